What follows belongs to an exercise in optimizing a design on an open flow for small area; a production flow would make more cautious choices. At most, simulation tests tie the RTL to the original design; equivalence was not proved. The runs stand in the order in which they began. Some may have run side by side, so a run need not build on the results above it, and the first need not be the original design. Some runs may be left out. An edit can pass the tests and still lose a function that they never use. Function not checked in runs 4 to 6: the RTL went through the layout flow alone. The clock input has no modelled driver; a real chip could not lean on it and would need a root buffer or a full tree.

==> design/flow/design.v <==
module sclk_gen #(
  parameter I2CCLK = 100,  
  parameter SYSCLK = 100   
)
(
  input	 clk,          
  input	 async_rst,    
  input	 sync_rst,     
  input	 sclk_en,      
  input	 sclk_sync,    
  output dbl_sclk,     
  output dbl_sclk_d,   
  output sclk,         
  output ticktock      
);
  parameter PRESCALE = (((SYSCLK*1000000)/(5*I2CCLK*1000))-1);
  parameter [1:0]
    STATE_CLK_HIGH = 2'b01,
    STATE_CLK_LOW  = 2'b10;
  wire [15:0] prescaleval = PRESCALE[15:0];  
  reg  [15:0] tick;      
  reg  [15:0] tock;      
  reg [1:0]   sclk_state;  
  reg         sclk_i;       
  reg         sclk_en_i;    
  reg         dbl_sclk_i;   
  reg         dbl_sclk_d_i;  
  reg         ticktock_i;   
  always @(posedge clk or negedge async_rst)
  begin : DSCLK_GEN
  	if (!async_rst) begin
  		tick       <= 16'h0001;
  		tock       <= 16'h0001;
  		ticktock_i <= 1'b0;
  		dbl_sclk_i   <= 1'b1;
  		dbl_sclk_d_i <= 1'b1;
  	end else if (sync_rst) begin
  		tick       <= 16'h0001;
  		tock       <= 16'h0001;
  		ticktock_i <= 1'b0;
  		dbl_sclk_i   <= 1'b1;
  		dbl_sclk_d_i <= 1'b1;
  	end else begin
  		if (tick == prescaleval) begin
  			tick <= 16'h0001;
  			dbl_sclk_i <= ~dbl_sclk_i;
  		end else if (tick == (prescaleval/2)) begin
  			tick <= tick+1;
  			dbl_sclk_i <= ~dbl_sclk_i;
  		end else begin
  			tick <= tick+1;
  			dbl_sclk_i <= dbl_sclk_i;		
  		end
  		dbl_sclk_d_i <= dbl_sclk_i;
  		ticktock_i <= 1'b0;
        if (tick == tock) begin
  	      ticktock_i <= 1'b1;
        end
        if (sclk_sync == 1'b1) begin
          tock <= tick;
        end
  	end
  end
  always @(posedge clk or negedge async_rst)
  begin : SCLK_GEN
    if (!async_rst) begin
      sclk_state <= STATE_CLK_HIGH;
      sclk_en_i  <= 1'b0;
      sclk_i     <= 1'b0;
    end else if (sync_rst) begin
      sclk_state <= STATE_CLK_HIGH;
      sclk_en_i  <= 1'b0;
      sclk_i     <= 1'b0;
    end else begin
      if (dbl_sclk_i == 1'b1 && dbl_sclk_d_i == 1'b0) begin
        sclk_en_i <= sclk_en;
        case (sclk_state)
          STATE_CLK_HIGH :
          begin
            if (sclk_en_i == 1'b1) begin
              sclk_state <= STATE_CLK_LOW;
              sclk_i     <= 1'b0;
            end else begin
              sclk_state <= STATE_CLK_HIGH;
              sclk_i     <= 1'b1;
            end
          end
          STATE_CLK_LOW :
          begin
            sclk_state <= STATE_CLK_HIGH;
            sclk_i     <= 1'b1;
          end
          default :
          begin
            sclk_state <= STATE_CLK_HIGH;
          end
        endcase
      end
    end
  end
  assign sclk       = sclk_i;
  assign dbl_sclk   = dbl_sclk_i;
  assign dbl_sclk_d = dbl_sclk_d_i;
  assign ticktock   = ticktock_i;
endmodule
module ser2par_gen #(
  parameter width = 16
)
(
  input	        clk,        
  input         dbl_sclk,   
  input         dbl_sclk_d, 
  input	        async_rst,  
  input	        sync_rst,   
  input	        ser2par_en, 
  input	        ser_in,     
  output [15:0] par_out,    
  output        valid       
);
  reg [15:0] par_data;
  reg [3:0]  bit_cntr;
  reg        validout;
  always @(posedge clk or negedge async_rst)
  begin
    if (!async_rst) begin
      par_data <= 16'h0000;
      bit_cntr <= 4'b0000;
      validout <= 1'b0;
    end else if (sync_rst) begin
      par_data <= 16'h0000;
      bit_cntr <= 4'b0000;
      validout <= 1'b0;
    end else begin
      if (dbl_sclk == 1'b0 && dbl_sclk_d == 1'b1) begin
        if(ser2par_en == 1'b1) begin
          par_data[15:1] <= par_data[14:0];
          par_data[0]    <= ser_in;
          if(bit_cntr == 4'b1111) begin
            bit_cntr <= 4'b0000;
            validout <= 1'b1;
          end else begin
            bit_cntr <= bit_cntr+1;
            validout <= 1'b0;
          end
        end
      end
    end
  end
  assign valid   = validout;
  assign par_out = par_data;
endmodule
module TWireSerIntrfc #(
  parameter I2CCLK = 100,  
  parameter SYSCLK = 100,  
  parameter [7:0] SLAVE_RD_ADDR = 8'h21,  
  parameter [7:0] SLAVE_WR_ADDR = 8'h20   
)
(
  input         clk,        
  input         async_rst,  
  input         sync_rst,   
  input         rw,         
  input         valid_in,   
  input  [15:0] reg_addr,   
  input  [15:0] data_in,    
  output        valid_out,  
  output [15:0] data_out,   
  output        busy,       
  output        error,      
  input         SDA_I,   
  output        SDA_O,   
  output        SDA_T,   
  output        SCL      
);
  parameter [23:0]
    WAIT_VALID           = 24'h000001,
    INIT_WRITE_START     = 24'h000002, 
    SEND_WRITE_START     = 24'h000004,
    SEND_WRITE_ADDR      = 24'h000008,
    RECV_WRITE_ADDR_ACK  = 24'h000010,
    SEND_HI_REG_ADDR     = 24'h000020,
    RECV_HI_REG_ADDR_ACK = 24'h000040,
    SEND_LO_REG_ADDR     = 24'h000080,
    RECV_LO_REG_ADDR_ACK = 24'h000100,
    SEND_HI_DATA         = 24'h000200,
    RECV_HI_DATA_ACK     = 24'h000400,
    SEND_LO_DATA         = 24'h000800,
    RECV_LO_DATA_ACK     = 24'h001000,
    STOP                 = 24'h002000,
    I2C_ERROR            = 24'h004000,
    INIT_READ_START      = 24'h008000,
    SEND_READ_START      = 24'h010000,
    SEND_READ_ADDR       = 24'h020000,
    RECV_READ_ADDR_ACK   = 24'h040000,
    RECV_HI_DATA         = 24'h080000,
    SEND_HI_DATA_ACK     = 24'h100000,
    RECV_LO_DATA         = 24'h200000,
    SEND_LO_DATA_NACK    = 24'h400000;
  reg  [23:0] i2c_state;       
  reg  [23:0] i2c_prev_state;  
  reg  [23:0] i2c_next_state;
  reg         bit_cntr_rst;   
  reg  [2:0]  bit_cntr;  
  wire        ticktock;           
  reg         sclk_sync;   
  wire        dbl_sclk;           
  wire        dbl_sclk_d;         
  wire        sclk;               
  reg         sclk_en;     
  reg         sdata;       
  reg         tdata;       
  reg         ser2par_en;       
  reg         ser2par_en_sync;  
  wire        i2c_valid_out;
  reg         i2c_valid_out_d;
  reg         validout;
  reg  [1:0]  valid;
  reg         i2c_valid_in;
  reg         i2c_failed;
  reg         busy0;      
  reg         busy1;      
  reg         sda_i_d;    
  sclk_gen #(
    I2CCLK,
    SYSCLK
  )
  u_sclk_gen
  (
    .clk       (clk),
    .async_rst (async_rst),
    .sync_rst  (sync_rst),
    .sclk_en   (sclk_en),
    .sclk_sync (sclk_sync),
    .dbl_sclk  (dbl_sclk),
    .dbl_sclk_d(dbl_sclk_d),
    .sclk      (sclk),
    .ticktock  (ticktock)
  );
  ser2par_gen u_ser2par_gen
  (
    .clk       (clk),
    .dbl_sclk  (dbl_sclk),
    .dbl_sclk_d(dbl_sclk_d),
    .async_rst (async_rst),
    .sync_rst  (sync_rst),
    .ser2par_en(ser2par_en_sync),
    .ser_in    (SDA_I),
    .valid     (i2c_valid_out),
    .par_out   (data_out)		
  );
  always @(posedge clk or negedge async_rst)
  begin : IN_OUT_VALID_HANDLER
    if (!async_rst) begin
      i2c_valid_out_d <= 1'b0;
      validout     <= 1'b0;
      i2c_valid_in <= 1'b0;
      sclk_sync    <= 1'b0;
      ser2par_en_sync <= 1'b0;
    end else if (sync_rst) begin
      i2c_valid_out_d <= 1'b0;
      validout     <= 1'b0;
      i2c_valid_in <= 1'b0;
      sclk_sync    <= 1'b0;
      ser2par_en_sync <= 1'b0;
    end else begin
      if (ser2par_en && sclk) begin
        ser2par_en_sync <= 1'b1;
      end else begin
        ser2par_en_sync <= 1'b0;
      end
      sclk_sync <= 1'b0;
      valid = {valid_in,i2c_valid_in};
      case(valid)
        2'b00 : 
        begin
          i2c_valid_in <= 1'b0;
        end
        2'b01 : 
        begin
          if (ticktock == 1'b1) begin
            i2c_valid_in <= 1'b0;
          end else begin
            i2c_valid_in <= 1'b1;
          end
        end
        2'b10 :
        begin
          i2c_valid_in <= 1'b1;
          sclk_sync <= 1'b1;
        end
        default : 
        begin
          i2c_valid_in <= i2c_valid_in;
        end
      endcase
      if (i2c_valid_out == 1'b1) begin
        if (i2c_valid_out_d == 1'b0) begin
          validout <= 1'b1;
        end else begin
          validout <= 1'b0;
        end
        i2c_valid_out_d <= 1'b1;
      end else begin
        validout <= 1'b0;
        i2c_valid_out_d <= 1'b0;
      end
    end
  end  
  always @(posedge clk or negedge async_rst)
  begin : SER_BIT_CNTR_HANDLER
    if (!async_rst) begin
      bit_cntr    <= 8'h07;
    end else if (sync_rst) begin
      bit_cntr    <= 8'h07;
    end else begin
      if (dbl_sclk == 1'b0 && dbl_sclk_d == 1'b1) begin
        if (bit_cntr_rst == 1'b1) begin
          bit_cntr <= 8'h07;
        end else if ((i2c_state == i2c_prev_state) && (sclk == 1'b0)) begin
          if (bit_cntr == 8'h00) begin
            bit_cntr <= 8'h07;
          end else begin
            bit_cntr <= bit_cntr-1;
          end
        end
      end
    end
  end  
  always @(posedge clk or negedge async_rst)
  begin : SYNC_FAILURE_GEN
    if (!async_rst) begin
      i2c_failed <= 1'b0;
    end else if (sync_rst) begin
      i2c_failed <= 1'b0;
    end else begin
      if (dbl_sclk == 1'b0 && dbl_sclk_d == 1'b1) begin
        case(i2c_state)
          WAIT_VALID : 
          begin
            i2c_failed <= i2c_failed;
          end
          I2C_ERROR : 
          begin
            i2c_failed <= 1'b1;
          end
          default : 
          begin
            i2c_failed <= 1'b0;
          end
        endcase
      end
    end
  end  
  always @(posedge clk or negedge async_rst)
  begin : BUSY_GEN
    if (!async_rst) begin
      busy1 <= 1'b0;
    end else if (sync_rst) begin
      busy1 <= 1'b0;
    end else begin
      if (i2c_state == WAIT_VALID) begin
        if (valid_in == 1'b1) begin
          busy1 <= 1'b1;
        end else begin
          busy1 <= busy1;
        end
      end else begin
        busy1 <= 1'b0;
      end
    end
  end  
  always @(posedge clk or negedge async_rst)
  begin : MAIN_FSM
    if (!async_rst) begin
      i2c_state  <= WAIT_VALID;
      i2c_prev_state <= WAIT_VALID;
      sda_i_d    <= 1'b1;
    end else if (sync_rst) begin
      i2c_state  <= WAIT_VALID;
      i2c_prev_state <= WAIT_VALID;
      sda_i_d    <= 1'b1;
    end else begin
      if (dbl_sclk == 1'b0 && dbl_sclk_d == 1'b1) begin
        i2c_prev_state <= i2c_state;
        i2c_state      <= i2c_next_state;
         sda_i_d <= SDA_I;
      end
    end
  end  
  always @(*)
  begin : FSM_COMBO
    case(i2c_state)
      WAIT_VALID : 
      begin
        if (i2c_valid_in == 1'b1) begin
          i2c_next_state = INIT_WRITE_START;
        end else begin
          i2c_next_state = WAIT_VALID;
        end
      end
      INIT_WRITE_START : 
      begin
        i2c_next_state = SEND_WRITE_START;
      end
      SEND_WRITE_START :
      begin
        i2c_next_state = SEND_WRITE_ADDR;
      end
      SEND_WRITE_ADDR :
      begin
        if (bit_cntr == 8'h00 && sclk == 1'b0) begin
          i2c_next_state = RECV_WRITE_ADDR_ACK;
        end else begin
          i2c_next_state = SEND_WRITE_ADDR;
        end
      end
      RECV_WRITE_ADDR_ACK :
      begin
        if (sclk == 1'b0) begin
          if (sda_i_d == 1'b0) begin
            i2c_next_state = SEND_HI_REG_ADDR;
          end else begin
            i2c_next_state = I2C_ERROR;
          end 
        end else begin
          i2c_next_state = RECV_WRITE_ADDR_ACK;
        end 
      end
      SEND_HI_REG_ADDR :
      begin
        if ( bit_cntr == 8'h00 && sclk == 1'b0 )	begin
          i2c_next_state = RECV_HI_REG_ADDR_ACK;
        end else begin
          i2c_next_state = SEND_HI_REG_ADDR;
        end 
      end
      RECV_HI_REG_ADDR_ACK :
      begin
        if ( sclk == 1'b0 ) begin
          if ( sda_i_d == 1'b0 ) begin
            i2c_next_state = SEND_LO_REG_ADDR;
          end else begin
            i2c_next_state = I2C_ERROR;
          end 
        end else begin
          i2c_next_state = RECV_HI_REG_ADDR_ACK;
        end 
      end
      SEND_LO_REG_ADDR :
      begin
        if ( bit_cntr == 8'h00 && sclk == 1'b0 ) begin
          i2c_next_state = RECV_LO_REG_ADDR_ACK;
        end else begin
          i2c_next_state = SEND_LO_REG_ADDR;
        end 
      end
      RECV_LO_REG_ADDR_ACK :
      begin
        if ( sclk == 1'b0 ) begin
          if ( sda_i_d == 1'b0 ) begin
            if ( rw == 1'b1 ) begin
              i2c_next_state = INIT_READ_START;
            end else begin
              i2c_next_state = SEND_HI_DATA;
            end 
          end else begin
            i2c_next_state = I2C_ERROR;
          end 
        end else begin
          i2c_next_state = RECV_LO_REG_ADDR_ACK;
        end 
      end
      SEND_HI_DATA :
      begin
        if ( bit_cntr == 8'h00 && sclk == 1'b0 ) begin
          i2c_next_state = RECV_HI_DATA_ACK;
        end else begin
          i2c_next_state = SEND_HI_DATA;
        end 
      end
      RECV_HI_DATA_ACK :
      begin
        if ( sclk == 1'b0 ) begin
          if ( sda_i_d == 1'b0 ) begin
            i2c_next_state = SEND_LO_DATA;
          end else begin
            i2c_next_state = I2C_ERROR;
          end 
        end else begin
          i2c_next_state = RECV_HI_DATA_ACK;
        end 
      end
      SEND_LO_DATA :
      begin
        if ( bit_cntr == 8'h00 && sclk == 1'b0 ) begin
          i2c_next_state = RECV_LO_DATA_ACK;
        end else begin
          i2c_next_state = SEND_LO_DATA;
        end 
      end
      RECV_LO_DATA_ACK :
      begin
        if ( sclk == 1'b0 ) begin
          if ( sda_i_d == 1'b0 ) begin
            i2c_next_state = STOP;
          end else begin
            i2c_next_state = I2C_ERROR;
          end 
        end else begin
          i2c_next_state = RECV_LO_DATA_ACK;
        end 
      end
      INIT_READ_START :
      begin
        i2c_next_state = SEND_READ_START;
      end
      SEND_READ_START :
      begin
        i2c_next_state = SEND_READ_ADDR;
      end
      SEND_READ_ADDR :
      begin
        if ( bit_cntr == 8'h00 && sclk == 1'b0 ) begin
          i2c_next_state = RECV_READ_ADDR_ACK;
        end else begin
          i2c_next_state = SEND_READ_ADDR;
        end 
      end
      RECV_READ_ADDR_ACK :
      begin
        if ( sclk == 1'b0 ) begin
          if ( sda_i_d == 1'b0 ) begin
            i2c_next_state = RECV_HI_DATA;
          end else begin
            i2c_next_state = I2C_ERROR;
          end 
        end else begin
          i2c_next_state = RECV_READ_ADDR_ACK;
        end 
      end
      RECV_HI_DATA :
      begin
        if ( bit_cntr == 8'h00 && sclk == 1'b0 ) begin
          i2c_next_state = SEND_HI_DATA_ACK;
        end else begin
          i2c_next_state = RECV_HI_DATA;
        end 
      end
      SEND_HI_DATA_ACK :
      begin
        if ( sclk == 1'b0 ) begin
          i2c_next_state = RECV_LO_DATA;
        end else begin
          i2c_next_state = SEND_HI_DATA_ACK;
        end 
      end
      RECV_LO_DATA :
      begin
        if ( bit_cntr == 8'h00 && sclk == 1'b0 ) begin
          i2c_next_state = SEND_LO_DATA_NACK;
        end else begin
          i2c_next_state = RECV_LO_DATA;
        end 
      end
      SEND_LO_DATA_NACK :
      begin
        if ( sclk == 1'b0 ) begin
          i2c_next_state = STOP;
        end else begin
          i2c_next_state = SEND_LO_DATA_NACK;
        end 
      end
      STOP :
      begin
        i2c_next_state = WAIT_VALID;
      end
      I2C_ERROR :
      begin
        i2c_next_state = WAIT_VALID;
      end
      default : 
      begin
        i2c_next_state = WAIT_VALID;
      end
    endcase		  
  end  
  always @(*)
  begin : FSM_OUTPUT
    case(i2c_state)
      WAIT_VALID : 
      begin
        busy0         = 1'b0;
        sdata         = 1'b1;
        tdata         = 1'b1;
        bit_cntr_rst  = 1'b1;
        sclk_en       = 1'b0;
        ser2par_en    = 1'b0;
      end
      INIT_WRITE_START : 
      begin
        busy0         = 1'b1;
        sdata         = 1'b1; 
        tdata         = 1'b1;
        bit_cntr_rst  = 1'b1; 
        sclk_en       = 1'b1; 
        ser2par_en    = 1'b0;
      end
      SEND_WRITE_START : 
      begin
        busy0         = 1'b1;
        sdata         = 1'b0; 
        tdata         = 1'b0;
        bit_cntr_rst  = 1'b1; 
        sclk_en       = 1'b1; 
        ser2par_en    = 1'b0;
      end
      SEND_WRITE_ADDR : 
      begin
        busy0         = 1'b1;
        sdata         = SLAVE_WR_ADDR[bit_cntr]; 
        tdata         = 1'b0;
        bit_cntr_rst  = 1'b0; 
        sclk_en       = 1'b1; 
        ser2par_en    = 1'b0;
      end
      RECV_WRITE_ADDR_ACK : 
      begin
        busy0         = 1'b1;
        sdata         = 1'b1; 
        tdata         = 1'b1;
        bit_cntr_rst  = 1'b1; 
        sclk_en       = 1'b1; 
        ser2par_en    = 1'b0;
      end
      SEND_HI_REG_ADDR : 
      begin
        busy0         = 1'b1;
        sdata         = reg_addr[bit_cntr+8]; 
        tdata         = 1'b0;
        bit_cntr_rst  = 1'b0; 
        sclk_en       = 1'b1; 
        ser2par_en    = 1'b0;
       end
      RECV_HI_REG_ADDR_ACK : 
      begin
        busy0         = 1'b1;
        sdata         = 1'b1; 
        tdata         = 1'b1;
        bit_cntr_rst  = 1'b1; 
        sclk_en       = 1'b1; 
        ser2par_en    = 1'b0;
      end
      SEND_LO_REG_ADDR : 
      begin
        busy0         = 1'b1;
        sdata         = reg_addr[bit_cntr]; 
        tdata         = 1'b0;
        bit_cntr_rst  = 1'b0; 
        sclk_en       = 1'b1; 
        ser2par_en    = 1'b0;
      end
      RECV_LO_REG_ADDR_ACK : 
      begin
        busy0         = 1'b1;
        sdata         = 1'b1; 
        tdata         = 1'b1;
        bit_cntr_rst  = 1'b1; 
        sclk_en       = 1'b1; 
        ser2par_en    = 1'b0;
      end
      SEND_HI_DATA : 
      begin
        busy0         =  1'b1;
        sdata         =  data_in[bit_cntr+8]; 
        tdata         = 1'b0;
        bit_cntr_rst  = 1'b0; 
        sclk_en       = 1'b1; 
        ser2par_en    = 1'b0;
      end
      RECV_HI_DATA_ACK : 
      begin
        busy0         = 1'b1;
        sdata         = 1'b1; 
        tdata         = 1'b1;
        bit_cntr_rst  = 1'b1; 
        sclk_en       = 1'b1; 
        ser2par_en    = 1'b0;
      end
      SEND_LO_DATA : 
      begin
        busy0         = 1'b1;
        sdata         = data_in[bit_cntr]; 
        tdata         = 1'b0;
        bit_cntr_rst  = 1'b0; 
        sclk_en       = 1'b1; 
        ser2par_en    = 1'b0;
      end
      RECV_LO_DATA_ACK : 
      begin
        busy0         = 1'b1;
        sdata         = 1'b1; 
        tdata         = 1'b1;
        bit_cntr_rst  = 1'b1; 
        sclk_en       = 1'b1; 
        ser2par_en    = 1'b0;
      end
      INIT_READ_START : 
      begin
        busy0         = 1'b1;
        sdata         = 1'b1; 
        tdata         = 1'b1;
        bit_cntr_rst  = 1'b1; 
        sclk_en       = 1'b1; 
        ser2par_en    = 1'b0;
      end
      SEND_READ_START : 
      begin
        busy0         = 1'b1;
        sdata         = 1'b0; 
        tdata         = 1'b0;
        bit_cntr_rst  = 1'b1; 
        sclk_en       = 1'b1; 
        ser2par_en    = 1'b0;
      end
      SEND_READ_ADDR : 
      begin
        busy0         = 1'b1;
        sdata         = SLAVE_RD_ADDR[bit_cntr]; 
        tdata         = 1'b0;
        bit_cntr_rst  = 1'b0; 
        sclk_en       = 1'b1; 
        ser2par_en    = 1'b0;
      end
      RECV_READ_ADDR_ACK : 
      begin
        busy0         = 1'b1;
        sdata         = 1'b1; 
        tdata         = 1'b1;
        bit_cntr_rst  = 1'b1; 
        sclk_en       = 1'b1; 
        ser2par_en    = 1'b0;
      end
      RECV_HI_DATA : 
      begin
        busy0         = 1'b1;
        sdata         = 1'b1; 
        tdata         = 1'b1;
        bit_cntr_rst  = 1'b0; 
        sclk_en       = 1'b1; 
        ser2par_en    = 1'b1;
      end
      SEND_HI_DATA_ACK : 
      begin
        busy0         = 1'b1;
        sdata         = 1'b0; 
        tdata         = 1'b0;
        bit_cntr_rst  = 1'b1; 
        sclk_en       = 1'b1; 
        ser2par_en    = 1'b0;
      end
      RECV_LO_DATA : 
      begin
        busy0         = 1'b1;
        sdata         = 1'b1; 
        tdata         = 1'b1;
        bit_cntr_rst  = 1'b0; 
        sclk_en       = 1'b1; 
        ser2par_en    = 1'b1;
      end
      SEND_LO_DATA_NACK : 
      begin
        busy0         = 1'b1;
        sdata         = 1'b1; 
        tdata         = 1'b0;
        bit_cntr_rst  = 1'b1; 
        sclk_en       = 1'b1; 
        ser2par_en    = 1'b0;
      end
      STOP : 
      begin
        busy0         = 1'b1;
        sdata         = 1'b0; 
        tdata         = 1'b0;
        bit_cntr_rst  = 1'b1; 
        sclk_en       = 1'b0; 
        ser2par_en    = 1'b0;
      end
      I2C_ERROR : 
      begin
        busy0         = 1'b1;
        sdata         = 1'b0; 
        tdata         = 1'b0;
        bit_cntr_rst  = 1'b1; 
        sclk_en       = 1'b0; 
        ser2par_en    = 1'b0;
      end
      default : 
      begin
        busy0         = 1'b1;
        sdata         = 1'b1; 
        tdata         = 1'b1;
        bit_cntr_rst  = 1'b1;
        sclk_en       = 1'b0;
        ser2par_en    = 1'b0;
      end
    endcase
  end  
  assign valid_out = validout;
  assign error = i2c_failed;
  assign busy  = busy0 | busy1;
  assign SCL   = sclk;
  assign SDA_O = sdata;
  assign SDA_T = tdata; 
endmodule
==> design/flow/run.sh <==
#!/bin/bash
# synth_recipe.tcl (not shown) runs the flow's synth.tcl, then flattens the netlist and writes it again
# the make line also repeats each setting of config.mk as NAME=value (left out here)
make -C /OpenROAD-flow-scripts/flow DESIGN_CONFIG=/design/flow/config.mk WORK_HOME=/design/flow/orfs CLKGATE_MAP_FILE= SYNTH_SCRIPT=/design/flow/synth_recipe.tcl finish
==> design/flow/config.mk <==
export PLATFORM = sky130hd
export DESIGN_NAME = TWireSerIntrfc
export DESIGN_NICKNAME = TWireSerIntrfc
export VERILOG_FILES = /design/flow/design.v
export SDC_FILE = /design/flow/constraint.sdc
export NUM_CORES = 4
export LEC_CHECK = 0
export CAP_MARGIN = 20
export CORE_MARGIN = 2
export CORE_UTILIZATION = 40
export SLEW_MARGIN = 20
==> design/flow/constraint.sdc <==
create_clock -name core_clock -period 10.0 [get_ports {clk}]
set_input_delay 2.0000 -clock core_clock [delete_from_list [all_inputs] [get_ports {clk}]]
set_output_delay 2.0000 -clock core_clock [all_outputs]
set_load 0.01 [all_outputs]
==> qor_table.md, run 1 <==
| Parameter | Reported | Unit |
|---|---|---|
| Clock transition at the registers of the reported paths | 0.05 | ns |
| Most frequent cell after synthesis | sky130_fd_sc_hd__dfrtp_1 | - |
| Filler-free cell count of the finished design | 897 | - |
| Biggest cell delay along the critical path | 0.68 | ns |
| Nets@finish | 718 | - |
| Buffering stage count on the worst path with inverters included | 1 | - |
| Cts-stage hold buffer count | 0 | - |
| Avg Cell Area, Syn | 9.905 | sq um |
| Primary flip-flop cell chosen by synthesis mapping | sky130_fd_sc_hd__dfrtp_1 | - |
| Met2 track demand over resource in global routing | 30.37 | % |
| Number of synthesized flops with an enable pin | 0 | - |
| Top achievable clock speed | 0.1605 | GHz |
| Result of the run | complete, no violations | - |
| Routed length per placed instance | 18.01 | um |
| Total negative slack | 0 | ns |
| Critical path, cell by cell | nor4_1 > nand3_2 > nor4_4 > mux4_2 > mux4_2 > nor2b_1 > a31o_1 > clkdlybuf4s50_1 | - |
| Total number of placement rows | 45 | - |
| Clk buf depth | 2 | - |
| Clock Skew | 0.01031 | ns |
| CP top delay family | simple AND/OR/NAND/NOR gates | - |
| Total count of hold-check failures in the final report | 0 | - |
| Routing usage on met1 | 29.85 | % |
| First-pass GRT wire length | 26560 | um |
| Resize count post-CTS | 0 | - |
| Classification of the worst-slack hold path | reg -> reg | - |
| Ant. Diodes | 0 | - |
| Worst Setup Start Kind | flop | - |
| Number of max-cap violations | 0 | - |
| Setup Viol. Count Final | 0 | - |
| Vias in the first global route | 5038 | - |
| Routed WL | 16160 | um |
| Flop and latch count out of synthesis | 117 | - |
| Time the final worst path needs with I/O delays and setup | 6.232 | ns |
| Part of the Yosys area used for sequential elements | 46.69 | % |
| Fin. max-slew vios | 0 | - |
| Area of the die | 0.01677 | sq mm |
| Placed cell count | 865 | - |
| Fraction of layout cells with a size suffix above 1 | 10.50 | % |
| Category of the worst setup path capture point | output pin | - |
| Number of antenna violations at the first check in global routing | 0 | - |
| Clock buffers created by TritonCTS | 17 | - |
| # Post-CTS Setup Buffers | 0 | - |
| Port bufs | 59 | - |
| Maximum net fanout on the critical path | 9 | - |
| Post-Synthesis Cell Area | 0.006300 | sq mm |
| Synth area leaders | sky130_fd_sc_hd__dfrtp_1 42%, sky130_fd_sc_hd__a22o_1 6.0%, sky130_fd_sc_hd__xor2_1 5.6%, sky130_fd_sc_hd__dfstp_2 4.6%, sky130_fd_sc_hd__nor2_1 3.5% | - |
| Vias after detailed routing | 5112 | - |
| Die Width | 129.5 | um |
| Measured slew at the worst slew-check pin | 0.9195 | ns |
| H-tree levels | 4 | - |
| Buffer cell driving the clock tree root | sky130_fd_sc_hd__clkbuf_16 | - |
| Area fraction of the dominant cell type after synthesis | 42.11 | % |
| Clock tree from TritonCTS | built | - |
| Final period utilization | 62.32 | % |
| Yosys Warn Count | 3 | - |
| RSZ-0062 raised after global routing | false | - |
| Post-Route Utilization | 49.35 | % |
| Count of clock tree sinks | 117 | - |
| Cell count after synthesis | 636 | - |
| Boundary Pins | 60 | - |
| Worst path slowest cell | sky130_fd_sc_hd__nor4_4 | - |
| Number of DRC violations after detailed-routing iteration 0 | 326 | - |
| Data arrival time of the critical path | 4.23 | ns |
| GR Util All Layers | 20.42 | % |
| Initial Util | 41.14 | % |
| Worst relative slew slack | 38.70 | % |
| Most repeated library cell on the critical path | sky130_fd_sc_hd__mux4_2 | - |
| Residual overflow from global routing | 0 | - |
| Layout Area Growth over Synthesis | 19.96 | % |
| Most utilized layer in the global route result | met2 | - |
| Required time of the worst setup path | 8.00 | ns |
| Post-Synthesis Net Count | 681 | - |
| Per-cell via count in the routed design | 5.699 | - |
| Post-synthesis cell type count | 63 | - |
| Largest net degree at the start of global routing | 68 | - |
| Standard cell core area | 0.01531 | sq mm |
| Number of antenna-violating nets in the routed design | 0 | - |
| First drt pass iteration count | 5 | - |
| Post-synth top cells | 106 x sky130_fd_sc_hd__dfrtp_1, 59 x sky130_fd_sc_hd__nor2_1, 52 x sky130_fd_sc_hd__nand2_1, 43 x sky130_fd_sc_hd__a22o_1, 40 x sky130_fd_sc_hd__xor2_1 | - |
| DRC violations left | 0 | - |
| Clock latency at the later pin of the worst-skew pair | 0.41 | ns |
| Post-synthesis cell type with the largest combined area | sky130_fd_sc_hd__dfrtp_1 | - |
| Async set or reset register ratio after synthesis | 100.0 | % |
| Path type of the worst setup path | reg -> out | - |
| Chip height | 129.5 | um |
| Global-route track usage on met3 | 3.675 | % |
| Routability Congestion | 0.9979 | - |
| Detailed-placement wirelength estimate | 11150 | um |
==> final timing paths <==
kind	start	to	cells after the start	slack, ns
worst min register to register	i2c_valid_out_d	validout	1	0.41
worst max register to register	i2c_state[5]	bit_cntr[2]	7	6.76
max in group asynchronous	async_rst	i2c_valid_out_d	2	7.11
worst max-delay path	i2c_state[5]	SDA_O	8	3.77
min in group asynchronous	async_rst	i2c_state[18]	1	1.62
worst min-delay path	i2c_valid_out_d	validout	1	0.41
==> stage by stage <==
stage | setup slack, ns | hold WS [ns] | area, sq um
global placement | 3.849 | 0.3842 | 7018
floorplan | 4.768 | 0.3777 | 6300
global route | 3.620 | 0.4422 | 7557
finish | 3.768 | 0.4061 | 7557
CTS | 3.763 | 0.4121 | 7557
detailed placement | 3.840 | 0.3919 | 7018
==> final cells by class <==
| cell class | count | area (sq um) |
|---|---|---|
| Clock buffer | 22 | 454.2 |
| Sequential cell | 117 | 2942 |
| Tap cell | 211 | 264.0 |
| Fill cell | 1437 | 7757 |
| Multi-Input combinational cell | 458 | 3123 |
| Clock inverter | 10 | 85.08 |
| Inverter | 13 | 48.80 |
| Timing Repair Buffer | 66 | 640.6 |
==> routing by layer <==
metal,share of wire [%],vias to the layer above
met5,0,-
met4,1.5,0
met3,5.8,18
li1,-,2390
met2,44,151
met1,48,2553
==> state kept, by name, summed over array words and instances, names as in the netlist, 2 cells and up <==
signal and flops:
i2c_state 23, i2c_prev_state 23, u_sclk_gen.tick 16, u_sclk_gen.tock 16
bit_cntr 3, u_sclk_gen.sclk_state 2, u_ser2par_gen.par_data 16, u_ser2par_gen.bit_cntr 4
==> layout by cell type (no fill, tap or decap), drive strengths merged, types with 5 or more instances in the layout <==
cell type / synthesis / routed
nor2: 59 / 59
nand4: 9 / 9
or3: 6 / 6
a22oi: 7 / 7
dfrtp: 106 / 106
and3: 5 / 5
inv: 13 / 14
o22a: 6 / 6
nor2b: 11 / 11
mux2i: 16 / 16
nand2b: 11 / 11
buf: 14 / 8
mux4: 5 / 5
clkinv: 0 / 7
xor2: 40 / 40
nor3: 16 / 16
nand3: 24 / 24
or4: 6 / 6
a22o: 44 / 44
o21ai: 31 / 31
ha: 7 / 7
nor4: 29 / 29
clkdlybuf4s50: 0 / 58
xnor2: 15 / 15
clkbuf: 34 / 22
a21oi: 10 / 10
dfstp: 11 / 11
nand2: 52 / 52
or2: 5 / 5
==> cells by family (layout without fill, tap and decap cells) <==
group,after synthesis,in the layout,share of synthesized area [%]
AND/OR/NAND/NOR,246,246,20.58
AO/OA/AOI/OAI,128,128,15.25
flip-flops,117,117,46.69
buffers and inverters,61,111,3.932
XOR/XNOR,55,55,7.647
multiplexers,22,22,4.508
adder cells (fa/ha/maj),7,7,1.390
Power of run 1 is not shown: the default activity estimate is doubtful for this run.
==> inputs of run 2 (changes only) <==
==> design/flow/design.v (replaced) <==
module TWireSerIntrfc #(
  parameter I2CCLK = 100,  
  parameter SYSCLK = 100,  
  parameter [7:0] SLAVE_RD_ADDR = 8'h21,  
  parameter [7:0] SLAVE_WR_ADDR = 8'h20   
)
(
  input         clk,
  input         async_rst,
  input         sync_rst,
  input         rw,
  input         valid_in,
  input  [15:0] reg_addr,
  input  [15:0] data_in,
  output        valid_out,
  output [15:0] data_out,
  output        busy,
  output        error,
  input         SDA_I,
  output        SDA_O,
  output        SDA_T,
  output        SCL
);
  localparam PRESCALE = (((SYSCLK*1000000)/(5*I2CCLK*1000))-1);
  localparam HALF     = PRESCALE/2;
  localparam TW       = 8;   
  localparam [TW-1:0] T_ONE  = 1;
  localparam [TW-1:0] T_LAST = PRESCALE;
  localparam [TW-1:0] T_FE   = HALF+1;
  localparam [TW-1:0] T_VO   = HALF+3;
  localparam [4:0]
    WAIT   = 5'd0,    
    WAIT_E = 5'd1,    
    INIT_W = 5'd2,
    INIT_E = 5'd3,    
    SWS    = 5'd4,    
    SWA    = 5'd5,    
    RWAA   = 5'd6,
    SHRA   = 5'd7,
    RHRAA  = 5'd8,
    SLRA   = 5'd9,
    RLRAA  = 5'd10,
    SHD    = 5'd11,
    RHDA   = 5'd12,
    SLD    = 5'd13,
    RLDA   = 5'd14,
    STOP   = 5'd15,
    ERR    = 5'd16,
    INIT_R = 5'd17,
    SRS    = 5'd18,
    SRA    = 5'd19,
    RRAA   = 5'd20,
    RHD    = 5'd21,
    SHDA   = 5'd22,
    RLD    = 5'd23,
    SLDN   = 5'd24;
  reg [TW-1:0] tick, tock;
  reg          ticktock, sclk_sync, ivi, first, sclk, busy1;
  reg [4:0]    st, nst;
  reg [2:0]    bc;
  reg [15:0]   par;
  wire fe   = (tick == T_FE);
  wire re   = (tick == T_ONE) & ~first;
  wire idle = (st == WAIT) | (st == WAIT_E);
  wire sen  = ~(idle | (st == INIT_W) | (st == INIT_E));
  wire last = (bc == 3'd0) & ~sclk;
  wire ack  = par[0];
  always @(posedge clk or negedge async_rst) begin
    if (!async_rst) begin
      tick      <= T_ONE;
      tock      <= T_ONE;
      ticktock  <= 1'b0;
      sclk_sync <= 1'b0;
      ivi       <= 1'b0;
      first     <= 1'b1;
      sclk      <= 1'b0;
      busy1     <= 1'b0;
    end else begin
      first <= sync_rst;
      if (sync_rst) begin
        tick      <= T_ONE;
        tock      <= T_ONE;
        ticktock  <= 1'b0;
        sclk_sync <= 1'b0;
        ivi       <= 1'b0;
        sclk      <= 1'b0;
        busy1     <= 1'b0;
      end else begin
        tick      <= (tick == T_LAST) ? T_ONE : tick + 1'b1;
        ticktock  <= (tick == tock);
        if (sclk_sync) tock <= tick;
        sclk_sync <= valid_in & ~ivi;
        ivi       <= valid_in | (ivi & ~ticktock);
        if (re) sclk <= ~(sclk & sen);
        busy1     <= idle & (valid_in | busy1);
      end
    end
  end
  always @(*) begin
    nst = st;
    case (st)
      WAIT   : if (ivi) nst = INIT_W;
      WAIT_E : if (ivi) nst = INIT_E;
      INIT_W : nst = SWS;
      INIT_E : nst = SWS;
      SWS    : nst = SWA;
      SWA    : if (last) nst = RWAA;
      RWAA   : if (!sclk) nst = ack ? ERR : SHRA;
      SHRA   : if (last) nst = RHRAA;
      RHRAA  : if (!sclk) nst = ack ? ERR : SLRA;
      SLRA   : if (last) nst = RLRAA;
      RLRAA  : if (!sclk) nst = ack ? ERR : (rw ? INIT_R : SHD);
      SHD    : if (last) nst = RHDA;
      RHDA   : if (!sclk) nst = ack ? ERR : SLD;
      SLD    : if (last) nst = RLDA;
      RLDA   : if (!sclk) nst = ack ? ERR : STOP;
      STOP   : nst = WAIT;
      ERR    : nst = WAIT_E;
      INIT_R : nst = SRS;
      SRS    : nst = SRA;
      SRA    : if (last) nst = RRAA;
      RRAA   : if (!sclk) nst = ack ? ERR : RHD;
      RHD    : if (last) nst = SHDA;
      SHDA   : if (!sclk) nst = RLD;
      RLD    : if (last) nst = SLDN;
      SLDN   : if (!sclk) nst = STOP;
      default: nst = WAIT;
    endcase
  end
  wire counting = (st == SWA) | (st == SHRA) | (st == SLRA) | (st == SHD) |
                  (st == SLD) | (st == SRA)  | (st == RHD)  | (st == RLD);
  always @(posedge clk or negedge async_rst) begin
    if (!async_rst) begin
      st <= WAIT;
      bc <= 3'd7;
    end else if (sync_rst) begin
      st <= WAIT;
      bc <= 3'd7;
    end else if (fe) begin
      st <= nst;
      if (!counting)
        bc <= 3'd7;
      else if (!sclk)
        bc <= bc - 1'b1;
    end
  end
  always @(posedge clk) begin
    if (fe & sclk & (st != SHDA))
      par <= {par[14:0], SDA_I};
  end
  reg sdo, sdt;
  always @(*) begin
    sdt = 1'b0;
    sdo = 1'b0;
    case (st)
      SWA    : sdo = SLAVE_WR_ADDR[bc];
      SHRA   : sdo = reg_addr[{1'b1, bc}];
      SLRA   : sdo = reg_addr[{1'b0, bc}];
      SHD    : sdo = data_in[{1'b1, bc}];
      SLD    : sdo = data_in[{1'b0, bc}];
      SRA    : sdo = SLAVE_RD_ADDR[bc];
      SLDN   : sdo = 1'b1;
      SWS, SRS, SHDA, STOP, ERR : sdo = 1'b0;
      default: begin sdt = 1'b1; sdo = 1'b1; end
    endcase
  end
  assign SDA_T     = sdt;
  assign SDA_O     = sdo;
  assign SCL       = sclk;
  assign busy      = ~idle | busy1;
  assign error     = (st == WAIT_E) | (st == INIT_E);
  assign valid_out = (tick == T_VO) & (st == RLD) & (bc == 3'd0) & sclk;
  assign data_out  = par;
endmodule
--- a/design/flow/config.mk
+++ b/design/flow/config.mk
@@ -5,6 +5,7 @@
 export SDC_FILE = /design/flow/constraint.sdc
 export NUM_CORES = 4
 export LEC_CHECK = 0
+export ABC_AREA = 1
 export CAP_MARGIN = 20
 export CORE_MARGIN = 2
 export CORE_UTILIZATION = 40
==> run 2 against run 1 <==
- fmax rose by 12%
- die area down 53%
- non-clock buffer count decreased by 5
- worst hold slack better by 0.044 ns
- count of clock-buffer cells in the layout decreased by 16
- cell area shrank 52%
- sequential cell count fell by 71
- first-iteration DRC count fell by 33%
- clock skew fell by 0.0048 ns
- final cell count fell by 42%
- synthesized cell count fell by 42%
- worst setup slack improved by 0.65 ns
==> qor_table.md, run 2 <==
| Parameter | Reported | Unit | Change |
|---|---|---|---|
| Count of clock tree sinks | 46 | - | -61% |
| Final period utilization | 55.87 | % | -6.5 points |
| Number of flip-flops in the largest register | 16 | - |  |
| Classification of the worst-slack hold path | reg -> reg | - |  |
| Worst Setup Start Kind | input port | - |  |
| Worst relative slew slack | 37.41 | % | -1.3 points |
| Post-synthesis share of cell area spent on and, or, nand and nor gates | 33.99 | % | +13 points |
| Yosys Warn Count | 1 | - | -2 |
| Vias in the first global route | 2461 | - | -51% |
| Number of synthesized flops with an enable pin | 16 | - | +16 |
| Total negative slack | 0 | ns | unchanged |
| CP top delay family | buffers and inverters | - |  |
| Per-cell via count in the routed design | 5.237 | - | -8.1% |
| Top register by number of flip-flops | par | - |  |
| Cts-stage hold buffer count | 0 | - | unchanged |
| Most repeated library cell on the critical path | sky130_fd_sc_hd__nand3_1 | - |  |
| Placed cell count | 515 | - | -40% |
| Commonest cells after routing, fill and taps aside | 82 x sky130_fd_sc_hd__nand2_1, 59 x sky130_fd_sc_hd__clkdlybuf4s50_1, 55 x sky130_fd_sc_hd__nand3_1, 38 x sky130_fd_sc_hd__inv_1, 34 x sky130_fd_sc_hd__nor2_1 | - |  |
| Clock transition at the registers of the reported paths | 0.09 | ns | +0.04 ns |
| Ant. Diodes | 0 | - | unchanged |
| H-tree levels | 2 | - | -2 |
| Port bufs | 59 | - | unchanged |
| Data arrival time of the critical path | 3.59 | ns | -0.64 ns |
| Primary flip-flop cell chosen by synthesis mapping | sky130_fd_sc_hd__dfrtp_1 | - |  |
| Vias after detailed routing | 2739 | - | -46% |
| Number of max-cap violations | 0 | - | unchanged |
| Most common cell after layout, fill and taps aside | sky130_fd_sc_hd__nand2_1 | - |  |
| Avg Cell Area, Syn | 7.732 | sq um | -22% |
| First drt pass iteration count | 6 | - | +1 |
| Clock Skew | 0.005521 | ns | -0.004793 ns |
| Clk buf depth | 2 | - | unchanged |
| DRC violations left | 0 | - | unchanged |
| RSZ-0062 raised after global routing | false | - |  |
| Worst path slowest cell | sky130_fd_sc_hd__clkdlybuf4s50_1 | - |  |
| Setup WS post-layout | 4.413 | ns | +0.6456 ns |
| Measured slew at the worst slew-check pin | 0.9353 | ns | +0.01583 ns |
| Routability Congestion | 0.9631 | - | -3.5% |
| Worst slack at placement | 4.415 | ns | +0.5750 ns |
| Setup Viol. Count Final | 0 | - | unchanged |
| Post-synthesis adder-cell area fraction | 2.639 | % | +1.2 points |
| Post-Synthesis Cell Area | 0.002845 | sq mm | -55% |
| Number of antenna violations at the first check in global routing | 0 | - | unchanged |
| XOR/XNOR Fraction of Synth Area | 1.847 | % | -5.8 points |
| Fin. max-slew vios | 0 | - | unchanged |
| Number of antenna-violating nets in the routed design | 0 | - | unchanged |
| Top achievable clock speed | 0.1790 | GHz | +12% |
| Standard cell core area | 0.006832 | sq mm | -55% |
| Flop and latch count out of synthesis | 46 | - | -61% |
| Routed WL | 7465 | um | -54% |
| Clock buffers created by TritonCTS | 5 | - | -12 |
| Post-synth top cells | 82 x sky130_fd_sc_hd__nand2_1, 55 x sky130_fd_sc_hd__nand3_1, 38 x sky130_fd_sc_hd__inv_1, 34 x sky130_fd_sc_hd__nor2_1, 24 x sky130_fd_sc_hd__dfrtp_1 | - |  |
| GR Util All Layers | 19.91 | % | -0.52 points |
| Fraction of layout cells with a size suffix above 1 | 9.133 | % | -1.4 points |
| Dominant combinational cell family by area after synthesis | simple AND/OR/NAND/NOR gates | - |  |
| Path type of the worst setup path | in -> out | - |  |
| Synth area leaders | sky130_fd_sc_hd__dfrtp_1 21%, sky130_fd_sc_hd__edfxtp_1 17%, sky130_fd_sc_hd__nand2_1 11%, sky130_fd_sc_hd__nand3_1 9.7%, sky130_fd_sc_hd__dfstp_2 5.5% | - |  |
| Category of the worst setup path capture point | output pin | - |  |
| # Post-CTS Setup Buffers | 0 | - | unchanged |
| Synthesized-area fraction occupied by ao, oa, aoi and oai cells | 10.25 | % | -5.0 points |
| Area fraction of the dominant cell type after synthesis | 21.11 | % | -21 points |
| Result of the run | complete, no violations | - |  |
| Time the final worst path needs with I/O delays and setup | 5.587 | ns | -0.6456 ns |
| Post-synthesis cell type count | 37 | - | -41% |
| Area of the die | 0.007804 | sq mm | -53% |
| Post-synthesis cell type with the largest combined area | sky130_fd_sc_hd__dfrtp_1 | - |  |
| Top flop regs | par (16), tick (8), tock (8) | - |  |
| Initial Util | 41.65 | % | +0.51 points |
| Residual overflow from global routing | 0 | - | unchanged |
| Cell count after synthesis | 368 | - | -42% |
| Total number of placement rows | 30 | - | -33% |
| Async set or reset register ratio after synthesis | 65.22 | % | -35 points |
| Buffering stage count on the worst path with inverters included | 3 | - | +2 |
| Number of DRC violations after detailed-routing iteration 0 | 218 | - | -33% |
| Buffer cell driving the clock tree root | sky130_fd_sc_hd__clkbuf_8 | - |  |
| Required time of the worst setup path | 8.00 | ns | about the same |
| Clock latency at the later pin of the worst-skew pair | 0.30 | ns | -0.11 ns |
| Largest net degree at the start of global routing | 31 | - | -54% |
| First-pass GRT wire length | 12200 | um | -54% |
| Post-Synthesis Net Count | 412 | - | -40% |
| Biggest cell delay along the critical path | 0.54 | ns | -0.14 ns |
| Most frequent cell after synthesis | sky130_fd_sc_hd__nand2_1 | - |  |
| Resize count post-CTS | 0 | - | unchanged |
| Boundary Pins | 60 | - | unchanged |
| Detailed-placement wirelength estimate | 5645 | um | -49% |
| Filler-free cell count of the finished design | 523 | - | -42% |
| Chip height | 88.34 | um | -32% |
| Die Width | 88.34 | um | -32% |
| Part of the Yosys area used for sequential elements | 43.54 | % | -3.2 points |
| Total count of hold-check failures in the final report | 0 | - | unchanged |
| Critical path, cell by cell | clkdlybuf4s50_1 > nand3_1 > nand3_1 > nand2_1 > inv_1 > nand2_1 > nand3_1 > nand3_1 > nand3_1 > clkdlybuf4s50_1 | - |  |
| Maximum net fanout on the critical path | 1 | - | -8 |
| Nets@finish | 470 | - | -35% |
| Routed length per placed instance | 14.27 | um | -21% |
| Clock tree from TritonCTS | built | - |  |
| Proportion of synthesized area in mux cells | 0 | % | -4.5 points |
| Layout Area Growth over Synthesis | 27.70 | % |  |
[run 2: cell types whose count changed in the layout (fill, tap and decap cells not counted), sizes merged, moves of 17 or more]
cell / before / now
inv: 14 / 45
xor2: 40 / 2
nor4: 29 / 3
nand2: 52 / 85
a22o: 44 / 0
nand3: 24 / 59
nor2: 59 / 42
dfrtp: 106 / 24
[run 2: stage by stage]
step	hold WS (ns)	area, sq um	util [%]
after floorplan	0.4552	2845	-
after global placement	0.4317	3525	51.59
after detailed placement	0.4367	3525	51.59
after CTS	0.4566	3633	53.19
after global routing	0.4665	3633	53.19
final	0.4502	3633	53.19
[run 2: kinds of logic after synthesis]
group / Yosys count
AND/OR/NAND/NOR: 206
buffers and inverters: 55
AO/OA/AOI/OAI: 49
flip-flops: 46
XOR/XNOR: 6
adder cells (fa/ha/maj): 6
[run 2: area by class of cell]
type / instances / area (sq um)
flip-flops and latches: 46 / 1239
clock inverters: 2 / 36.28
fillers: 657 / 3198
inverters: 45 / 168.9
well taps: 96 / 120.1
repair buffers: 61 / 605.6
multi-input cells: 267 / 1391
clock buffers: 6 / 72.57
[run 2: worst paths after layout]
check	from	end	slack [ns]	cells after the start
setup / recovery	reg_addr[4]	SDA_O	4.41	10
hold / removal	par[6]	par[7]	0.45	0
setup reg to reg	st[4]	st[4]	7.77	8
hold reg to reg	par[6]	par[7]	0.45	0
max in group asynchronous	async_rst	bc[0]	7.59	2
min in group asynchronous	async_rst	tick[7]	2.08	2
[run 2: metal layers]
metal  wire length, um  global-route usage [%]
met2              3373                   29.67
met3               430                   3.638
met5                 0                       0
met1              3579                   30.55
met4                82                   3.581
Power of run 2 is not shown: the default activity estimate is doubtful for this run.
==> inputs of run 3 (changes only) <==
--- a/design/flow/design.v
+++ b/design/flow/design.v
@@ -21,13 +21,16 @@
   output        SDA_T,
   output        SCL
 );
-  localparam PRESCALE = (((SYSCLK*1000000)/(5*I2CCLK*1000))-1);
-  localparam HALF     = PRESCALE/2;
-  localparam TW       = 8;   
-  localparam [TW-1:0] T_ONE  = 1;
-  localparam [TW-1:0] T_LAST = PRESCALE;
-  localparam [TW-1:0] T_FE   = HALF+1;
-  localparam [TW-1:0] T_VO   = HALF+3;
+  localparam [7:0] LMASK = 8'b11100001;
+  localparam [7:0] LJ    = 8'b11100101;    
+  localparam [7:0] LR    = 8'b01100101;    
+  localparam [7:0] LL    = 8'b11001011;    
+  localparam [7:0] MJT   = 8'b10011111;    
+  localparam [7:0] MJD   = 8'b00111111;    
+  localparam [7:0] LF    = 8'b10101110;    
+  localparam [7:0] MF    = 8'b11110011;
+  localparam [7:0] LV    = 8'b10111001;    
+  localparam [7:0] MV    = 8'b11001111;
   localparam [4:0]
     WAIT   = 5'd0,    
     WAIT_E = 5'd1,    
@@ -54,41 +57,41 @@
     SHDA   = 5'd22,
     RLD    = 5'd23,
     SLDN   = 5'd24;
-  reg [TW-1:0] tick, tock;
-  reg          ticktock, sclk_sync, ivi, first, sclk, busy1;
+  reg [7:0]    tick, dly;
+  reg          ticktock, sclk_sync, ivi, sclk, busy1;
   reg [4:0]    st, nst;
   reg [2:0]    bc;
   reg [15:0]   par;
-  wire fe   = (tick == T_FE);
-  wire re   = (tick == T_ONE) & ~first;
+  wire tj   = (tick & MJT) == (LJ & MJT);
+  wire dj   = (dly & MJD) == (LJ & MJD);
+  wire fe   = (tick & MF) == (LF & MF);
+  wire re   = tj;
   wire idle = (st == WAIT) | (st == WAIT_E);
   wire sen  = ~(idle | (st == INIT_W) | (st == INIT_E));
   wire last = (bc == 3'd0) & ~sclk;
   wire ack  = par[0];
   always @(posedge clk or negedge async_rst) begin
     if (!async_rst) begin
-      tick      <= T_ONE;
-      tock      <= T_ONE;
+      tick      <= LR;
+      dly       <= LJ;
       ticktock  <= 1'b0;
       sclk_sync <= 1'b0;
       ivi       <= 1'b0;
-      first     <= 1'b1;
       sclk      <= 1'b0;
       busy1     <= 1'b0;
     end else begin
-      first <= sync_rst;
       if (sync_rst) begin
-        tick      <= T_ONE;
-        tock      <= T_ONE;
+        tick      <= LR;
+        dly       <= LJ;
         ticktock  <= 1'b0;
         sclk_sync <= 1'b0;
         ivi       <= 1'b0;
         sclk      <= 1'b0;
         busy1     <= 1'b0;
       end else begin
-        tick      <= (tick == T_LAST) ? T_ONE : tick + 1'b1;
-        ticktock  <= (tick == tock);
-        if (sclk_sync) tock <= tick;
+        tick      <= {tick[6:0], ^(tick & LMASK) ^ tj};
+        dly       <= sclk_sync ? LL : {dly[6:0], ^(dly & LMASK) ^ dj};
+        ticktock  <= dj;
         sclk_sync <= valid_in & ~ivi;
         ivi       <= valid_in | (ivi & ~ticktock);
         if (re) sclk <= ~(sclk & sen);
@@ -169,6 +172,6 @@
   assign SCL       = sclk;
   assign busy      = ~idle | busy1;
   assign error     = (st == WAIT_E) | (st == INIT_E);
-  assign valid_out = (tick == T_VO) & (st == RLD) & (bc == 3'd0) & sclk;
+  assign valid_out = ((tick & MV) == (LV & MV)) & (st == RLD) & (bc == 3'd0) & sclk;
   assign data_out  = par;
 endmodule
==> design/flow/flow/run.sh (new file) <==
#!/bin/bash
set -euo pipefail
export BUFFER_PORTS_ARGS="-buffer_cell sky130_fd_sc_hd__buf_1"
bash standard.sh > standard_flow.log 2>&1
==> design/flow/standard.sh (new file) <==
#!/bin/bash
# synth_recipe.tcl (not shown) runs the flow's synth.tcl, then flattens the netlist and writes it again
# the make line also repeats each setting of config.mk as NAME=value (left out here)
make -C /OpenROAD-flow-scripts/flow DESIGN_CONFIG=/design/flow/config.mk WORK_HOME=/design/flow/orfs CLKGATE_MAP_FILE= SYNTH_SCRIPT=/design/flow/synth_recipe.tcl "${@:-finish}"
removed: design/flow/run.sh
==> run 3 against run 2 <==
- register-to-register slack better by 0.14 ns
- non-clock buffer count decreased by 1
- still clean on timing, DRC and antenna
- clock skew rose by 0.0029 ns
- wire length is 15% lower
- cell area shrank 17%
==> qor_table.md, run 3 <==
| Parameter | Reported | Unit | Change |
|---|---|---|---|
| Hold path startpoint | par[11] | - |  |
| Count of clock tree sinks | 45 | - | -2.2% |
| Maximum net fanout on the critical path | 1 | - | unchanged |
| Worst path slowest cell | sky130_fd_sc_hd__nor3_1 | - |  |
| DRC violations left | 0 | - | unchanged |
| Cts-stage hold buffer count | 0 | - | unchanged |
| GR Util All Layers | 18.29 | % | -1.6 points |
| Buffer cell driving the clock tree root | sky130_fd_sc_hd__clkbuf_8 | - |  |
| Multi-input logic area | 0.001237 | sq mm | -11% |
| Most repeated library cell on the critical path | sky130_fd_sc_hd__nand3_1 | - |  |
| Filler cells | 674 | - | +2.6% |
| Final period utilization | 48.40 | % | -7.5 points |
| Clk buf depth | 2 | - | unchanged |
| Path type of the worst setup path | in -> out | - |  |
| Vias after detailed routing | 2420 | - | -12% |
| Number of antenna violations at the first check in global routing | 0 | - | unchanged |
| Number of synthesized flops with an enable pin | 16 | - | unchanged |
| Total count of hold-check failures in the final report | 0 | - | unchanged |
| Number of antenna-violating nets in the routed design | 0 | - | unchanged |
| Clock tree from TritonCTS | built | - |  |
| Result of the run | complete, no violations | - |  |
| Boundary Pins | 60 | - | unchanged |
| Clock Skew | 0.008414 | ns | +0.002893 ns |
| Total negative slack | 0 | ns | unchanged |
| Setup Viol. Count Final | 0 | - | unchanged |
| Worst Setup Start Kind | input port | - |  |
| Port bufs | 59 | - | unchanged |
| Part of the Yosys area used for sequential elements | 45.89 | % | +2.4 points |
| Startpoint of the worst-slack reg-to-reg timing path | st[3] | - |  |
| Worst relative slew slack | 42.80 | % | +5.4 points |
| Measured slew at the worst slew-check pin | 0.8549 | ns | -0.08046 ns |
| Post-Synthesis Net Count | 376 | - | -8.7% |
| Buffering stage count on the worst path with inverters included | 3 | - | unchanged |
| Post-synthesis cell type count | 39 | - | +5.4% |
| Routed length per placed instance | 13.57 | um | -5.0% |
| Category of the worst setup path capture point | output pin | - |  |
| Avg Cell Area, Syn | 7.944 | sq um | +2.7% |
| First-pass GRT wire length | 10760 | um | -12% |
| Biggest cell delay along the critical path | 0.17 | ns | -0.37 ns |
| Area fraction of the dominant cell type after synthesis | 18.05 | % | -3.1 points |
| Top achievable clock speed | 0.2066 | GHz | +15% |
| Initial Util | 41.67 | % | about the same |
| Total area of sequential cells | 0.001221 | sq mm | -1.4% |
| Residual overflow from global routing | 0 | - | unchanged |
| Async set or reset register ratio after synthesis | 64.44 | % | -0.77 points |
| Area of the die | 0.007321 | sq mm | -6.2% |
| Most frequent cell after synthesis | sky130_fd_sc_hd__nand2_1 | - |  |
| Yosys Warn Count | 1 | - | unchanged |
| Number of flip-flops in the largest register | 16 | - | unchanged |
| Fraction of layout cells with a size suffix above 1 | 11.96 | % | +2.8 points |
| Die Width | 85.57 | um | -3.1% |
| CP top delay family | simple AND/OR/NAND/NOR gates | - |  |
| Clock latency at the later pin of the worst-skew pair | 0.30 | ns | about the same |
| Required time of the worst setup path | 8.00 | ns | about the same |
| Fin. max-slew vios | 0 | - | unchanged |
| Data arrival time of the critical path | 2.84 | ns | -0.75 ns |
| Critical path, cell by cell | buf_1 > inv_1 > nor3_1 > nor2_1 > nor2_1 > nand2_1 > nand3_1 > nand3_1 > nand3_1 > buf_1 | - |  |
| Most common cell after layout, fill and taps aside | sky130_fd_sc_hd__nand2_1 | - |  |
| Time the final worst path needs with I/O delays and setup | 4.840 | ns | -0.7468 ns |
| Per-cell via count in the routed design | 5.149 | - | -1.7% |
| RSZ-0062 raised after global routing | false | - |  |
| Detailed-placement wirelength estimate | 4746 | um | -16% |
| Top flop regs | par (16), dly (8), tick (8) | - |  |
| Routed WL | 6376 | um | -15% |
| # Post-CTS Setup Buffers | 0 | - | unchanged |
| Largest net degree at the start of global routing | 30 | - | -3.2% |
| First drt pass iteration count | 4 | - | -2 |
| Primary flip-flop cell chosen by synthesis mapping | sky130_fd_sc_hd__dfrtp_1 | - |  |
| Vias in the first global route | 2390 | - | -2.9% |
| Chip height | 85.57 | um | -3.1% |
| Classification of the worst-slack hold path | reg -> reg | - |  |
| Standard cell core area | 0.006386 | sq mm | -6.5% |
| Ant. Diodes | 0 | - | unchanged |
| Commonest cells after routing, fill and taps aside | 70 x sky130_fd_sc_hd__nand2_1, 59 x sky130_fd_sc_hd__buf_1, 58 x sky130_fd_sc_hd__nand3_1, 43 x sky130_fd_sc_hd__nor2_1, 28 x sky130_fd_sc_hd__inv_1 | - |  |
| Cell count after synthesis | 335 | - | -9.0% |
| H-tree levels | 2 | - | unchanged |
| Flop and latch count out of synthesis | 45 | - | -2.2% |
| Nets@finish | 433 | - | -7.9% |
| Routability Congestion | 0.8756 | - | -9.1% |
| Resize count post-CTS | 0 | - | unchanged |
| Post-synth top cells | 70 x sky130_fd_sc_hd__nand2_1, 58 x sky130_fd_sc_hd__nand3_1, 43 x sky130_fd_sc_hd__nor2_1, 28 x sky130_fd_sc_hd__inv_1, 17 x sky130_fd_sc_hd__dfrtp_1 | - |  |
| Total number of placement rows | 29 | - | -3.3% |
| Clock buffers created by TritonCTS | 5 | - | unchanged |
| Number of DRC violations after detailed-routing iteration 0 | 273 | - | +25% |
| Top register by number of flip-flops | par | - |  |
| Synth area leaders | sky130_fd_sc_hd__edfxtp_1 18%, sky130_fd_sc_hd__dfrtp_1 16%, sky130_fd_sc_hd__dfstp_2 12%, sky130_fd_sc_hd__nand3_1 11%, sky130_fd_sc_hd__nand2_1 9.9% | - |  |
| Number of max-cap violations | 0 | - | unchanged |
| Post-Synthesis Cell Area | 0.002661 | sq mm | -6.5% |
| Clock transition at the registers of the reported paths | 0.09 | ns | about the same |
| Critical path launch point | reg_addr[4] | - |  |
| Layout Area Growth over Synthesis | 13.26 | % |  |
| Post-synthesis cell type with the largest combined area | sky130_fd_sc_hd__edfxtp_1 | - |  |
-- run 3: cell types whose count changed after synthesis, sizes merged, moves of 3 or more --
cell	previous run	this run
nor2	42	48
dfrtp	24	17
nand2	85	75
o21ai	25	16
dfstp	6	12
o21a	4	0
ha	6	3
inv	44	35
o22ai	4	0
-- run 3: layout make-up --
type | count | share of cell area, %
inverters | 36 | 4.566
repair buffers | 60 | 7.597
clock buffers | 7 | 2.864
flip-flops and latches | 45 | 40.51
clock inverters | 1 | 0.2076
multi-input cells | 244 | 41.05
well taps | 77 | 3.196
-- run 3: metal layers --
metal / part of all wire [%] / global-route usage [%] / routed length (um) / vias up
met5: 0 / 0 / 0 / -
met4: 2.0 / 6.061 / 126 / 0
met3: 6.2 / 3.754 / 398 / 11
met2: 45 / 29.19 / 2897 / 81
met1: 46 / 25.00 / 2954 / 1105
li1: - / - / - / 1223
-- run 3: path summary, 6_finish.rpt --
| check | endpoint | slack [ns] | depth (start not counted) |
|---|---|---|---|
| setup / recovery | SDA_O | 5.16 | 10 |
| hold / removal | par[12] | 0.45 | 0 |
| setup reg to reg | st[4] | 7.91 | 9 |
| hold reg to reg | par[12] | 0.45 | 0 |
| max in group asynchronous | bc[0] | 8.00 | 2 |
| min in group asynchronous | dly[4] | 1.69 | 2 |
-- run 3: stage by stage --
step	worst slack, ns	hold WS [ns]	utilization [%]	instances	area [sq um]
global placement	5.161	0.4353	45.75	462	2922
CTS	5.155	0.4514	47.20	470	3014
global route	4.998	0.4586	47.20	470	3014
floorplan	5.405	0.4251	-	335	2661
finish	5.160	0.4524	47.20	470	3014
detailed placement	5.156	0.4350	45.75	462	2922
-- run 3: cells by family after synthesis --
logic type / Yosys count / synth area share [%]
AOI/OAI and AO/OA: 32 / 7.617
xor gates and xnor gates: 5 / 1.646
adders and majority gates: 3 / 1.411
buffers and inverters: 46 / 7.616
DFF: 45 / 45.89
and+or+nand+nor: 204 / 35.82
Power of run 3 is not shown: the default activity estimate is doubtful for this run.
==> inputs of run 4 (changes only) <==
--- a/design/flow/design.v
+++ b/design/flow/design.v
@@ -32,31 +32,31 @@
   localparam [7:0] LV    = 8'b10111001;    
   localparam [7:0] MV    = 8'b11001111;
   localparam [4:0]
-    WAIT   = 5'd0,    
+    WAIT   = 5'd3,    
     WAIT_E = 5'd1,    
-    INIT_W = 5'd2,
-    INIT_E = 5'd3,    
-    SWS    = 5'd4,    
-    SWA    = 5'd5,    
-    RWAA   = 5'd6,
-    SHRA   = 5'd7,
-    RHRAA  = 5'd8,
-    SLRA   = 5'd9,
-    RLRAA  = 5'd10,
-    SHD    = 5'd11,
-    RHDA   = 5'd12,
-    SLD    = 5'd13,
-    RLDA   = 5'd14,
-    STOP   = 5'd15,
-    ERR    = 5'd16,
-    INIT_R = 5'd17,
-    SRS    = 5'd18,
-    SRA    = 5'd19,
-    RRAA   = 5'd20,
-    RHD    = 5'd21,
-    SHDA   = 5'd22,
-    RLD    = 5'd23,
-    SLDN   = 5'd24;
+    INIT_W = 5'd4,
+    INIT_E = 5'd2,    
+    SWS    = 5'd5,    
+    SWA    = 5'd6,    
+    RWAA   = 5'd7,
+    SHRA   = 5'd8,
+    RHRAA  = 5'd9,
+    SLRA   = 5'd10,
+    RLRAA  = 5'd11,
+    SHD    = 5'd12,
+    RHDA   = 5'd13,
+    SLD    = 5'd14,
+    RLDA   = 5'd15,
+    STOP   = 5'd16,
+    ERR    = 5'd0,
+    INIT_R = 5'd18,
+    SRS    = 5'd19,
+    SRA    = 5'd20,
+    RRAA   = 5'd21,
+    RHD    = 5'd22,
+    SHDA   = 5'd23,
+    RLD    = 5'd24,
+    SLDN   = 5'd25;
   reg [7:0]    tick, dly;
   reg          ticktock, sclk_sync, ivi, sclk, busy1;
   reg [4:0]    st, nst;
==> design/flow/flow/run.sh (replaced) <==
#!/bin/bash
# The standard layout, with: the smallest buffer cell for the port buffers,
# combinational cells reset to their smallest drive strength after floorplan,
# and a clock tree built from smaller clusters without dummy loads.
set -euo pipefail
export BUFFER_PORTS_ARGS="-buffer_cell sky130_fd_sc_hd__buf_1"
if [[ -f flow/cts_args ]]; then export CTS_ARGS="$(cat flow/cts_args)"; fi
bash standard.sh floorplan > standard_floorplan.log 2>&1
ODB=orfs/results/${FLOW_PLATFORM}/TWireSerIntrfc/base/2_floorplan.odb openroad -no_init -exit flow/downsize.tcl > downsize.log 2>&1
bash standard.sh > standard_finish.log 2>&1
==> design/flow/flow/downsize.tcl (new file) <==
# Give every combinational cell of the synthesized netlist the smallest drive
# strength of its cell family; later repair steps size up where needed.
read_db $::env(ODB)
set block [ord::get_db_block]
set db [ord::get_db]
set saved 0.0
set n 0
foreach inst [$block getInsts] {
  set m [$inst getMaster]
  set name [$m getName]
  if {![regexp {^(sky130_fd_sc_hd__([a-z0-9]+))_([0-9]+)$} $name -> base fam drive]} { continue }
  if {[regexp {^(e?df|sdf|dl|lpflow|probe|tap|fill|decap|conb|diode)} $fam]} { continue }
  set best $m
  set barea [expr {[$m getWidth] * [$m getHeight]}]
  foreach d {0 1 2} {
    set c [$db findMaster "${base}_$d"]
    if {$c eq "NULL" || $c eq ""} { continue }
    set a [expr {[$c getWidth] * [$c getHeight]}]
    if {$a < $barea} { set best $c; set barea $a }
  }
  if {$best ne $m} {
    set old [expr {[$m getWidth] * [$m getHeight]}]
    if {[$inst swapMaster $best]} {
      set saved [expr {$saved + ($old - $barea) / 1e6}]
      incr n
      puts "[$inst getName]: $name -> [$best getName]"
    }
  }
}
puts "downsized $n cells, [format %.2f $saved] um2"
write_db $::env(ODB)
==> run 4 against run 3 <==
- wire length down 1.4%
- still clean on timing, DRC and antenna
- synthesized area fell by 1.4%
- sequential share of layout area up 0.56 points
- sequential cell count stayed put
- core utilization decreased by 0.28 points
- count of clock-buffer cells in the layout shrank 1
- fmax barely moved
- largest cell class is now registers
- cell area fell by 1.2%
==> qor_table.md, run 4 <==
| Parameter | Reported | Unit | Change |
|---|---|---|---|
| Clock latency at the later pin of the worst-skew pair | 0.29 | ns | about the same |
| Time the final worst path needs with I/O delays and setup | 4.838 | ns | -0.002270 ns |
| Post-synthesis cell type count | 36 | - | -7.7% |
| Flop and latch count out of synthesis | 45 | - | unchanged |
| Critical path, cell by cell | buf_1 > inv_1 > nor3_1 > nor2_1 > nand3_1 > nand2_1 > nand3_1 > nand3_1 > nand3_1 > buf_1 | - |  |
| Post-synthesis cell type with the largest combined area | sky130_fd_sc_hd__edfxtp_1 | - |  |
| Worst Setup Start Kind | input port | - |  |
| Measured slew at the worst slew-check pin | 0.5029 | ns | -0.3519 ns |
| First-pass GRT wire length | 10630 | um | -1.3% |
| Commonest cells after routing, fill and taps aside | 96 x sky130_fd_sc_hd__nand2_1, 59 x sky130_fd_sc_hd__buf_1, 54 x sky130_fd_sc_hd__nand3_1, 45 x sky130_fd_sc_hd__nor2_1, 32 x sky130_fd_sc_hd__inv_1 | - |  |
| Cell count after synthesis | 341 | - | +1.8% |
| Total number of placement rows | 29 | - | unchanged |
| Biggest cell delay along the critical path | 0.19 | ns | +0.02 ns |
| Layout Area Growth over Synthesis | 13.54 | % |  |
| Clock buffers created by TritonCTS | 5 | - | unchanged |
| Boundary Pins | 60 | - | unchanged |
| Vias after detailed routing | 2439 | - | +0.79% |
| Most repeated library cell on the critical path | sky130_fd_sc_hd__nand3_1 | - |  |
| Number of antenna violations at the first check in global routing | 0 | - | unchanged |
| Total negative slack | 0 | ns | unchanged |
| CP top delay family | simple AND/OR/NAND/NOR gates | - |  |
| RSZ-0062 raised after global routing | false | - |  |
| Number of synthesized flops with an enable pin | 16 | - | unchanged |
| Setup Viol. Count Final | 0 | - | unchanged |
| Clock transition at the registers of the reported paths | 0.08 | ns | about the same |
| Yosys Warn Count | 1 | - | unchanged |
| Initial Util | 41.32 | % | -0.35 points |
| Routed WL | 6287 | um | -1.4% |
| First drt pass iteration count | 4 | - | unchanged |
| Maximum net fanout on the critical path | 1 | - | unchanged |
| Clock tree from TritonCTS | built | - |  |
| Final period utilization | 48.38 | % | about the same |
| DRC violations left | 0 | - | unchanged |
| Required time of the worst setup path | 8.00 | ns | about the same |
| Clk buf depth | 2 | - | unchanged |
| Number of antenna-violating nets in the routed design | 0 | - | unchanged |
| Area of the die | 0.007223 | sq mm | -1.3% |
| Part of the Yosys area used for sequential elements | 46.64 | % | +0.75 points |
| Multi-input logic area | 0.001167 | sq mm | -5.7% |
| Routed length per placed instance | 13.07 | um | -3.7% |
| Area fraction of the dominant cell type after synthesis | 18.31 | % | +0.26 points |
| Number of DRC violations after detailed-routing iteration 0 | 117 | - | -57% |
| Data arrival time of the critical path | 2.84 | ns | about the same |
| Ant. Diodes | 0 | - | unchanged |
| Vias in the first global route | 2251 | - | -5.8% |
| Async set or reset register ratio after synthesis | 64.44 | % | unchanged |
| GR Util All Layers | 18.14 | % | -0.15 points |
| Port bufs | 59 | - | unchanged |
| Detailed-placement wirelength estimate | 4945 | um | +4.2% |
| Most common cell after layout, fill and taps aside | sky130_fd_sc_hd__nand2_1 | - |  |
| Post-Route Utilization | 46.92 | % | -0.28 points |
| Most frequent cell after synthesis | sky130_fd_sc_hd__nand2_1 | - |  |
| Resize count post-CTS | 0 | - | unchanged |
| Number of max-cap violations | 0 | - | unchanged |
| Post-Synthesis Net Count | 382 | - | +1.6% |
| Largest net degree at the start of global routing | 30 | - | unchanged |
| Residual overflow from global routing | 0 | - | unchanged |
| Top register by number of flip-flops | par | - |  |
| Clock Skew | 0.002058 | ns | -0.006355 ns |
| Standard cell core area | 0.006350 | sq mm | -0.57% |
| Fin. max-slew vios | 0 | - | unchanged |
| Classification of the worst-slack hold path | reg -> reg | - |  |
| Chip height | 84.99 | um | -0.67% |
| Nets@finish | 444 | - | +2.5% |
| Avg Cell Area, Syn | 7.694 | sq um | -3.1% |
| Post-synth top cells | 93 x sky130_fd_sc_hd__nand2_1, 52 x sky130_fd_sc_hd__nand3_1, 38 x sky130_fd_sc_hd__nor2_1, 32 x sky130_fd_sc_hd__inv_1, 16 x sky130_fd_sc_hd__edfxtp_1 | - |  |
| Count of clock tree sinks | 45 | - | unchanged |
| Post-Synthesis Cell Area | 0.002624 | sq mm | -1.4% |
| Buffer cell driving the clock tree root | sky130_fd_sc_hd__clkbuf_8 | - |  |
| Worst path slowest cell | sky130_fd_sc_hd__nor3_1 | - |  |
| Buffering stage count on the worst path with inverters included | 3 | - | unchanged |
| Primary flip-flop cell chosen by synthesis mapping | sky130_fd_sc_hd__edfxtp_1 | - |  |
| Final Hold Slack | 0.4522 | ns | -0.0001900 ns |
| Top achievable clock speed | 0.2067 | GHz | about the same |
| # Post-CTS Setup Buffers | 0 | - | unchanged |
| Path type of the worst setup path | in -> out | - |  |
| Cts-stage hold buffer count | 0 | - | unchanged |
| Filler cells | 669 | - | -0.74% |
| Number of flip-flops in the largest register | 16 | - | unchanged |
| Total area of sequential cells | 0.001224 | sq mm | +0.20% |
| Die Width | 84.99 | um | -0.67% |
| Fraction of layout cells with a size suffix above 1 | 7.921 | % | -4.0 points |
| Synth area leaders | sky130_fd_sc_hd__edfxtp_1 18%, sky130_fd_sc_hd__dfrtp_1 14%, sky130_fd_sc_hd__dfstp_2 14%, sky130_fd_sc_hd__nand2_1 13%, sky130_fd_sc_hd__nand3_1 9.9% | - |  |
| Top flop regs | par (16), dly (8), tick (8) | - |  |
| Per-cell via count in the routed design | 5.071 | - | -1.5% |
| Total count of hold-check failures in the final report | 0 | - | unchanged |
| Routability Congestion | 0.9190 | - | +5.0% |
| H-tree levels | 2 | - | unchanged |
| Worst relative slew slack | 66.21 | % | +23 points |
| Category of the worst setup path capture point | output pin | - |  |
| Result of the run | complete, no violations | - |  |
## run 4: layout make-up
| class | instances | area share (%) |
|---|---|---|
| multi-input cells | 251 | 39.19 |
| clock buffers | 6 | 3.150 |
| flip-flops and latches | 45 | 41.08 |
| well taps | 77 | 3.234 |
| inverters | 38 | 4.788 |
| repair buffers | 62 | 8.190 |
| clock inverters | 2 | 0.3780 |
## run 4: cell families (layout without fill, tap and decap cells)
logic type,Yosys count,in the layout,share of synthesized area [%]
DFF,45,45,46.64
adders and majority gates,3,3,1.431
and+or+nand+nor,220,220,37.86
xor gates and xnor gates,7,7,2.337
AOI/OAI and AO/OA,21,21,4.960
buffers and inverters,45,108,6.772
## run 4: worst paths after layout
check	start	end	slack (ns)	cells after the start
max	data_in[5]	SDA_O	5.16	10
min	par[8]	par[9]	0.45	0
max reg2reg	st[4]	st[3]	7.42	11
min reg2reg	par[8]	par[9]	0.45	0
max in group asynchronous	async_rst	bc[2]	7.99	2
min in group asynchronous	async_rst	tick[7]	1.70	2
## run 4: layer usage
layer,GRT usage (%),up-vias,wire length (um)
met5,0,-,0
met4,5.628,0,78
met3,2.529,6,350
met2,29.19,85,2964
met1,25.42,1108,2894
li1,-,1240,-
## run 4: worst register-to-register path, cell delays in order, from the launching register on
cell,delay (ns)
sky130_fd_sc_hd__dfrtp_1,0.59
sky130_fd_sc_hd__inv_2,0.17
sky130_fd_sc_hd__nand2_1,0.14
sky130_fd_sc_hd__nor2_1,0.10
sky130_fd_sc_hd__nand2_1,0.34
sky130_fd_sc_hd__nand3_1,0.13
sky130_fd_sc_hd__nor2_1,0.30
sky130_fd_sc_hd__nor2_1,0.07
sky130_fd_sc_hd__nor2_1,0.41
sky130_fd_sc_hd__inv_2,0.11
sky130_fd_sc_hd__nand2_1,0.08
sky130_fd_sc_hd__nand2_1,0.05
## run 4: stage by stage
step | instances | instance area [sq um] | worst slack, ns
2_1_floorplan | 341 | 2624 | 5.435
3_3_place_gp | 473 | 2874 | 5.201
3_5_place_dp | 473 | 2874 | 5.180
4_1_cts | 481 | 2979 | 5.175
5_1_grt | 481 | 2979 | 5.030
6_report | 481 | 2979 | 5.162
Power of run 4 is not shown: the default activity estimate is doubtful for this run.
==> inputs of run 5 (changes only) <==
==> design/flow/flow/cts_args (new file) <==
-sink_clustering_enable -repair_clock_nets -buf_list sky130_fd_sc_hd__clkbuf_8 -sink_clustering_size 24 -sink_clustering_max_diameter 200 -dont_use_dummy_load
==> run 5 against run 4 <==
- global-route usage grew 0.082 points
- register-to-register slack worse by 0.02 ns
- worst hold slack worse by 0.014 ns
- critical endpoint unchanged
- synthesized cell count stayed put
- sequential share of layout area is 0.51 points higher
- largest cell class unchanged
- via count shrank 0.21%
- synthesized area unchanged
- worst setup slack got worse by 0.0017 ns
- count of clock-buffer cells in the layout decreased by 1
- sequential cell count did not move
==> qor_table.md, run 5 <==
| Parameter | Reported | Unit | Change |
|---|---|---|---|
| Result of the run | complete, no violations | - |  |
| Standard cell core area | 0.006350 | sq mm | unchanged |
| Number of synthesized flops with an enable pin | 16 | - | unchanged |
| Worst Setup Start Kind | input port | - |  |
| Most common cell after layout, fill and taps aside | sky130_fd_sc_hd__nand2_1 | - |  |
| First-pass GRT wire length | 10670 | um | +0.45% |
| Largest net degree at the start of global routing | 30 | - | unchanged |
| Path type of the worst setup path | in -> out | - |  |
| Area fraction of the dominant cell type after synthesis | 18.31 | % | unchanged |
| Post-Synthesis Cell Area | 0.002624 | sq mm | unchanged |
| Part of the Yosys area used for sequential elements | 46.64 | % | unchanged |
| Post-synth top cells | 93 x sky130_fd_sc_hd__nand2_1, 52 x sky130_fd_sc_hd__nand3_1, 38 x sky130_fd_sc_hd__nor2_1, 32 x sky130_fd_sc_hd__inv_1, 16 x sky130_fd_sc_hd__edfxtp_1 | - |  |
| Clk buf depth | 2 | - | unchanged |
| Time the final worst path needs with I/O delays and setup | 4.839 | ns | +0.001650 ns |
| Ant. Diodes | 0 | - | unchanged |
| Final period utilization | 48.39 | % | about the same |
| Buffer cell driving the clock tree root | sky130_fd_sc_hd__clkbuf_8 | - |  |
| Total count of hold-check failures in the final report | 0 | - | unchanged |
| Clock tree from TritonCTS | built | - |  |
| Hold path startpoint | par[10] | - |  |
| Number of antenna violations at the first check in global routing | 0 | - | unchanged |
| Number of flip-flops in the largest register | 16 | - | unchanged |
| Vias in the first global route | 2265 | - | +0.62% |
| Clock transition at the registers of the reported paths | 0.08 | ns | about the same |
| Boundary Pins | 60 | - | unchanged |
| Routed length per placed instance | 13.25 | um | +1.4% |
| Post-Synthesis Net Count | 382 | - | unchanged |
| First drt pass iteration count | 4 | - | unchanged |
| Port bufs | 59 | - | unchanged |
| Routed WL | 6333 | um | +0.73% |
| Measured slew at the worst slew-check pin | 0.5029 | ns | -0.00008351 ns |
| Total negative slack | 0 | ns | unchanged |
| Data arrival time of the critical path | 2.84 | ns | about the same |
| Count of cells along the worst hold path | 0 | - | unchanged |
| Endpoint with the worst hold slack | par[11] | - |  |
| Flop and latch count out of synthesis | 45 | - | unchanged |
| Post-synthesis cell type count | 36 | - | unchanged |
| Commonest cells after routing, fill and taps aside | 96 x sky130_fd_sc_hd__nand2_1, 59 x sky130_fd_sc_hd__buf_1, 54 x sky130_fd_sc_hd__nand3_1, 45 x sky130_fd_sc_hd__nor2_1, 32 x sky130_fd_sc_hd__inv_1 | - |  |
| RSZ-0062 raised after global routing | false | - |  |
| Async set or reset register ratio after synthesis | 64.44 | % | unchanged |
| Cell count after synthesis | 341 | - | unchanged |
| Resize count post-CTS | 0 | - | unchanged |
| Setup Viol. Count Final | 0 | - | unchanged |
| Detailed-placement wirelength estimate | 4945 | um | unchanged |
| GR Util All Layers | 18.22 | % | +0.082 points |
| Chip height | 84.99 | um | unchanged |
| Top flop regs | par (16), dly (8), tick (8) | - |  |
| Initial Util | 41.32 | % | unchanged |
| Top achievable clock speed | 0.2066 | GHz | about the same |
| Classification of the worst-slack hold path | reg -> reg | - |  |
| Total number of placement rows | 29 | - | unchanged |
| Fin. max-slew vios | 0 | - | unchanged |
| Post-synthesis cell type with the largest combined area | sky130_fd_sc_hd__edfxtp_1 | - |  |
| Clock buffers created by TritonCTS | 5 | - | unchanged |
| Top register by number of flip-flops | par | - |  |
| Category of the worst setup path capture point | output pin | - |  |
| Startpoint of the worst-slack reg-to-reg timing path | st[4] | - |  |
| Count of clock tree sinks | 45 | - | unchanged |
| Primary flip-flop cell chosen by synthesis mapping | sky130_fd_sc_hd__edfxtp_1 | - |  |
| Number of DRC violations after detailed-routing iteration 0 | 115 | - | -1.7% |
| Number of max-cap violations | 0 | - | unchanged |
| Number of cells on the worst reg-to-reg path | 11 | - | unchanged |
| # Post-CTS Setup Buffers | 0 | - | unchanged |
| Synth area leaders | sky130_fd_sc_hd__edfxtp_1 18%, sky130_fd_sc_hd__dfrtp_1 14%, sky130_fd_sc_hd__dfstp_2 14%, sky130_fd_sc_hd__nand2_1 13%, sky130_fd_sc_hd__nand3_1 9.9% | - |  |
| Fraction of layout cells with a size suffix above 1 | 7.481 | % | -0.44 points |
| Reg-to-reg critical path endpoint | st[2] | - |  |
| Clock Skew | 0.01436 | ns | +0.01230 ns |
| Die Width | 84.99 | um | unchanged |
| Area of the die | 0.007223 | sq mm | unchanged |
| Number of antenna-violating nets in the routed design | 0 | - | unchanged |
| Layout Area Growth over Synthesis | 12.16 | % |  |
| H-tree levels | 2 | - | unchanged |
| Nets@finish | 444 | - | unchanged |
| Most frequent cell after synthesis | sky130_fd_sc_hd__nand2_1 | - |  |
| Maximum net fanout on the critical path | 1 | - | unchanged |
| Cts-stage hold buffer count | 0 | - | unchanged |
| Routability Congestion | 0.9190 | - | unchanged |
| Worst relative slew slack | 66.22 | % | about the same |
| DRC violations left | 0 | - | unchanged |
| Per-cell via count in the routed design | 5.092 | - | +0.42% |
| Clock latency at the later pin of the worst-skew pair | 0.29 | ns | about the same |
| Yosys Warn Count | 1 | - | unchanged |
| Register-to-register setup slack | 7.40 | ns | -0.02 ns |
| Residual overflow from global routing | 0 | - | unchanged |
| Avg Cell Area, Syn | 7.694 | sq um | unchanged |
| Required time of the worst setup path | 8.00 | ns | about the same |
| Vias after detailed routing | 2434 | - | -0.21% |
## run 5: cell counts after synthesis
No cell type changed its count.
## run 5: logic make-up (layout without fill, tap and decap cells)
kind of cell    Yosys count  in the layout  share of synthesized area [%]
xor+xnor                  7              7                          2.337
compound gates           21             21                          4.960
flops                    45             45                          46.64
simple gates            220            220                          37.86
buf+inv                  45            105                          6.772
fa+ha+maj                 3              3                          1.431
## run 5: critical path, cell delays in order
cell                      delay [ns]
sky130_fd_sc_hd__buf_1          0.06
sky130_fd_sc_hd__inv_1          0.04
sky130_fd_sc_hd__nor3_1         0.19
sky130_fd_sc_hd__nor2_1         0.06
sky130_fd_sc_hd__nand3_1        0.06
sky130_fd_sc_hd__nand2_1        0.06
sky130_fd_sc_hd__nand3_1        0.06
sky130_fd_sc_hd__nand3_1        0.07
sky130_fd_sc_hd__nand3_1        0.08
sky130_fd_sc_hd__buf_1          0.15
## run 5: area by class of cell
cell class	count	area, sq um
fill	671	3407
inverter	38	142.6
multi-input combinational	251	1167
clock buffer	5	68.82
sequential	45	1224
timing repair buffer	62	244.0
tap	77	96.34
## run 5: how the worst max path moves through the flow
| stage | startpoint | end | cells after the start |
|---|---|---|---|
| after floorplan | data_in[5] | SDA_O | 8 |
| after global placement | data_in[5] | SDA_O | 10 |
| after detailed placement | data_in[5] | SDA_O | 10 |
| after CTS | data_in[5] | SDA_O | 10 |
| after global routing | data_in[5] | SDA_O | 10 |
| final | data_in[5] | SDA_O | 10 |
## run 5: metal layers
metal	track usage, %	part of all wire [%]
met1	25.36	47
met2	29.55	47
met3	2.529	5.1
met4	5.628	1.2
met5	0	0
## run 5: metrics by stage
step           utilization, %  instances  area (sq um)  hold slack [ns]  setup WS (ns)
2_1_floorplan               -        341          2624           0.4248          5.435
3_3_place_gp            45.26        473          2874           0.4281          5.201
3_5_place_dp            45.26        473          2874           0.4332          5.180
4_1_cts                 46.34        478          2943           0.4415          5.175
5_1_grt                 46.34        478          2943           0.4606          5.030
6_report                46.34        478          2943           0.4380          5.161
Power of run 5 is not shown: the default activity estimate is doubtful for this run.
==> inputs of run 6 (changes only) <==
==> design/flow/flow/cts_args (replaced) <==
-sink_clustering_enable -repair_clock_nets -buf_list sky130_fd_sc_hd__clkbuf_16 -root_buf sky130_fd_sc_hd__clkbuf_16 -sink_clustering_size 50 -sink_clustering_max_diameter 500 -dont_use_dummy_load
==> run 6 against run 5 <==
- fmax about the same
- still clean on timing, DRC and antenna
- worst hold slack improved by 0.0038 ns
- final cell count unchanged
- highest routed layer unchanged
- synthesized area unchanged
- synthesized cell count unchanged
- sequential cell count unchanged
- global-route usage about the same
==> qor_table.md, run 6 <==
| Parameter | Reported | Unit | Change |
|---|---|---|---|
| Result of the run | complete, no violations | - |  |
| Clock buffers created by TritonCTS | 5 | - | unchanged |
| Data arrival time of the critical path | 2.84 | ns | about the same |
| Post-synth top cells | 93 x sky130_fd_sc_hd__nand2_1, 52 x sky130_fd_sc_hd__nand3_1, 38 x sky130_fd_sc_hd__nor2_1, 32 x sky130_fd_sc_hd__inv_1, 16 x sky130_fd_sc_hd__edfxtp_1 | - |  |
| Routed WL | 6341 | um | +0.13% |
| Flop and latch count out of synthesis | 45 | - | unchanged |
| Area fraction of the dominant cell type after synthesis | 18.31 | % | unchanged |
| Filler cells | 669 | - | -0.30% |
| RSZ-0062 raised after global routing | false | - |  |
| Measured slew at the worst slew-check pin | 0.5218 | ns | +0.01896 ns |
| Fin. max-slew vios | 0 | - | unchanged |
| Die Width | 84.99 | um | unchanged |
| Routability Congestion | 0.9190 | - | unchanged |
| Worst Setup Start Kind | input port | - |  |
| Total number of placement rows | 29 | - | unchanged |
| Time the final worst path needs with I/O delays and setup | 4.840 | ns | +0.0006800 ns |
| Part of the Yosys area used for sequential elements | 46.64 | % | unchanged |
| Post-Synthesis Cell Area | 0.002624 | sq mm | unchanged |
| Cell area after placement | 0.002874 | sq mm | unchanged |
| Post-synthesis cell type with the largest combined area | sky130_fd_sc_hd__edfxtp_1 | - |  |
| Final period utilization | 48.40 | % | about the same |
| Number of flip-flops in the largest register | 16 | - | unchanged |
| Number of antenna violations at the first check in global routing | 0 | - | unchanged |
| Most frequent cell after synthesis | sky130_fd_sc_hd__nand2_1 | - |  |
| Top achievable clock speed | 0.2066 | GHz | about the same |
| Port bufs | 59 | - | unchanged |
| Yosys Warn Count | 1 | - | unchanged |
| Category of the worst setup path capture point | output pin | - |  |
| Async set or reset register ratio after synthesis | 64.44 | % | unchanged |
| Resize count post-CTS | 0 | - | unchanged |
| # Post-CTS Setup Buffers | 0 | - | unchanged |
| First drt pass iteration count | 4 | - | unchanged |
| Clock transition at the registers of the reported paths | 0.06 | ns | -0.02 ns |
| Path type of the worst setup path | in -> out | - |  |
| Required time of the worst setup path | 8.00 | ns | about the same |
| Worst relative slew slack | 64.94 | % | -1.3 points |
| Per-cell via count in the routed design | 5.105 | - | +0.25% |
| Boundary Pins | 60 | - | unchanged |
| Maximum net fanout on the critical path | 1 | - | unchanged |
| Chip height | 84.99 | um | unchanged |
| Layout Area Growth over Synthesis | 14.31 | % |  |
| Synth area leaders | sky130_fd_sc_hd__edfxtp_1 18%, sky130_fd_sc_hd__dfrtp_1 14%, sky130_fd_sc_hd__dfstp_2 14%, sky130_fd_sc_hd__nand2_1 13%, sky130_fd_sc_hd__nand3_1 9.9% | - |  |
| Ant. Diodes | 0 | - | unchanged |
| Commonest cells after routing, fill and taps aside | 96 x sky130_fd_sc_hd__nand2_1, 59 x sky130_fd_sc_hd__buf_1, 54 x sky130_fd_sc_hd__nand3_1, 45 x sky130_fd_sc_hd__nor2_1, 32 x sky130_fd_sc_hd__inv_1 | - |  |
| H-tree levels | 2 | - | unchanged |
| Initial Util | 41.32 | % | unchanged |
| Classification of the worst-slack hold path | reg -> reg | - |  |
| Total count of hold-check failures in the final report | 0 | - | unchanged |
| Number of max-cap violations | 0 | - | unchanged |
| Area of the die | 0.007223 | sq mm | unchanged |
| Clock Skew | 0.008723 | ns | -0.005637 ns |
| Cell count after synthesis | 341 | - | unchanged |
| Post-synthesis cell type count | 36 | - | unchanged |
| Nets@finish | 444 | - | unchanged |
| Final Instance Area | 0.002999 | sq mm | +1.9% |
| Largest net degree at the start of global routing | 30 | - | unchanged |
| Fraction of layout cells with a size suffix above 1 | 7.481 | % | unchanged |
| Routed length per placed instance | 13.27 | um | +0.13% |
| Vias in the first global route | 2258 | - | -0.31% |
| Count of clock tree sinks | 45 | - | unchanged |
| Setup Viol. Count Final | 0 | - | unchanged |
| Primary flip-flop cell chosen by synthesis mapping | sky130_fd_sc_hd__edfxtp_1 | - |  |
| Top flop regs | par (16), dly (8), tick (8) | - |  |
| Clk buf depth | 2 | - | unchanged |
| Vias after detailed routing | 2440 | - | +0.25% |
| Filler-free cell count of the finished design | 478 | - | unchanged |
| Placed cell count | 473 | - | unchanged |
| Multi-input logic area | 0.001167 | sq mm | unchanged |
| Total area of sequential cells | 0.001224 | sq mm | unchanged |
| Top register by number of flip-flops | par | - |  |
| DRC violations left | 0 | - | unchanged |
| Number of antenna-violating nets in the routed design | 0 | - | unchanged |
| Residual overflow from global routing | 0 | - | unchanged |
| Standard cell core area | 0.006350 | sq mm | unchanged |
| First-pass GRT wire length | 10630 | um | -0.39% |
| Number of synthesized flops with an enable pin | 16 | - | unchanged |
| Avg Cell Area, Syn | 7.694 | sq um | unchanged |
| Total negative slack | 0 | ns | unchanged |
| Clock tree from TritonCTS | built | - |  |
| Buffer cell driving the clock tree root | sky130_fd_sc_hd__clkbuf_16 | - |  |
| Post-Synthesis Net Count | 382 | - | unchanged |
| Number of DRC violations after detailed-routing iteration 0 | 113 | - | -1.7% |
| Most common cell after layout, fill and taps aside | sky130_fd_sc_hd__nand2_1 | - |  |
| Clock latency at the later pin of the worst-skew pair | 0.28 | ns | about the same |
| Detailed-placement wirelength estimate | 4945 | um | unchanged |
| Cts-stage hold buffer count | 0 | - | unchanged |
| GR Util All Layers | 18.18 | % | -0.045 points |
==> run 6: cells by family after synthesis <==
kind of cell,count (synthesis),synth area share (%)
and+or+nand+nor,220,37.86
xor gates and xnor gates,7,2.337
adders and majority gates,3,1.431
AOI/OAI and AO/OA,21,4.960
buffers and inverters,45,6.772
DFF,45,46.64
==> run 6: worst max-delay path, cell delays in order <==
cell and delay (ns):
sky130_fd_sc_hd__buf_1 0.06, sky130_fd_sc_hd__inv_1 0.04, sky130_fd_sc_hd__nor3_1 0.19, sky130_fd_sc_hd__nor2_1 0.06, sky130_fd_sc_hd__nand3_1 0.06, sky130_fd_sc_hd__nand2_1 0.06
sky130_fd_sc_hd__nand3_1 0.06, sky130_fd_sc_hd__nand3_1 0.07, sky130_fd_sc_hd__nand3_1 0.08, sky130_fd_sc_hd__buf_1 0.15
==> run 6: routing by layer <==
metal | global-route usage [%] | vias up | wire length (um)
met4 | 5.628 | 0 | 92
met1 | 25.59 | 1113 | 2969
met2 | 29.12 | 80 | 2934
li1 | - | 1239 | -
met5 | 0 | - | 0
met3 | 2.529 | 8 | 345
==> run 6: layout make-up <==
cell class	count	area share [%]
inverter	38	4.756
tap	77	3.212
sequential	45	40.80
multi-input combinational	251	38.92
clock buffer	5	4.172
timing repair buffer	62	8.135
==> run 6: stage by stage <==
stage          utilization [%]  worst slack [ns]  hold WS [ns]
3_5_place_dp             45.26             5.180        0.4332
2_1_floorplan                -             5.435        0.4248
6_report                 47.23             5.160        0.4418
5_1_grt                  47.23             5.030        0.4598
3_3_place_gp             45.26             5.201        0.4281
4_1_cts                  47.23             5.175        0.4415
==> run 6: worst paths after layout <==
kind / startpoint / endpoint / slack (ns) / cells past startpoint
min: par[10] / par[11] / 0.44 / 0
max: data_in[5] / SDA_O / 5.16 / 10
min in group asynchronous: async_rst / st[4] / 1.71 / 2
min reg2reg: par[10] / par[11] / 0.44 / 0
max reg2reg: st[4] / st[2] / 7.42 / 11
max in group asynchronous: async_rst / bc[2] / 7.97 / 2
Power of run 6 is not shown: the default activity estimate is doubtful for this run.
==> inputs of run 7 (changes only) <==
--- a/design/flow/design.v
+++ b/design/flow/design.v
@@ -24,9 +24,9 @@
   localparam [7:0] LMASK = 8'b11100001;
   localparam [7:0] LJ    = 8'b11100101;    
   localparam [7:0] LR    = 8'b01100101;    
-  localparam [7:0] LL    = 8'b11001011;    
   localparam [7:0] MJT   = 8'b10011111;    
-  localparam [7:0] MJD   = 8'b00111111;    
+  localparam [7:0] LP    = 8'b11110010;    
+  localparam [7:0] MP    = 8'b10101111;    
   localparam [7:0] LF    = 8'b10101110;    
   localparam [7:0] MF    = 8'b11110011;
   localparam [7:0] LV    = 8'b10111001;    
@@ -57,13 +57,17 @@
     SHDA   = 5'd23,
     RLD    = 5'd24,
     SLDN   = 5'd25;
-  reg [7:0]    tick, dly;
-  reg          ticktock, sclk_sync, ivi, sclk, busy1;
+  reg [7:0]    tq, dq;    
+  wire [7:0]   tick = tq ^ LR;
+  wire [7:0]   dly  = dq ^ LP;
+  reg          sclk_sync, ivi, sclk, busy1;
   reg [4:0]    st, nst;
-  reg [2:0]    bc;
+  reg [2:0]    bq;        
+  wire [2:0]   bc = ~bq;
   reg [15:0]   par;
   wire tj   = (tick & MJT) == (LJ & MJT);
-  wire dj   = (dly & MJD) == (LJ & MJD);
+  wire dj   = (dly & MJT) == (LJ & MJT);    
+  wire dp   = (dly & MP) == (LP & MP);
   wire fe   = (tick & MF) == (LF & MF);
   wire re   = tj;
   wire idle = (st == WAIT) | (st == WAIT_E);
@@ -72,28 +76,25 @@
   wire ack  = par[0];
   always @(posedge clk or negedge async_rst) begin
     if (!async_rst) begin
-      tick      <= LR;
-      dly       <= LJ;
-      ticktock  <= 1'b0;
+      tq        <= 8'd0;
+      dq        <= 8'd0;
       sclk_sync <= 1'b0;
       ivi       <= 1'b0;
       sclk      <= 1'b0;
       busy1     <= 1'b0;
     end else begin
       if (sync_rst) begin
-        tick      <= LR;
-        dly       <= LJ;
-        ticktock  <= 1'b0;
+        tq        <= 8'd0;
+        dq        <= 8'd0;
         sclk_sync <= 1'b0;
         ivi       <= 1'b0;
         sclk      <= 1'b0;
         busy1     <= 1'b0;
       end else begin
-        tick      <= {tick[6:0], ^(tick & LMASK) ^ tj};
-        dly       <= sclk_sync ? LL : {dly[6:0], ^(dly & LMASK) ^ dj};
-        ticktock  <= dj;
+        tq        <= {tick[6:0], ^(tick & LMASK) ^ tj} ^ LR;
+        dq        <= (sclk_sync ? {dp, LJ[6:0]} : {dly[6:0], ^(dly & LMASK) ^ dj}) ^ LP;
         sclk_sync <= valid_in & ~ivi;
-        ivi       <= valid_in | (ivi & ~ticktock);
+        ivi       <= valid_in | (ivi & ~dj);
         if (re) sclk <= ~(sclk & sen);
         busy1     <= idle & (valid_in | busy1);
       end
@@ -135,16 +136,16 @@
   always @(posedge clk or negedge async_rst) begin
     if (!async_rst) begin
       st <= WAIT;
-      bc <= 3'd7;
+      bq <= 3'd0;
     end else if (sync_rst) begin
       st <= WAIT;
-      bc <= 3'd7;
+      bq <= 3'd0;
     end else if (fe) begin
       st <= nst;
       if (!counting)
-        bc <= 3'd7;
+        bq <= 3'd0;
       else if (!sclk)
-        bc <= bc - 1'b1;
+        bq <= bq + 1'b1;
     end
   end
   always @(posedge clk) begin
==> design/flow/flow/run.sh (replaced) <==
#!/bin/bash
# The standard layout (standard.sh) with these changes:
#  - synthesis maps the logic with an area-oriented ABC script (flow/abc_area.script,
#    used through a copy of ORFS's scripts folder; registers are left as they are);
#  - combinational cells get their smallest drive strength after floorplan
#    (flow/downsize.tcl); later repair steps size up where needed;
#  - the port buffers use the smallest buffer cell;
#  - the clock tree uses the CTS arguments in flow/cts_args.
set -euo pipefail
rm -rf scripts_abc
cp -r "$FLOW_HOME/scripts" scripts_abc
cp flow/abc_area.script scripts_abc/abc_area.script
SCRIPTS_DIR="$PWD/scripts_abc" bash standard.sh synth > standard_synth.log 2>&1
export BUFFER_PORTS_ARGS="-buffer_cell sky130_fd_sc_hd__buf_1"
export CTS_ARGS="$(cat flow/cts_args)"
bash standard.sh floorplan > standard_floorplan.log 2>&1
ODB="orfs/results/${FLOW_PLATFORM}/TWireSerIntrfc/base/2_floorplan.odb" openroad -no_init -exit flow/downsize.tcl > downsize.log 2>&1
bash standard.sh > standard_finish.log 2>&1
==> design/flow/flow/abc_area.script (new file) <==
strash
balance
rewrite
refactor
balance
rewrite
rewrite -z
balance
refactor -z
rewrite -z
balance
dc2
dch -f
map -a
mfs2
map -a
topo
==> design/flow/flow/cts_args (replaced) <==
-sink_clustering_enable -repair_clock_nets -buf_list sky130_fd_sc_hd__clkbuf_8 -sink_clustering_size 24 -sink_clustering_max_diameter 200 -dont_use_dummy_load
==> run 7 against run 6 <==
- worst hold slack got worse by 0.022 ns
- clock skew up 0.010 ns
- non-clock buffer count fell by 1
- sequential cell count decreased by 1
==> qor_table.md, run 7 <==
| Parameter | Reported | Unit | Change |
|---|---|---|---|
| Count of cells along the worst hold path | 1 | - | +1 |
| Vias after detailed routing | 2098 | - | -14% |
| Number of DRC violations after detailed-routing iteration 0 | 199 | - | +76% |
| Number of max-cap violations | 0 | - | unchanged |
| Number of antenna violations at the first check in global routing | 0 | - | unchanged |
| Total area of sequential cells | 0.001184 | sq mm | -3.3% |
| Primary flip-flop cell chosen by synthesis mapping | sky130_fd_sc_hd__dfrtp_1 | - |  |
| Cts-stage hold buffer count | 0 | - | unchanged |
| Path type of the worst setup path | reg -> out | - |  |
| Filler cells | 565 | - | -16% |
| Worst Setup Start Kind | flop | - |  |
| Cell count after synthesis | 259 | - | -24% |
| Residual overflow from global routing | 0 | - | unchanged |
| Commonest cells after routing, fill and taps aside | 59 x sky130_fd_sc_hd__buf_1, 46 x sky130_fd_sc_hd__nor2_1, 36 x sky130_fd_sc_hd__clkinv_1, 26 x sky130_fd_sc_hd__nand2_1, 26 x sky130_fd_sc_hd__dfrtp_1 | - |  |
| Number of flip-flops in the largest register | 16 | - | unchanged |
| Die Width | 79.87 | um | -6.0% |
| Total number of placement rows | 27 | - | -6.9% |
| Initial Util | 41.55 | % | +0.23 points |
| Measured slew at the worst slew-check pin | 1.022 | ns | +0.5007 ns |
| Most frequent cell after synthesis | sky130_fd_sc_hd__nor2_1 | - |  |
| Layout Area Growth over Synthesis | 16.79 | % |  |
| Cell area after placement | 0.002620 | sq mm | -8.8% |
| Flop and latch count out of synthesis | 44 | - | -2.2% |
| GR Util All Layers | 18.71 | % | +0.53 points |
| Maximum net fanout on the critical path | 12 | - | +11 |
| Worst path slowest cell | sky130_fd_sc_hd__nor2_1 | - |  |
| Number of antenna-violating nets in the routed design | 0 | - | unchanged |
| Area of the die | 0.006378 | sq mm | -12% |
| Final Instance Area | 0.002689 | sq mm | -10% |
| Buffer cell driving the clock tree root | sky130_fd_sc_hd__clkbuf_8 | - |  |
| Data arrival time of the critical path | 3.28 | ns | +0.44 ns |
| Post-synthesis cell type with the largest combined area | sky130_fd_sc_hd__dfrtp_1 | - |  |
| Synth area leaders | sky130_fd_sc_hd__dfrtp_1 28%, sky130_fd_sc_hd__edfxtp_1 21%, sky130_fd_sc_hd__nor2_1 7.5%, sky130_fd_sc_hd__clkinv_1 5.9%, sky130_fd_sc_hd__nand2_1 4.2% | - |  |
| Category of the worst setup path capture point | output pin | - |  |
| Ant. Diodes | 0 | - | unchanged |
| Part of the Yosys area used for sequential elements | 51.41 | % | +4.8 points |
| Fraction of layout cells with a size suffix above 1 | 3.395 | % | -4.1 points |
| Worst relative slew slack | 31.83 | % | -33 points |
| Clock buffers created by TritonCTS | 5 | - | unchanged |
| Most common cell after layout, fill and taps aside | sky130_fd_sc_hd__buf_1 | - |  |
| Avg Cell Area, Syn | 8.889 | sq um | +16% |
| Clock Skew | 0.01908 | ns | +0.01036 ns |
| Clock latency at the later pin of the worst-skew pair | 0.29 | ns | about the same |
| Routed length per placed instance | 13.97 | um | +5.3% |
| First drt pass iteration count | 4 | - | unchanged |
| Required time of the worst setup path | 8.00 | ns | about the same |
| Area fraction of the dominant cell type after synthesis | 28.26 | % | +9.9 points |
| Clk buf depth | 2 | - | unchanged |
| Final period utilization | 52.82 | % | +4.4 points |
| Routability Congestion | 0.9626 | - | +4.7% |
| Yosys Warn Count | 1 | - | unchanged |
| Total count of hold-check failures in the final report | 0 | - | unchanged |
| Critical path, cell by cell | nor3_1 > clkinv_1 > nor2_1 > clkinv_1 > o21ai_0 > nor2_1 > o311ai_0 > nand2_1 > nand2_1 > nand3_1 > buf_1 | - |  |
| Setup Viol. Count Final | 0 | - | unchanged |
| First-pass GRT wire length | 9404 | um | -12% |
| Post-synth top cells | 46 x sky130_fd_sc_hd__nor2_1, 36 x sky130_fd_sc_hd__clkinv_1, 26 x sky130_fd_sc_hd__dfrtp_1, 26 x sky130_fd_sc_hd__nand2_1 | - |  |
| Time the final worst path needs with I/O delays and setup | 5.282 | ns | +0.4415 ns |
| Post-Synthesis Net Count | 300 | - | -21% |
| Total negative slack | 0 | ns | unchanged |
| Top register by number of flip-flops | par | - |  |
| Resize count post-CTS | 0 | - | unchanged |
| Biggest cell delay along the critical path | 0.58 | ns | +0.39 ns |
| Detailed-placement wirelength estimate | 4234 | um | -14% |
| Clock tree from TritonCTS | built | - |  |
| Classification of the worst-slack hold path | reg -> reg | - |  |
| Post-Synthesis Cell Area | 0.002302 | sq mm | -12% |
| Standard cell core area | 0.005540 | sq mm | -13% |
| # Post-CTS Setup Buffers | 0 | - | unchanged |
| Async set or reset register ratio after synthesis | 63.64 | % | -0.81 points |
| Port bufs | 59 | - | unchanged |
| DRC violations left | 0 | - | unchanged |
| Largest net degree at the start of global routing | 29 | - | -3.3% |
| Multi-input logic area | 974.7 | sq um | -17% |
| Result of the run | complete, no violations | - |  |
| Top achievable clock speed | 0.1893 | GHz | -8.4% |
| RSZ-0062 raised after global routing | false | - |  |
| H-tree levels | 2 | - | unchanged |
| Top flop regs | par (16), dq (8), tq (8) | - |  |
| Nets@finish | 367 | - | -17% |
| Number of synthesized flops with an enable pin | 16 | - | unchanged |
| Clock transition at the registers of the reported paths | 0.07 | ns | about the same |
| Routed WL | 5533 | um | -13% |
| Boundary Pins | 60 | - | unchanged |
| Post-synthesis cell type count | 33 | - | -8.3% |
| Chip height | 79.87 | um | -6.0% |
| Per-cell via count in the routed design | 5.298 | - | +3.8% |
| Vias in the first global route | 2019 | - | -11% |
| Count of clock tree sinks | 44 | - | -2.2% |
| Fin. max-slew vios | 0 | - | unchanged |
| Number of cells on the worst reg-to-reg path | 15 | - | +4 |
## run 7: worst paths after layout
check / startpoint / endpoint / slack, ns
min in group asynchronous: async_rst / dq[3] / 1.70
max in group asynchronous: async_rst / st[1] / 7.98
worst max-delay path: st[4] / SDA_O / 4.72
worst min register to register: tq[6] / tq[7] / 0.42
worst max register to register: st[1] / st[3] / 7.18
worst min-delay path: tq[6] / tq[7] / 0.42
## run 7: kinds of logic after synthesis
| kind of cell | synth area share (%) |
|---|---|
| adder cells (fa/ha/maj) | 1.631 |
| multiplexers | 0.4348 |
| buffers and inverters | 6.196 |
| XOR/XNOR | 2.283 |
| AO/OA/AOI/OAI | 18.97 |
| flip-flops | 51.41 |
| AND/OR/NAND/NOR | 19.08 |
## run 7: area by class of cell
cell class / count / area share, %
multi-input cells: 178 / 36.25
repair buffers: 61 / 8.795
well taps: 72 / 3.350
inverters: 36 / 5.026
flip-flops and latches: 44 / 44.02
clock buffers: 5 / 2.559
## run 7: worst max-delay path: cells and delay by family, from the launching register on
family	cells	cell delay, ns
buffers and inverters	3	0.73
AOI/OAI and AO/OA	2	0.56
and+or+nand+nor	6	1.21
DFF	1	0.52
## run 7: routing by layer
metal,global-route usage [%],up-vias,routed length (um)
met4,6.780,0,82
met1,26.21,953,2661
li1,-,1069,-
met3,3.846,10,293
met2,28.66,66,2496
met5,0,-,0
## run 7: metrics by stage
stage | instances | util (%) | worst slack [ns] | hold slack, ns
after detailed placement | 391 | 47.29 | 4.952 | 0.4179
after global routing | 396 | 48.53 | 4.287 | 0.4460
final | 396 | 48.53 | 4.718 | 0.4201
after global placement | 391 | 47.29 | 4.950 | 0.4168
after CTS | 396 | 48.53 | 4.756 | 0.4234
after floorplan | 259 | - | 5.193 | 0.4016
Power of run 7 is not shown: the default activity estimate is doubtful for this run.
==> inputs of run 8 (changes only) <==
==> design/flow/flow/cts_args (replaced) <==
-sink_clustering_enable -repair_clock_nets -buf_list sky130_fd_sc_hd__clkbuf_4 -dont_use_dummy_load
--- a/design/flow/config.mk
+++ b/design/flow/config.mk
@@ -8,5 +8,5 @@
 export ABC_AREA = 1
 export CAP_MARGIN = 20
 export CORE_MARGIN = 2
-export CORE_UTILIZATION = 40
+export CORE_UTILIZATION = 65
 export SLEW_MARGIN = 20
==> run 8 against run 7 <==
- largest cell class unchanged
- via count is 5.1% higher
- non-clock buffer count is the same
- sequential share of layout area is 1.0 points higher
- sequential cell count did not move
==> qor_table.md, run 8 <==
| Parameter | Reported | Unit | Change |
|---|---|---|---|
| Result of the run | complete, no violations | - |  |
| Total negative slack | 0 | ns | unchanged |
| Classification of the worst-slack hold path | reg -> reg | - |  |
| Routability Congestion | 0.9518 | - | -1.1% |
| Standard cell core area | 0.003363 | sq mm | -39% |
| Area fraction of the dominant cell type after synthesis | 28.26 | % | unchanged |
| Part of the Yosys area used for sequential elements | 51.41 | % | unchanged |
| Initial Util | 68.45 | % | +27 points |
| Setup WS post-layout | 4.750 | ns | +0.03185 ns |
| Clock Skew | 0.03097 | ns | +0.01189 ns |
| Largest net degree at the start of global routing | 29 | - | unchanged |
| Top flop regs | par (16), dq (8), tq (8) | - |  |
| Post-Route Utilization | 78.13 | % | +30 points |
| Total number of placement rows | 21 | - | -22% |
| Area of the die | 0.004034 | sq mm | -37% |
| Post-synthesis cell type count | 33 | - | unchanged |
| First-pass GRT wire length | 9273 | um | -1.4% |
| Yosys Warn Count | 1 | - | unchanged |
| Cell count after synthesis | 259 | - | unchanged |
| Maximum net fanout on the critical path | 12 | - | unchanged |
| Routed WL | 5457 | um | -1.4% |
| Top register by number of flip-flops | par | - |  |
| Nets@finish | 367 | - | unchanged |
| Number of DRC violations after detailed-routing iteration 0 | 221 | - | +11% |
| Top achievable clock speed | 0.1905 | GHz | +0.61% |
| Worst Setup Start Kind | flop | - |  |
| Clk buf depth | 2 | - | unchanged |
| H-tree levels | 2 | - | unchanged |
| Clock buffers created by TritonCTS | 5 | - | unchanged |
| Number of max-cap violations | 0 | - | unchanged |
| Critical path launch point | st[4] | - |  |
| Cts-stage hold buffer count | 0 | - | unchanged |
| Die Width | 63.52 | um | -20% |
| Fraction of layout cells with a size suffix above 1 | 3.704 | % | +0.31 points |
| Data arrival time of the critical path | 3.25 | ns | -0.03 ns |
| Post-synth top cells | 46 x sky130_fd_sc_hd__nor2_1, 36 x sky130_fd_sc_hd__clkinv_1, 26 x sky130_fd_sc_hd__dfrtp_1, 26 x sky130_fd_sc_hd__nand2_1 | - |  |
| Worst path slowest cell | sky130_fd_sc_hd__nor2_1 | - |  |
| Chip height | 63.52 | um | -20% |
| Count of clock tree sinks | 44 | - | unchanged |
| Avg Cell Area, Syn | 8.889 | sq um | unchanged |
| Clock transition at the registers of the reported paths | 0.12 | ns | +0.05 ns |
| Per-cell via count in the routed design | 5.959 | - | +12% |
| Number of flip-flops in the largest register | 16 | - | unchanged |
| Resize count post-CTS | 0 | - | unchanged |
| DRC violations left | 0 | - | unchanged |
| Routed length per placed instance | 14.75 | um | +5.6% |
| Vias after detailed routing | 2205 | - | +5.1% |
| Fin. max-slew vios | 0 | - | unchanged |
| Biggest cell delay along the critical path | 0.54 | ns | -0.04 ns |
| Worst relative slew slack | 52.83 | % | +21 points |
| RSZ-0062 raised after global routing | false | - |  |
| # Post-CTS Setup Buffers | 0 | - | unchanged |
| Layout Area Growth over Synthesis | 14.13 | % |  |
| Synth area leaders | sky130_fd_sc_hd__dfrtp_1 28%, sky130_fd_sc_hd__edfxtp_1 21%, sky130_fd_sc_hd__nor2_1 7.5%, sky130_fd_sc_hd__clkinv_1 5.9%, sky130_fd_sc_hd__nand2_1 4.2% | - |  |
| Vias in the first global route | 2001 | - | -0.89% |
| GR Util All Layers | 29.53 | % | +11 points |
| Most frequent cell after synthesis | sky130_fd_sc_hd__nor2_1 | - |  |
| Primary flip-flop cell chosen by synthesis mapping | sky130_fd_sc_hd__dfrtp_1 | - |  |
| Most common cell after layout, fill and taps aside | sky130_fd_sc_hd__buf_1 | - |  |
| Commonest cells after routing, fill and taps aside | 59 x sky130_fd_sc_hd__buf_1, 45 x sky130_fd_sc_hd__nor2_1, 36 x sky130_fd_sc_hd__clkinv_1, 26 x sky130_fd_sc_hd__nand2_1, 26 x sky130_fd_sc_hd__dfrtp_1 | - |  |
| Time the final worst path needs with I/O delays and setup | 5.250 | ns | -0.03185 ns |
| Total count of hold-check failures in the final report | 0 | - | unchanged |
| Post-synthesis cell type with the largest combined area | sky130_fd_sc_hd__dfrtp_1 | - |  |
| Clock tree from TritonCTS | built | - |  |
| Path type of the worst setup path | reg -> out | - |  |
| Required time of the worst setup path | 8.00 | ns | about the same |
| Number of antenna-violating nets in the routed design | 0 | - | unchanged |
| Hold path startpoint | par[13] | - |  |
| Detailed-placement wirelength estimate | 4190 | um | -1.0% |
| First drt pass iteration count | 6 | - | +2 |
| Category of the worst setup path capture point | output pin | - |  |
| Final period utilization | 52.50 | % | -0.32 points |
| Residual overflow from global routing | 0 | - | unchanged |
| Async set or reset register ratio after synthesis | 63.64 | % | unchanged |
| Post-Synthesis Net Count | 300 | - | unchanged |
| Critical path, cell by cell | nor3_1 > clkinv_1 > nor2_1 > clkinv_1 > o21ai_0 > nor2_1 > o311ai_0 > nand2_1 > nand2_1 > nand3_1 > buf_1 | - |  |
| Setup Viol. Count Final | 0 | - | unchanged |
| Number of antenna violations at the first check in global routing | 0 | - | unchanged |
| Number of synthesized flops with an enable pin | 16 | - | unchanged |
| Post-Synthesis Cell Area | 0.002302 | sq mm | unchanged |
| Boundary Pins | 60 | - | unchanged |
| Port bufs | 59 | - | unchanged |
| Clock latency at the later pin of the worst-skew pair | 0.36 | ns | +0.07 ns |
| Flop and latch count out of synthesis | 44 | - | unchanged |
| Buffer cell driving the clock tree root | sky130_fd_sc_hd__clkbuf_4 | - |  |
| Startpoint of the worst-slack reg-to-reg timing path | st[1] | - |  |
| Ant. Diodes | 0 | - | unchanged |
| Measured slew at the worst slew-check pin | 0.7069 | ns | -0.3156 ns |
| Worst slack at placement | 4.930 | ns | -0.02224 ns |
## run 8: cell counts after synthesis
Identical to the previous run, type by type.
## run 8: path summary, 6_finish.rpt
| check | to | slack [ns] | cells past startpoint |
|---|---|---|---|
| min in group asynchronous | tq[6] | 1.63 | 2 |
| worst max register to register | st[2] | 7.23 | 15 |
| worst min register to register | par[14] | 0.44 | 0 |
| worst max-delay path | SDA_O | 4.75 | 11 |
| max in group asynchronous | st[0] | 8.03 | 2 |
| worst min-delay path | par[14] | 0.44 | 0 |
## run 8: layout make-up
cell class	count	area, sq um
clock buffers	5	37.54
fillers	250	735.7
inverters	36	135.1
multi-input cells	178	977.2
flip-flops and latches	44	1184
well taps	46	57.56
repair buffers	61	236.5
## run 8: cell families (layout without fill, tap and decap cells)
kind of cell | Yosys count | count (layout) | synth area share [%]
AOI/OAI and AO/OA | 65 | 65 | 18.97
xor gates and xnor gates | 6 | 6 | 2.283
adders and majority gates | 3 | 3 | 1.631
buffers and inverters | 37 | 102 | 6.196
DFF | 44 | 44 | 51.41
muxes | 1 | 1 | 0.4348
and+or+nand+nor | 103 | 103 | 19.08
## run 8: critical path, delay by kind of cell (launching register included)
kind / cells / cell delay (ns)
compound gates: 2 / 0.52
buf+inv: 3 / 0.72
flops: 1 / 0.52
simple gates: 6 / 1.15
## run 8: per-stage QoR
step / cell area (sq um) / hold WS, ns / cells
after floorplan: 2302 / 0.4016 / 259
after global placement: 2587 / 0.4255 / 365
after detailed placement: 2590 / 0.4341 / 365
after CTS: 2628 / 0.4418 / 370
after global routing: 2628 / 0.4580 / 370
final: 2628 / 0.4429 / 370
## run 8: per-layer routing
metal	GRT usage, %	vias to the layer above	part of all wire [%]
met4	8.696	0	1.0
met5	0	-	0
met3	5.536	6	8.1
met1	42.93	1018	44
met2	45.53	108	47
li1	-	1073	-
Power of run 8 is not shown: the default activity estimate is doubtful for this run.
==> inputs of run 9 (changes only) <==
==> design/flow/flow/cts_args (replaced) <==
-sink_clustering_enable -repair_clock_nets -buf_list sky130_fd_sc_hd__clkbuf_8 -sink_clustering_size 24 -sink_clustering_max_diameter 200 -dont_use_dummy_load
==> run 9 against run 8 <==
- global-route usage unchanged
- die area unchanged
- count of clock-buffer cells in the layout unchanged
- critical path depth unchanged
- fmax decreased by 0.49%
- highest routed layer unchanged
- via count increased by 3.1%
- critical path type unchanged
- worst hold slack got worse by 0.0083 ns
==> qor_table.md, run 9 <==
| Parameter | Reported | Unit | Change |
|---|---|---|---|
| Maximum net fanout on the critical path | 12 | - | unchanged |
| Nets@finish | 367 | - | unchanged |
| # Post-CTS Setup Buffers | 0 | - | unchanged |
| Fin. max-slew vios | 0 | - | unchanged |
| Clock transition at the registers of the reported paths | 0.08 | ns | -0.04 ns |
| Total count of hold-check failures in the final report | 0 | - | unchanged |
| Fraction of layout cells with a size suffix above 1 | 3.704 | % | unchanged |
| Vias after detailed routing | 2273 | - | +3.1% |
| Chip height | 63.52 | um | unchanged |
| Resize count post-CTS | 0 | - | unchanged |
| Most common cell after layout, fill and taps aside | sky130_fd_sc_hd__buf_1 | - |  |
| Per-cell via count in the routed design | 6.143 | - | +3.1% |
| Number of antenna-violating nets in the routed design | 0 | - | unchanged |
| Count of clock tree sinks | 44 | - | unchanged |
| Standard cell core area | 0.003363 | sq mm | unchanged |
| Synth area leaders | sky130_fd_sc_hd__dfrtp_1 28%, sky130_fd_sc_hd__edfxtp_1 21%, sky130_fd_sc_hd__nor2_1 7.5%, sky130_fd_sc_hd__clkinv_1 5.9%, sky130_fd_sc_hd__nand2_1 4.2% | - |  |
| First-pass GRT wire length | 9363 | um | +0.97% |
| Routed WL | 5601 | um | +2.6% |
| Primary flip-flop cell chosen by synthesis mapping | sky130_fd_sc_hd__dfrtp_1 | - |  |
| Path type of the worst setup path | reg -> out | - |  |
| Port bufs | 59 | - | unchanged |
| RSZ-0062 raised after global routing | false | - |  |
| Time the final worst path needs with I/O delays and setup | 5.276 | ns | +0.02605 ns |
| Number of max-cap violations | 0 | - | unchanged |
| Async set or reset register ratio after synthesis | 63.64 | % | unchanged |
| Critical path, cell by cell | nor3_1 > clkinv_1 > nor2_1 > clkinv_1 > o21ai_0 > nor2_1 > o311ai_0 > nand2_1 > nand2_1 > nand3_1 > buf_1 | - |  |
| Most frequent cell after synthesis | sky130_fd_sc_hd__nor2_1 | - |  |
| Worst relative slew slack | 50.35 | % | -2.5 points |
| DRC violations left | 0 | - | unchanged |
| Total negative slack | 0 | ns | unchanged |
| Worst Setup Start Kind | flop | - |  |
| Biggest cell delay along the critical path | 0.58 | ns | +0.04 ns |
| Vias in the first global route | 2029 | - | +1.4% |
| Total number of placement rows | 21 | - | unchanged |
| Setup Viol. Count Final | 0 | - | unchanged |
| Residual overflow from global routing | 0 | - | unchanged |
| Top register by number of flip-flops | par | - |  |
| Result of the run | complete, no violations | - |  |
| Yosys Warn Count | 1 | - | unchanged |
| Initial Util | 68.45 | % | unchanged |
| Category of the worst setup path capture point | output pin | - |  |
| Number of DRC violations after detailed-routing iteration 0 | 214 | - | -3.2% |
| GR Util All Layers | 29.53 | % | unchanged |
| Clock buffers created by TritonCTS | 5 | - | unchanged |
| Buffer cell driving the clock tree root | sky130_fd_sc_hd__clkbuf_8 | - |  |
| Cts-stage hold buffer count | 0 | - | unchanged |
| Avg Cell Area, Syn | 8.889 | sq um | unchanged |
| Cell count after synthesis | 259 | - | unchanged |
| Top achievable clock speed | 0.1895 | GHz | -0.49% |
| Clock Skew | 0.01861 | ns | -0.01236 ns |
| Clk buf depth | 2 | - | unchanged |
| Buffering stage count on the worst path with inverters included | 3 | - | unchanged |
| Classification of the worst-slack hold path | reg -> reg | - |  |
| Data arrival time of the critical path | 3.28 | ns | +0.03 ns |
| Area fraction of the dominant cell type after synthesis | 28.26 | % | unchanged |
| Final Instance Area | 0.002659 | sq mm | +1.2% |
| Top flop regs | par (16), dq (8), tq (8) | - |  |
| Post-synth top cells | 46 x sky130_fd_sc_hd__nor2_1, 36 x sky130_fd_sc_hd__clkinv_1, 26 x sky130_fd_sc_hd__dfrtp_1, 26 x sky130_fd_sc_hd__nand2_1 | - |  |
| Routability Congestion | 0.9518 | - | unchanged |
| Die Width | 63.52 | um | unchanged |
| Post-synthesis cell type count | 33 | - | unchanged |
| CP top delay family | simple AND/OR/NAND/NOR gates | - |  |
| Final period utilization | 52.76 | % | +0.26 points |
| H-tree levels | 2 | - | unchanged |
| First drt pass iteration count | 7 | - | +1 |
| Post-Synthesis Cell Area | 0.002302 | sq mm | unchanged |
| Area of the die | 0.004034 | sq mm | unchanged |
| Commonest cells after routing, fill and taps aside | 59 x sky130_fd_sc_hd__buf_1, 45 x sky130_fd_sc_hd__nor2_1, 36 x sky130_fd_sc_hd__clkinv_1, 26 x sky130_fd_sc_hd__nand2_1, 26 x sky130_fd_sc_hd__dfrtp_1 | - |  |
| Routed length per placed instance | 15.14 | um | +2.6% |
| Part of the Yosys area used for sequential elements | 51.41 | % | unchanged |
| Cell area after placement | 0.002590 | sq mm | unchanged |
| Post-synthesis cell type with the largest combined area | sky130_fd_sc_hd__dfrtp_1 | - |  |
| Number of synthesized flops with an enable pin | 16 | - | unchanged |
| Number of flip-flops in the largest register | 16 | - | unchanged |
| Layout Area Growth over Synthesis | 15.49 | % |  |
| Flop and latch count out of synthesis | 44 | - | unchanged |
| Clock latency at the later pin of the worst-skew pair | 0.29 | ns | -0.07 ns |
| Boundary Pins | 60 | - | unchanged |
| Required time of the worst setup path | 8.00 | ns | about the same |
| Ant. Diodes | 0 | - | unchanged |
| Measured slew at the worst slew-check pin | 0.7440 | ns | +0.03711 ns |
| Number of antenna violations at the first check in global routing | 0 | - | unchanged |
| Post-Synthesis Net Count | 300 | - | unchanged |
| Worst path slowest cell | sky130_fd_sc_hd__nor2_1 | - |  |
| Clock tree from TritonCTS | built | - |  |
| Detailed-placement wirelength estimate | 4190 | um | unchanged |
| Largest net degree at the start of global routing | 29 | - | unchanged |
| Post-Route Utilization | 79.06 | % | +0.93 points |
[run 9: cells by family after synthesis]
group	Yosys count	share of synthesized area, %
compound gates	65	18.97
mux	1	0.4348
fa+ha+maj	3	1.631
buf+inv	37	6.196
simple gates	103	19.08
flops	44	51.41
xor+xnor	6	2.283
[run 9: metal layers]
layer / track usage [%] / part of all wire, % / vias to the layer above / routed length [um]
met3: 5.357 / 9.4 / 12 / 527
li1: - / - / 1071 / -
met4: 6.793 / 1.2 / 0 / 70
met1: 42.93 / 42 / 1043 / 2357
met5: 0 / 0 / - / 0
met2: 46.58 / 47 / 147 / 2645
[run 9: final timing paths]
kind / endpoint / cells past startpoint / slack, ns / start
worst min register to register: par[14] / 0 / 0.43 / par[13]
worst max-delay path: SDA_O / 11 / 4.72 / st[4]
worst min-delay path: par[14] / 0 / 0.43 / par[13]
worst max register to register: st[2] / 15 / 7.20 / st[1]
min in group asynchronous: tq[6] / 2 / 1.71 / async_rst
max in group asynchronous: st[0] / 2 / 7.96 / async_rst
[run 9: area by class of cell]
cell class | count | area [sq um]
Sequential cell | 44 | 1184
Multi-Input combinational cell | 178 | 977.2
Fill cell | 252 | 704.4
Timing Repair Buffer | 61 | 236.5
Inverter | 36 | 135.1
Clock buffer | 5 | 68.82
Tap cell | 46 | 57.56
[run 9: metrics by stage]
step / worst slack [ns] / hold WS, ns / instances
after floorplan: 5.193 / 0.4016 / 259
after global placement: 4.951 / 0.4255 / 365
after detailed placement: 4.930 / 0.4341 / 365
after CTS: 4.807 / 0.4408 / 370
after global routing: 4.268 / 0.4582 / 370
final: 4.724 / 0.4345 / 370
Power of run 9 is not shown: the default activity estimate is doubtful for this run.
==> inputs of run 10 (changes only) <==
--- a/design/flow/design.v
+++ b/design/flow/design.v
@@ -21,16 +21,16 @@
   output        SDA_T,
   output        SCL
 );
-  localparam [7:0] LMASK = 8'b11100001;
-  localparam [7:0] LJ    = 8'b11100101;    
-  localparam [7:0] LR    = 8'b01100101;    
-  localparam [7:0] MJT   = 8'b10011111;    
-  localparam [7:0] LP    = 8'b11110010;    
-  localparam [7:0] MP    = 8'b10101111;    
-  localparam [7:0] LF    = 8'b10101110;    
-  localparam [7:0] MF    = 8'b11110011;
-  localparam [7:0] LV    = 8'b10111001;    
-  localparam [7:0] MV    = 8'b11001111;
+  localparam [7:0] LMASK = 8'b10010000;
+  localparam [7:0] LJ    = 8'b00011111;    
+  localparam [7:0] LR    = 8'b10011111;    
+  localparam [7:0] MJT   = 8'b11011111;    
+  localparam [7:0] LP    = 8'b10001111;    
+  localparam [7:0] MP    = 8'b10111111;    
+  localparam [7:0] LF    = 8'b11110111;    
+  localparam [7:0] MF    = 8'b01110111;
+  localparam [7:0] LV    = 8'b11011101;    
+  localparam [7:0] MV    = 8'b11111101;
   localparam [4:0]
     WAIT   = 5'd3,    
     WAIT_E = 5'd1,    
@@ -92,7 +92,7 @@
         busy1     <= 1'b0;
       end else begin
         tq        <= {tick[6:0], ^(tick & LMASK) ^ tj} ^ LR;
-        dq        <= (sclk_sync ? {dp, LJ[6:0]} : {dly[6:0], ^(dly & LMASK) ^ dj}) ^ LP;
+        dq        <= (sclk_sync ? {LJ[7] ^ ~dp, LJ[6:0]} : {dly[6:0], ^(dly & LMASK) ^ dj}) ^ LP;
         sclk_sync <= valid_in & ~ivi;
         ivi       <= valid_in | (ivi & ~dj);
         if (re) sclk <= ~(sclk & sen);
--- a/design/flow/config.mk
+++ b/design/flow/config.mk
@@ -8,5 +8,5 @@
 export ABC_AREA = 1
 export CAP_MARGIN = 20
 export CORE_MARGIN = 2
-export CORE_UTILIZATION = 65
+export CORE_UTILIZATION = 40
 export SLEW_MARGIN = 20
==> run 10 against run 9 <==
- critical path depth fell by 5
- still clean on timing, DRC and antenna
- final cell count rose by 6.8%
- critical path type is now in -> out
- first-iteration DRC count fell by 45%
- core utilization fell by 31 points
- clock skew rose by 0.011 ns
- sequential share of layout area rose by 0.49 points
- via count fell by 6.4%
==> qor_table.md, run 10 <==
| Parameter | Reported | Unit | Change |
|---|---|---|---|
| Required time of the worst setup path | 8.00 | ns | about the same |
| RSZ-0062 raised after global routing | false | - |  |
| Ant. Diodes | 0 | - | unchanged |
| Fin. max-slew vios | 0 | - | unchanged |
| Category of the worst setup path capture point | output pin | - |  |
| Post-synth top cells | 50 x sky130_fd_sc_hd__nor2_1, 40 x sky130_fd_sc_hd__clkinv_1, 26 x sky130_fd_sc_hd__dfrtp_1, 23 x sky130_fd_sc_hd__o21ai_0, 20 x sky130_fd_sc_hd__nand2_1 | - |  |
| Nets@finish | 365 | - | -0.54% |
| Avg Cell Area, Syn | 8.652 | sq um | -2.7% |
| Number of max-cap violations | 0 | - | unchanged |
| Standard cell core area | 0.005473 | sq mm | +63% |
| Chip height | 78.85 | um | +24% |
| Largest net degree at the start of global routing | 29 | - | unchanged |
| Filler-free cell count of the finished design | 395 | - | +6.8% |
| Number of antenna-violating nets in the routed design | 0 | - | unchanged |
| Yosys Warn Count | 1 | - | unchanged |
| Post-Synthesis Cell Area | 0.002241 | sq mm | -2.7% |
| H-tree levels | 2 | - | unchanged |
| Top register by number of flip-flops | par | - |  |
| Area of the die | 0.006217 | sq mm | +54% |
| Clock tree from TritonCTS | built | - |  |
| Synth area leaders | sky130_fd_sc_hd__dfrtp_1 29%, sky130_fd_sc_hd__edfxtp_1 21%, sky130_fd_sc_hd__nor2_1 8.4%, sky130_fd_sc_hd__clkinv_1 6.7%, sky130_fd_sc_hd__o21ai_0 5.1% | - |  |
| Result of the run | complete, no violations | - |  |
| Worst Setup Start Kind | input port | - |  |
| Buffer cell driving the clock tree root | sky130_fd_sc_hd__clkbuf_8 | - |  |
| Part of the Yosys area used for sequential elements | 52.82 | % | +1.4 points |
| Per-cell via count in the routed design | 5.385 | - | -12% |
| Routed WL | 5346 | um | -4.6% |
| Initial Util | 40.95 | % | -28 points |
| Most common cell after layout, fill and taps aside | sky130_fd_sc_hd__buf_1 | - |  |
| Maximum net fanout on the critical path | 1 | - | -11 |
| Clock Skew | 0.02987 | ns | +0.01126 ns |
| DRC violations left | 0 | - | unchanged |
| Number of synthesized flops with an enable pin | 16 | - | unchanged |
| Time the final worst path needs with I/O delays and setup | 5.171 | ns | -0.1048 ns |
| Post-synthesis cell type count | 28 | - | -15% |
| Classification of the worst-slack hold path | reg -> reg | - |  |
| Top flop regs | par (16), dq (8), tq (8) | - |  |
| Routed length per placed instance | 13.53 | um | -11% |
| Clock buffers created by TritonCTS | 5 | - | unchanged |
| Detailed-placement wirelength estimate | 4088 | um | -2.4% |
| Path type of the worst setup path | in -> out | - |  |
| First-pass GRT wire length | 8838 | um | -5.6% |
| Async set or reset register ratio after synthesis | 63.64 | % | unchanged |
| Worst relative slew slack | 49.65 | % | -0.70 points |
| Primary flip-flop cell chosen by synthesis mapping | sky130_fd_sc_hd__dfrtp_1 | - |  |
| Post-synthesis cell type with the largest combined area | sky130_fd_sc_hd__dfrtp_1 | - |  |
| First drt pass iteration count | 4 | - | -3 |
| Number of antenna violations at the first check in global routing | 0 | - | unchanged |
| Measured slew at the worst slew-check pin | 0.7529 | ns | +0.008905 ns |
| Setup Viol. Count Final | 0 | - | unchanged |
| Layout Area Growth over Synthesis | 17.36 | % |  |
| Total negative slack | 0 | ns | unchanged |
| Top achievable clock speed | 0.1934 | GHz | +2.0% |
| Clock transition at the registers of the reported paths | 0.09 | ns | about the same |
| Flop and latch count out of synthesis | 44 | - | unchanged |
| Die Width | 78.85 | um | +24% |
| Resize count post-CTS | 0 | - | unchanged |
| Number of DRC violations after detailed-routing iteration 0 | 117 | - | -45% |
| Fraction of layout cells with a size suffix above 1 | 2.786 | % | -0.92 points |
| Boundary Pins | 60 | - | unchanged |
| Cell count after synthesis | 259 | - | unchanged |
| Commonest cells after routing, fill and taps aside | 59 x sky130_fd_sc_hd__buf_1, 50 x sky130_fd_sc_hd__nor2_1, 40 x sky130_fd_sc_hd__clkinv_1, 26 x sky130_fd_sc_hd__dfrtp_1, 23 x sky130_fd_sc_hd__o21ai_0 | - |  |
| Count of clock tree sinks | 44 | - | unchanged |
| Routability Congestion | 0.8973 | - | -5.7% |
| Clk buf depth | 2 | - | unchanged |
| Total number of placement rows | 27 | - | +29% |
| Residual overflow from global routing | 0 | - | unchanged |
| Placed cell count | 390 | - | +6.8% |
| Cts-stage hold buffer count | 0 | - | unchanged |
| Clock latency at the later pin of the worst-skew pair | 0.30 | ns | about the same |
| Area fraction of the dominant cell type after synthesis | 29.03 | % | +0.77 points |
| Post-Synthesis Net Count | 299 | - | -0.33% |
| Vias in the first global route | 1933 | - | -4.7% |
| Port bufs | 59 | - | unchanged |
| Total count of hold-check failures in the final report | 0 | - | unchanged |
| # Post-CTS Setup Buffers | 0 | - | unchanged |
| GR Util All Layers | 17.65 | % | -12 points |
| Final period utilization | 51.71 | % | -1.0 points |
| Data arrival time of the critical path | 3.17 | ns | -0.11 ns |
| Most frequent cell after synthesis | sky130_fd_sc_hd__nor2_1 | - |  |
| Number of flip-flops in the largest register | 16 | - | unchanged |
| Vias after detailed routing | 2127 | - | -6.4% |
[run 10: cell types whose count changed after synthesis, sizes merged, moves of 4 or more]
cell | previous run | this run
clkinv | 36 | 40
nand2 | 26 | 20
nand3 | 7 | 12
nand4 | 3 | 7
nor2 | 46 | 50
o21ai | 11 | 23
xnor2 | 5 | 1
[run 10: cell families (layout without fill, tap and decap cells)]
family | Yosys count | in the layout | synth area share, %
adder cells (fa/ha/maj) | 2 | 2 | 1.117
AND/OR/NAND/NOR | 106 | 106 | 20.38
AO/OA/AOI/OAI | 65 | 65 | 18.26
XOR/XNOR | 1 | 1 | 0.3909
flip-flops | 44 | 44 | 52.82
buffers and inverters | 41 | 105 | 7.035
[run 10: final cells by class]
| cell class | count | area [sq um] |
|---|---|---|
| timing repair buffer | 60 | 229.0 |
| fill | 565 | 2843 |
| multi-input combinational | 174 | 908.4 |
| sequential | 44 | 1184 |
| inverter | 40 | 150.1 |
| clock buffer | 5 | 68.82 |
| tap | 72 | 90.09 |
[run 10: worst paths after layout]
check | startpoint | end | slack, ns | depth (start not counted)
worst max-delay path | data_in[6] | SDA_O | 4.83 | 6
max in group asynchronous | async_rst | st[1] | 7.98 | 2
worst max register to register | st[4] | st[2] | 6.21 | 18
worst min register to register | tq[6] | tq[7] | 0.42 | 1
worst min-delay path | tq[6] | tq[7] | 0.42 | 1
min in group asynchronous | async_rst | dq[3] | 1.68 | 2
[run 10: through the flow]
step | util [%] | area [sq um] | setup WS, ns | hold WS [ns]
6_report | 48.06 | 2630 | 4.829 | 0.4244
5_1_grt | 48.06 | 2630 | 4.556 | 0.4524
4_1_cts | 48.06 | 2630 | 4.862 | 0.4264
3_5_place_dp | 46.80 | 2561 | 4.862 | 0.4132
3_3_place_gp | 46.69 | 2555 | 4.908 | 0.4080
2_1_floorplan | - | 2241 | 4.986 | 0.4028
[run 10: worst max-delay path, stage by stage]
cell and delay, ns:
sky130_fd_sc_hd__buf_1 0.07, sky130_fd_sc_hd__a221oi_1 0.28, sky130_fd_sc_hd__nor3_1 0.08, sky130_fd_sc_hd__o311ai_0 0.37, sky130_fd_sc_hd__o311ai_0 0.20, sky130_fd_sc_hd__buf_1 0.17
[run 10: routing by layer]
metal | part of all wire [%] | up-vias | track usage [%]
met5 | 0 | - | 0
met4 | 1.6 | 0 | 5.000
met3 | 5.2 | 10 | 3.864
met2 | 46 | 66 | 27.09
met1 | 48 | 1001 | 25.26
li1 | - | 1050 | -
Power of run 10 is not shown: the default activity estimate is doubtful for this run.
==> inputs of run 11 (changes only) <==
--- a/design/flow/design.v
+++ b/design/flow/design.v
@@ -21,16 +21,16 @@
   output        SDA_T,
   output        SCL
 );
-  localparam [7:0] LMASK = 8'b10010000;
-  localparam [7:0] LJ    = 8'b00011111;    
-  localparam [7:0] LR    = 8'b10011111;    
-  localparam [7:0] MJT   = 8'b11011111;    
-  localparam [7:0] LP    = 8'b10001111;    
-  localparam [7:0] MP    = 8'b10111111;    
-  localparam [7:0] LF    = 8'b11110111;    
-  localparam [7:0] MF    = 8'b01110111;
-  localparam [7:0] LV    = 8'b11011101;    
-  localparam [7:0] MV    = 8'b11111101;
+  localparam [7:0] LMASK = 8'b11100001;
+  localparam [7:0] LJ    = 8'b11100101;    
+  localparam [7:0] LR    = 8'b01100101;    
+  localparam [7:0] MJT   = 8'b10011111;    
+  localparam [7:0] LP    = 8'b11110010;    
+  localparam [7:0] MP    = 8'b10101111;    
+  localparam [7:0] LF    = 8'b10101110;    
+  localparam [7:0] MF    = 8'b11110011;
+  localparam [7:0] LV    = 8'b10111001;    
+  localparam [7:0] MV    = 8'b11001111;
   localparam [4:0]
     WAIT   = 5'd3,    
     WAIT_E = 5'd1,    
@@ -92,7 +92,7 @@
         busy1     <= 1'b0;
       end else begin
         tq        <= {tick[6:0], ^(tick & LMASK) ^ tj} ^ LR;
-        dq        <= (sclk_sync ? {LJ[7] ^ ~dp, LJ[6:0]} : {dly[6:0], ^(dly & LMASK) ^ dj}) ^ LP;
+        dq        <= (sclk_sync ? {dp, LJ[6:0]} : {dly[6:0], ^(dly & LMASK) ^ dj}) ^ LP;
         sclk_sync <= valid_in & ~ivi;
         ivi       <= valid_in | (ivi & ~dj);
         if (re) sclk <= ~(sclk & sen);
==> design/flow/flow/cts_args (replaced) <==
-repair_clock_nets -buf_list sky130_fd_sc_hd__clkbuf_8 -dont_use_dummy_load
==> run 11 against run 10 <==
- still clean on timing, DRC and antenna
- sequential cell count is the same
- fmax shrank 2.1%
- global-route usage grew 1.1 points
- synthesized cell count is the same
- via count shrank 1.4%
- non-clock buffer count grew 1
- final cell count grew 0.25%
- clock skew shrank 0.011 ns
- critical path type is now reg -> out
- largest cell class unchanged
==> qor_table.md, run 11 <==
| Parameter | Reported | Unit | Change |
|---|---|---|---|
| RSZ-0062 raised after global routing | false | - |  |
| Most frequent cell after synthesis | sky130_fd_sc_hd__nor2_1 | - |  |
| Post-synthesis cell type with the largest combined area | sky130_fd_sc_hd__dfrtp_1 | - |  |
| Total negative slack | 0 | ns | unchanged |
| Top register by number of flip-flops | par | - |  |
| Flop and latch count out of synthesis | 44 | - | unchanged |
| Area of the die | 0.006378 | sq mm | +2.6% |
| Routed length per placed instance | 13.97 | um | +3.2% |
| Commonest cells after routing, fill and taps aside | 59 x sky130_fd_sc_hd__buf_1, 46 x sky130_fd_sc_hd__nor2_1, 36 x sky130_fd_sc_hd__clkinv_1, 26 x sky130_fd_sc_hd__nand2_1, 26 x sky130_fd_sc_hd__dfrtp_1 | - |  |
| Chip height | 79.87 | um | +1.3% |
| Cts-stage hold buffer count | 0 | - | unchanged |
| Clock transition at the registers of the reported paths | 0.07 | ns | -0.02 ns |
| Number of DRC violations after detailed-routing iteration 0 | 199 | - | +70% |
| Yosys Warn Count | 1 | - | unchanged |
| Post-synthesis cell type count | 33 | - | +18% |
| Avg Cell Area, Syn | 8.889 | sq um | +2.7% |
| Vias after detailed routing | 2098 | - | -1.4% |
| Vias in the first global route | 2019 | - | +4.4% |
| Number of synthesized flops with an enable pin | 16 | - | unchanged |
| Worst relative slew slack | 31.83 | % | -18 points |
| CP top delay family | simple AND/OR/NAND/NOR gates | - |  |
| Number of max-cap violations | 0 | - | unchanged |
| Synth area leaders | sky130_fd_sc_hd__dfrtp_1 28%, sky130_fd_sc_hd__edfxtp_1 21%, sky130_fd_sc_hd__nor2_1 7.5%, sky130_fd_sc_hd__clkinv_1 5.9%, sky130_fd_sc_hd__nand2_1 4.2% | - |  |
| Total count of hold-check failures in the final report | 0 | - | unchanged |
| Filler cells | 565 | - | unchanged |
| Data arrival time of the critical path | 3.28 | ns | +0.11 ns |
| Largest net degree at the start of global routing | 29 | - | unchanged |
| DRC violations left | 0 | - | unchanged |
| Clock buffers created by TritonCTS | 5 | - | unchanged |
| Worst Setup Start Kind | flop | - |  |
| H-tree levels | 2 | - | unchanged |
| Number of flip-flops in the largest register | 16 | - | unchanged |
| Port bufs | 59 | - | unchanged |
| Post-synth top cells | 46 x sky130_fd_sc_hd__nor2_1, 36 x sky130_fd_sc_hd__clkinv_1, 26 x sky130_fd_sc_hd__dfrtp_1, 26 x sky130_fd_sc_hd__nand2_1 | - |  |
| Clk buf depth | 2 | - | unchanged |
| Boundary Pins | 60 | - | unchanged |
| Cell count after synthesis | 259 | - | unchanged |
| Fin. max-slew vios | 0 | - | unchanged |
| Clock latency at the later pin of the worst-skew pair | 0.29 | ns | about the same |
| Count of clock tree sinks | 44 | - | unchanged |
| Clock tree from TritonCTS | built | - |  |
| First drt pass iteration count | 4 | - | unchanged |
| Standard cell core area | 0.005540 | sq mm | +1.2% |
| Buffer cell driving the clock tree root | sky130_fd_sc_hd__clkbuf_8 | - |  |
| Most common cell after layout, fill and taps aside | sky130_fd_sc_hd__buf_1 | - |  |
| Post-Synthesis Net Count | 300 | - | +0.33% |
| Area fraction of the dominant cell type after synthesis | 28.26 | % | -0.77 points |
| Resize count post-CTS | 0 | - | unchanged |
| Primary flip-flop cell chosen by synthesis mapping | sky130_fd_sc_hd__dfrtp_1 | - |  |
| Detailed-placement wirelength estimate | 4234 | um | +3.6% |
| Time the final worst path needs with I/O delays and setup | 5.282 | ns | +0.1106 ns |
| Post-Synthesis Cell Area | 0.002302 | sq mm | +2.7% |
| Fraction of layout cells with a size suffix above 1 | 3.395 | % | +0.61 points |
| Per-cell via count in the routed design | 5.298 | - | -1.6% |
| Buffering stage count on the worst path with inverters included | 3 | - | +1 |
| Part of the Yosys area used for sequential elements | 51.41 | % | -1.4 points |
| Residual overflow from global routing | 0 | - | unchanged |
| Top flop regs | par (16), dq (8), tq (8) | - |  |
| Critical path, cell by cell | nor3_1 > clkinv_1 > nor2_1 > clkinv_1 > o21ai_0 > nor2_1 > o311ai_0 > nand2_1 > nand2_1 > nand3_1 > buf_1 | - |  |
| Final period utilization | 52.82 | % | +1.1 points |
| Required time of the worst setup path | 8.00 | ns | about the same |
| First-pass GRT wire length | 9404 | um | +6.4% |
| Clock Skew | 0.01908 | ns | -0.01079 ns |
| Total number of placement rows | 27 | - | unchanged |
| Final Hold Slack | 0.4201 | ns | -0.004286 ns |
| Classification of the worst-slack hold path | reg -> reg | - |  |
| Initial Util | 41.55 | % | +0.61 points |
| Ant. Diodes | 0 | - | unchanged |
| # Post-CTS Setup Buffers | 0 | - | unchanged |
| Measured slew at the worst slew-check pin | 1.022 | ns | +0.2696 ns |
| Top achievable clock speed | 0.1893 | GHz | -2.1% |
| Routed WL | 5533 | um | +3.5% |
| Number of antenna violations at the first check in global routing | 0 | - | unchanged |
| Result of the run | complete, no violations | - |  |
| Routability Congestion | 0.9626 | - | +7.3% |
| Worst path slowest cell | sky130_fd_sc_hd__nor2_1 | - |  |
| Path type of the worst setup path | reg -> out | - |  |
| GR Util All Layers | 18.71 | % | +1.1 points |
| Category of the worst setup path capture point | output pin | - |  |
| Biggest cell delay along the critical path | 0.58 | ns | +0.21 ns |
| Async set or reset register ratio after synthesis | 63.64 | % | unchanged |
| Maximum net fanout on the critical path | 12 | - | +11 |
| Nets@finish | 367 | - | +0.55% |
| Number of antenna-violating nets in the routed design | 0 | - | unchanged |
| Layout Area Growth over Synthesis | 16.79 | % |  |
| Setup Viol. Count Final | 0 | - | unchanged |
| Die Width | 79.87 | um | +1.3% |
==> run 11: cell type report <==
class | count | area [sq um] | share of cell area (%)
multi-input combinational | 178 | 974.7 | 36.25
sequential | 44 | 1184 | 44.02
timing repair buffer | 61 | 236.5 | 8.795
clock buffer | 5 | 68.82 | 2.559
tap | 72 | 90.09 | 3.350
inverter | 36 | 135.1 | 5.026
==> run 11: per-stage QoR <==
| stage | instance area [sq um] | util [%] | cells | setup WS [ns] |
|---|---|---|---|---|
| after floorplan | 2302 | - | 259 | 5.193 |
| after global placement | 2620 | 47.29 | 391 | 4.950 |
| after detailed placement | 2620 | 47.29 | 391 | 4.952 |
| after CTS | 2689 | 48.53 | 396 | 4.756 |
| after global routing | 2689 | 48.53 | 396 | 4.287 |
| final | 2689 | 48.53 | 396 | 4.718 |
==> run 11: worst register-to-register path: cells and delay by family (launching register included) <==
family | cells | cell delay (ns)
buffers and inverters | 5 | 0.77
and+or+nand+nor | 6 | 0.78
DFF | 1 | 0.60
AOI/OAI and AO/OA | 4 | 0.55
==> run 11: final timing paths <==
check | start | endpoint | slack (ns) | cells past startpoint
hold reg to reg | tq[6] | tq[7] | 0.42 | 1
min in group asynchronous | async_rst | dq[3] | 1.70 | 2
setup / recovery | st[4] | SDA_O | 4.72 | 11
max in group asynchronous | async_rst | st[1] | 7.98 | 2
setup reg to reg | st[1] | st[3] | 7.18 | 15
hold / removal | tq[6] | tq[7] | 0.42 | 1
==> run 11: layer usage <==
layer	GRT usage [%]	share of wire [%]	up-vias
met4	6.780	1.5	0
met5	0	0	-
met2	28.66	45	66
met3	3.846	5.3	10
li1	-	-	1069
met1	26.21	48	953
==> run 11: kinds of logic after synthesis <==
kind of cell	count (synthesis)	share of synthesized area (%)
AO/OA/AOI/OAI	65	18.97
XOR/XNOR	6	2.283
buffers and inverters	37	6.196
adder cells (fa/ha/maj)	3	1.631
multiplexers	1	0.4348
flip-flops	44	51.41
AND/OR/NAND/NOR	103	19.08
Power of run 11 is not shown: the default activity estimate is doubtful for this run.
==> inputs of run 12 (changes only) <==
--- a/design/flow/design.v
+++ b/design/flow/design.v
@@ -21,16 +21,16 @@
   output        SDA_T,
   output        SCL
 );
-  localparam [7:0] LMASK = 8'b11100001;
-  localparam [7:0] LJ    = 8'b11100101;    
-  localparam [7:0] LR    = 8'b01100101;    
-  localparam [7:0] MJT   = 8'b10011111;    
-  localparam [7:0] LP    = 8'b11110010;    
-  localparam [7:0] MP    = 8'b10101111;    
-  localparam [7:0] LF    = 8'b10101110;    
-  localparam [7:0] MF    = 8'b11110011;
-  localparam [7:0] LV    = 8'b10111001;    
-  localparam [7:0] MV    = 8'b11001111;
+  localparam [7:0] LMASK = 8'b10010000;
+  localparam [7:0] LJ    = 8'b00011111;    
+  localparam [7:0] LR    = 8'b10011111;    
+  localparam [7:0] MJT   = 8'b11011111;    
+  localparam [7:0] LP    = 8'b10001111;    
+  localparam [7:0] MP    = 8'b10111111;    
+  localparam [7:0] LF    = 8'b11110111;    
+  localparam [7:0] MF    = 8'b01110111;
+  localparam [7:0] LV    = 8'b11011101;    
+  localparam [7:0] MV    = 8'b11111101;
   localparam [4:0]
     WAIT   = 5'd3,    
     WAIT_E = 5'd1,    
@@ -92,7 +92,7 @@
         busy1     <= 1'b0;
       end else begin
         tq        <= {tick[6:0], ^(tick & LMASK) ^ tj} ^ LR;
-        dq        <= (sclk_sync ? {dp, LJ[6:0]} : {dly[6:0], ^(dly & LMASK) ^ dj}) ^ LP;
+        dq        <= (sclk_sync ? {LJ[7] ^ ~dp, LJ[6:0]} : {dly[6:0], ^(dly & LMASK) ^ dj}) ^ LP;
         sclk_sync <= valid_in & ~ivi;
         ivi       <= valid_in | (ivi & ~dj);
         if (re) sclk <= ~(sclk & sen);
==> design/flow/flow/cts_args (replaced) <==
-sink_clustering_enable -repair_clock_nets -buf_list sky130_fd_sc_hd__clkbuf_8 -sink_clustering_size 24 -sink_clustering_max_diameter 200 -dont_use_dummy_load
--- a/design/flow/config.mk
+++ b/design/flow/config.mk
@@ -6,7 +6,7 @@
 export NUM_CORES = 4
 export LEC_CHECK = 0
 export ABC_AREA = 1
-export CAP_MARGIN = 20
+export CAP_MARGIN = 0
 export CORE_MARGIN = 2
 export CORE_UTILIZATION = 40
-export SLEW_MARGIN = 20
+export SLEW_MARGIN = 0
==> run 12 against run 11 <==
- worst hold slack got worse by 0.00097 ns
- largest cell class unchanged
- critical path type is now in -> out
- still clean
- clock skew is 0.0014 ns higher
- critical path depth down 5
==> qor_table.md, run 12 <==
| Parameter | Reported | Unit | Change |
|---|---|---|---|
| Number of flip-flops in the largest register | 16 | - | unchanged |
| Result of the run | complete, no violations | - |  |
| Count of clock tree sinks | 44 | - | unchanged |
| GR Util All Layers | 17.77 | % | -0.93 points |
| Yosys Warn Count | 1 | - | unchanged |
| Async set or reset register ratio after synthesis | 63.64 | % | unchanged |
| Path type of the worst setup path | in -> out | - |  |
| Clock latency at the later pin of the worst-skew pair | 0.29 | ns | about the same |
| Post-Synthesis Cell Area | 0.002241 | sq mm | -2.7% |
| Chip height | 78.85 | um | -1.3% |
| Detailed-placement wirelength estimate | 4111 | um | -2.9% |
| Required time of the worst setup path | 8.00 | ns | about the same |
| Category of the worst setup path capture point | output pin | - |  |
| Clock transition at the registers of the reported paths | 0.08 | ns | about the same |
| Per-cell via count in the routed design | 5.357 | - | +1.1% |
| Routed WL | 5369 | um | -3.0% |
| Total negative slack | 0 | ns | unchanged |
| Classification of the worst-slack hold path | reg -> reg | - |  |
| DRC violations left | 0 | - | unchanged |
| Top flop regs | par (16), dq (8), tq (8) | - |  |
| Total number of placement rows | 27 | - | unchanged |
| Data arrival time of the critical path | 3.20 | ns | -0.08 ns |
| Final period utilization | 51.96 | % | -0.86 points |
| Clock Skew | 0.02047 | ns | +0.001385 ns |
| Die Width | 78.85 | um | -1.3% |
| Post-synth top cells | 50 x sky130_fd_sc_hd__nor2_1, 40 x sky130_fd_sc_hd__clkinv_1, 26 x sky130_fd_sc_hd__dfrtp_1, 23 x sky130_fd_sc_hd__o21ai_0, 20 x sky130_fd_sc_hd__nand2_1 | - |  |
| Most frequent cell after synthesis | sky130_fd_sc_hd__nor2_1 | - |  |
| Post-synthesis cell type count | 28 | - | -15% |
| Clk buf depth | 2 | - | unchanged |
| Routability Congestion | 0.8973 | - | -6.8% |
| Maximum net fanout on the critical path | 1 | - | -11 |
| Most common cell after layout, fill and taps aside | sky130_fd_sc_hd__buf_1 | - |  |
| Measured slew at the worst slew-check pin | 1.201 | ns | +0.1783 ns |
| Number of DRC violations after detailed-routing iteration 0 | 148 | - | -26% |
| Number of max-cap violations | 0 | - | unchanged |
| Buffer cell driving the clock tree root | sky130_fd_sc_hd__clkbuf_8 | - |  |
| Time the final worst path needs with I/O delays and setup | 5.196 | ns | -0.08580 ns |
| Post-Synthesis Net Count | 299 | - | -0.33% |
| Synth area leaders | sky130_fd_sc_hd__dfrtp_1 29%, sky130_fd_sc_hd__edfxtp_1 21%, sky130_fd_sc_hd__nor2_1 8.4%, sky130_fd_sc_hd__clkinv_1 6.7%, sky130_fd_sc_hd__o21ai_0 5.1% | - |  |
| Flop and latch count out of synthesis | 44 | - | unchanged |
| Clock tree from TritonCTS | built | - |  |
| Number of synthesized flops with an enable pin | 16 | - | unchanged |
| Setup Viol. Count Final | 0 | - | unchanged |
| Worst Setup Start Kind | input port | - |  |
| # Post-CTS Setup Buffers | 0 | - | unchanged |
| Vias after detailed routing | 2116 | - | +0.86% |
| Final Instance Area | 0.002624 | sq mm | -2.4% |
| Top achievable clock speed | 0.1925 | GHz | +1.7% |
| Cts-stage hold buffer count | 0 | - | unchanged |
| Ant. Diodes | 0 | - | unchanged |
| Avg Cell Area, Syn | 8.652 | sq um | -2.7% |
| Fin. max-slew vios | 0 | - | unchanged |
| Standard cell core area | 0.005473 | sq mm | -1.2% |
| Nets@finish | 365 | - | -0.54% |
| Boundary Pins | 60 | - | unchanged |
| Residual overflow from global routing | 0 | - | unchanged |
| Primary flip-flop cell chosen by synthesis mapping | sky130_fd_sc_hd__dfrtp_1 | - |  |
| Number of antenna violations at the first check in global routing | 0 | - | unchanged |
| Largest net degree at the start of global routing | 29 | - | unchanged |
| Top register by number of flip-flops | par | - |  |
| Worst relative slew slack | 19.51 | % | -12 points |
| Commonest cells after routing, fill and taps aside | 59 x sky130_fd_sc_hd__buf_1, 50 x sky130_fd_sc_hd__nor2_1, 40 x sky130_fd_sc_hd__clkinv_1, 26 x sky130_fd_sc_hd__dfrtp_1, 23 x sky130_fd_sc_hd__o21ai_0 | - |  |
| Cell area after placement | 0.002555 | sq mm | -2.5% |
| Resize count post-CTS | 0 | - | unchanged |
| Area fraction of the dominant cell type after synthesis | 29.03 | % | +0.77 points |
| Port bufs | 59 | - | unchanged |
| First drt pass iteration count | 4 | - | unchanged |
| Clock buffers created by TritonCTS | 5 | - | unchanged |
| Fraction of layout cells with a size suffix above 1 | 2.786 | % | -0.61 points |
| RSZ-0062 raised after global routing | false | - |  |
| Part of the Yosys area used for sequential elements | 52.82 | % | +1.4 points |
| Area of the die | 0.006217 | sq mm | -2.5% |
| Layout Area Growth over Synthesis | 17.09 | % |  |
| Routed length per placed instance | 13.59 | um | -2.7% |
| Total count of hold-check failures in the final report | 0 | - | unchanged |
| Number of antenna-violating nets in the routed design | 0 | - | unchanged |
| First-pass GRT wire length | 8942 | um | -4.9% |
| Initial Util | 40.95 | % | -0.61 points |
| Vias in the first global route | 1953 | - | -3.3% |
| Post-synthesis cell type with the largest combined area | sky130_fd_sc_hd__dfrtp_1 | - |  |
| H-tree levels | 2 | - | unchanged |
| Cell count after synthesis | 259 | - | unchanged |
## run 12: cell types whose count changed in the layout (fill, tap and decap cells not counted), sizes merged, moves of 4 or more
cell	before	now
clkinv	36	40
nand2	26	20
nand3	7	12
nand4	3	7
nor2	46	50
o21ai	11	23
xnor2	5	1
## run 12: worst max-delay path, cell delays in order
cell	delay (ns)
sky130_fd_sc_hd__buf_1	0.07
sky130_fd_sc_hd__a221oi_1	0.30
sky130_fd_sc_hd__nor3_1	0.08
sky130_fd_sc_hd__o311ai_0	0.35
sky130_fd_sc_hd__o311ai_0	0.22
sky130_fd_sc_hd__buf_1	0.17
## run 12: logic make-up after synthesis
family                   count (synthesis)  synth area share [%]
AND/OR/NAND/NOR                        106                 20.38
AO/OA/AOI/OAI                           65                 18.26
flip-flops                              44                 52.82
buffers and inverters                   41                 7.035
adder cells (fa/ha/maj)                  2                 1.117
XOR/XNOR                                 1                0.3909
## run 12: per-layer routing
| metal | part of all wire (%) | GRT usage (%) |
|---|---|---|
| met1 | 49 | 26.21 |
| met2 | 46 | 26.67 |
| met3 | 4.4 | 3.750 |
| met4 | 0.24 | 4.655 |
| met5 | 0 | 0 |
## run 12: layout make-up
cell class	count	area [sq um]
clock buffer	5	68.82
fill	561	2849
inverter	40	150.1
multi-input combinational	174	902.1
sequential	44	1184
tap	72	90.09
timing repair buffer	60	229.0
## run 12: per-stage QoR
| step | worst slack [ns] | hold WS [ns] | utilization [%] | std cells |
|---|---|---|---|---|
| finish | 4.804 | 0.4192 | 47.94 | 395 |
| global route | 4.547 | 0.4545 | 47.94 | 395 |
| CTS | 4.842 | 0.4228 | 47.94 | 395 |
| detailed placement | 4.869 | 0.4103 | 46.69 | 390 |
| global placement | 4.908 | 0.4080 | 46.69 | 390 |
| floorplan | 4.986 | 0.4028 | - | 259 |
## run 12: final timing paths
| check | start | to | slack [ns] | cells after the start |
|---|---|---|---|---|
| min | tq[6] | tq[7] | 0.42 | 1 |
| max in group asynchronous | async_rst | st[1] | 7.97 | 2 |
| max | reg_addr[6] | SDA_O | 4.80 | 6 |
| max reg2reg | st[4] | st[2] | 6.29 | 18 |
| min reg2reg | tq[6] | tq[7] | 0.42 | 1 |
| min in group asynchronous | async_rst | dq[2] | 1.70 | 2 |
Power of run 12 is not shown: the default activity estimate is doubtful for this run.
==> inputs of run 13 (changes only) <==
==> design/flow/flow/abc_area.script (replaced) <==
strash
dch -f
map -a
mfs2
strash
dch -f
map -a
mfs2
map -a
topo
--- a/design/flow/config.mk
+++ b/design/flow/config.mk
@@ -6,7 +6,7 @@
 export NUM_CORES = 4
 export LEC_CHECK = 0
 export ABC_AREA = 1
-export CAP_MARGIN = 0
+export CAP_MARGIN = 20
 export CORE_MARGIN = 2
 export CORE_UTILIZATION = 40
-export SLEW_MARGIN = 0
+export SLEW_MARGIN = 20
==> run 13 against run 12 <==
- via count rose by 2.4%
- final cell count decreased by 1.8%
- synthesized cell count down 3.5%
- fmax decreased by 3.4%
- register-to-register slack improved by 0.73 ns
- sequential share of layout area fell by 0.086 points
- worst setup slack worse by 0.18 ns
- clock skew decreased by 0.010 ns
- non-clock buffer count increased by 2
- critical path depth grew 5
- critical endpoint unchanged
==> qor_table.md, run 13 <==
| Parameter | Reported | Unit | Change |
|---|---|---|---|
| Clock transition at the registers of the reported paths | 0.08 | ns | about the same |
| # Post-CTS Setup Buffers | 0 | - | unchanged |
| Synthesized-area fraction occupied by ao, oa, aoi and oai cells | 18.68 | % | +0.42 points |
| Top achievable clock speed | 0.1859 | GHz | -3.4% |
| Startpoint of the worst-slack reg-to-reg timing path | st[3] | - |  |
| Filler-free cell count of the finished design | 388 | - | -1.8% |
| DRC violations left | 0 | - | unchanged |
| Most frequent cell after synthesis | sky130_fd_sc_hd__nor2_1 | - |  |
| Post-synthesis share of cell area spent on and, or, nand and nor gates | 20.19 | % | -0.19 points |
| Post-synthesis cell type with the largest combined area | sky130_fd_sc_hd__dfrtp_1 | - |  |
| Ant. Diodes | 0 | - | unchanged |
| Number of antenna-violating nets in the routed design | 0 | - | unchanged |
| Filler cells | 552 | - | -1.6% |
| Top register by number of flip-flops | par | - |  |
| Clock buffers created by TritonCTS | 5 | - | unchanged |
| Area fraction of the dominant cell type after synthesis | 29.16 | % | +0.13 points |
| Clock tree from TritonCTS | built | - |  |
| Largest net degree at the start of global routing | 29 | - | unchanged |
| Time the final worst path needs with I/O delays and setup | 5.378 | ns | +0.1825 ns |
| Vias in the first global route | 2017 | - | +3.3% |
| Maximum net fanout on the critical path | 9 | - | +8 |
| Synth area leaders | sky130_fd_sc_hd__dfrtp_1 29%, sky130_fd_sc_hd__edfxtp_1 22%, sky130_fd_sc_hd__nor2_1 6.4%, sky130_fd_sc_hd__clkinv_1 6.2%, sky130_fd_sc_hd__nand2_1 4.0% | - |  |
| Final Hold Slack | 0.4519 | ns | +0.03276 ns |
| Endpoint with the worst hold slack | par[7] | - |  |
| Vias after detailed routing | 2167 | - | +2.4% |
| Layout Area Growth over Synthesis | 17.84 | % |  |
| Fin. max-slew vios | 0 | - | unchanged |
| Result of the run | complete, no violations | - |  |
| Post-Synthesis Cell Area | 0.002231 | sq mm | -0.45% |
| Detailed-placement wirelength estimate | 4097 | um | -0.34% |
| Number of cells on the worst reg-to-reg path | 14 | - | -4 |
| Measured slew at the worst slew-check pin | 0.7205 | ns | -0.4803 ns |
| Routed WL | 5428 | um | +1.1% |
| Total area of sequential cells | 0.001184 | sq mm | unchanged |
| First drt pass iteration count | 7 | - | +3 |
| Buffer cell driving the clock tree root | sky130_fd_sc_hd__clkbuf_8 | - |  |
| Avg Cell Area, Syn | 8.924 | sq um | +3.1% |
| Fraction of layout cells with a size suffix above 1 | 3.797 | % | +1.0 points |
| Part of the Yosys area used for sequential elements | 53.06 | % | +0.24 points |
| Setup WS post-layout | 4.622 | ns | -0.1825 ns |
| Post-Synthesis Net Count | 290 | - | -3.0% |
| Multi-input logic area | 903.4 | sq um | +0.14% |
| Resize count post-CTS | 0 | - | unchanged |
| Path type of the worst setup path | reg -> out | - |  |
| GR Util All Layers | 18.57 | % | +0.80 points |
| Cts-stage hold buffer count | 0 | - | unchanged |
| Yosys Warn Count | 1 | - | unchanged |
| Count of clock tree sinks | 44 | - | unchanged |
| Required time of the worst setup path | 8.00 | ns | about the same |
| Flop and latch count out of synthesis | 44 | - | unchanged |
| Routability Congestion | 0.9651 | - | +7.6% |
| Async set or reset register ratio after synthesis | 63.64 | % | unchanged |
| Clock latency at the later pin of the worst-skew pair | 0.30 | ns | about the same |
| Post-synthesis adder-cell area fraction | 1.122 | % | +0.0050 points |
| Total negative slack | 0 | ns | unchanged |
| Die Width | 78.68 | um | -0.22% |
| Setup Viol. Count Final | 0 | - | unchanged |
| Standard cell core area | 0.005439 | sq mm | -0.62% |
| Number of flip-flops in the largest register | 16 | - | unchanged |
| Hold path startpoint | par[6] | - |  |
| Per-cell via count in the routed design | 5.585 | - | +4.3% |
| Number of max-cap violations | 0 | - | unchanged |
| RSZ-0062 raised after global routing | false | - |  |
| H-tree levels | 2 | - | unchanged |
| Cell count after synthesis | 250 | - | -3.5% |
| Chip height | 78.68 | um | -0.22% |
| Total number of placement rows | 27 | - | unchanged |
| Nets@finish | 358 | - | -1.9% |
| Proportion of synthesized area in mux cells | 0 | % | unchanged |
| Primary flip-flop cell chosen by synthesis mapping | sky130_fd_sc_hd__dfrtp_1 | - |  |
| Placed cell count | 383 | - | -1.8% |
| Initial Util | 41.02 | % | +0.070 points |
| Clock Skew | 0.009968 | ns | -0.01050 ns |
| Classification of the worst-slack hold path | reg -> reg | - |  |
| Worst slack at placement | 4.860 | ns | -0.009610 ns |
| Boundary Pins | 60 | - | unchanged |
| Worst Setup Start Kind | flop | - |  |
| First-pass GRT wire length | 9225 | um | +3.2% |
| Worst relative slew slack | 51.97 | % | +32 points |
| Total count of hold-check failures in the final report | 0 | - | unchanged |
| XOR/XNOR Fraction of Synth Area | 0.3926 | % | +0.0018 points |
| Port bufs | 59 | - | unchanged |
| Register-to-register setup slack | 7.02 | ns | +0.73 ns |
| Post-synth top cells | 38 x sky130_fd_sc_hd__nor2_1, 37 x sky130_fd_sc_hd__clkinv_1, 26 x sky130_fd_sc_hd__dfrtp_1, 24 x sky130_fd_sc_hd__nand2_1, 17 x sky130_fd_sc_hd__a21oi_1 | - |  |
| Reg-to-reg critical path endpoint | st[0] | - |  |
| Data arrival time of the critical path | 3.38 | ns | +0.18 ns |
| Residual overflow from global routing | 0 | - | unchanged |
| Clk buf depth | 2 | - | unchanged |
| Number of antenna violations at the first check in global routing | 0 | - | unchanged |
| Routed length per placed instance | 13.99 | um | +2.9% |
| Most common cell after layout, fill and taps aside | sky130_fd_sc_hd__buf_1 | - |  |
| Dominant combinational cell family by area after synthesis | simple AND/OR/NAND/NOR gates | - |  |
| Post-synthesis cell type count | 28 | - | unchanged |
| Count of cells along the worst hold path | 0 | - | -1 |
| Number of DRC violations after detailed-routing iteration 0 | 156 | - | +5.4% |
| Category of the worst setup path capture point | output pin | - |  |
| Area of the die | 0.006191 | sq mm | -0.43% |
| Commonest cells after routing, fill and taps aside | 59 x sky130_fd_sc_hd__buf_1, 38 x sky130_fd_sc_hd__nor2_1, 37 x sky130_fd_sc_hd__clkinv_1, 26 x sky130_fd_sc_hd__dfrtp_1, 24 x sky130_fd_sc_hd__nand2_1 | - |  |
| Final period utilization | 53.78 | % | +1.8 points |
| Number of synthesized flops with an enable pin | 16 | - | unchanged |
| Top flop regs | par (16), dq (8), tq (8) | - |  |
[run 13: cell types whose count changed after synthesis, moves of 4 or more]
cell	previous run	this run
sky130_fd_sc_hd__o21ai_0	23	12
sky130_fd_sc_hd__nor2_1	50	38
sky130_fd_sc_hd__nand2_1	20	24
sky130_fd_sc_hd__nand3_1	12	16
[run 13: worst max-delay path by stage]
stage	startpoint	end	slack, ns
2_1_floorplan	data_in[14]	SDA_O	5.02
3_3_place_gp	data_in[14]	SDA_O	4.86
3_5_place_dp	data_in[14]	SDA_O	4.86
4_1_cts	st[3]	SDA_O	4.65
5_1_grt	st[3]	SDA_O	4.38
6_report	st[3]	SDA_O	4.62
[run 13: final cells by class]
cell class                 instances  area share, %
sequential                        44          45.03
multi-input combinational        168          34.36
timing repair buffer              62          9.281
tap                               72          3.427
inverter                          37          5.283
clock buffer                       5          2.618
[run 13: per-layer routing]
metal	GRT usage, %	wire length [um]
met1	26.77	2578
met2	27.69	2345
met3	3.793	388
met4	6.491	116
met5	0	0
[run 13: cells by family after synthesis]
logic type	count (synthesis)
xor+xnor	1
simple gates	102
compound gates	63
buf+inv	38
flops	44
fa+ha+maj	2
[run 13: stage by stage]
stage	util, %	cell area [sq um]
floorplan	-	2231
detailed placement	47.07	2560
global placement	47.07	2560
CTS	48.33	2629
finish	48.33	2629
global route	48.33	2629
[run 13: critical path, cell delays in order (launching register included)]
cell,delay (ns)
sky130_fd_sc_hd__dfrtp_1,0.44
sky130_fd_sc_hd__clkinv_1,0.14
sky130_fd_sc_hd__nor2_1,0.23
sky130_fd_sc_hd__clkinv_1,0.18
sky130_fd_sc_hd__nor2_1,0.46
sky130_fd_sc_hd__clkinv_1,0.26
sky130_fd_sc_hd__nor2_1,0.42
sky130_fd_sc_hd__a221oi_1,0.17
sky130_fd_sc_hd__o311ai_0,0.37
sky130_fd_sc_hd__nand3b_1,0.12
sky130_fd_sc_hd__o311ai_0,0.11
sky130_fd_sc_hd__buf_1,0.19
Power of run 13 is not shown: the default activity estimate is doubtful for this run.
==> inputs of run 14 (changes only) <==
==> design/flow/flow/cts_args (replaced) <==
-sink_clustering_enable -repair_clock_nets -buf_list sky130_fd_sc_hd__clkbuf_4 -dont_use_dummy_load
--- a/design/flow/config.mk
+++ b/design/flow/config.mk
@@ -8,5 +8,5 @@
 export ABC_AREA = 1
 export CAP_MARGIN = 20
 export CORE_MARGIN = 2
-export CORE_UTILIZATION = 40
+export CORE_UTILIZATION = 80
 export SLEW_MARGIN = 20
==> run 14 against run 13 <==
- the flow now stops in global placement
- synthesized cell count stayed put
- synthesized area unchanged
==> qor_table.md, run 14 <==
| Parameter | Reported | Unit | Change |
|---|---|---|---|
| Post-synth top cells | 38 x sky130_fd_sc_hd__nor2_1, 37 x sky130_fd_sc_hd__clkinv_1, 26 x sky130_fd_sc_hd__dfrtp_1, 24 x sky130_fd_sc_hd__nand2_1, 17 x sky130_fd_sc_hd__a21oi_1 | - |  |
| Avg Cell Area, Syn | 8.924 | sq um | unchanged |
| Total number of placement rows | 19 | - | -30% |
| Number of synthesized flops with an enable pin | 16 | - | unchanged |
| Part of the Yosys area used for sequential elements | 53.06 | % | unchanged |
| Halt point of the flow | global placement | - |  |
| Cell count after synthesis | 250 | - | unchanged |
| Post-Synthesis Net Count | 290 | - | unchanged |
| Primary flip-flop cell chosen by synthesis mapping | sky130_fd_sc_hd__dfrtp_1 | - |  |
| Flop and latch count out of synthesis | 44 | - | unchanged |
| Boundary Pins | 60 | - | unchanged |
| Area fraction of the dominant cell type after synthesis | 29.16 | % | unchanged |
| Post-Synthesis Cell Area | 0.002231 | sq mm | unchanged |
| Most frequent cell after synthesis | sky130_fd_sc_hd__nor2_1 | - |  |
| Die Width | 56.81 | um | -28% |
| Async set or reset register ratio after synthesis | 63.64 | % | unchanged |
| Initial Util | 82.32 | % | +41 points |
| Port bufs | 59 | - | unchanged |
| Post-synthesis cell type with the largest combined area | sky130_fd_sc_hd__dfrtp_1 | - |  |
| Result of the run | aborted with a tool error | - |  |
| First error in the log | [ERROR GPL-0301] Utilization 101.076 % exceeds 100%. | - |  |
| Synth area leaders | sky130_fd_sc_hd__dfrtp_1 29%, sky130_fd_sc_hd__edfxtp_1 22%, sky130_fd_sc_hd__nor2_1 6.4%, sky130_fd_sc_hd__clkinv_1 6.2%, sky130_fd_sc_hd__nand2_1 4.0% | - |  |
| Yosys Warn Count | 1 | - | unchanged |
| Post-synthesis cell type count | 28 | - | unchanged |
| Chip height | 56.81 | um | -28% |
==> run 14: cell counts after synthesis <==
No cell type changed its count.
==> run 14: cells by family after synthesis <==
family,synth area share [%]
compound gates,18.68
xor+xnor,0.3927
fa+ha+maj,1.122
buf+inv,6.562
flops,53.06
simple gates,20.19
==> inputs of run 15 (changes only) <==
--- a/design/flow/flow/run.sh
+++ b/design/flow/flow/run.sh
@@ -5,7 +5,8 @@
 #  - combinational cells get their smallest drive strength after floorplan
 #    (flow/downsize.tcl); later repair steps size up where needed;
 #  - the port buffers use the smallest buffer cell;
-#  - the clock tree uses the CTS arguments in flow/cts_args.
+#  - one clock buffer drives all register clock pins (flow/clock_buffer.tcl, run
+#    before CTS); CTS then runs with the arguments in flow/cts_args.
 set -euo pipefail
 rm -rf scripts_abc
 cp -r "$FLOW_HOME/scripts" scripts_abc
@@ -13,6 +14,7 @@
 SCRIPTS_DIR="$PWD/scripts_abc" bash standard.sh synth > standard_synth.log 2>&1
 export BUFFER_PORTS_ARGS="-buffer_cell sky130_fd_sc_hd__buf_1"
 export CTS_ARGS="$(cat flow/cts_args)"
+export PRE_CTS_TCL="$PWD/flow/clock_buffer.tcl"
 bash standard.sh floorplan > standard_floorplan.log 2>&1
 ODB="orfs/results/${FLOW_PLATFORM}/TWireSerIntrfc/base/2_floorplan.odb" openroad -no_init -exit flow/downsize.tcl > downsize.log 2>&1
 bash standard.sh > standard_finish.log 2>&1
==> design/flow/flow/clock_buffer.tcl (new file) <==
# PRE_CTS hook: drive every register clock pin from one clock buffer placed at
# the centre of the registers; the clock port then feeds only that buffer.
set block [ord::get_db_block]
set db [ord::get_db]
set clknet [$block findNet clk]
set master [$db findMaster sky130_fd_sc_hd__clkbuf_16]
set buf [odb::dbInst_create $block $master clkbuf_root]
set leaf [odb::dbNet_create $block clk_leaf]
$leaf setSigType CLOCK
set sx 0; set sy 0; set n 0
foreach it [$clknet getITerms] {
  set inst [$it getInst]
  if {$inst eq $buf} { continue }
  set bb [$inst getBBox]
  set sx [expr {$sx + ([$bb xMin] + [$bb xMax]) / 2}]
  set sy [expr {$sy + ([$bb yMin] + [$bb yMax]) / 2}]
  incr n
  $it disconnect
  $it connect $leaf
}
[$buf findITerm A] connect $clknet
[$buf findITerm X] connect $leaf
$buf setLocation [expr {$sx / $n}] [expr {$sy / $n}]
$buf setPlacementStatus PLACED
$block globalConnect
puts "clock buffer clkbuf_root drives $n register clock pins"
==> design/flow/flow/cts_args (replaced) <==
-sink_clustering_enable -repair_clock_nets -buf_list sky130_fd_sc_hd__clkbuf_16 -dont_use_dummy_load
--- a/design/flow/config.mk
+++ b/design/flow/config.mk
@@ -8,5 +8,5 @@
 export ABC_AREA = 1
 export CAP_MARGIN = 20
 export CORE_MARGIN = 2
-export CORE_UTILIZATION = 80
+export CORE_UTILIZATION = 40
 export SLEW_MARGIN = 20
==> run 15 against run 14 <==
- the run fails in clock tree synthesis
- synthesized cell count did not move
- synthesized area did not move
==> qor_table.md, run 15 <==
| Parameter | Reported | Unit | Change |
|---|---|---|---|
| Result of the run | aborted with a tool error | - |  |
| Halt point of the flow | clock tree synthesis | - |  |
| First error in the log | Error: cts.tcl, 6 Wrong number or type of arguments for overloaded function 'dbBlock_globalConnect'. | - |  |
| Async set or reset register ratio after synthesis | 63.64 | % | unchanged |
| Cell area after placement | 0.002560 | sq mm |  |
| Number of synthesized flops with an enable pin | 16 | - | unchanged |
| Cell count after synthesis | 250 | - | unchanged |
| Port bufs | 59 | - | unchanged |
| Die Width | 78.68 | um | +39% |
| Post-synth top cells | 38 x sky130_fd_sc_hd__nor2_1, 37 x sky130_fd_sc_hd__clkinv_1, 26 x sky130_fd_sc_hd__dfrtp_1, 24 x sky130_fd_sc_hd__nand2_1, 17 x sky130_fd_sc_hd__a21oi_1 | - |  |
| Total number of placement rows | 27 | - | +8 |
| Chip height | 78.68 | um | +39% |
| Part of the Yosys area used for sequential elements | 53.06 | % | unchanged |
| Post-Synthesis Net Count | 290 | - | unchanged |
| Most frequent cell after synthesis | sky130_fd_sc_hd__nor2_1 | - |  |
| Post-synthesis cell type count | 28 | - | unchanged |
| Primary flip-flop cell chosen by synthesis mapping | sky130_fd_sc_hd__dfrtp_1 | - |  |
| Detailed-placement wirelength estimate | 4097 | um |  |
| Area fraction of the dominant cell type after synthesis | 29.16 | % | unchanged |
| Avg Cell Area, Syn | 8.924 | sq um | unchanged |
| Worst slack at placement | 4.860 | ns |  |
| Initial Util | 41.02 | % | -41 points |
| Synth area leaders | sky130_fd_sc_hd__dfrtp_1 29%, sky130_fd_sc_hd__edfxtp_1 22%, sky130_fd_sc_hd__nor2_1 6.4%, sky130_fd_sc_hd__clkinv_1 6.2%, sky130_fd_sc_hd__nand2_1 4.0% | - |  |
| Flop and latch count out of synthesis | 44 | - | unchanged |
| Post-Synthesis Cell Area | 0.002231 | sq mm | unchanged |
| Routability Congestion | 0.9651 | - |  |
| Boundary Pins | 60 | - | unchanged |
| Yosys Warn Count | 1 | - | unchanged |
| Post-synthesis cell type with the largest combined area | sky130_fd_sc_hd__dfrtp_1 | - |  |
-- run 15: cell families after synthesis --
kind of cell | synth area share (%)
AOI/OAI and AO/OA | 18.68
and+or+nand+nor | 20.19
buffers and inverters | 6.562
DFF | 53.06
xor gates and xnor gates | 0.3927
adders and majority gates | 1.122
-- run 15: worst max-delay path by stage --
stage | startpoint | to | cells past startpoint
after global placement | data_in[14] | SDA_O | 6
after floorplan | data_in[14] | SDA_O | 4
after detailed placement | data_in[14] | SDA_O | 6
-- run 15: metrics by stage --
| stage | utilization, % | std cells |
|---|---|---|
| after floorplan | - | 250 |
| after global placement | 47.07 | 383 |
| after detailed placement | 47.07 | 383 |
==> inputs of run 16 (changes only) <==
--- a/design/flow/flow/clock_buffer.tcl
+++ b/design/flow/flow/clock_buffer.tcl
@@ -22,5 +22,5 @@
 [$buf findITerm X] connect $leaf
 $buf setLocation [expr {$sx / $n}] [expr {$sy / $n}]
 $buf setPlacementStatus PLACED
-$block globalConnect
+global_connect
 puts "clock buffer clkbuf_root drives $n register clock pins"
==> run 16 against run 15 <==
- the run now finishes clean
- synthesized cell count unchanged
- synthesized area unchanged
==> qor_table.md, run 16 <==
| Parameter | Reported | Unit | Change |
|---|---|---|---|
| Residual overflow from global routing | 0 | - |  |
| Register-to-register setup slack | 7.01 | ns |  |
| Number of cells on the worst reg-to-reg path | 14 | - |  |
| Clock latency at the later pin of the worst-skew pair | 0.40 | ns |  |
| Cell count after synthesis | 250 | - | unchanged |
| Nets@finish | 359 | - |  |
| Number of DRC violations after detailed-routing iteration 0 | 171 | - |  |
| Result of the run | complete, no violations | - |  |
| Synth area leaders | sky130_fd_sc_hd__dfrtp_1 29%, sky130_fd_sc_hd__edfxtp_1 22%, sky130_fd_sc_hd__nor2_1 6.4%, sky130_fd_sc_hd__clkinv_1 6.2%, sky130_fd_sc_hd__nand2_1 4.0% | - |  |
| Cts-stage hold buffer count | 0 | - |  |
| XOR/XNOR Fraction of Synth Area | 0.3926 | % | unchanged |
| Total count of hold-check failures in the final report | 0 | - |  |
| Top flop regs | par (16), dq (8), tq (8) | - |  |
| Post-synthesis cell type with the largest combined area | sky130_fd_sc_hd__dfrtp_1 | - |  |
| Primary flip-flop cell chosen by synthesis mapping | sky130_fd_sc_hd__dfrtp_1 | - |  |
| First-pass GRT wire length | 9349 | um |  |
| Maximum net fanout on the critical path | 9 | - |  |
| Area fraction of the dominant cell type after synthesis | 29.16 | % | unchanged |
| Synthesized-area fraction occupied by ao, oa, aoi and oai cells | 18.68 | % | unchanged |
| Final period utilization | 54.70 | % |  |
| Port bufs | 59 | - | unchanged |
| Count of clock tree sinks | 44 | - |  |
| Number of max-cap violations | 0 | - |  |
| Measured slew at the worst slew-check pin | 0.7332 | ns |  |
| Per-cell via count in the routed design | 5.578 | - |  |
| Worst relative slew slack | 51.12 | % |  |
| Most frequent cell after synthesis | sky130_fd_sc_hd__nor2_1 | - |  |
| Vias in the first global route | 2023 | - |  |
| Detailed-placement wirelength estimate | 4097 | um | unchanged |
| Clock transition at the registers of the reported paths | 0.05 | ns |  |
| Most common cell after layout, fill and taps aside | sky130_fd_sc_hd__buf_1 | - |  |
| Hold path startpoint | par[6] | - |  |
| Post-synthesis cell type count | 28 | - | unchanged |
| Chip height | 78.68 | um | unchanged |
| Data arrival time of the critical path | 3.47 | ns |  |
| First drt pass iteration count | 4 | - |  |
| # Post-CTS Setup Buffers | 0 | - |  |
| Commonest cells after routing, fill and taps aside | 59 x sky130_fd_sc_hd__buf_1, 38 x sky130_fd_sc_hd__nor2_1, 37 x sky130_fd_sc_hd__clkinv_1, 26 x sky130_fd_sc_hd__dfrtp_1, 24 x sky130_fd_sc_hd__nand2_1 | - |  |
| Total number of placement rows | 27 | - | unchanged |
| Vias after detailed routing | 2170 | - |  |
| Dominant combinational cell family by area after synthesis | simple AND/OR/NAND/NOR gates | - |  |
| GR Util All Layers | 18.92 | % |  |
| Clock Skew | 0.004421 | ns |  |
| Yosys Warn Count | 1 | - | unchanged |
| Die Width | 78.68 | um | unchanged |
| Ant. Diodes | 0 | - |  |
| Fin. max-slew vios | 0 | - |  |
| Time the final worst path needs with I/O delays and setup | 5.470 | ns |  |
| Clock tree from TritonCTS | built | - |  |
| Count of cells along the worst hold path | 0 | - |  |
| Category of the worst setup path capture point | output pin | - |  |
| Top achievable clock speed | 0.1828 | GHz |  |
| Required time of the worst setup path | 8.00 | ns |  |
| Endpoint with the worst hold slack | par[7] | - |  |
| Initial Util | 41.02 | % | unchanged |
| Total negative slack | 0 | ns |  |
| Reg-to-reg critical path endpoint | st[0] | - |  |
| Largest net degree at the start of global routing | 29 | - |  |
| Number of flip-flops in the largest register | 16 | - |  |
| Worst Setup Start Kind | flop | - |  |
| Classification of the worst-slack hold path | reg -> reg | - |  |
| Avg Cell Area, Syn | 8.924 | sq um | unchanged |
| Number of antenna-violating nets in the routed design | 0 | - |  |
| DRC violations left | 0 | - |  |
| Post-Synthesis Net Count | 290 | - | unchanged |
| Total area of sequential cells | 0.001184 | sq mm |  |
| Layout Area Growth over Synthesis | 21.48 | % |  |
| Biggest cell delay along the critical path | 0.46 | ns |  |
| Routability Congestion | 0.9651 | - | unchanged |
| Post-synth top cells | 38 x sky130_fd_sc_hd__nor2_1, 37 x sky130_fd_sc_hd__clkinv_1, 26 x sky130_fd_sc_hd__dfrtp_1, 24 x sky130_fd_sc_hd__nand2_1, 17 x sky130_fd_sc_hd__a21oi_1 | - |  |
| RSZ-0062 raised after global routing | false | - |  |
| Async set or reset register ratio after synthesis | 63.64 | % | unchanged |
| Standard cell core area | 0.005439 | sq mm |  |
| Post-Synthesis Cell Area | 0.002231 | sq mm | unchanged |
| Fraction of layout cells with a size suffix above 1 | 4.101 | % |  |
| Flop and latch count out of synthesis | 44 | - | unchanged |
| Proportion of synthesized area in mux cells | 0 | % | unchanged |
| Post-synthesis share of cell area spent on and, or, nand and nor gates | 20.19 | % | unchanged |
| Routed length per placed instance | 14.23 | um |  |
| Routed WL | 5534 | um |  |
| Resize count post-CTS | 0 | - |  |
| Post-synthesis adder-cell area fraction | 1.122 | % | unchanged |
| Area of the die | 0.006191 | sq mm |  |
| Startpoint of the worst-slack reg-to-reg timing path | st[3] | - |  |
| Worst path slowest cell | sky130_fd_sc_hd__nor2_1 | - |  |
| Setup Viol. Count Final | 0 | - |  |
| Multi-input logic area | 903.4 | sq um |  |
| Part of the Yosys area used for sequential elements | 53.06 | % | unchanged |
| Critical path, cell by cell | clkinv_1 > nor2_1 > clkinv_1 > nor2_1 > clkinv_1 > nor2_1 > a221oi_1 > o311ai_0 > nand3b_1 > o311ai_0 > buf_1 | - |  |
| Clock buffers created by TritonCTS | 5 | - |  |
| Filler cells | 538 | - |  |
| Boundary Pins | 60 | - | unchanged |
| Path type of the worst setup path | reg -> out | - |  |
| Number of antenna violations at the first check in global routing | 0 | - |  |
| Top register by number of flip-flops | par | - |  |
| Number of synthesized flops with an enable pin | 16 | - | unchanged |
run 16: logic make-up after synthesis:
group,Yosys count
AO/OA/AOI/OAI,63
AND/OR/NAND/NOR,102
XOR/XNOR,1
buffers and inverters,38
adder cells (fa/ha/maj),2
flip-flops,44
run 16: area by class of cell, without the clock buffers:
type,instances,share of cell area [%]
flip-flops and latches,44,43.68
multi-input cells,168,33.33
repair buffers,62,9.003
inverters,37,5.125
well taps,72,3.324
plain buffers,1,0.9234
run 16: critical path: cells and delay by family, from the launching register on:
| family | cells | cell delay (ns) |
|---|---|---|
| simple gates | 4 | 1.21 |
| buf+inv | 4 | 0.78 |
| compound gates | 3 | 0.65 |
| flops | 1 | 0.43 |
run 16: worst max path at each step:
stage                  to   startpoint  cells past startpoint  slack [ns]
global placement    SDA_O  data_in[14]                      6        4.86
global route        SDA_O        st[3]                     11        4.28
finish              SDA_O        st[3]                     11        4.53
CTS                 SDA_O        st[3]                     11        4.55
floorplan           SDA_O  data_in[14]                      4        5.02
detailed placement  SDA_O  data_in[14]                      6        4.86
run 16: metrics by stage:
step                      instances  area (sq um)  worst slack (ns)  hold slack (ns)  util, %
final                           389          2710             4.530           0.4460    49.83
after global routing            389          2710             4.281           0.4560    49.83
after CTS                       389          2710             4.552           0.4477    49.83
after detailed placement        383          2560             4.860           0.4344    47.07
after global placement          383          2560             4.862           0.4262    47.07
after floorplan                 250          2231             5.020           0.4182        -
run 16: layer usage:
| layer | vias to the layer above | wire length (um) | track usage [%] |
|---|---|---|---|
| met5 | - | 0 | 0 |
| met4 | 0 | 80 | 6.491 |
| met3 | 11 | 414 | 4.483 |
| met2 | 93 | 2454 | 28.38 |
| met1 | 1010 | 2584 | 26.77 |
| li1 | 1056 | - | - |
Power of run 16 is not shown: the default activity estimate is doubtful for this run.
==> inputs of run 17 (changes only) <==
==> design/flow/flow/run.sh (replaced) <==
#!/bin/bash
# The standard layout (standard.sh) with these changes:
#  - synthesis maps the logic with an area-oriented ABC script (flow/abc_area.script,
#    used through a copy of ORFS's scripts folder; registers are left as they are);
#  - combinational cells get their smallest drive strength after floorplan
#    (flow/downsize.tcl); later repair steps size up where needed;
#  - the port buffers use the smallest buffer cell;
#  - CTS runs with the arguments in flow/cts_args; its tree is then collapsed
#    into the root buffer, which drives all register clock pins (flow/clock_merge.tcl).
set -euo pipefail
rm -rf scripts_abc
cp -r "$FLOW_HOME/scripts" scripts_abc
cp flow/abc_area.script scripts_abc/abc_area.script
SCRIPTS_DIR="$PWD/scripts_abc" bash standard.sh synth > standard_synth.log 2>&1
export BUFFER_PORTS_ARGS="-buffer_cell sky130_fd_sc_hd__buf_1"
export CTS_ARGS="$(cat flow/cts_args)"
export POST_CTS_TCL="$PWD/flow/clock_merge.tcl"
bash standard.sh floorplan > standard_floorplan.log 2>&1
ODB="orfs/results/${FLOW_PLATFORM}/TWireSerIntrfc/base/2_floorplan.odb" openroad -no_init -exit flow/downsize.tcl > downsize.log 2>&1
bash standard.sh > standard_finish.log 2>&1
==> design/flow/flow/clock_merge.tcl (new file) <==
# POST_CTS hook: replace the two-level clock tree that CTS built (a root buffer
# driving four leaf buffers) by two buffers fed straight from the clock port:
# the leaves are paired by position, each pair's registers move to one buffer
# of the pair, and the other buffer and the root are removed.
set block [ord::get_db_block]
set root [$block findInst clkbuf_0_clk]
if {$root eq "NULL" || $root eq ""} { error "clock_merge: no root clock buffer" }
set clknet [[$root findITerm A] getNet]
set rootnet [[$root findITerm X] getNet]
set leaves {}
foreach inst [$block getInsts] {
  if {$inst eq $root} { continue }
  if {[string match "clkbuf_*" [$inst getName]]} {
    if {[[$inst findITerm A] getNet] ne $rootnet} { error "clock_merge: unexpected tree" }
    lappend leaves [list [lindex [$inst getLocation] 0] $inst]
  }
}
if {[llength $leaves] != 4} { error "clock_merge: expected 4 leaf buffers" }
set leaves [lsort -integer -index 0 $leaves]
foreach {a b} $leaves {
  set keep [lindex $a 1]
  set drop [lindex $b 1]
  set keepnet [[$keep findITerm X] getNet]
  set dropnet [[$drop findITerm X] getNet]
  set sinks {}
  foreach it [$dropnet getITerms] {
    if {[$it getInst] ne $drop} { lappend sinks $it }
  }
  foreach it $sinks { $it disconnect; $it connect $keepnet }
  odb::dbInst_destroy $drop
  odb::dbNet_destroy $dropnet
  [$keep findITerm A] disconnect
  [$keep findITerm A] connect $clknet
  puts "clock_merge: [$keep getName] drives [expr {[llength [$keepnet getITerms]] - 1}] pins"
}
odb::dbInst_destroy $root
odb::dbNet_destroy $rootnet
estimate_parasitics -placement
report_check_types -max_slew -violators
report_checks -path_delay min -format end -group_path_count 3
report_checks -path_delay max -format end -group_path_count 3
removed: design/flow/flow/clock_buffer.tcl
==> run 17 against run 16 <==
- critical path type unchanged
- cell area is 3.7% lower
- highest routed layer unchanged
- die area unchanged
- critical endpoint unchanged
- fmax up 3.8%
- still clean
==> qor_table.md, run 17 <==
| Parameter | Reported | Unit | Change |
|---|---|---|---|
| Startpoint of the worst-slack reg-to-reg timing path | st[3] | - |  |
| Result of the run | complete, no violations | - |  |
| Number of antenna-violating nets in the routed design | 0 | - | unchanged |
| Hold path startpoint | par[11] | - |  |
| Number of DRC violations after detailed-routing iteration 0 | 138 | - | -19% |
| Setup Viol. Count Final | 0 | - | unchanged |
| Critical path launch point | st[3] | - |  |
| CP top delay family | simple AND/OR/NAND/NOR gates | - |  |
| First-pass GRT wire length | 9149 | um | -2.1% |
| Boundary Pins | 60 | - | unchanged |
| Layout Area Growth over Synthesis | 16.99 | % |  |
| Post-synth top cells | 38 x sky130_fd_sc_hd__nor2_1, 37 x sky130_fd_sc_hd__clkinv_1, 26 x sky130_fd_sc_hd__dfrtp_1, 24 x sky130_fd_sc_hd__nand2_1, 17 x sky130_fd_sc_hd__a21oi_1 | - |  |
| Number of max-cap violations | 0 | - | unchanged |
| Number of flip-flops in the largest register | 16 | - | unchanged |
| Buffering stage count on the worst path with inverters included | 4 | - | unchanged |
| Port bufs | 59 | - | unchanged |
| Primary flip-flop cell chosen by synthesis mapping | sky130_fd_sc_hd__dfrtp_1 | - |  |
| Top flop regs | par (16), dq (8), tq (8) | - |  |
| Total number of placement rows | 27 | - | unchanged |
| DRC violations left | 0 | - | unchanged |
| Reg-to-reg critical path endpoint | st[0] | - |  |
| Vias after detailed routing | 2163 | - | -0.32% |
| Cell count after synthesis | 250 | - | unchanged |
| Filler cells | 548 | - | +1.9% |
| Worst path slowest cell | sky130_fd_sc_hd__nor2_1 | - |  |
| Clock latency at the later pin of the worst-skew pair | 0.15 | ns | -0.25 ns |
| Most common cell after layout, fill and taps aside | sky130_fd_sc_hd__buf_1 | - |  |
| RSZ-0062 raised after global routing | false | - |  |
| Initial Util | 41.02 | % | unchanged |
| Category of the worst setup path capture point | output pin | - |  |
| Clock Skew | 0.007191 | ns | +0.002771 ns |
| Post-synthesis cell type with the largest combined area | sky130_fd_sc_hd__dfrtp_1 | - |  |
| Post-Synthesis Net Count | 290 | - | unchanged |
| Worst relative slew slack | 51.89 | % | +0.77 points |
| Most frequent cell after synthesis | sky130_fd_sc_hd__nor2_1 | - |  |
| Final Instance Area | 0.002610 | sq mm | -3.7% |
| Top register by number of flip-flops | par | - |  |
| Async set or reset register ratio after synthesis | 63.64 | % | unchanged |
| Post-Synthesis Cell Area | 0.002231 | sq mm | unchanged |
| Die Width | 78.68 | um | unchanged |
| Number of synthesized flops with an enable pin | 16 | - | unchanged |
| Data arrival time of the critical path | 3.27 | ns | -0.20 ns |
| Vias in the first global route | 1985 | - | -1.9% |
| Count of clock tree sinks | 44 | - | unchanged |
| Final period utilization | 52.69 | % | -2.0 points |
| Worst Setup Start Kind | flop | - |  |
| Critical path, cell by cell | clkinv_1 > nor2_1 > clkinv_1 > nor2_1 > clkinv_1 > nor2_1 > a221oi_1 > o311ai_0 > nand3b_1 > o311ai_0 > buf_1 | - |  |
| Fraction of layout cells with a size suffix above 1 | 2.875 | % | -1.2 points |
| Chip height | 78.68 | um | unchanged |
| Ant. Diodes | 0 | - | unchanged |
| Yosys Warn Count | 1 | - | unchanged |
| Detailed-placement wirelength estimate | 4097 | um | unchanged |
| Routed WL | 5391 | um | -2.6% |
| Standard cell core area | 0.005439 | sq mm | unchanged |
| Number of cells on the worst reg-to-reg path | 14 | - | unchanged |
| Per-cell via count in the routed design | 5.618 | - | +0.71% |
| Register-to-register setup slack | 7.01 | ns | about the same |
| Number of antenna violations at the first check in global routing | 0 | - | unchanged |
| Residual overflow from global routing | 0 | - | unchanged |
| Cell area after placement | 0.002560 | sq mm | unchanged |
| Routability Congestion | 0.9651 | - | unchanged |
| Required time of the worst setup path | 8.00 | ns | about the same |
| Measured slew at the worst slew-check pin | 0.7216 | ns | -0.01155 ns |
| Path type of the worst setup path | reg -> out | - |  |
| Area of the die | 0.006191 | sq mm | unchanged |
| Time the final worst path needs with I/O delays and setup | 5.269 | ns | -0.2005 ns |
| Count of cells along the worst hold path | 0 | - | unchanged |
| GR Util All Layers | 18.06 | % | -0.86 points |
| Area fraction of the dominant cell type after synthesis | 29.16 | % | unchanged |
| Classification of the worst-slack hold path | reg -> reg | - |  |
| Avg Cell Area, Syn | 8.924 | sq um | unchanged |
| Part of the Yosys area used for sequential elements | 53.06 | % | unchanged |
| Routed length per placed instance | 14.00 | um | -1.6% |
| Nets@finish | 355 | - | -1.1% |
| Synth area leaders | sky130_fd_sc_hd__dfrtp_1 29%, sky130_fd_sc_hd__edfxtp_1 22%, sky130_fd_sc_hd__nor2_1 6.4%, sky130_fd_sc_hd__clkinv_1 6.2%, sky130_fd_sc_hd__nand2_1 4.0% | - |  |
| Clock transition at the registers of the reported paths | 0.09 | ns | +0.04 ns |
| Endpoint with the worst hold slack | par[12] | - |  |
| Fin. max-slew vios | 0 | - | unchanged |
| Total negative slack | 0 | ns | unchanged |
| Maximum net fanout on the critical path | 9 | - | unchanged |
| First drt pass iteration count | 5 | - | +1 |
| Total count of hold-check failures in the final report | 0 | - | unchanged |
| Top achievable clock speed | 0.1898 | GHz | +3.8% |
| Biggest cell delay along the critical path | 0.46 | ns | about the same |
| Commonest cells after routing, fill and taps aside | 59 x sky130_fd_sc_hd__buf_1, 38 x sky130_fd_sc_hd__nor2_1, 37 x sky130_fd_sc_hd__clkinv_1, 26 x sky130_fd_sc_hd__dfrtp_1, 24 x sky130_fd_sc_hd__nand2_1 | - |  |
| Largest net degree at the start of global routing | 29 | - | unchanged |
| Post-synthesis cell type count | 28 | - | unchanged |
| Flop and latch count out of synthesis | 44 | - | unchanged |
==> run 17: cell counts after synthesis <==
Identical to the previous run, type by type.
==> run 17: cell type report <==
| class | count | area [sq um] | share of cell area [%] |
|---|---|---|---|
| multi-input combinational | 168 | 903.4 | 34.61 |
| timing repair buffer | 62 | 244.0 | 9.348 |
| sequential | 44 | 1184 | 45.35 |
| inverter | 37 | 138.9 | 5.321 |
| tap | 72 | 90.09 | 3.452 |
| clock buffer | 2 | 50.05 | 1.918 |
==> run 17: how the worst max path moves through the flow <==
stage                  to  slack [ns]  cells past startpoint
floorplan           SDA_O        5.02                      4
detailed placement  SDA_O        4.86                      6
finish              SDA_O        4.73                     11
global placement    SDA_O        4.86                      6
global route        SDA_O        4.52                     11
==> run 17: per-layer routing <==
metal	vias up	track usage, %	wire [um]	part of all wire, %
met2	84	28.80	2373	44
met5	-	0	0	0
met1	1019	26.33	2545	47
met3	13	2.874	399	7.4
li1	1047	-	-	-
met4	0	2.982	72	1.3
==> run 17: worst reg2reg max path, stage by stage, from the launching register on <==
cell and delay [ns]:
sky130_fd_sc_hd__dfrtp_1 0.45, sky130_fd_sc_hd__clkinv_1 0.14, sky130_fd_sc_hd__nor2_1 0.23, sky130_fd_sc_hd__clkinv_1 0.18, sky130_fd_sc_hd__nor2_1 0.46, sky130_fd_sc_hd__nand2_1 0.38
sky130_fd_sc_hd__nand2_1 0.15, sky130_fd_sc_hd__o21ai_0 0.12, sky130_fd_sc_hd__clkinv_1 0.12, sky130_fd_sc_hd__nand2_1 0.06, sky130_fd_sc_hd__nand3_1 0.14, sky130_fd_sc_hd__clkinv_1 0.16
sky130_fd_sc_hd__nand2_1 0.16, sky130_fd_sc_hd__o21ai_0 0.10, sky130_fd_sc_hd__o21ai_0 0.08
==> run 17: cell families after synthesis <==
family	after synthesis	share of synthesized area, %
simple gates	102	20.19
compound gates	63	18.68
flops	44	53.06
buf+inv	38	6.562
fa+ha+maj	2	1.122
xor+xnor	1	0.3927
==> run 17: per-stage QoR <==
step | setup slack [ns] | utilization [%] | hold slack [ns] | cells
global route | 4.518 | 47.99 | 0.4591 | 385
detailed placement | 4.860 | 47.07 | 0.4344 | 383
floorplan | 5.020 | - | 0.4182 | 250
finish | 4.731 | 47.99 | 0.4488 | 385
global placement | 4.862 | 47.07 | 0.4262 | 383
Power of run 17 is not shown: the default activity estimate is doubtful for this run.
==> inputs of run 18 (changes only) <==
--- a/design/flow/flow/clock_merge.tcl
+++ b/design/flow/flow/clock_merge.tcl
@@ -1,7 +1,8 @@
 # POST_CTS hook: replace the two-level clock tree that CTS built (a root buffer
 # driving four leaf buffers) by two buffers fed straight from the clock port:
 # the leaves are paired by position, each pair's registers move to one buffer
-# of the pair, and the other buffer and the root are removed.
+# of the pair, which becomes a buf_12, and the other buffer and the root are
+# removed.
 set block [ord::get_db_block]
 set root [$block findInst clkbuf_0_clk]
 if {$root eq "NULL" || $root eq ""} { error "clock_merge: no root clock buffer" }
@@ -31,6 +32,7 @@
   odb::dbNet_destroy $dropnet
   [$keep findITerm A] disconnect
   [$keep findITerm A] connect $clknet
+  if {![$keep swapMaster [[ord::get_db] findMaster sky130_fd_sc_hd__buf_12]]} { error "clock_merge: swap failed" }
   puts "clock_merge: [$keep getName] drives [expr {[llength [$keepnet getITerms]] - 1}] pins"
 }
 odb::dbInst_destroy $root
==> run 18 against run 17 <==
- core utilization is 0.18 points lower
- wire length grew 0.30%
- count of clock-buffer cells in the layout unchanged
- die area stayed put
- synthesized cell count unchanged
- sequential share of layout area rose by 0.17 points
- synthesized area unchanged
- final cell count is the same
- critical path depth did not move
- first-iteration DRC count fell by 2.9%
- worst hold slack improved by 0.0019 ns
- critical path type unchanged
==> qor_table.md, run 18 <==
| Parameter | Reported | Unit | Change |
|---|---|---|---|
| Result of the run | complete, no violations | - |  |
| Number of cells on the worst reg-to-reg path | 14 | - | unchanged |
| Clock latency at the later pin of the worst-skew pair | 0.12 | ns | -0.03 ns |
| Final Instance Area | 0.002600 | sq mm | -0.38% |
| Count of clock tree sinks | 44 | - | unchanged |
| Startpoint of the worst-slack reg-to-reg timing path | st[3] | - |  |
| Met2 track demand over resource in global routing | 28.80 | % | unchanged |
| Vias after detailed routing | 2160 | - | -0.14% |
| Flop and latch count out of synthesis | 44 | - | unchanged |
| Avg Cell Area, Syn | 8.924 | sq um | unchanged |
| Area fraction of the dominant cell type after synthesis | 29.16 | % | unchanged |
| Most common cell after layout, fill and taps aside | sky130_fd_sc_hd__buf_1 | - |  |
| Global-route track usage on met3 | 2.874 | % | unchanged |
| Fin. max-slew vios | 0 | - | unchanged |
| Path type of the worst setup path | reg -> out | - |  |
| Count of cells along the worst hold path | 0 | - | unchanged |
| Clock transition at the registers of the reported paths | 0.09 | ns | about the same |
| Most frequent cell after synthesis | sky130_fd_sc_hd__nor2_1 | - |  |
| Biggest cell delay along the critical path | 0.45 | ns | about the same |
| Cell count after synthesis | 250 | - | unchanged |
| Per-cell via count in the routed design | 5.610 | - | -0.14% |
| Residual overflow from global routing | 0 | - | unchanged |
| Die Width | 78.68 | um | unchanged |
| Worst path slowest cell | sky130_fd_sc_hd__nor2_1 | - |  |
| Port bufs | 59 | - | unchanged |
| Number of antenna violations at the first check in global routing | 0 | - | unchanged |
| Boundary Pins | 60 | - | unchanged |
| GR Util All Layers | 18.06 | % | unchanged |
| Routed length per placed instance | 14.04 | um | +0.30% |
| Total negative slack | 0 | ns | unchanged |
| Required time of the worst setup path | 8.00 | ns | about the same |
| Commonest cells after routing, fill and taps aside | 59 x sky130_fd_sc_hd__buf_1, 38 x sky130_fd_sc_hd__nor2_1, 37 x sky130_fd_sc_hd__clkinv_1, 26 x sky130_fd_sc_hd__dfrtp_1, 24 x sky130_fd_sc_hd__nand2_1 | - |  |
| Most utilized layer in the global route result | met2 | - |  |
| Post-synth top cells | 38 x sky130_fd_sc_hd__nor2_1, 37 x sky130_fd_sc_hd__clkinv_1, 26 x sky130_fd_sc_hd__dfrtp_1, 24 x sky130_fd_sc_hd__nand2_1, 17 x sky130_fd_sc_hd__a21oi_1 | - |  |
| Async set or reset register ratio after synthesis | 63.64 | % | unchanged |
| Largest net degree at the start of global routing | 29 | - | unchanged |
| Total number of placement rows | 27 | - | unchanged |
| Post-synthesis cell type with the largest combined area | sky130_fd_sc_hd__dfrtp_1 | - |  |
| Standard cell core area | 0.005439 | sq mm | unchanged |
| Setup Viol. Count Final | 0 | - | unchanged |
| Worst relative slew slack | 51.80 | % | -0.095 points |
| Register-to-register setup slack | 7.03 | ns | +0.02 ns |
| Routing usage on met1 | 26.33 | % | unchanged |
| Initial Util | 41.02 | % | unchanged |
| Number of synthesized flops with an enable pin | 16 | - | unchanged |
| Ant. Diodes | 0 | - | unchanged |
| Detailed-placement wirelength estimate | 4097 | um | unchanged |
| Part of the Yosys area used for sequential elements | 53.06 | % | unchanged |
| Hold path startpoint | par[11] | - |  |
| Number of flip-flops in the largest register | 16 | - | unchanged |
| Top flop regs | par (16), dq (8), tq (8) | - |  |
| Top register by number of flip-flops | par | - |  |
| First-pass GRT wire length | 9149 | um | unchanged |
| RSZ-0062 raised after global routing | false | - |  |
| Worst Setup Start Kind | flop | - |  |
| Critical path, cell by cell | clkinv_1 > nor2_1 > clkinv_1 > nor2_1 > clkinv_1 > nor2_1 > a221oi_1 > o311ai_0 > nand3b_1 > o311ai_0 > buf_1 | - |  |
| Measured slew at the worst slew-check pin | 0.7231 | ns | +0.001432 ns |
| Number of antenna-violating nets in the routed design | 0 | - | unchanged |
| Routed WL | 5407 | um | +0.30% |
| Category of the worst setup path capture point | output pin | - |  |
| Clock Skew | 0.007143 | ns | -0.00004808 ns |
| Number of max-cap violations | 0 | - | unchanged |
| Cell area after placement | 0.002560 | sq mm | unchanged |
| Nets@finish | 355 | - | unchanged |
| Reg-to-reg critical path endpoint | st[0] | - |  |
| Final period utilization | 51.99 | % | -0.70 points |
| Post-synthesis cell type count | 28 | - | unchanged |
| Fraction of layout cells with a size suffix above 1 | 2.875 | % | unchanged |
| Vias in the first global route | 1985 | - | unchanged |
| Data arrival time of the critical path | 3.20 | ns | -0.07 ns |
| Routability Congestion | 0.9651 | - | unchanged |
| Buffering stage count on the worst path with inverters included | 4 | - | unchanged |
| Layout Area Growth over Synthesis | 16.54 | % |  |
| Top achievable clock speed | 0.1923 | GHz | +1.4% |
| Synth area leaders | sky130_fd_sc_hd__dfrtp_1 29%, sky130_fd_sc_hd__edfxtp_1 22%, sky130_fd_sc_hd__nor2_1 6.4%, sky130_fd_sc_hd__clkinv_1 6.2%, sky130_fd_sc_hd__nand2_1 4.0% | - |  |
| Post-Synthesis Cell Area | 0.002231 | sq mm | unchanged |
| First drt pass iteration count | 4 | - | -1 |
| Classification of the worst-slack hold path | reg -> reg | - |  |
| Chip height | 78.68 | um | unchanged |
| Total count of hold-check failures in the final report | 0 | - | unchanged |
| Time the final worst path needs with I/O delays and setup | 5.199 | ns | -0.07045 ns |
| Primary flip-flop cell chosen by synthesis mapping | sky130_fd_sc_hd__dfrtp_1 | - |  |
| Yosys Warn Count | 1 | - | unchanged |
| CP top delay family | simple AND/OR/NAND/NOR gates | - |  |
| Filler cells | 550 | - | +0.36% |
| Maximum net fanout on the critical path | 9 | - | unchanged |
| DRC violations left | 0 | - | unchanged |
| Post-Synthesis Net Count | 290 | - | unchanged |
| Area of the die | 0.006191 | sq mm | unchanged |
| Endpoint with the worst hold slack | par[12] | - |  |
| Number of DRC violations after detailed-routing iteration 0 | 134 | - | -2.9% |
| Instance count on the critical path | 11 | - | unchanged |
## run 18: metal layers
metal / vias up / part of all wire (%) / routed length (um)
li1: 1048 / - / -
met1: 1009 / 48 / 2584
met2: 88 / 44 / 2388
met3: 15 / 6.8 / 368
met4: 0 / 1.2 / 66
met5: - / 0 / 0
## run 18: worst max-delay path by stage
| stage | from | to | slack [ns] |
|---|---|---|---|
| 2_1_floorplan | data_in[14] | SDA_O | 5.02 |
| 3_3_place_gp | data_in[14] | SDA_O | 4.86 |
| 3_5_place_dp | data_in[14] | SDA_O | 4.86 |
| 5_1_grt | st[3] | SDA_O | 4.54 |
| 6_report | st[3] | SDA_O | 4.80 |
## run 18: logic make-up (layout without fill, tap and decap cells)
kind of cell    after synthesis  after routing  share of synthesized area [%]
simple gates                102            102                          20.19
compound gates               63             63                          18.68
flops                        44             44                          53.06
buf+inv                      38            101                          6.562
fa+ha+maj                     2              2                          1.122
xor+xnor                      1              1                         0.3927
## run 18: per-stage QoR
step                      utilization, %  hold WS, ns  setup WS [ns]  std cells
after global placement             47.07       0.4262          4.862        383
after detailed placement           47.07       0.4344          4.860        383
after floorplan                        -       0.4182          5.020        250
final                              47.80       0.4507          4.801        385
after global routing               47.80       0.4598          4.542        385
## run 18: final cells by class
type                    count  area (sq um)  share of cell area, %
flip-flops and latches     44          1184                  45.52
inverters                  37         138.9                  5.342
repair buffers             62         244.0                  9.384
well taps                  72         90.09                  3.465
multi-input cells         168         903.4                  34.74
clock buffers               2         40.04                  1.540
Power of run 18 is not shown: the default activity estimate is doubtful for this run.
==> inputs of run 19 (changes only) <==
--- a/design/flow/config.mk
+++ b/design/flow/config.mk
@@ -6,7 +6,7 @@
 export NUM_CORES = 4
 export LEC_CHECK = 0
 export ABC_AREA = 1
-export CAP_MARGIN = 20
+export CAP_MARGIN = 5
 export CORE_MARGIN = 2
 export CORE_UTILIZATION = 40
-export SLEW_MARGIN = 20
+export SLEW_MARGIN = 5
==> run 19 against run 18 <==
- critical path depth is the same
- count of clock-buffer cells in the layout unchanged
- core utilization unchanged
- synthesized area stayed put
- wire length did not move
- fmax is the same
- cell area unchanged
- via count unchanged
- still clean on timing, DRC and antenna
- non-clock buffer count is the same
- final cell count is the same
==> qor_table.md, run 19 <==
| Parameter | Reported | Unit | Change |
|---|---|---|---|
| Most common cell after layout, fill and taps aside | sky130_fd_sc_hd__buf_1 | - |  |
| Fraction of layout cells with a size suffix above 1 | 2.875 | % | unchanged |
| Total count of hold-check failures in the final report | 0 | - | unchanged |
| Top flop regs | par (16), dq (8), tq (8) | - |  |
| First drt pass iteration count | 4 | - | unchanged |
| Final period utilization | 51.99 | % | unchanged |
| Number of flip-flops in the largest register | 16 | - | unchanged |
| Category of the worst setup path capture point | output pin | - |  |
| Routability Congestion | 0.9651 | - | unchanged |
| Vias in the first global route | 1985 | - | unchanged |
| Area fraction of the dominant cell type after synthesis | 29.16 | % | unchanged |
| Worst slack at placement | 4.860 | ns | unchanged |
| Top register by number of flip-flops | par | - |  |
| Clock transition at the registers of the reported paths | 0.09 | ns | about the same |
| Most frequent cell after synthesis | sky130_fd_sc_hd__nor2_1 | - |  |
| Per-cell via count in the routed design | 5.610 | - | unchanged |
| Fin. max-slew vios | 0 | - | unchanged |
| Data arrival time of the critical path | 3.20 | ns | about the same |
| Routing usage on met1 | 26.33 | % | unchanged |
| Residual overflow from global routing | 0 | - | unchanged |
| Cell count after synthesis | 250 | - | unchanged |
| Biggest cell delay along the critical path | 0.45 | ns | about the same |
| Measured slew at the worst slew-check pin | 0.7231 | ns | unchanged |
| Detailed-placement wirelength estimate | 4097 | um | unchanged |
| Final Hold Slack | 0.4507 | ns | unchanged |
| Yosys Warn Count | 1 | - | unchanged |
| Largest net degree at the start of global routing | 29 | - | unchanged |
| Primary flip-flop cell chosen by synthesis mapping | sky130_fd_sc_hd__dfrtp_1 | - |  |
| Initial Util | 41.02 | % | unchanged |
| Routed length per placed instance | 14.04 | um | unchanged |
| Post-synthesis cell type count | 28 | - | unchanged |
| First-pass GRT wire length | 9149 | um | unchanged |
| Number of max-cap violations | 0 | - | unchanged |
| Routed WL | 5407 | um | unchanged |
| Maximum net fanout on the critical path | 9 | - | unchanged |
| Vias after detailed routing | 2160 | - | unchanged |
| Worst path slowest cell | sky130_fd_sc_hd__nor2_1 | - |  |
| Setup WS post-layout | 4.801 | ns | unchanged |
| Number of antenna-violating nets in the routed design | 0 | - | unchanged |
| Synth area leaders | sky130_fd_sc_hd__dfrtp_1 29%, sky130_fd_sc_hd__edfxtp_1 22%, sky130_fd_sc_hd__nor2_1 6.4%, sky130_fd_sc_hd__clkinv_1 6.2%, sky130_fd_sc_hd__nand2_1 4.0% | - |  |
| Total number of placement rows | 27 | - | unchanged |
| Top achievable clock speed | 0.1923 | GHz | unchanged |
| Area of the die | 0.006191 | sq mm | unchanged |
| Critical path, cell by cell | clkinv_1 > nor2_1 > clkinv_1 > nor2_1 > clkinv_1 > nor2_1 > a221oi_1 > o311ai_0 > nand3b_1 > o311ai_0 > buf_1 | - |  |
| Number of antenna violations at the first check in global routing | 0 | - | unchanged |
| Commonest cells after routing, fill and taps aside | 59 x sky130_fd_sc_hd__buf_1, 38 x sky130_fd_sc_hd__nor2_1, 37 x sky130_fd_sc_hd__clkinv_1, 26 x sky130_fd_sc_hd__dfrtp_1, 24 x sky130_fd_sc_hd__nand2_1 | - |  |
| Setup Viol. Count Final | 0 | - | unchanged |
| Ant. Diodes | 0 | - | unchanged |
| Layout Area Growth over Synthesis | 16.54 | % | unchanged |
| RSZ-0062 raised after global routing | false | - |  |
| Nets@finish | 355 | - | unchanged |
| Standard cell core area | 0.005439 | sq mm | unchanged |
| Clock Skew | 0.007143 | ns | unchanged |
| Clock latency at the later pin of the worst-skew pair | 0.12 | ns | about the same |
| Post-Synthesis Cell Area | 0.002231 | sq mm | unchanged |
| Path type of the worst setup path | reg -> out | - |  |
| Port bufs | 59 | - | unchanged |
| Flop and latch count out of synthesis | 44 | - | unchanged |
| DRC violations left | 0 | - | unchanged |
| Post-synthesis cell type with the largest combined area | sky130_fd_sc_hd__dfrtp_1 | - |  |
| Count of clock tree sinks | 44 | - | unchanged |
| Post-synth top cells | 38 x sky130_fd_sc_hd__nor2_1, 37 x sky130_fd_sc_hd__clkinv_1, 26 x sky130_fd_sc_hd__dfrtp_1, 24 x sky130_fd_sc_hd__nand2_1, 17 x sky130_fd_sc_hd__a21oi_1 | - |  |
| Number of DRC violations after detailed-routing iteration 0 | 134 | - | unchanged |
| Most utilized layer in the global route result | met2 | - |  |
| Met2 track demand over resource in global routing | 28.80 | % | unchanged |
| Result of the run | complete, no violations | - |  |
| Die Width | 78.68 | um | unchanged |
| Post-Synthesis Net Count | 290 | - | unchanged |
| GR Util All Layers | 18.06 | % | unchanged |
| Required time of the worst setup path | 8.00 | ns | about the same |
| Total negative slack | 0 | ns | unchanged |
| Number of synthesized flops with an enable pin | 16 | - | unchanged |
| Worst Setup Start Kind | flop | - |  |
| Time the final worst path needs with I/O delays and setup | 5.199 | ns | unchanged |
| Async set or reset register ratio after synthesis | 63.64 | % | unchanged |
| Boundary Pins | 60 | - | unchanged |
| Chip height | 78.68 | um | unchanged |
| Avg Cell Area, Syn | 8.924 | sq um | unchanged |
| Part of the Yosys area used for sequential elements | 53.06 | % | unchanged |
| Worst relative slew slack | 51.80 | % | unchanged |
| Global-route track usage on met3 | 2.874 | % | unchanged |
| Classification of the worst-slack hold path | reg -> reg | - |  |
[run 19: cell counts in the layout (fill, tap and decap cells not counted)]
Identical to the previous run, type by type.
[run 19: per-stage QoR]
stage	instances	cell area [sq um]	utilization [%]
after floorplan	250	2231	-
after global placement	383	2560	47.07
after detailed placement	383	2560	47.07
after global routing	385	2600	47.80
final	385	2600	47.80
[run 19: metal layers]
layer  share of wire, %  wire length (um)
met3                6.8               368
met5                  0                 0
met4                1.2                66
met1                 48              2584
met2                 44              2388
[run 19: cell type report]
type / instances / area (sq um)
well taps: 72 / 90.09
repair buffers: 62 / 244.0
inverters: 37 / 138.9
multi-input cells: 168 / 903.4
fillers: 550 / 2839
flip-flops and latches: 44 / 1184
clock buffers: 2 / 40.04
[run 19: cells by family after synthesis]
kind of cell               count (synthesis)  share of synthesized area (%)
AOI/OAI and AO/OA                         63                          18.68
xor gates and xnor gates                   1                         0.3927
buffers and inverters                     38                          6.562
and+or+nand+nor                          102                          20.19
DFF                                       44                          53.06
adders and majority gates                  2                          1.122
[run 19: final timing paths]
kind	from	end	slack (ns)	cells past startpoint
max	st[3]	SDA_O	4.80	11
min	par[11]	par[12]	0.45	0
max reg2reg	st[3]	st[0]	7.03	14
min reg2reg	par[11]	par[12]	0.45	0
max in group asynchronous	async_rst	st[0]	7.84	2
min in group asynchronous	async_rst	dq[0]	1.86	2
[run 19: worst max-delay path: cells and delay by family (launching register included)]
family / cells / cell delay (ns)
AND/OR/NAND/NOR: 4 / 1.20
flip-flops: 1 / 0.44
buffers and inverters: 4 / 0.78
AO/OA/AOI/OAI: 3 / 0.65
Power of run 19 is not shown: the default activity estimate is doubtful for this run.
==> inputs of run 20 (changes only) <==
--- a/design/flow/config.mk
+++ b/design/flow/config.mk
@@ -6,7 +6,8 @@
 export NUM_CORES = 4
 export LEC_CHECK = 0
 export ABC_AREA = 1
-export CAP_MARGIN = 5
+export CAP_MARGIN = 20
 export CORE_MARGIN = 2
 export CORE_UTILIZATION = 40
-export SLEW_MARGIN = 5
+export GPL_TIMING_DRIVEN = 0
+export SLEW_MARGIN = 20
==> run 20 against run 19 <==
- clock skew fell by 0.0039 ns
- synthesized cell count did not move
- sequential cell count did not move
- highest routed layer is now met3
- sequential share of layout area rose by 0.11 points
- core utilization fell by 0.11 points
- final cell count fell by 0.26%
- cell area fell by 0.24%
==> qor_table.md, run 20 <==
| Parameter | Reported | Unit | Change |
|---|---|---|---|
| Area of the die | 0.006191 | sq mm | unchanged |
| Top flop regs | par (16), dq (8), tq (8) | - |  |
| Initial Util | 41.02 | % | unchanged |
| Maximum net fanout on the critical path | 9 | - | unchanged |
| Layout Area Growth over Synthesis | 16.26 | % |  |
| Standard cell core area | 0.005439 | sq mm | unchanged |
| Largest net degree at the start of global routing | 29 | - | unchanged |
| Routability Congestion | 0.9492 | - | -1.6% |
| Most common cell after layout, fill and taps aside | sky130_fd_sc_hd__buf_1 | - |  |
| Clock Skew | 0.003213 | ns | -0.003931 ns |
| Filler cells | 564 | - | +2.5% |
| Endpoint with the worst hold slack | par[13] | - |  |
| Time the final worst path needs with I/O delays and setup | 5.293 | ns | +0.09375 ns |
| CP top delay family | simple AND/OR/NAND/NOR gates | - |  |
| Detailed-placement wirelength estimate | 4066 | um | -0.75% |
| Vias in the first global route | 1918 | - | -3.4% |
| Result of the run | complete, no violations | - |  |
| Post-Synthesis Net Count | 290 | - | unchanged |
| Clock transition at the registers of the reported paths | 0.09 | ns | about the same |
| Count of clock tree sinks | 44 | - | unchanged |
| Port bufs | 59 | - | unchanged |
| Path type of the worst setup path | reg -> out | - |  |
| Number of antenna-violating nets in the routed design | 0 | - | unchanged |
| Worst Setup Start Kind | flop | - |  |
| Data arrival time of the critical path | 3.29 | ns | +0.09 ns |
| Clock latency at the later pin of the worst-skew pair | 0.12 | ns | about the same |
| Fraction of layout cells with a size suffix above 1 | 2.564 | % | -0.31 points |
| Worst path slowest cell | sky130_fd_sc_hd__dfrtp_1 | - |  |
| Post-synth top cells | 38 x sky130_fd_sc_hd__nor2_1, 37 x sky130_fd_sc_hd__clkinv_1, 26 x sky130_fd_sc_hd__dfrtp_1, 24 x sky130_fd_sc_hd__nand2_1, 17 x sky130_fd_sc_hd__a21oi_1 | - |  |
| Biggest cell delay along the critical path | 0.46 | ns | about the same |
| Required time of the worst setup path | 8.00 | ns | about the same |
| Worst relative slew slack | 36.27 | % | -16 points |
| Post-synthesis cell type count | 28 | - | unchanged |
| Total negative slack | 0 | ns | unchanged |
| Final Hold Slack | 0.4487 | ns | -0.002018 ns |
| Category of the worst setup path capture point | output pin | - |  |
| Commonest cells after routing, fill and taps aside | 59 x sky130_fd_sc_hd__buf_1, 38 x sky130_fd_sc_hd__nor2_1, 37 x sky130_fd_sc_hd__clkinv_1, 26 x sky130_fd_sc_hd__dfrtp_1, 24 x sky130_fd_sc_hd__nand2_1 | - |  |
| GR Util All Layers | 17.40 | % | -0.66 points |
| Critical path, cell by cell | clkinv_1 > nor2_1 > clkinv_1 > nor2_1 > clkinv_1 > nor2_1 > a221oi_1 > o311ai_0 > nand3b_1 > o311ai_0 > buf_1 | - |  |
| Cell count after synthesis | 250 | - | unchanged |
| Number of synthesized flops with an enable pin | 16 | - | unchanged |
| Most frequent cell after synthesis | sky130_fd_sc_hd__nor2_1 | - |  |
| Hold path startpoint | par[12] | - |  |
| Buffering stage count on the worst path with inverters included | 4 | - | unchanged |
| Residual overflow from global routing | 0 | - | unchanged |
| Number of antenna violations at the first check in global routing | 0 | - | unchanged |
| Area fraction of the dominant cell type after synthesis | 29.16 | % | unchanged |
| Nets@finish | 354 | - | -0.28% |
| Post-synthesis cell type with the largest combined area | sky130_fd_sc_hd__dfrtp_1 | - |  |
| Startpoint of the worst-slack reg-to-reg timing path | st[3] | - |  |
| Flop and latch count out of synthesis | 44 | - | unchanged |
| Boundary Pins | 60 | - | unchanged |
| Post-Synthesis Cell Area | 0.002231 | sq mm | unchanged |
| DRC violations left | 0 | - | unchanged |
| Chip height | 78.68 | um | unchanged |
| Die Width | 78.68 | um | unchanged |
| Part of the Yosys area used for sequential elements | 53.06 | % | unchanged |
| Top register by number of flip-flops | par | - |  |
| Routed WL | 5294 | um | -2.1% |
| Measured slew at the worst slew-check pin | 0.9525 | ns | +0.2294 ns |
| Number of DRC violations after detailed-routing iteration 0 | 101 | - | -25% |
| Ant. Diodes | 0 | - | unchanged |
| Number of flip-flops in the largest register | 16 | - | unchanged |
| Avg Cell Area, Syn | 8.924 | sq um | unchanged |
| Register-to-register setup slack | 6.99 | ns | -0.04 ns |
| Routed length per placed instance | 13.79 | um | -1.8% |
| Total count of hold-check failures in the final report | 0 | - | unchanged |
| Per-cell via count in the routed design | 5.326 | - | -5.1% |
| Reg-to-reg critical path endpoint | st[0] | - |  |
| Top achievable clock speed | 0.1889 | GHz | -1.8% |
| Synth area leaders | sky130_fd_sc_hd__dfrtp_1 29%, sky130_fd_sc_hd__edfxtp_1 22%, sky130_fd_sc_hd__nor2_1 6.4%, sky130_fd_sc_hd__clkinv_1 6.2%, sky130_fd_sc_hd__nand2_1 4.0% | - |  |
| Count of cells along the worst hold path | 0 | - | unchanged |
| Yosys Warn Count | 1 | - | unchanged |
| Primary flip-flop cell chosen by synthesis mapping | sky130_fd_sc_hd__dfrtp_1 | - |  |
| RSZ-0062 raised after global routing | false | - |  |
| Fin. max-slew vios | 0 | - | unchanged |
| Async set or reset register ratio after synthesis | 63.64 | % | unchanged |
| Total number of placement rows | 27 | - | unchanged |
| Number of cells on the worst reg-to-reg path | 14 | - | unchanged |
| Vias after detailed routing | 2045 | - | -5.3% |
| First drt pass iteration count | 4 | - | unchanged |
| Number of max-cap violations | 0 | - | unchanged |
| Classification of the worst-slack hold path | reg -> reg | - |  |
| Final period utilization | 52.93 | % | +0.94 points |
| First-pass GRT wire length | 8914 | um | -2.6% |
| Setup Viol. Count Final | 0 | - | unchanged |
| Filler-free cell count of the finished design | 384 | - | -0.26% |
| Placed cell count | 382 | - | -0.26% |
==> run 20: cell counts after synthesis <==
No cell type changed its count.
==> run 20: worst max path at each step <==
| stage | start | endpoint | slack [ns] | cells past startpoint |
|---|---|---|---|---|
| floorplan | data_in[14] | SDA_O | 5.02 | 4 |
| global placement | data_in[14] | SDA_O | 4.86 | 6 |
| detailed placement | st[3] | SDA_O | 4.89 | 11 |
| global route | st[3] | SDA_O | 4.35 | 11 |
| finish | st[3] | SDA_O | 4.71 | 11 |
==> run 20: cell type report <==
cell class / instances / area [sq um] / area share (%)
flip-flops and latches: 44 / 1184 / 45.63
multi-input cells: 168 / 903.4 / 34.83
repair buffers: 60 / 234.0 / 9.021
inverters: 37 / 138.9 / 5.355
well taps: 72 / 90.09 / 3.473
clock buffers: 2 / 40.04 / 1.544
plain buffers: 1 / 3.754 / 0.1447
==> run 20: cell families (layout without fill, tap and decap cells) <==
family	after synthesis	count (layout)	synth area share (%)
xor gates and xnor gates	1	1	0.3927
buffers and inverters	38	100	6.562
and+or+nand+nor	102	102	20.19
AOI/OAI and AO/OA	63	63	18.68
adders and majority gates	2	2	1.122
DFF	44	44	53.06
==> run 20: layer usage <==
layer | up-vias | part of all wire, % | routed length [um] | GRT usage (%)
met5 | - | 0 | 0 | 0
met4 | 0 | 0 | 0 | 1.930
met3 | 0 | 5.3 | 282 | 2.874
met2 | 78 | 46 | 2421 | 27.44
met1 | 929 | 49 | 2589 | 25.98
li1 | 1038 | - | - | -
==> run 20: stage by stage <==
| stage | utilization [%] | cell area, sq um | worst slack [ns] |
|---|---|---|---|
| after floorplan | - | 2231 | 5.020 |
| after global placement | 46.63 | 2536 | 4.862 |
| after detailed placement | 46.95 | 2554 | 4.886 |
| after global routing | 47.69 | 2594 | 4.346 |
| final | 47.69 | 2594 | 4.707 |
Power of run 20 is not shown: the default activity estimate is doubtful for this run.
==> inputs of run 21 (changes only) <==
--- a/design/flow/flow/run.sh
+++ b/design/flow/flow/run.sh
@@ -5,8 +5,9 @@
 #  - combinational cells get their smallest drive strength after floorplan
 #    (flow/downsize.tcl); later repair steps size up where needed;
 #  - the port buffers use the smallest buffer cell;
-#  - CTS runs with the arguments in flow/cts_args; its tree is then collapsed
-#    into the root buffer, which drives all register clock pins (flow/clock_merge.tcl).
+#  - CTS runs with the arguments in flow/cts_args; its root buffer and four leaf
+#    buffers are then replaced by two buf_12 clock buffers, each driving half of
+#    the registers, fed straight from the clock port (flow/clock_merge.tcl).
 set -euo pipefail
 rm -rf scripts_abc
 cp -r "$FLOW_HOME/scripts" scripts_abc
==> run 21 against run 20 <==
- still clean
- final cell count did not move
- sequential share of layout area did not move
- non-clock buffer count did not move
- critical path depth did not move
- synthesized cell count did not move
- first-iteration DRC count did not move
- synthesized area did not move
- worst setup slack did not move
- clock skew did not move
- cell area did not move
- core utilization did not move
- largest cell class unchanged
==> qor_table.md, run 21 <==
| Parameter | Reported | Unit | Change |
|---|---|---|---|
| Result of the run | complete, no violations | - |  |
| Total number of placement rows | 27 | - | unchanged |
| Yosys Warn Count | 1 | - | unchanged |
| Port bufs | 59 | - | unchanged |
| Worst Setup Start Kind | flop | - |  |
| Synth area leaders | sky130_fd_sc_hd__dfrtp_1 29%, sky130_fd_sc_hd__edfxtp_1 22%, sky130_fd_sc_hd__nor2_1 6.4%, sky130_fd_sc_hd__clkinv_1 6.2%, sky130_fd_sc_hd__nand2_1 4.0% | - |  |
| Setup Viol. Count Final | 0 | - | unchanged |
| Routed WL | 5294 | um | unchanged |
| Number of antenna-violating nets in the routed design | 0 | - | unchanged |
| Final period utilization | 52.93 | % | unchanged |
| Die Width | 78.68 | um | unchanged |
| Routed length per placed instance | 13.79 | um | unchanged |
| Number of DRC violations after detailed-routing iteration 0 | 101 | - | unchanged |
| Largest net degree at the start of global routing | 29 | - | unchanged |
| Avg Cell Area, Syn | 8.924 | sq um | unchanged |
| Clock Skew | 0.003213 | ns | unchanged |
| Path type of the worst setup path | reg -> out | - |  |
| Residual overflow from global routing | 0 | - | unchanged |
| Top achievable clock speed | 0.1889 | GHz | unchanged |
| Primary flip-flop cell chosen by synthesis mapping | sky130_fd_sc_hd__dfrtp_1 | - |  |
| Top register by number of flip-flops | par | - |  |
| Layout Area Growth over Synthesis | 16.26 | % | unchanged |
| Post-synthesis cell type with the largest combined area | sky130_fd_sc_hd__dfrtp_1 | - |  |
| Clock transition at the registers of the reported paths | 0.09 | ns | about the same |
| Filler cells | 564 | - | unchanged |
| Category of the worst setup path capture point | output pin | - |  |
| Nets@finish | 354 | - | unchanged |
| Boundary Pins | 60 | - | unchanged |
| Vias in the first global route | 1918 | - | unchanged |
| Classification of the worst-slack hold path | reg -> reg | - |  |
| Per-cell via count in the routed design | 5.326 | - | unchanged |
| Maximum net fanout on the critical path | 9 | - | unchanged |
| Fin. max-slew vios | 0 | - | unchanged |
| Total negative slack | 0 | ns | unchanged |
| Vias after detailed routing | 2045 | - | unchanged |
| RSZ-0062 raised after global routing | false | - |  |
| Count of clock tree sinks | 44 | - | unchanged |
| Most frequent cell after synthesis | sky130_fd_sc_hd__nor2_1 | - |  |
| Most common cell after layout, fill and taps aside | sky130_fd_sc_hd__buf_1 | - |  |
| Chip height | 78.68 | um | unchanged |
| Standard cell core area | 0.005439 | sq mm | unchanged |
| Top flop regs | par (16), dq (8), tq (8) | - |  |
| Detailed-placement wirelength estimate | 4066 | um | unchanged |
| Post-Synthesis Cell Area | 0.002231 | sq mm | unchanged |
| Post-Synthesis Net Count | 290 | - | unchanged |
| DRC violations left | 0 | - | unchanged |
| Commonest cells after routing, fill and taps aside | 59 x sky130_fd_sc_hd__buf_1, 38 x sky130_fd_sc_hd__nor2_1, 37 x sky130_fd_sc_hd__clkinv_1, 26 x sky130_fd_sc_hd__dfrtp_1, 24 x sky130_fd_sc_hd__nand2_1 | - |  |
| Post-synthesis cell type count | 28 | - | unchanged |
| Data arrival time of the critical path | 3.29 | ns | about the same |
| GR Util All Layers | 17.40 | % | unchanged |
| First-pass GRT wire length | 8914 | um | unchanged |
| Number of flip-flops in the largest register | 16 | - | unchanged |
| Total count of hold-check failures in the final report | 0 | - | unchanged |
| Cell count after synthesis | 250 | - | unchanged |
| Area of the die | 0.006191 | sq mm | unchanged |
| Area fraction of the dominant cell type after synthesis | 29.16 | % | unchanged |
| Part of the Yosys area used for sequential elements | 53.06 | % | unchanged |
| Number of max-cap violations | 0 | - | unchanged |
| Async set or reset register ratio after synthesis | 63.64 | % | unchanged |
| Initial Util | 41.02 | % | unchanged |
| Required time of the worst setup path | 8.00 | ns | about the same |
| Flop and latch count out of synthesis | 44 | - | unchanged |
| Fraction of layout cells with a size suffix above 1 | 2.564 | % | unchanged |
| First drt pass iteration count | 4 | - | unchanged |
| Post-synth top cells | 38 x sky130_fd_sc_hd__nor2_1, 37 x sky130_fd_sc_hd__clkinv_1, 26 x sky130_fd_sc_hd__dfrtp_1, 24 x sky130_fd_sc_hd__nand2_1, 17 x sky130_fd_sc_hd__a21oi_1 | - |  |
| Clock latency at the later pin of the worst-skew pair | 0.12 | ns | about the same |
| Ant. Diodes | 0 | - | unchanged |
| Routability Congestion | 0.9492 | - | unchanged |
| Measured slew at the worst slew-check pin | 0.9525 | ns | unchanged |
| Worst relative slew slack | 36.27 | % | unchanged |
| Time the final worst path needs with I/O delays and setup | 5.293 | ns | unchanged |
| Number of antenna violations at the first check in global routing | 0 | - | unchanged |
| Number of synthesized flops with an enable pin | 16 | - | unchanged |
-- run 21: stage by stage --
step	hold WS, ns	area [sq um]	std cells	utilization, %	setup slack (ns)
global placement	0.4276	2536	381	46.63	4.862
finish	0.4487	2594	384	47.69	4.707
detailed placement	0.4318	2554	382	46.95	4.886
floorplan	0.4182	2231	250	-	5.020
global route	0.4577	2594	384	47.69	4.346
-- run 21: critical path, cell delays in order, from the launching register on --
cell                       delay (ns)
sky130_fd_sc_hd__dfrtp_1         0.46
sky130_fd_sc_hd__clkinv_1        0.15
sky130_fd_sc_hd__nor2_1          0.24
sky130_fd_sc_hd__clkinv_1        0.22
sky130_fd_sc_hd__nor2_1          0.46
sky130_fd_sc_hd__clkinv_1        0.27
sky130_fd_sc_hd__nor2_1          0.43
sky130_fd_sc_hd__a221oi_1        0.16
sky130_fd_sc_hd__o311ai_0        0.37
sky130_fd_sc_hd__nand3b_1        0.12
sky130_fd_sc_hd__o311ai_0        0.10
sky130_fd_sc_hd__buf_1           0.20
-- run 21: layout make-up --
| class | instances | area, sq um | area share, % |
|---|---|---|---|
| Sequential cell | 44 | 1184 | 45.63 |
| Multi-Input combinational cell | 168 | 903.4 | 34.83 |
| Timing Repair Buffer | 60 | 234.0 | 9.021 |
| Inverter | 37 | 138.9 | 5.355 |
| Tap cell | 72 | 90.09 | 3.473 |
| Clock buffer | 2 | 40.04 | 1.544 |
| Buffer | 1 | 3.754 | 0.1447 |
-- run 21: logic make-up (layout without fill, tap and decap cells) --
logic type	count (synthesis)	count (layout)	share of synthesized area [%]
compound gates	63	63	18.68
simple gates	102	102	20.19
flops	44	44	53.06
buf+inv	38	100	6.562
fa+ha+maj	2	2	1.122
xor+xnor	1	1	0.3927
-- run 21: worst paths after layout --
| check | start | endpoint | slack, ns | depth (start not counted) |
|---|---|---|---|---|
| min in group asynchronous | async_rst | dq[2] | 1.88 | 1 |
| min reg2reg | par[12] | par[13] | 0.45 | 0 |
| max in group asynchronous | async_rst | bq[0] | 7.73 | 1 |
| min | par[12] | par[13] | 0.45 | 0 |
| max | st[3] | SDA_O | 4.71 | 11 |
| max reg2reg | st[3] | st[0] | 6.99 | 14 |
-- run 21: metal layers --
metal,vias up,track usage [%],part of all wire [%],wire length (um)
li1,1038,-,-,-
met1,929,25.98,49,2589
met2,78,27.44,46,2421
met3,0,2.874,5.3,282
met4,0,1.930,0,0
met5,-,0,0,0
Power of run 21 is not shown: the default activity estimate is doubtful for this run.
==> inputs of run 22 (changes only) <==
--- a/design/flow/flow/run.sh
+++ b/design/flow/flow/run.sh
@@ -6,7 +6,7 @@
 #    (flow/downsize.tcl); later repair steps size up where needed;
 #  - the port buffers use the smallest buffer cell;
 #  - CTS runs with the arguments in flow/cts_args; its root buffer and four leaf
-#    buffers are then replaced by two buf_12 clock buffers, each driving half of
+#    buffers are then replaced by two clkbuf_8 clock buffers, each driving half of
 #    the registers, fed straight from the clock port (flow/clock_merge.tcl).
 set -euo pipefail
 rm -rf scripts_abc
--- a/design/flow/flow/clock_merge.tcl
+++ b/design/flow/flow/clock_merge.tcl
@@ -1,7 +1,7 @@
 # POST_CTS hook: replace the two-level clock tree that CTS built (a root buffer
 # driving four leaf buffers) by two buffers fed straight from the clock port:
 # the leaves are paired by position, each pair's registers move to one buffer
-# of the pair, which becomes a buf_12, and the other buffer and the root are
+# of the pair, which becomes a clkbuf_8, and the other buffer and the root are
 # removed.
 set block [ord::get_db_block]
 set root [$block findInst clkbuf_0_clk]
@@ -32,7 +32,7 @@
   odb::dbNet_destroy $dropnet
   [$keep findITerm A] disconnect
   [$keep findITerm A] connect $clknet
-  if {![$keep swapMaster [[ord::get_db] findMaster sky130_fd_sc_hd__buf_12]]} { error "clock_merge: swap failed" }
+  if {![$keep swapMaster [[ord::get_db] findMaster sky130_fd_sc_hd__clkbuf_8]]} { error "clock_merge: swap failed" }
   puts "clock_merge: [$keep getName] drives [expr {[llength [$keepnet getITerms]] - 1}] pins"
 }
 odb::dbInst_destroy $root
--- a/design/flow/config.mk
+++ b/design/flow/config.mk
@@ -8,6 +8,6 @@
 export ABC_AREA = 1
 export CAP_MARGIN = 20
 export CORE_MARGIN = 2
-export CORE_UTILIZATION = 40
+export CORE_UTILIZATION = 65
 export GPL_TIMING_DRIVEN = 0
 export SLEW_MARGIN = 20
==> run 22 against run 21 <==
- clock skew increased by 0.00099 ns
- final cell count decreased by 6.8%
- sequential cell count unchanged
- global-route usage increased by 12 points
- worst hold slack improved by 0.0095 ns
- critical path type unchanged
- critical endpoint unchanged
- highest routed layer is now met4
==> qor_table.md, run 22 <==
| Parameter | Reported | Unit | Change |
|---|---|---|---|
| Total negative slack | 0 | ns | unchanged |
| Ant. Diodes | 0 | - | unchanged |
| Filler cells | 246 | - | -56% |
| First drt pass iteration count | 5 | - | +1 |
| Instance count on the critical path | 11 | - | unchanged |
| Residual overflow from global routing | 0 | - | unchanged |
| Largest net degree at the start of global routing | 29 | - | unchanged |
| Vias in the first global route | 1905 | - | -0.68% |
| Data arrival time of the critical path | 3.42 | ns | +0.13 ns |
| Commonest cells after routing, fill and taps aside | 59 x sky130_fd_sc_hd__buf_1, 38 x sky130_fd_sc_hd__nor2_1, 37 x sky130_fd_sc_hd__clkinv_1, 26 x sky130_fd_sc_hd__dfrtp_1, 24 x sky130_fd_sc_hd__nand2_1 | - |  |
| Worst relative slew slack | 34.37 | % | -1.9 points |
| Final Hold Slack | 0.4582 | ns | +0.009480 ns |
| Post-synth top cells | 38 x sky130_fd_sc_hd__nor2_1, 37 x sky130_fd_sc_hd__clkinv_1, 26 x sky130_fd_sc_hd__dfrtp_1, 24 x sky130_fd_sc_hd__nand2_1, 17 x sky130_fd_sc_hd__a21oi_1 | - |  |
| Async set or reset register ratio after synthesis | 63.64 | % | unchanged |
| Port bufs | 59 | - | unchanged |
| Total count of hold-check failures in the final report | 0 | - | unchanged |
| Flop and latch count out of synthesis | 44 | - | unchanged |
| Post-Synthesis Cell Area | 0.002231 | sq mm | unchanged |
| Clock transition at the registers of the reported paths | 0.12 | ns | +0.03 ns |
| Number of antenna-violating nets in the routed design | 0 | - | unchanged |
| RSZ-0062 raised after global routing | false | - |  |
| Post-synthesis cell type with the largest combined area | sky130_fd_sc_hd__dfrtp_1 | - |  |
| Avg Cell Area, Syn | 8.924 | sq um | unchanged |
| Biggest cell delay along the critical path | 0.49 | ns | +0.03 ns |
| First-pass GRT wire length | 8983 | um | +0.77% |
| Vias after detailed routing | 2182 | - | +6.7% |
| Primary flip-flop cell chosen by synthesis mapping | sky130_fd_sc_hd__dfrtp_1 | - |  |
| Number of antenna violations at the first check in global routing | 0 | - | unchanged |
| Standard cell core area | 0.003311 | sq mm | -39% |
| Critical path, cell by cell | clkinv_1 > nor2_1 > clkinv_1 > nor2_1 > clkinv_1 > nor2_1 > a221oi_1 > o311ai_0 > nand3b_1 > o311ai_0 > buf_1 | - |  |
| Cell count after synthesis | 250 | - | unchanged |
| Initial Util | 67.38 | % | +26 points |
| Detailed-placement wirelength estimate | 4054 | um | -0.30% |
| Worst Setup Start Kind | flop | - |  |
| Path type of the worst setup path | reg -> out | - |  |
| Buffering stage count on the worst path with inverters included | 4 | - | unchanged |
| Placed cell count | 356 | - | -6.8% |
| Nets@finish | 354 | - | unchanged |
| Yosys Warn Count | 1 | - | unchanged |
| Top register by number of flip-flops | par | - |  |
| Final period utilization | 54.21 | % | +1.3 points |
| Number of flip-flops in the largest register | 16 | - | unchanged |
| Per-cell via count in the routed design | 6.095 | - | +14% |
| Layout Area Growth over Synthesis | 14.08 | % |  |
| Result of the run | complete, no violations | - |  |
| Time the final worst path needs with I/O delays and setup | 5.421 | ns | +0.1286 ns |
| Classification of the worst-slack hold path | reg -> reg | - |  |
| Routed WL | 5660 | um | +6.9% |
| Synth area leaders | sky130_fd_sc_hd__dfrtp_1 29%, sky130_fd_sc_hd__edfxtp_1 22%, sky130_fd_sc_hd__nor2_1 6.4%, sky130_fd_sc_hd__clkinv_1 6.2%, sky130_fd_sc_hd__nand2_1 4.0% | - |  |
| Most common cell after layout, fill and taps aside | sky130_fd_sc_hd__buf_1 | - |  |
| Fin. max-slew vios | 0 | - | unchanged |
| Number of DRC violations after detailed-routing iteration 0 | 232 | - | +130% |
| Count of clock tree sinks | 44 | - | unchanged |
| Number of max-cap violations | 0 | - | unchanged |
| CP top delay family | simple AND/OR/NAND/NOR gates | - |  |
| Routability Congestion | 0.9687 | - | +2.1% |
| Top achievable clock speed | 0.1845 | GHz | -2.4% |
| Total number of placement rows | 21 | - | -22% |
| Chip height | 62.59 | um | -20% |
| Routed length per placed instance | 15.81 | um | +15% |
| Count of cells along the worst hold path | 0 | - | unchanged |
| Most frequent cell after synthesis | sky130_fd_sc_hd__nor2_1 | - |  |
| Setup Viol. Count Final | 0 | - | unchanged |
| Boundary Pins | 60 | - | unchanged |
| Number of synthesized flops with an enable pin | 16 | - | unchanged |
| Post-Synthesis Net Count | 290 | - | unchanged |
| Area fraction of the dominant cell type after synthesis | 29.16 | % | unchanged |
| Clock Skew | 0.004206 | ns | +0.0009928 ns |
| Area of the die | 0.003917 | sq mm | -37% |
| DRC violations left | 0 | - | unchanged |
| Measured slew at the worst slew-check pin | 0.9808 | ns | +0.02833 ns |
| Category of the worst setup path capture point | output pin | - |  |
| Part of the Yosys area used for sequential elements | 53.06 | % | unchanged |
| Number of cells on the worst reg-to-reg path | 14 | - | unchanged |
| Required time of the worst setup path | 8.00 | ns | about the same |
| Maximum net fanout on the critical path | 9 | - | unchanged |
| GR Util All Layers | 28.98 | % | +12 points |
| Top flop regs | par (16), dq (8), tq (8) | - |  |
| Post-synthesis cell type count | 28 | - | unchanged |
| Fraction of layout cells with a size suffix above 1 | 2.564 | % | unchanged |
| Clock latency at the later pin of the worst-skew pair | 0.17 | ns | +0.05 ns |
| Filler-free cell count of the finished design | 358 | - | -6.8% |
| Worst path slowest cell | sky130_fd_sc_hd__nor2_1 | - |  |
| Die Width | 62.59 | um | -20% |
[run 22: metrics by stage]
stage	util (%)	instance area, sq um	setup WS [ns]
finish	76.87	2545	4.579
global route	76.87	2545	4.231
detailed placement	76.04	2517	4.889
global placement	75.62	2504	4.909
floorplan	-	2231	5.020
[run 22: path summary, 6_finish.rpt]
| check | from | slack, ns | endpoint |
|---|---|---|---|
| min in group asynchronous | async_rst | 1.81 | dq[3] |
| max in group asynchronous | async_rst | 7.79 | sclk |
| setup / recovery | st[3] | 4.58 | SDA_O |
| setup reg to reg | st[3] | 6.89 | st[0] |
| hold reg to reg | par[5] | 0.46 | par[6] |
| hold / removal | par[5] | 0.46 | par[6] |
[run 22: worst reg2reg max path: stages, from the launching register on]
cell	delay, ns
sky130_fd_sc_hd__dfrtp_1	0.45
sky130_fd_sc_hd__clkinv_1	0.14
sky130_fd_sc_hd__nor2_1	0.24
sky130_fd_sc_hd__clkinv_1	0.23
sky130_fd_sc_hd__nor2_1	0.49
sky130_fd_sc_hd__nand2_1	0.37
sky130_fd_sc_hd__nand2_1	0.19
sky130_fd_sc_hd__o21ai_0	0.12
sky130_fd_sc_hd__clkinv_1	0.11
sky130_fd_sc_hd__nand2_1	0.05
sky130_fd_sc_hd__nand3_1	0.16
sky130_fd_sc_hd__clkinv_1	0.17
sky130_fd_sc_hd__nand2_1	0.15
sky130_fd_sc_hd__o21ai_0	0.09
sky130_fd_sc_hd__o21ai_0	0.08
[run 22: cells by family after synthesis]
group	count (synthesis)	share of synthesized area, %
buffers and inverters	38	6.562
and+or+nand+nor	102	20.19
adders and majority gates	2	1.122
DFF	44	53.06
xor gates and xnor gates	1	0.3927
AOI/OAI and AO/OA	63	18.68
[run 22: area by class of cell]
type,instances,area (sq um),share of cell area (%)
sequential,44,1184,46.51
tap,46,57.56,2.262
timing repair buffer,60,230.2,9.046
multi-input combinational,168,903.4,35.50
clock buffer,2,27.53,1.082
buffer,1,3.754,0.1475
inverter,37,138.9,5.457
[run 22: metal layers]
layer	up-vias	global-route usage [%]	part of all wire (%)
li1	1032	-	-
met1	1017	39.41	41
met2	121	49.19	50
met3	12	3.964	6.8
met4	0	8.056	1.8
met5	-	0	0
Power of run 22 is not shown: the default activity estimate is doubtful for this run.

afterwards: timing with drivers on the ports:
The results above use ideal ports. As a check the final layouts listed here were re-extracted and re-timed, cells and wires unchanged.
Step 1, drivers: a clkbuf_16 drives clk and a buf_2 each remaining input, both assumed.
Step 2 also shifts input and output timing later by t, the mid clock arrival at the registers, as if the neighbouring blocks saw the same clock.
a / b / c = ideal / step 1 / step 2; a / b = the first two.
run	t, ns	slack for setup (ns)	clock arrival spread, ns	slew at the worst register clock pin (ns)
run 1	0.451	3.768 / 3.726 / 3.820	0.011 / 0.011	0.06 / 0.06
run 2	0.321	4.413 / 4.391 / 4.391	0.006 / 0.006	0.09 / 0.09
run 3	0.327	5.160 / 5.135 / 5.135	0.011 / 0.010	0.09 / 0.09
run 4	0.318	5.162 / 5.141 / 5.141	0.003 / 0.002	0.08 / 0.08
run 5	0.312	5.161 / 5.139 / 5.139	0.015 / 0.015	0.08 / 0.08
run 6	0.309	5.160 / 5.139 / 5.139	0.009 / 0.009	0.06 / 0.06
run 7	0.307	4.718 / 4.690 / 4.922	0.019 / 0.019	0.08 / 0.08
run 8	0.365	4.750 / 4.725 / 4.866	0.031 / 0.031	0.12 / 0.12
run 9	0.303	4.724 / 4.697 / 4.856	0.018 / 0.019	0.08 / 0.08
run 10	0.310	4.829 / 4.807 / 4.807	0.029 / 0.030	0.09 / 0.09
run 11	0.307	4.718 / 4.690 / 4.922	0.019 / 0.019	0.08 / 0.08
run 12	0.304	4.804 / 4.784 / 4.784	0.020 / 0.021	0.08 / 0.08
run 13	0.315	4.622 / 4.597 / 4.849	0.010 / 0.010	0.08 / 0.08
run 16	0.427	4.530 / 4.498 / 4.833	0.004 / 0.004	0.06 / 0.06
run 17	0.194	4.731 / 4.683 / 4.826	0.007 / 0.007	0.09 / 0.09
run 18	0.171	4.801 / 4.751 / 4.822	0.007 / 0.007	0.09 / 0.09
run 19	0.171	4.801 / 4.751 / 4.822	0.007 / 0.007	0.09 / 0.09
run 20	0.167	4.707 / 4.663 / 4.829	0.004 / 0.003	0.09 / 0.09
run 21	0.167	4.707 / 4.663 / 4.829	0.004 / 0.003	0.09 / 0.09
run 22	0.209	4.579 / 4.540 / 4.749	0.005 / 0.004	0.12 / 0.12
After both steps every run listed still meets setup and hold. For run 3, which loses most, drivers alone change the setup slack by -0.025 ns; drivers and shift together by -0.025 ns.
